What follows belongs to an exercise in optimizing a design on an open flow for small area, a short achievable clock period and few clock cycles per item; a production flow would make more cautious choices.
Function was checked by simulation only, so behaviour that the tests miss may differ from the original.
Order is by start time. A run may have started before the one above it ended, and the first run may already hold edits.
The series may have gaps, and a smaller design here may also do less where the tests do not look.
No activity file was given, so power comes from the tool's default toggle rates.

**flow/run.sh**
```bash
#!/bin/bash
# synth_recipe.tcl (not shown) runs the flow's synth.tcl, then flattens the netlist and writes it again
# the make line also repeats each setting of config.mk as NAME=value (left out here)
make -C /OpenROAD-flow-scripts/flow DESIGN_CONFIG=/design/flow/config.mk WORK_HOME=/design/flow/orfs CLKGATE_MAP_FILE= SYNTH_SCRIPT=/design/flow/synth_recipe.tcl finish
```
**flow/config.mk**
```make
export PLATFORM = sky130hd
export DESIGN_NAME = matrix_mul
export DESIGN_NICKNAME = matrix_mul
export VERILOG_FILES = /design/flow/design.v
export SDC_FILE = /design/flow/constraint.sdc
export NUM_CORES = 4
export LEC_CHECK = 0
export CAP_MARGIN = 20
export CORE_MARGIN = 2
export CORE_UTILIZATION = 40
export SLEW_MARGIN = 20
```
**flow/constraint.sdc**
```tcl
create_clock -name core_clock -period 8.0 [get_ports {clk}]
set_input_delay 1.6000 -clock core_clock [delete_from_list [all_inputs] [get_ports {clk}]]
set_output_delay 1.6000 -clock core_clock [all_outputs]
set_load 0.01 [all_outputs]
```
**flow/design.v**
```verilog
`timescale 1ns / 1ps
module mac_core;
endmodule
`timescale 1ns / 1ps
module mac_string #(
    parameter int BITS = 8,
    parameter WIDTH = 4
)(
    input logic [WIDTH*BITS-1:0] element_i,
    input logic [WIDTH*BITS-1:0] element_j,
    output logic [2*BITS-1:0] res
);
logic signed [2*BITS-1:0] prod [WIDTH];
logic signed [BITS-1:0] ei [WIDTH];
logic signed [BITS-1:0] ej [WIDTH];
always_comb begin
    res = '0;
    for (int k = 0; k < WIDTH; k++) begin
        ei[k] = element_i[k*BITS +: BITS];
        ej[k] = element_j[k*BITS +: BITS];
        prod[k] = ei[k] * ej[k];
        res = res + prod[k];
    end
end
endmodule
`timescale 1ns / 1ps
module matrix_mul #(
    parameter BITS = 8,
    parameter WIDTH = 4,
    parameter HEIGHT_A = 4,
    parameter WIDTH_B = 4
)(
    input logic clk,
    input logic reset,
    input logic start,
    input logic [HEIGHT_A*WIDTH*BITS-1:0] i_array_a,
    input logic [WIDTH*WIDTH_B*BITS-1:0] i_array_b,
    output logic [HEIGHT_A*WIDTH_B*2*BITS-1:0] o_array_res,
    output logic done
);
logic [HEIGHT_A*WIDTH_B*2*BITS-1:0] res_d;
genvar i, j;
generate
    for (i = 0; i < HEIGHT_A; i++) begin : row
        for (j = 0; j < WIDTH_B; j++) begin : col
            mac_string #(.BITS(BITS), .WIDTH(WIDTH)) dot (
                .element_i(i_array_a[i*WIDTH*BITS +: WIDTH*BITS]),
                .element_j({i_array_b[(3*WIDTH_B+j)*BITS +: BITS], i_array_b[(2*WIDTH_B+j)*BITS +: BITS],
                            i_array_b[(1*WIDTH_B+j)*BITS +: BITS], i_array_b[(0*WIDTH_B+j)*BITS +: BITS]}),
                .res(res_d[(i*WIDTH_B+j)*2*BITS +: 2*BITS])
            );
        end
    end
endgenerate
always_ff @(posedge clk) begin
    if (start) o_array_res <= res_d;
end
always_ff @(posedge clk or negedge reset) begin
    if (!reset) done <= 1'b0;
    else if (start) done <= 1'b1;
end
endmodule
```
==> results of run 1 <==
-- final cells by class --
class,instances,area (um2)
multi-input cells,11490,143300
well taps,5734,7174
fillers,41380,229500
clock inverters,25,259.0
repair buffers,2630,24430
diodes,66,165.2
flip-flops and latches,257,7712
clock buffers,49,1099
inverters,5468,20530
-- flip-flops by register name, indices dropped and copies added (netlist names) --
| name | flops |
|---|---|
| done | 1 |
| o_array_res | 256 |
-- per-stage QoR --
| step | std cells | setup slack [ns] | util | hold WS, ns |
|---|---|---|---|---|
| 2_1_floorplan | 17980 | 0.06793 | - | 0.5121 |
| 3_3_place_gp | 25580 | -0.7642 | 0.4676 | 0.4534 |
| 3_5_place_dp | 25580 | -0.7961 | 0.4676 | 0.4589 |
| 4_1_cts | 25650 | 0.03974 | 0.4707 | 0.4786 |
| 5_1_grt | 25700 | -0.04574 | 0.4713 | 0.5333 |
| 6_report | 25720 | 0.1381 | 0.4714 | 0.4779 |
-- cells by family (layout without fill, tap and decap cells) --
| kind of cell | Yosys count | after routing | share of synthesized area |
|---|---|---|---|
| AOI/OAI and AO/OA | 358 | 358 | 0.01364 |
| xor gates and xnor gates | 667 | 667 | 0.03351 |
| adders and majority gates | 6164 | 6164 | 0.6417 |
| buffers and inverters | 6234 | 8172 | 0.1342 |
| DFF | 257 | 257 | 0.04424 |
| muxes | 2 | 2 | 0.0001148 |
| other | 0 | 66 | 0 |
| and+or+nand+nor | 4302 | 4302 | 0.1326 |
-- worst paths after layout --
| check | cells after the start | startpoint | to |
|---|---|---|---|
| worst min-delay path | 1 | done$_DFFE_PN0P_ | done$_DFFE_PN0P_ |
| worst min register to register | 1 | done$_DFFE_PN0P_ | done$_DFFE_PN0P_ |
| worst max-delay path | 24 | i_array_b[15] | o_array_res[95]$_DFFE_PP_ |
| min in group asynchronous | 1 | reset | done$_DFFE_PN0P_ |
| max in group asynchronous | 1 | reset | done$_DFFE_PN0P_ |
| worst max register to register | 1 | done$_DFFE_PN0P_ | done$_DFFE_PN0P_ |
-- layer usage --
layer	routed length [um]	vias up	GRT usage
li1	-	54170	-
met1	217000	63260	0.3246
met2	262800	2744	0.4326
met3	28040	657	0.03283
met4	29840	28	0.1135
met5	174	-	0
-- what timing repair did --
action	4_1_cts	5_1_grt
setup endpoints to repair	1	22
endpoints found under the hold margin	0	0
gates resized for setup	1	35
setup buffers	0	3
pin swaps	0	6
-- synth_stat cells, types with 2 or more instances --
| cell | instances |
|---|---|
| sky130_fd_sc_hd__nand2b_1 | 235 |
| sky130_fd_sc_hd__o211ai_1 | 14 |
| sky130_fd_sc_hd__a311oi_1 | 5 |
| sky130_fd_sc_hd__edfxtp_1 | 256 |
| sky130_fd_sc_hd__mux2i_1 | 2 |
| sky130_fd_sc_hd__or2_2 | 3 |
| sky130_fd_sc_hd__nand2_1 | 1304 |
| sky130_fd_sc_hd__ha_1 | 1536 |
| sky130_fd_sc_hd__a22o_1 | 2 |
| sky130_fd_sc_hd__fa_1 | 4628 |
| sky130_fd_sc_hd__nand3_1 | 21 |
| sky130_fd_sc_hd__o21bai_1 | 27 |
| sky130_fd_sc_hd__a31o_2 | 7 |
| sky130_fd_sc_hd__and3_1 | 10 |
| sky130_fd_sc_hd__a21o_1 | 47 |
| sky130_fd_sc_hd__a2111oi_4 | 2 |
| sky130_fd_sc_hd__o311ai_1 | 2 |
| sky130_fd_sc_hd__or4_1 | 8 |
| sky130_fd_sc_hd__a21boi_0 | 5 |
| sky130_fd_sc_hd__and2_1 | 2345 |
| sky130_fd_sc_hd__inv_1 | 5467 |
| sky130_fd_sc_hd__nor2_1 | 186 |
| sky130_fd_sc_hd__nor2b_1 | 134 |
| sky130_fd_sc_hd__xor2_1 | 98 |
| sky130_fd_sc_hd__clkbuf_1 | 764 |
| sky130_fd_sc_hd__a31oi_1 | 8 |
| sky130_fd_sc_hd__a211oi_2 | 2 |
| sky130_fd_sc_hd__nor3_1 | 50 |
| sky130_fd_sc_hd__xnor2_1 | 569 |
| sky130_fd_sc_hd__nor4_1 | 2 |
| sky130_fd_sc_hd__o21ai_0 | 74 |
| sky130_fd_sc_hd__a21oi_2 | 2 |
| sky130_fd_sc_hd__nand4_1 | 2 |
| sky130_fd_sc_hd__a41oi_1 | 8 |
| sky130_fd_sc_hd__buf_1 | 2 |
| sky130_fd_sc_hd__a21oi_1 | 98 |
| sky130_fd_sc_hd__o21a_1 | 37 |
| sky130_fd_sc_hd__a2111oi_0 | 4 |
| sky130_fd_sc_hd__o41ai_2 | 3 |
==> results.sh, run 1 <==
export IMPL_crit_buf_inv=8
export IMPL_cts_inserted_buffers=42
export IMPL_dieHeight_um=664.2
export IMPL_post_route_cell_area_um2=204700
export IMPL_grt_start_max_net_pins=90
export IMPL_min_period_ns=7.862
export IMPL_cp_cell_sequence="clkdlybuf4s50_1, buf_12, clkinvlp_4, buf_4, nor2_1, fa_1, fa_2, fa_1, inv_1, fa_1, fa_1, inv_1, fa_1, fa_1, inv_1, fa_1, inv_1, ha_1, and3_1, a221o_1, a21bo_2, a21o_1, a21oi_1, xnor2_1"
export IMPL_min_period_over_period=0.9827
export IMPL_synth_top_cell_by_area="sky130_fd_sc_hd__fa_1"
export IMPL_vias_per_cell=4.699
export IMPL_drc=0
export IMPL_area_growth_syn_to_layout_pct=17.42
export IMPL_timing_critical_path_to_type="flip-flop"
export IMPL_worst_ep_required_time_ns=8.49
export IMPL_most_common_layout_cells="5463 x sky130_fd_sc_hd__inv_1, 4624 x sky130_fd_sc_hd__fa_1, 2344 x sky130_fd_sc_hd__and2_1"
export IMPL_synth_top_area_share=0.5315
export IMPL_final_hold_fails=0
export IMPL_yosys_most_used_dff="sky130_fd_sc_hd__edfxtp_1"
export IMPL_start_kind="input pin"
export IMPL_worst_skew_pair_late_latency_ns=0.72
export IMPL_cp_common_cell="sky130_fd_sc_hd__fa_1"
export IMPL_io_buffer_count=515
export IMPL_fin_skew_ns=0
export IMPL_design_final_nets=26320
export IMPL_max_slew_margin_rel=0.4685
export IMPL_timing_critical_path_slowest_stage_cell="sky130_fd_sc_hd__clkdlybuf4s50_1"
export IMPL_cp_top_family="adder cells"
export IMPL_syn_area_per_cell_um2=9.693
export IMPL_count_of_different_cell_masters_after_synthesis=54
export IMPL_cts_root_buf="sky130_fd_sc_hd__clkbuf_16"
export IMPL_clock_path_buffers=3
export IMPL_netlist_area_pre_place_um2=174300
export IMPL_asyncSetResetFlopFracSynth=0.003891
export IMPL_finish_stage_setup_viols=0
export IMPL_top_cells_by_area_in_the_synthesized_netlist="sky130_fd_sc_hd__fa_1 53%, sky130_fd_sc_hd__inv_1 12%, sky130_fd_sc_hd__ha_1 11%"
export IMPL_delay_contributed_by_the_slowest_stage_of_the_critical_path_ns=0.51
export IMPL_timing_setup_critical_path_class="input pin to flip-flop"
export IMPL_critPathArrivalTime_ns=8.35
export IMPL_slew_viol_final=0
export IMPL_status="complete, no violations"
export IMPL_synth_yosys_warnings=5
export IMPL_maxCapViolations=0
export IMPL_coreArea_um2=434200
export IMPL_postSynthRegisterBits=257
export IMPL_hpwl_um=485400
export IMPL_dr_total_vias=120900
export IMPL_first_global_vias=136300
export IMPL_timing_critical_path_fanout_max=7
export IMPL_holdBufCountCts=0
export IMPL_initial_core_util=0.4015
export IMPL_routedWlPerCell_um=20.91
export IMPL_number_of_antenna_violations_at_the_first_check_in_global_routing=74
export IMPL_grt_residual_overflow=0
export IMPL_worst_setup_hold_path_clk_slew_ns=0.07
export IMPL_finalSetupTns_ns=0
export IMPL_proportion_of_layout_cells_with_a_drive_suffix_above_1=0.1200
export IMPL_gp_congestion=0.9094
export IMPL_synth_edff_count=256
export IMPL_worst_hold_path_type="flip-flop to flip-flop"
export IMPL_layout_cells_most_common="sky130_fd_sc_hd__inv_1"
export IMPL_antenna_violating_nets_post_route=0
export IMPL_tritoncts="built"
export IMPL_die_area_um2=441100
export IMPL_rsz_0062_raised_after_global_routing="yes"
export IMPL_synth_seq_area_share=0.04424
export IMPL_grt_pass1_wl_um=837300
export IMPL_synth_cells=17980
export IMPL_clock_sink_count=257
export IMPL_htree_levels=2
export IMPL_post_dp_cell_area_um2=203000
export IMPL_drt_pre_antenna_iters=6
export IMPL_rrSetupSlack_ns=7.22
export IMPL_grt_total_usage=0.2544
export IMPL_placementRows=242
export IMPL_dr_first_iter_drc_count=6225
export IMPL_least_margin_pin_slew_ns=0.7973
export IMPL_max_freq_ghz=0.1272
export IMPL_die_wd_um=664.2
export IMPL_floorplan_io_pins=516
export IMPL_finalWirelength_um=537800
export IMPL_syn_num_nets=24410
Testbench counts, summed over its fixed seeds: cycles 2,000, items 2,000.
Power of run 1 is left out: the tool's default activity adds up to more than one toggle a clock period on the data nets, which glitch-free logic cannot reach.
==> run 2, diff against run 1 <==
==> flow/design.v (replaced) <==
`timescale 1ns / 1ps
module fa (
    input logic a, b, c,
    output logic s, co
);
assign s = a ^ b ^ c;
assign co = (a & b) | (a & c) | (b & c);
endmodule
module ha (
    input logic a, b,
    output logic s, co
);
assign s = a ^ b;
assign co = a & b;
endmodule
module hb (
    input logic a, b,
    output logic s, co
);
assign s = ~(a ^ b);
assign co = a | b;
endmodule
`timescale 1ns / 1ps
module dot4 (
    input logic [7:0] a0, a1, a2, a3,
    input logic [7:0] b0, b1, b2, b3,
    output logic [15:0] row0,
    output logic [15:0] row1
);
logic p1;
logic p2;
logic p3;
logic p4;
logic p5;
logic p6;
logic p7;
logic p8;
logic p9;
logic p10;
logic p11;
logic p12;
logic p13;
logic p14;
logic p15;
logic p16;
logic p17;
logic p18;
logic p19;
logic p20;
logic p21;
logic p22;
logic p23;
logic p24;
logic p25;
logic p26;
logic p27;
logic p28;
logic p29;
logic p30;
logic p31;
logic p32;
logic p33;
logic p34;
logic p35;
logic p36;
logic p37;
logic p38;
logic p39;
logic p40;
logic p41;
logic p42;
logic p43;
logic p44;
logic p45;
logic p46;
logic p47;
logic p48;
logic p49;
logic p50;
logic p51;
logic p52;
logic p53;
logic p54;
logic p55;
logic p56;
logic p57;
logic p58;
logic p59;
logic p60;
logic p61;
logic p62;
logic p63;
logic p64;
logic p65;
logic p66;
logic p67;
logic p68;
logic p69;
logic p70;
logic p71;
logic p72;
logic p73;
logic p74;
logic p75;
logic p76;
logic p77;
logic p78;
logic p79;
logic p80;
logic p81;
logic p82;
logic p83;
logic p84;
logic p85;
logic p86;
logic p87;
logic p88;
logic p89;
logic p90;
logic p91;
logic p92;
logic p93;
logic p94;
logic p95;
logic p96;
logic p97;
logic p98;
logic p99;
logic p100;
logic p101;
logic p102;
logic p103;
logic p104;
logic p105;
logic p106;
logic p107;
logic p108;
logic p109;
logic p110;
logic p111;
logic p112;
logic p113;
logic p114;
logic p115;
logic p116;
logic p117;
logic p118;
logic p119;
logic p120;
logic p121;
logic p122;
logic p123;
logic p124;
logic p125;
logic p126;
logic p127;
logic p128;
logic p129;
logic p130;
logic p131;
logic p132;
logic p133;
logic p134;
logic p135;
logic p136;
logic p137;
logic p138;
logic p139;
logic p140;
logic p141;
logic p142;
logic p143;
logic p144;
logic p145;
logic p146;
logic p147;
logic p148;
logic p149;
logic p150;
logic p151;
logic p152;
logic p153;
logic p154;
logic p155;
logic p156;
logic p157;
logic p158;
logic p159;
logic p160;
logic p161;
logic p162;
logic p163;
logic p164;
logic p165;
logic p166;
logic p167;
logic p168;
logic p169;
logic p170;
logic p171;
logic p172;
logic p173;
logic p174;
logic p175;
logic p176;
logic p177;
logic p178;
logic p179;
logic p180;
logic p181;
logic p182;
logic p183;
logic p184;
logic p185;
logic p186;
logic p187;
logic p188;
logic p189;
logic p190;
logic p191;
logic p192;
logic p194;
logic p195;
logic p196;
logic p197;
logic p198;
logic p199;
logic p200;
logic p201;
logic p202;
logic p203;
logic p204;
logic p205;
logic p206;
logic p207;
logic p208;
logic p209;
logic p210;
logic p211;
logic p212;
logic p213;
logic p214;
logic p215;
logic p216;
logic p217;
logic p218;
logic p219;
logic p220;
logic p221;
logic p222;
logic p223;
logic p224;
logic p225;
logic p226;
logic p227;
logic p228;
logic p229;
logic p230;
logic p231;
logic p232;
logic p233;
logic p234;
logic p235;
logic p236;
logic p237;
logic p238;
logic p239;
logic p240;
logic p241;
logic p242;
logic p243;
logic p244;
logic p245;
logic p246;
logic p247;
logic p248;
logic p249;
logic p250;
logic p251;
logic p252;
logic p253;
logic p254;
logic p255;
logic p256;
logic s257;
logic c258;
logic s259;
logic c260;
logic s261;
logic c262;
logic s263;
logic c264;
logic s265;
logic c266;
logic s267;
logic c268;
logic s269;
logic c270;
logic s271;
logic c272;
logic s273;
logic c274;
logic s275;
logic c276;
logic s277;
logic c278;
logic s279;
logic c280;
logic s281;
logic c282;
logic s283;
logic c284;
logic s285;
logic c286;
logic s287;
logic c288;
logic s289;
logic c290;
logic s291;
logic c292;
logic s293;
logic c294;
logic s295;
logic c296;
logic s297;
logic c298;
logic s299;
logic c300;
logic s301;
logic c302;
logic s303;
logic c304;
logic s305;
logic c306;
logic s307;
logic c308;
logic s309;
logic c310;
logic s311;
logic c312;
logic s313;
logic c314;
logic s315;
logic c316;
logic s317;
logic c318;
logic s319;
logic c320;
logic s321;
logic c322;
logic s323;
logic c324;
logic s325;
logic c326;
logic s327;
logic c328;
logic s329;
logic c330;
logic s331;
logic c332;
logic s333;
logic c334;
logic s335;
logic c336;
logic s337;
logic c338;
logic s339;
logic c340;
logic s341;
logic c342;
logic s343;
logic c344;
logic s345;
logic c346;
logic s347;
logic c348;
logic s349;
logic c350;
logic s351;
logic c352;
logic s353;
logic c354;
logic s355;
logic c356;
logic s357;
logic c358;
logic s359;
logic c360;
logic s361;
logic c362;
logic s363;
logic c364;
logic s365;
logic c366;
logic s367;
logic c368;
logic s369;
logic c370;
logic s371;
logic c372;
logic s373;
logic c374;
logic s375;
logic c376;
logic s377;
logic c378;
logic s379;
logic c380;
logic s381;
logic c382;
logic s383;
logic c384;
logic s385;
logic c386;
logic s387;
logic c388;
logic s389;
logic c390;
logic s391;
logic c392;
logic s393;
logic c394;
logic s395;
logic c396;
logic s397;
logic c398;
logic s399;
logic c400;
logic s401;
logic c402;
logic s403;
logic c404;
logic s405;
logic c406;
logic s407;
logic c408;
logic s409;
logic c410;
logic s411;
logic c412;
logic s413;
logic c414;
logic s415;
logic c416;
logic s417;
logic c418;
logic s419;
logic c420;
logic s421;
logic c422;
logic s423;
logic c424;
logic s425;
logic c426;
logic s427;
logic c428;
logic s429;
logic c430;
logic s431;
logic c432;
logic s433;
logic c434;
logic s435;
logic c436;
logic s437;
logic c438;
logic s439;
logic c440;
logic s441;
logic c442;
logic s443;
logic c444;
logic s445;
logic c446;
logic s447;
logic c448;
logic s449;
logic c450;
logic s451;
logic c452;
logic s453;
logic c454;
logic s455;
logic c456;
logic s457;
logic c458;
logic s459;
logic c460;
logic s461;
logic c462;
logic s463;
logic c464;
logic s465;
logic c466;
logic s467;
logic c468;
logic s469;
logic c470;
logic s471;
logic c472;
logic s473;
logic c474;
logic s475;
logic c476;
logic s477;
logic c478;
logic s479;
logic c480;
logic s481;
logic c482;
logic s483;
logic c484;
logic s485;
logic c486;
logic s487;
logic c488;
logic s489;
logic c490;
logic s491;
logic c492;
logic s493;
logic c494;
logic s495;
logic c496;
logic s497;
logic c498;
logic s499;
logic c500;
logic s501;
logic c502;
logic s503;
logic c504;
logic s505;
logic c506;
logic s507;
logic c508;
logic s509;
logic c510;
logic s511;
logic c512;
logic s513;
logic c514;
logic s515;
logic c516;
logic s517;
logic c518;
logic s519;
logic c520;
logic s521;
logic c522;
logic s523;
logic c524;
logic s525;
logic c526;
logic s527;
logic c528;
logic s529;
logic c530;
logic s531;
logic c532;
logic s533;
logic c534;
logic s535;
logic c536;
logic s537;
logic c538;
logic s539;
logic c540;
logic s541;
logic c542;
logic s543;
logic c544;
logic s545;
logic c546;
logic s547;
logic c548;
logic s549;
logic c550;
logic s551;
logic c552;
logic s553;
logic c554;
logic s555;
logic c556;
logic s557;
logic c558;
logic s559;
logic c560;
logic s561;
logic c562;
logic s563;
logic c564;
logic s565;
logic c566;
logic s567;
logic c568;
logic s569;
logic c570;
logic s571;
logic c572;
logic s573;
logic c574;
logic s575;
logic c576;
logic s577;
logic c578;
logic s579;
logic c580;
logic s581;
logic c582;
logic s583;
logic c584;
logic s585;
logic c586;
logic s587;
logic c588;
logic s589;
logic c590;
logic s591;
logic c592;
logic s593;
logic c594;
logic s595;
logic c596;
logic s597;
logic c598;
logic s599;
logic c600;
logic s601;
logic c602;
logic s603;
logic c604;
logic s605;
logic c606;
logic s607;
logic c608;
logic s609;
logic c610;
logic s611;
logic c612;
logic s613;
logic c614;
logic s615;
logic c616;
logic s617;
logic c618;
logic s619;
logic c620;
logic s621;
logic c622;
logic s623;
logic c624;
logic s625;
logic c626;
logic s627;
logic c628;
logic s629;
logic c630;
logic s631;
logic c632;
logic s633;
logic c634;
logic s635;
logic c636;
logic s637;
logic c638;
logic s639;
logic c640;
logic s641;
logic c642;
logic s643;
logic c644;
logic s645;
logic c646;
logic s647;
logic c648;
logic s649;
logic c650;
logic s651;
logic c652;
logic s653;
logic c654;
logic s655;
logic c656;
logic s657;
logic c658;
logic s659;
logic c660;
logic s661;
logic c662;
logic s663;
logic c664;
logic s665;
logic c666;
logic s667;
logic c668;
logic s669;
logic c670;
logic s671;
logic c672;
logic s673;
logic c674;
logic s675;
logic c676;
logic s677;
logic c678;
logic s679;
logic c680;
logic s681;
logic c682;
logic s683;
logic c684;
logic s685;
logic c686;
logic s687;
logic c688;
logic s689;
logic c690;
logic s691;
logic c692;
logic s693;
assign p1 = ~(a0[0] & b0[0]);
assign p2 = ~(a0[0] & b0[1]);
assign p3 = ~(a0[0] & b0[2]);
assign p4 = ~(a0[0] & b0[3]);
assign p5 = ~(a0[0] & b0[4]);
assign p6 = ~(a0[0] & b0[5]);
assign p7 = ~(a0[0] & b0[6]);
assign p8 = a0[0] & b0[7];
assign p9 = ~(a0[1] & b0[0]);
assign p10 = ~(a0[1] & b0[1]);
assign p11 = ~(a0[1] & b0[2]);
assign p12 = ~(a0[1] & b0[3]);
assign p13 = ~(a0[1] & b0[4]);
assign p14 = ~(a0[1] & b0[5]);
assign p15 = ~(a0[1] & b0[6]);
assign p16 = a0[1] & b0[7];
assign p17 = ~(a0[2] & b0[0]);
assign p18 = ~(a0[2] & b0[1]);
assign p19 = ~(a0[2] & b0[2]);
assign p20 = ~(a0[2] & b0[3]);
assign p21 = ~(a0[2] & b0[4]);
assign p22 = ~(a0[2] & b0[5]);
assign p23 = ~(a0[2] & b0[6]);
assign p24 = a0[2] & b0[7];
assign p25 = ~(a0[3] & b0[0]);
assign p26 = ~(a0[3] & b0[1]);
assign p27 = ~(a0[3] & b0[2]);
assign p28 = ~(a0[3] & b0[3]);
assign p29 = ~(a0[3] & b0[4]);
assign p30 = ~(a0[3] & b0[5]);
assign p31 = ~(a0[3] & b0[6]);
assign p32 = a0[3] & b0[7];
assign p33 = ~(a0[4] & b0[0]);
assign p34 = ~(a0[4] & b0[1]);
assign p35 = ~(a0[4] & b0[2]);
assign p36 = ~(a0[4] & b0[3]);
assign p37 = ~(a0[4] & b0[4]);
assign p38 = ~(a0[4] & b0[5]);
assign p39 = ~(a0[4] & b0[6]);
assign p40 = a0[4] & b0[7];
assign p41 = ~(a0[5] & b0[0]);
assign p42 = ~(a0[5] & b0[1]);
assign p43 = ~(a0[5] & b0[2]);
assign p44 = ~(a0[5] & b0[3]);
assign p45 = ~(a0[5] & b0[4]);
assign p46 = ~(a0[5] & b0[5]);
assign p47 = ~(a0[5] & b0[6]);
assign p48 = a0[5] & b0[7];
assign p49 = ~(a0[6] & b0[0]);
assign p50 = ~(a0[6] & b0[1]);
assign p51 = ~(a0[6] & b0[2]);
assign p52 = ~(a0[6] & b0[3]);
assign p53 = ~(a0[6] & b0[4]);
assign p54 = ~(a0[6] & b0[5]);
assign p55 = ~(a0[6] & b0[6]);
assign p56 = a0[6] & b0[7];
assign p57 = a0[7] & b0[0];
assign p58 = a0[7] & b0[1];
assign p59 = a0[7] & b0[2];
assign p60 = a0[7] & b0[3];
assign p61 = a0[7] & b0[4];
assign p62 = a0[7] & b0[5];
assign p63 = a0[7] & b0[6];
assign p64 = ~(a0[7] & b0[7]);
assign p65 = ~(a1[0] & b1[0]);
assign p66 = ~(a1[0] & b1[1]);
assign p67 = ~(a1[0] & b1[2]);
assign p68 = ~(a1[0] & b1[3]);
assign p69 = ~(a1[0] & b1[4]);
assign p70 = ~(a1[0] & b1[5]);
assign p71 = ~(a1[0] & b1[6]);
assign p72 = a1[0] & b1[7];
assign p73 = ~(a1[1] & b1[0]);
assign p74 = ~(a1[1] & b1[1]);
assign p75 = ~(a1[1] & b1[2]);
assign p76 = ~(a1[1] & b1[3]);
assign p77 = ~(a1[1] & b1[4]);
assign p78 = ~(a1[1] & b1[5]);
assign p79 = ~(a1[1] & b1[6]);
assign p80 = a1[1] & b1[7];
assign p81 = ~(a1[2] & b1[0]);
assign p82 = ~(a1[2] & b1[1]);
assign p83 = ~(a1[2] & b1[2]);
assign p84 = ~(a1[2] & b1[3]);
assign p85 = ~(a1[2] & b1[4]);
assign p86 = ~(a1[2] & b1[5]);
assign p87 = ~(a1[2] & b1[6]);
assign p88 = a1[2] & b1[7];
assign p89 = ~(a1[3] & b1[0]);
assign p90 = ~(a1[3] & b1[1]);
assign p91 = ~(a1[3] & b1[2]);
assign p92 = ~(a1[3] & b1[3]);
assign p93 = ~(a1[3] & b1[4]);
assign p94 = ~(a1[3] & b1[5]);
assign p95 = ~(a1[3] & b1[6]);
assign p96 = a1[3] & b1[7];
assign p97 = ~(a1[4] & b1[0]);
assign p98 = ~(a1[4] & b1[1]);
assign p99 = ~(a1[4] & b1[2]);
assign p100 = ~(a1[4] & b1[3]);
assign p101 = ~(a1[4] & b1[4]);
assign p102 = ~(a1[4] & b1[5]);
assign p103 = ~(a1[4] & b1[6]);
assign p104 = a1[4] & b1[7];
assign p105 = ~(a1[5] & b1[0]);
assign p106 = ~(a1[5] & b1[1]);
assign p107 = ~(a1[5] & b1[2]);
assign p108 = ~(a1[5] & b1[3]);
assign p109 = ~(a1[5] & b1[4]);
assign p110 = ~(a1[5] & b1[5]);
assign p111 = ~(a1[5] & b1[6]);
assign p112 = a1[5] & b1[7];
assign p113 = ~(a1[6] & b1[0]);
assign p114 = ~(a1[6] & b1[1]);
assign p115 = ~(a1[6] & b1[2]);
assign p116 = ~(a1[6] & b1[3]);
assign p117 = ~(a1[6] & b1[4]);
assign p118 = ~(a1[6] & b1[5]);
assign p119 = ~(a1[6] & b1[6]);
assign p120 = a1[6] & b1[7];
assign p121 = a1[7] & b1[0];
assign p122 = a1[7] & b1[1];
assign p123 = a1[7] & b1[2];
assign p124 = a1[7] & b1[3];
assign p125 = a1[7] & b1[4];
assign p126 = a1[7] & b1[5];
assign p127 = a1[7] & b1[6];
assign p128 = ~(a1[7] & b1[7]);
assign p129 = ~(a2[0] & b2[0]);
assign p130 = ~(a2[0] & b2[1]);
assign p131 = ~(a2[0] & b2[2]);
assign p132 = ~(a2[0] & b2[3]);
assign p133 = ~(a2[0] & b2[4]);
assign p134 = ~(a2[0] & b2[5]);
assign p135 = ~(a2[0] & b2[6]);
assign p136 = a2[0] & b2[7];
assign p137 = ~(a2[1] & b2[0]);
assign p138 = ~(a2[1] & b2[1]);
assign p139 = ~(a2[1] & b2[2]);
assign p140 = ~(a2[1] & b2[3]);
assign p141 = ~(a2[1] & b2[4]);
assign p142 = ~(a2[1] & b2[5]);
assign p143 = ~(a2[1] & b2[6]);
assign p144 = a2[1] & b2[7];
assign p145 = ~(a2[2] & b2[0]);
assign p146 = ~(a2[2] & b2[1]);
assign p147 = ~(a2[2] & b2[2]);
assign p148 = ~(a2[2] & b2[3]);
assign p149 = ~(a2[2] & b2[4]);
assign p150 = ~(a2[2] & b2[5]);
assign p151 = ~(a2[2] & b2[6]);
assign p152 = a2[2] & b2[7];
assign p153 = ~(a2[3] & b2[0]);
assign p154 = ~(a2[3] & b2[1]);
assign p155 = ~(a2[3] & b2[2]);
assign p156 = ~(a2[3] & b2[3]);
assign p157 = ~(a2[3] & b2[4]);
assign p158 = ~(a2[3] & b2[5]);
assign p159 = ~(a2[3] & b2[6]);
assign p160 = a2[3] & b2[7];
assign p161 = ~(a2[4] & b2[0]);
assign p162 = ~(a2[4] & b2[1]);
assign p163 = ~(a2[4] & b2[2]);
assign p164 = ~(a2[4] & b2[3]);
assign p165 = ~(a2[4] & b2[4]);
assign p166 = ~(a2[4] & b2[5]);
assign p167 = ~(a2[4] & b2[6]);
assign p168 = a2[4] & b2[7];
assign p169 = ~(a2[5] & b2[0]);
assign p170 = ~(a2[5] & b2[1]);
assign p171 = ~(a2[5] & b2[2]);
assign p172 = ~(a2[5] & b2[3]);
assign p173 = ~(a2[5] & b2[4]);
assign p174 = ~(a2[5] & b2[5]);
assign p175 = ~(a2[5] & b2[6]);
assign p176 = a2[5] & b2[7];
assign p177 = ~(a2[6] & b2[0]);
assign p178 = ~(a2[6] & b2[1]);
assign p179 = ~(a2[6] & b2[2]);
assign p180 = ~(a2[6] & b2[3]);
assign p181 = ~(a2[6] & b2[4]);
assign p182 = ~(a2[6] & b2[5]);
assign p183 = ~(a2[6] & b2[6]);
assign p184 = a2[6] & b2[7];
assign p185 = a2[7] & b2[0];
assign p186 = a2[7] & b2[1];
assign p187 = a2[7] & b2[2];
assign p188 = a2[7] & b2[3];
assign p189 = a2[7] & b2[4];
assign p190 = a2[7] & b2[5];
assign p191 = a2[7] & b2[6];
assign p192 = ~(a2[7] & b2[7]);
assign row1[0] = ~(a3[0] & b3[0]);
assign p194 = ~(a3[0] & b3[1]);
assign p195 = ~(a3[0] & b3[2]);
assign p196 = ~(a3[0] & b3[3]);
assign p197 = ~(a3[0] & b3[4]);
assign p198 = ~(a3[0] & b3[5]);
assign p199 = ~(a3[0] & b3[6]);
assign p200 = a3[0] & b3[7];
assign p201 = ~(a3[1] & b3[0]);
assign p202 = ~(a3[1] & b3[1]);
assign p203 = ~(a3[1] & b3[2]);
assign p204 = ~(a3[1] & b3[3]);
assign p205 = ~(a3[1] & b3[4]);
assign p206 = ~(a3[1] & b3[5]);
assign p207 = ~(a3[1] & b3[6]);
assign p208 = a3[1] & b3[7];
assign p209 = ~(a3[2] & b3[0]);
assign p210 = ~(a3[2] & b3[1]);
assign p211 = ~(a3[2] & b3[2]);
assign p212 = ~(a3[2] & b3[3]);
assign p213 = ~(a3[2] & b3[4]);
assign p214 = ~(a3[2] & b3[5]);
assign p215 = ~(a3[2] & b3[6]);
assign p216 = a3[2] & b3[7];
assign p217 = ~(a3[3] & b3[0]);
assign p218 = ~(a3[3] & b3[1]);
assign p219 = ~(a3[3] & b3[2]);
assign p220 = ~(a3[3] & b3[3]);
assign p221 = ~(a3[3] & b3[4]);
assign p222 = ~(a3[3] & b3[5]);
assign p223 = ~(a3[3] & b3[6]);
assign p224 = a3[3] & b3[7];
assign p225 = ~(a3[4] & b3[0]);
assign p226 = ~(a3[4] & b3[1]);
assign p227 = ~(a3[4] & b3[2]);
assign p228 = ~(a3[4] & b3[3]);
assign p229 = ~(a3[4] & b3[4]);
assign p230 = ~(a3[4] & b3[5]);
assign p231 = ~(a3[4] & b3[6]);
assign p232 = a3[4] & b3[7];
assign p233 = ~(a3[5] & b3[0]);
assign p234 = ~(a3[5] & b3[1]);
assign p235 = ~(a3[5] & b3[2]);
assign p236 = ~(a3[5] & b3[3]);
assign p237 = ~(a3[5] & b3[4]);
assign p238 = ~(a3[5] & b3[5]);
assign p239 = ~(a3[5] & b3[6]);
assign p240 = a3[5] & b3[7];
assign p241 = ~(a3[6] & b3[0]);
assign p242 = ~(a3[6] & b3[1]);
assign p243 = ~(a3[6] & b3[2]);
assign p244 = ~(a3[6] & b3[3]);
assign p245 = ~(a3[6] & b3[4]);
assign p246 = ~(a3[6] & b3[5]);
assign p247 = ~(a3[6] & b3[6]);
assign p248 = a3[6] & b3[7];
assign p249 = a3[7] & b3[0];
assign p250 = a3[7] & b3[1];
assign p251 = a3[7] & b3[2];
assign p252 = a3[7] & b3[3];
assign p253 = a3[7] & b3[4];
assign p254 = a3[7] & b3[5];
assign p255 = a3[7] & b3[6];
assign p256 = ~(a3[7] & b3[7]);
fa u258 (.a(p8), .b(p15), .c(p22), .s(s257), .co(c258));
fa u260 (.a(p29), .b(p36), .c(p43), .s(s259), .co(c260));
fa u262 (.a(p16), .b(p23), .c(p30), .s(s261), .co(c262));
hb u264 (.a(p5), .b(p12), .s(s263), .co(c264));
fa u266 (.a(p6), .b(p13), .c(p20), .s(s265), .co(c266));
fa u268 (.a(p27), .b(p34), .c(p41), .s(s267), .co(c268));
fa u270 (.a(p70), .b(p77), .c(p84), .s(s269), .co(c270));
fa u272 (.a(p7), .b(p14), .c(p21), .s(s271), .co(c272));
fa u274 (.a(p28), .b(p35), .c(p42), .s(s273), .co(c274));
fa u276 (.a(p49), .b(p71), .c(p78), .s(s275), .co(c276));
fa u278 (.a(p85), .b(p92), .c(p99), .s(s277), .co(c278));
fa u280 (.a(p106), .b(p113), .c(p135), .s(s279), .co(c280));
fa u282 (.a(p142), .b(p149), .c(p156), .s(s281), .co(c282));
fa u284 (.a(s257), .b(s259), .c(p50), .s(s283), .co(c284));
fa u286 (.a(p57), .b(p72), .c(p79), .s(s285), .co(c286));
fa u288 (.a(p86), .b(p93), .c(p100), .s(s287), .co(c288));
fa u290 (.a(p107), .b(p114), .c(p121), .s(s289), .co(c290));
fa u292 (.a(p136), .b(p143), .c(p150), .s(s291), .co(c292));
fa u294 (.a(p157), .b(p164), .c(p171), .s(s293), .co(c294));
fa u296 (.a(p178), .b(p185), .c(p200), .s(s295), .co(c296));
hb u298 (.a(p207), .b(p214), .s(s297), .co(c298));
fa u300 (.a(c258), .b(c260), .c(s261), .s(s299), .co(c300));
fa u302 (.a(p37), .b(p44), .c(p51), .s(s301), .co(c302));
fa u304 (.a(p58), .b(p80), .c(p87), .s(s303), .co(c304));
fa u306 (.a(p94), .b(p101), .c(p108), .s(s305), .co(c306));
fa u308 (.a(p115), .b(p122), .c(p144), .s(s307), .co(c308));
fa u310 (.a(p151), .b(p158), .c(p165), .s(s309), .co(c310));
fa u312 (.a(p172), .b(p179), .c(p186), .s(s311), .co(c312));
fa u314 (.a(p208), .b(p215), .c(p222), .s(s313), .co(c314));
hb u316 (.a(p229), .b(p236), .s(s315), .co(c316));
fa u318 (.a(c262), .b(p24), .c(p31), .s(s317), .co(c318));
fa u320 (.a(p38), .b(p45), .c(p52), .s(s319), .co(c320));
fa u322 (.a(p59), .b(p88), .c(p95), .s(s321), .co(c322));
fa u324 (.a(p102), .b(p109), .c(p116), .s(s323), .co(c324));
fa u326 (.a(p123), .b(p152), .c(p159), .s(s325), .co(c326));
fa u328 (.a(p166), .b(p173), .c(p180), .s(s327), .co(c328));
fa u330 (.a(p187), .b(p216), .c(p223), .s(s329), .co(c330));
hb u332 (.a(p230), .b(p237), .s(s331), .co(c332));
fa u334 (.a(p32), .b(p39), .c(p46), .s(s333), .co(c334));
fa u336 (.a(p53), .b(p60), .c(p96), .s(s335), .co(c336));
fa u338 (.a(p103), .b(p110), .c(p117), .s(s337), .co(c338));
fa u340 (.a(p124), .b(p160), .c(p167), .s(s339), .co(c340));
fa u342 (.a(p174), .b(p181), .c(p188), .s(s341), .co(c342));
fa u344 (.a(p40), .b(p47), .c(p54), .s(s343), .co(c344));
fa u346 (.a(p4), .b(p11), .c(p18), .s(s345), .co(c346));
hb u348 (.a(p25), .b(p68), .s(s347), .co(c348));
fa u350 (.a(s263), .b(p19), .c(p26), .s(s349), .co(c350));
fa u352 (.a(p33), .b(p69), .c(p76), .s(s351), .co(c352));
fa u354 (.a(p83), .b(p90), .c(p97), .s(s353), .co(c354));
fa u356 (.a(p133), .b(p140), .c(p147), .s(s355), .co(c356));
fa u358 (.a(c264), .b(s265), .c(s267), .s(s357), .co(c358));
fa u360 (.a(s269), .b(p91), .c(p98), .s(s359), .co(c360));
fa u362 (.a(p105), .b(p134), .c(p141), .s(s361), .co(c362));
fa u364 (.a(p148), .b(p155), .c(p162), .s(s363), .co(c364));
fa u366 (.a(p169), .b(p198), .c(p205), .s(s365), .co(c366));
fa u368 (.a(c266), .b(c268), .c(c270), .s(s367), .co(c368));
fa u370 (.a(s271), .b(s273), .c(s275), .s(s369), .co(c370));
fa u372 (.a(s277), .b(s279), .c(s281), .s(s371), .co(c372));
fa u374 (.a(p163), .b(p170), .c(p177), .s(s373), .co(c374));
fa u376 (.a(p199), .b(p206), .c(p213), .s(s375), .co(c376));
hb u378 (.a(p220), .b(p227), .s(s377), .co(c378));
fa u380 (.a(c272), .b(c274), .c(c276), .s(s379), .co(c380));
fa u382 (.a(c278), .b(c280), .c(c282), .s(s381), .co(c382));
fa u384 (.a(s283), .b(s285), .c(s287), .s(s383), .co(c384));
fa u386 (.a(s289), .b(s291), .c(s293), .s(s385), .co(c386));
fa u388 (.a(s295), .b(s297), .c(p221), .s(s387), .co(c388));
fa u390 (.a(p228), .b(p235), .c(p242), .s(s389), .co(c390));
fa u392 (.a(c284), .b(c286), .c(c288), .s(s391), .co(c392));
fa u394 (.a(c290), .b(c292), .c(c294), .s(s393), .co(c394));
fa u396 (.a(c296), .b(c298), .c(s299), .s(s395), .co(c396));
fa u398 (.a(s301), .b(s303), .c(s305), .s(s397), .co(c398));
fa u400 (.a(s307), .b(s309), .c(s311), .s(s399), .co(c400));
fa u402 (.a(s313), .b(s315), .c(p243), .s(s401), .co(c402));
fa u404 (.a(c300), .b(c302), .c(c304), .s(s403), .co(c404));
fa u406 (.a(c306), .b(c308), .c(c310), .s(s405), .co(c406));
fa u408 (.a(c312), .b(c314), .c(c316), .s(s407), .co(c408));
fa u410 (.a(s317), .b(s319), .c(s321), .s(s409), .co(c410));
fa u412 (.a(s323), .b(s325), .c(s327), .s(s411), .co(c412));
fa u414 (.a(s329), .b(s331), .c(p244), .s(s413), .co(c414));
fa u416 (.a(c318), .b(c320), .c(c322), .s(s415), .co(c416));
fa u418 (.a(c324), .b(c326), .c(c328), .s(s417), .co(c418));
fa u420 (.a(c330), .b(c332), .c(s333), .s(s419), .co(c420));
fa u422 (.a(s335), .b(s337), .c(s339), .s(s421), .co(c422));
fa u424 (.a(s341), .b(p224), .c(p231), .s(s423), .co(c424));
fa u426 (.a(p238), .b(p245), .c(p252), .s(s425), .co(c426));
fa u428 (.a(c334), .b(c336), .c(c338), .s(s427), .co(c428));
fa u430 (.a(c340), .b(c342), .c(s343), .s(s429), .co(c430));
fa u432 (.a(p61), .b(p104), .c(p111), .s(s431), .co(c432));
fa u434 (.a(p118), .b(p125), .c(p168), .s(s433), .co(c434));
fa u436 (.a(p175), .b(p182), .c(p189), .s(s435), .co(c436));
fa u438 (.a(p232), .b(p239), .c(p246), .s(s437), .co(c438));
fa u440 (.a(c344), .b(p48), .c(p55), .s(s439), .co(c440));
fa u442 (.a(p62), .b(p112), .c(p119), .s(s441), .co(c442));
fa u444 (.a(p126), .b(p176), .c(p183), .s(s443), .co(c444));
fa u446 (.a(p3), .b(p10), .c(p17), .s(s445), .co(c446));
hb u448 (.a(p67), .b(p74), .s(s447), .co(c448));
fa u450 (.a(s345), .b(s347), .c(p75), .s(s449), .co(c450));
fa u452 (.a(p82), .b(p89), .c(p132), .s(s451), .co(c452));
fa u454 (.a(p139), .b(p146), .c(p153), .s(s453), .co(c454));
fa u456 (.a(c346), .b(c348), .c(s349), .s(s455), .co(c456));
fa u458 (.a(s351), .b(s353), .c(s355), .s(s457), .co(c458));
fa u460 (.a(p154), .b(p161), .c(p197), .s(s459), .co(c460));
hb u462 (.a(p204), .b(p211), .s(s461), .co(c462));
fa u464 (.a(c350), .b(c352), .c(c354), .s(s463), .co(c464));
fa u466 (.a(c356), .b(s357), .c(s359), .s(s465), .co(c466));
fa u468 (.a(s361), .b(s363), .c(s365), .s(s467), .co(c468));
fa u470 (.a(p212), .b(p219), .c(p226), .s(s469), .co(c470));
fa u472 (.a(c358), .b(c360), .c(c362), .s(s471), .co(c472));
fa u474 (.a(c364), .b(c366), .c(s367), .s(s473), .co(c474));
fa u476 (.a(s369), .b(s371), .c(s373), .s(s475), .co(c476));
fa u478 (.a(s375), .b(s377), .c(p234), .s(s477), .co(c478));
fa u480 (.a(c368), .b(c370), .c(c372), .s(s479), .co(c480));
fa u482 (.a(c374), .b(c376), .c(c378), .s(s481), .co(c482));
fa u484 (.a(s379), .b(s381), .c(s383), .s(s483), .co(c484));
fa u486 (.a(s385), .b(s387), .c(s389), .s(s485), .co(c486));
fa u488 (.a(c380), .b(c382), .c(c384), .s(s487), .co(c488));
fa u490 (.a(c386), .b(c388), .c(c390), .s(s489), .co(c490));
fa u492 (.a(s391), .b(s393), .c(s395), .s(s491), .co(c492));
fa u494 (.a(s397), .b(s399), .c(s401), .s(s493), .co(c494));
fa u496 (.a(c392), .b(c394), .c(c396), .s(s495), .co(c496));
fa u498 (.a(c398), .b(c400), .c(c402), .s(s497), .co(c498));
fa u500 (.a(s403), .b(s405), .c(s407), .s(s499), .co(c500));
fa u502 (.a(s409), .b(s411), .c(s413), .s(s501), .co(c502));
fa u504 (.a(c404), .b(c406), .c(c408), .s(s503), .co(c504));
fa u506 (.a(c410), .b(c412), .c(c414), .s(s505), .co(c506));
fa u508 (.a(s415), .b(s417), .c(s419), .s(s507), .co(c508));
fa u510 (.a(s421), .b(s423), .c(s425), .s(s509), .co(c510));
fa u512 (.a(c416), .b(c418), .c(c420), .s(s511), .co(c512));
fa u514 (.a(c422), .b(c424), .c(c426), .s(s513), .co(c514));
fa u516 (.a(s427), .b(s429), .c(s431), .s(s515), .co(c516));
fa u518 (.a(s433), .b(s435), .c(s437), .s(s517), .co(c518));
fa u520 (.a(c428), .b(c430), .c(c432), .s(s519), .co(c520));
fa u522 (.a(c434), .b(c436), .c(c438), .s(s521), .co(c522));
fa u524 (.a(s439), .b(s441), .c(s443), .s(s523), .co(c524));
fa u526 (.a(p190), .b(p240), .c(p247), .s(s525), .co(c526));
fa u528 (.a(c440), .b(c442), .c(c444), .s(s527), .co(c528));
fa u530 (.a(p56), .b(p63), .c(p120), .s(s529), .co(c530));
fa u532 (.a(p127), .b(p184), .c(p191), .s(s531), .co(c532));
fa u534 (.a(p2), .b(p9), .c(p66), .s(s533), .co(c534));
fa u536 (.a(s445), .b(s447), .c(p81), .s(s535), .co(c536));
fa u538 (.a(p131), .b(p138), .c(p145), .s(s537), .co(c538));
fa u540 (.a(c446), .b(c448), .c(s449), .s(s539), .co(c540));
fa u542 (.a(s451), .b(s453), .c(p196), .s(s541), .co(c542));
hb u544 (.a(p203), .b(p210), .s(s543), .co(c544));
fa u546 (.a(c450), .b(c452), .c(c454), .s(s545), .co(c546));
fa u548 (.a(s455), .b(s457), .c(s459), .s(s547), .co(c548));
fa u550 (.a(s461), .b(p218), .c(p225), .s(s549), .co(c550));
fa u552 (.a(c456), .b(c458), .c(c460), .s(s551), .co(c552));
fa u554 (.a(c462), .b(s463), .c(s465), .s(s553), .co(c554));
fa u556 (.a(s467), .b(s469), .c(p233), .s(s555), .co(c556));
fa u558 (.a(c464), .b(c466), .c(c468), .s(s557), .co(c558));
fa u560 (.a(c470), .b(s471), .c(s473), .s(s559), .co(c560));
fa u562 (.a(s475), .b(s477), .c(p241), .s(s561), .co(c562));
fa u564 (.a(c472), .b(c474), .c(c476), .s(s563), .co(c564));
fa u566 (.a(c478), .b(s479), .c(s481), .s(s565), .co(c566));
fa u568 (.a(s483), .b(s485), .c(p249), .s(s567), .co(c568));
fa u570 (.a(c480), .b(c482), .c(c484), .s(s569), .co(c570));
fa u572 (.a(c486), .b(s487), .c(s489), .s(s571), .co(c572));
fa u574 (.a(s491), .b(s493), .c(p250), .s(s573), .co(c574));
fa u576 (.a(c488), .b(c490), .c(c492), .s(s575), .co(c576));
fa u578 (.a(c494), .b(s495), .c(s497), .s(s577), .co(c578));
fa u580 (.a(s499), .b(s501), .c(p251), .s(s579), .co(c580));
fa u582 (.a(c496), .b(c498), .c(c500), .s(s581), .co(c582));
fa u584 (.a(c502), .b(s503), .c(s505), .s(s583), .co(c584));
ha u586 (.a(s507), .b(s509), .s(s585), .co(c586));
fa u588 (.a(c504), .b(c506), .c(c508), .s(s587), .co(c588));
fa u590 (.a(c510), .b(s511), .c(s513), .s(s589), .co(c590));
fa u592 (.a(s515), .b(s517), .c(p253), .s(s591), .co(c592));
fa u594 (.a(c512), .b(c514), .c(c516), .s(s593), .co(c594));
fa u596 (.a(c518), .b(s519), .c(s521), .s(s595), .co(c596));
fa u598 (.a(s523), .b(s525), .c(p254), .s(s597), .co(c598));
fa u600 (.a(c520), .b(c522), .c(c524), .s(s599), .co(c600));
fa u602 (.a(c526), .b(s527), .c(s529), .s(s601), .co(c602));
fa u604 (.a(s531), .b(p248), .c(p255), .s(s603), .co(c604));
fa u606 (.a(c528), .b(c530), .c(c532), .s(s605), .co(c606));
fa u608 (.a(p64), .b(p128), .c(p192), .s(s607), .co(c608));
fa u610 (.a(s533), .b(p73), .c(p130), .s(s609), .co(c610));
fa u612 (.a(c534), .b(s535), .c(s537), .s(s611), .co(c612));
hb u614 (.a(p195), .b(p202), .s(s613), .co(c614));
fa u616 (.a(c536), .b(c538), .c(s539), .s(s615), .co(c616));
fa u618 (.a(s541), .b(s543), .c(p217), .s(s617), .co(c618));
fa u620 (.a(c540), .b(c542), .c(c544), .s(s619), .co(c620));
fa u622 (.a(s545), .b(s547), .c(s549), .s(s621), .co(c622));
fa u624 (.a(c546), .b(c548), .c(c550), .s(s623), .co(c624));
fa u626 (.a(s551), .b(s553), .c(s555), .s(s625), .co(c626));
fa u628 (.a(c552), .b(c554), .c(c556), .s(s627), .co(c628));
fa u630 (.a(s557), .b(s559), .c(s561), .s(s629), .co(c630));
fa u632 (.a(c558), .b(c560), .c(c562), .s(s631), .co(c632));
fa u634 (.a(s563), .b(s565), .c(s567), .s(s633), .co(c634));
fa u636 (.a(c564), .b(c566), .c(c568), .s(s635), .co(c636));
fa u638 (.a(s569), .b(s571), .c(s573), .s(s637), .co(c638));
fa u640 (.a(c570), .b(c572), .c(c574), .s(s639), .co(c640));
fa u642 (.a(s575), .b(s577), .c(s579), .s(s641), .co(c642));
fa u644 (.a(c576), .b(c578), .c(c580), .s(s643), .co(c644));
fa u646 (.a(s581), .b(s583), .c(s585), .s(s645), .co(c646));
fa u648 (.a(c582), .b(c584), .c(c586), .s(s647), .co(c648));
fa u650 (.a(s587), .b(s589), .c(s591), .s(s649), .co(c650));
fa u652 (.a(c588), .b(c590), .c(c592), .s(s651), .co(c652));
fa u654 (.a(s593), .b(s595), .c(s597), .s(s653), .co(c654));
fa u656 (.a(c594), .b(c596), .c(c598), .s(s655), .co(c656));
fa u658 (.a(s599), .b(s601), .c(s603), .s(s657), .co(c658));
fa u660 (.a(c600), .b(c602), .c(c604), .s(s659), .co(c660));
fa u662 (.a(s605), .b(s607), .c(p256), .s(s661), .co(c662));
hb u664 (.a(p1), .b(p65), .s(s663), .co(c664));
fa u666 (.a(s609), .b(p137), .c(p194), .s(s665), .co(c666));
fa u668 (.a(c610), .b(s611), .c(s613), .s(s667), .co(c668));
fa u670 (.a(c612), .b(c614), .c(s615), .s(s669), .co(c670));
fa u672 (.a(c616), .b(c618), .c(s619), .s(s671), .co(c672));
fa u674 (.a(c620), .b(c622), .c(s623), .s(s673), .co(c674));
fa u676 (.a(c624), .b(c626), .c(s627), .s(s675), .co(c676));
fa u678 (.a(c628), .b(c630), .c(s631), .s(s677), .co(c678));
fa u680 (.a(c632), .b(c634), .c(s635), .s(s679), .co(c680));
fa u682 (.a(c636), .b(c638), .c(s639), .s(s681), .co(c682));
fa u684 (.a(c640), .b(c642), .c(s643), .s(s683), .co(c684));
fa u686 (.a(c644), .b(c646), .c(s647), .s(s685), .co(c686));
fa u688 (.a(c648), .b(c650), .c(s651), .s(s687), .co(c688));
fa u690 (.a(c652), .b(c654), .c(s655), .s(s689), .co(c690));
fa u692 (.a(c656), .b(c658), .c(s659), .s(s691), .co(c692));
assign s693 = c660 ^ c662 ^ c606;
hb u695 (.a(s663), .b(p129), .s(row0[0]), .co(row0[1]));
fa u697 (.a(c664), .b(s665), .c(p201), .s(row1[1]), .co(row0[2]));
fa u699 (.a(c666), .b(s667), .c(p209), .s(row1[2]), .co(row0[3]));
fa u701 (.a(c668), .b(s669), .c(s617), .s(row1[3]), .co(row0[4]));
fa u703 (.a(c670), .b(s671), .c(s621), .s(row1[4]), .co(row0[5]));
fa u705 (.a(c672), .b(s673), .c(s625), .s(row1[5]), .co(row0[6]));
fa u707 (.a(c674), .b(s675), .c(s629), .s(row1[6]), .co(row0[7]));
fa u709 (.a(c676), .b(s677), .c(s633), .s(row1[7]), .co(row0[8]));
fa u711 (.a(c678), .b(s679), .c(s637), .s(row1[8]), .co(row0[9]));
fa u713 (.a(c680), .b(s681), .c(s641), .s(row1[9]), .co(row0[10]));
fa u715 (.a(c682), .b(s683), .c(s645), .s(row1[10]), .co(row0[11]));
fa u717 (.a(c684), .b(s685), .c(s649), .s(row1[11]), .co(row0[12]));
fa u719 (.a(c686), .b(s687), .c(s653), .s(row1[12]), .co(row0[13]));
fa u721 (.a(c688), .b(s689), .c(s657), .s(row1[13]), .co(row0[14]));
fa u723 (.a(c690), .b(s691), .c(s661), .s(row1[14]), .co(row0[15]));
assign row1[15] = c692 ^ s693 ^ c608;
endmodule
`timescale 1ns / 1ps
module matrix_mul #(
    parameter BITS = 8,  
    parameter WIDTH = 4,  
    parameter HEIGHT_A = 4,  
    parameter WIDTH_B = 4  
)(
    input logic clk,  
    input logic reset,  
    input logic start,  
    input logic [HEIGHT_A*WIDTH*BITS-1:0] i_array_a,  
    input logic [WIDTH*WIDTH_B*BITS-1:0] i_array_b,  
    output logic [HEIGHT_A*WIDTH_B*2*BITS-1:0] o_array_res,  
    output logic done  
);
logic [HEIGHT_A*WIDTH_B*2*BITS-1:0] row0, row1, res;
genvar i, j;
generate
    for (i = 0; i < HEIGHT_A; i++) begin : row
        for (j = 0; j < WIDTH_B; j++) begin : col
            localparam int R = i*WIDTH_B + j;
            dot4 dot (
                .a0(i_array_a[(i*WIDTH+0)*BITS +: BITS]), .b0(i_array_b[(0*WIDTH_B+j)*BITS +: BITS]),
                .a1(i_array_a[(i*WIDTH+1)*BITS +: BITS]), .b1(i_array_b[(1*WIDTH_B+j)*BITS +: BITS]),
                .a2(i_array_a[(i*WIDTH+2)*BITS +: BITS]), .b2(i_array_b[(2*WIDTH_B+j)*BITS +: BITS]),
                .a3(i_array_a[(i*WIDTH+3)*BITS +: BITS]), .b3(i_array_b[(3*WIDTH_B+j)*BITS +: BITS]),
                .row0(row0[R*2*BITS +: 2*BITS]),
                .row1(row1[R*2*BITS +: 2*BITS])
            );
            assign res[R*2*BITS +: 2*BITS] = ~row0_q[R*2*BITS +: 2*BITS] + ~row1_q[R*2*BITS +: 2*BITS];
        end
    end
endgenerate
logic [HEIGHT_A*WIDTH_B*2*BITS-1:0] row0_q, row1_q;
always_ff @(posedge clk) begin
    if (start) begin
        row0_q <= row0;
        row1_q <= row1;
    end
end
assign o_array_res = res;
always_ff @(posedge clk or negedge reset) begin
    if (!reset) done <= 1'b0;
    else if (start) done <= 1'b1;
end
endmodule
--- a/flow/config.mk
+++ b/flow/config.mk
@@ -9,3 +9,4 @@
 export CORE_MARGIN = 2
 export CORE_UTILIZATION = 40
 export SLEW_MARGIN = 20
+export SYNTH_HIERARCHICAL = 1
==> results.sh, run 2 <==
export IMPL_area_growth_syn_to_layout_pct=11.58
export IMPL_worst_ep_required_time_ns=8.55
export IMPL_cts_inserted_buffers=81
export IMPL_synth_cells=11400
export IMPL_count_of_different_cell_masters_after_synthesis=62
export IMPL_die_area_um2=312400
export IMPL_grt_residual_overflow=0
export IMPL_cp_common_cell="sky130_fd_sc_hd__fa_1"
export IMPL_yosys_most_used_dff="sky130_fd_sc_hd__edfxtp_1"
export IMPL_number_of_antenna_violations_at_the_first_check_in_global_routing=63
export IMPL_dp_worst_setup_slack_ns=0.9775
export IMPL_coreArea_um2=306100
export IMPL_fin_skew_ns=0
export IMPL_timing_critical_path_slowest_stage_cell="sky130_fd_sc_hd__clkdlybuf4s50_1"
export IMPL_reg2reg_to="done$_DFFE_PN0P_"
export IMPL_vias_per_cell=5.709
export IMPL_antenna_violating_nets_post_route=0
export IMPL_reg_top3="row0_q (256), row1_q (256), done (1)"
export IMPL_regToRegStartpoint="done$_DFFE_PN0P_"
export IMPL_worst_hold_path_type="flip-flop to flip-flop"
export IMPL_max_slew_margin_rel=0.1587
export IMPL_min_period_over_period=0.7879
export IMPL_io_buffer_count=515
export IMPL_final_setup_worst_slack_ns=1.697
export IMPL_clock_sink_count=513
export IMPL_power_density_nw_per_um2=429.7
export IMPL_tritoncts="built"
export IMPL_top_cells_by_area_in_the_synthesized_netlist="sky130_fd_sc_hd__fa_1 57%, sky130_fd_sc_hd__edfxtp_1 12%, sky130_fd_sc_hd__nand2_1 9.9%"
export IMPL_setup_worst_path_end="row1_q[168]$_DFFE_PP_"
export IMPL_postSynthRegisterBits=513
export IMPL_drt_pre_antenna_iters=8
export IMPL_netlist_area_pre_place_um2=123200
export IMPL_finalWirelength_um=493600
export IMPL_holdBufCountCts=0
export IMPL_critPathArrivalTime_ns=6.85
export IMPL_instances_no_fill=16150
export IMPL_asyncSetResetFlopFracSynth=0.001949
export IMPL_synth_yosys_warnings=7
export IMPL_clock_path_buffers=4
export IMPL_status="complete, no violations"
export IMPL_postCtsSetupRepairBufs=0
export IMPL_max_freq_ghz=0.1587
export IMPL_synth_top_area_share=0.5747
export IMPL_htree_levels=3
export IMPL_synthMostInstantiatedCell="sky130_fd_sc_hd__fa_1"
export IMPL_hold_path_cell_count=1
export IMPL_finalSetupTns_ns=0
export IMPL_min_period_ns=6.303
export IMPL_rsz_0062_raised_after_global_routing="no"
export IMPL_grt_pass1_wl_um=713800
export IMPL_routedWlPerCell_um=30.56
export IMPL_layout_cells_most_common="sky130_fd_sc_hd__fa_1"
export IMPL_hpwl_um=348100
export IMPL_startpoint="i_array_a[69]"
export IMPL_cts_root_buf="sky130_fd_sc_hd__clkbuf_16"
export IMPL_dr_first_iter_drc_count=10690
export IMPL_worst_skew_pair_late_latency_ns=0.81
export IMPL_timing_setup_critical_path_class="input pin to flip-flop"
export IMPL_floorplan_io_pins=516
export IMPL_synth_seq_area_share=0.1250
export IMPL_final_fill_count=28650
export IMPL_die_wd_um=558.9
export IMPL_slew_viol_final=0
export IMPL_maxCapViolations=0
export IMPL_rr_worst_depth=1
export IMPL_sequential_cell_area_um2=15400
export IMPL_dr_total_vias=92220
export IMPL_rrSetupSlack_ns=7.23
export IMPL_placed_cells_incl_taps=15960
export IMPL_gp_congestion=0.9360
export IMPL_total_power_w=0.05906
export IMPL_synth_top_cell_by_area="sky130_fd_sc_hd__fa_1"
export IMPL_peakVddDrop_v=0.0004225
export IMPL_start_kind="input pin"
export IMPL_proportion_of_layout_cells_with_a_drive_suffix_above_1=0.06032
export IMPL_syn_area_per_cell_um2=10.80
export IMPL_placementRows=203
export IMPL_worst_setup_hold_path_clk_slew_ns=0.05
export IMPL_ys_top_cells_by_count="3536 x sky130_fd_sc_hd__fa_1, 3253 x sky130_fd_sc_hd__nand2_1, 1289 x sky130_fd_sc_hd__inv_1"
export IMPL_least_margin_pin_slew_ns=1.262
export IMPL_cp_cell_sequence="clkdlybuf4s50_1, nand2_1, fa_1, fa_1, fa_1, fa_1, fa_1, fa_1, fa_1, fa_1"
export IMPL_ctsResizeCount=0
export IMPL_finish_stage_setup_viols=0
export IMPL_design_final_nets=16190
export IMPL_dieHeight_um=558.9
export IMPL_syn_num_nets=15650
export IMPL_grt_start_max_net_pins=137
export IMPL_first_global_vias=101600
export IMPL_leakage_nw=55.73
export IMPL_timing_critical_path_to_type="flip-flop"
export IMPL_most_common_layout_cells="3536 x sky130_fd_sc_hd__fa_1, 3253 x sky130_fd_sc_hd__nand2_1, 1289 x sky130_fd_sc_hd__inv_1"
export IMPL_timing_critical_path_fanout_max=9
export IMPL_initial_core_util=0.4024
export IMPL_multi_input_comb_area_um2=101200
export IMPL_delay_contributed_by_the_slowest_stage_of_the_critical_path_ns=1.11
export IMPL_final_hold_fails=0
export IMPL_grt_total_usage=0.3194
export IMPL_final_core_util=0.4490
export IMPL_synth_edff_count=512
export IMPL_drc=0
-- run 2: cell count changes after synthesis, moves of 45 or more --
cell / delta
sky130_fd_sc_hd__nand2_1: +1949
sky130_fd_sc_hd__nor2_1: -89
sky130_fd_sc_hd__nand2b_1: -227
sky130_fd_sc_hd__inv_1: -4178
sky130_fd_sc_hd__a21oi_1: +69
sky130_fd_sc_hd__clkbuf_1: -300
sky130_fd_sc_hd__and2_1: -1440
sky130_fd_sc_hd__xnor2_1: -403
sky130_fd_sc_hd__a21o_1: +45
sky130_fd_sc_hd__ha_1: -1088
sky130_fd_sc_hd__fa_1: -1092
sky130_fd_sc_hd__nor2b_1: -107
sky130_fd_sc_hd__edfxtp_1: +256
-- run 2: critical path, delay by kind of cell --
kind / cells / cell delay (ns)
fa+ha+maj: 8 / 3.91
simple gates: 1 / 0.22
buf+inv: 1 / 1.11
-- run 2: cells by family after synthesis --
family          synth area share
xor+xnor                 0.02106
buf+inv                  0.05342
simple gates              0.1537
flops                     0.1250
fa+ha+maj                 0.6202
mux                   0.00008127
compound gates           0.02648
-- run 2: cell type report --
class                   instances  share of cell area
multi-input cells            9138              0.7363
diodes                         51           0.0009286
inverters                    1289             0.03521
flip-flops and latches        513              0.1121
well taps                    4100             0.03733
repair buffers                921             0.05927
clock buffers                  91             0.01518
clock inverters                51            0.003751
-- run 2: worst min-delay path by stage --
| stage | slack (ns) | from | endpoint |
|---|---|---|---|
| 3_3_place_gp | 0.45 | done$_DFFE_PN0P_ | done$_DFFE_PN0P_ |
| 5_1_grt | 0.49 | done$_DFFE_PN0P_ | done$_DFFE_PN0P_ |
| 3_5_place_dp | 0.46 | done$_DFFE_PN0P_ | done$_DFFE_PN0P_ |
| 2_1_floorplan | 0.51 | done$_DFFE_PN0P_ | done$_DFFE_PN0P_ |
| 6_report | 0.46 | done$_DFFE_PN0P_ | done$_DFFE_PN0P_ |
| 4_1_cts | 0.47 | done$_DFFE_PN0P_ | done$_DFFE_PN0P_ |
-- run 2: per-module statistics from Yosys, one instance, submodules excluded --
module / times used / cells inside
hb: 192 / 5
ha: 16 / 1
dot4: 16 / 288
fa: 3520 / 1
matrix_mul: 1 / 2300
-- run 2: routing by layer --
metal,global-route usage,share of wire
met5,0.0007622,0.00044
met2,0.4702,0.43
met1,0.4029,0.36
met4,0.2008,0.073
met3,0.1099,0.13
-- run 2: where the power goes --
group	leakage, nW	switching [W]	internal [W]
logic	49.4	0.0255	0.0219
clock network	1.26	0.00159	0.00214
registers	5.04	0.000387	0.00758
-- run 2: per-stage QoR --
stage | hold slack, ns | instance area [um2]
CTS | 0.4679 | 137300
floorplan | 0.5121 | 123200
global placement | 0.4526 | 134700
global route | 0.4909 | 137300
detailed placement | 0.4557 | 134700
finish | 0.4619 | 137400
Testbench counts for the RTL of run 2, summed over its fixed seeds: cycles 2,000, items 2,000.
==> run 3, diff against run 2 <==
==> flow/design.v (replaced) <==
`timescale 1ns / 1ps
module fa (
    input logic a, b, c,
    output logic s, co
);
assign s = a ^ b ^ c;
assign co = (a & b) | (a & c) | (b & c);
endmodule
module ha (
    input logic a, b,
    output logic s, co
);
assign s = a ^ b;
assign co = a & b;
endmodule
module hb (
    input logic a, b,
    output logic s, co
);
fa add (.a(a), .b(b), .c(1'b1), .s(s), .co(co));
endmodule
module booth_enc (
    input logic [7:0] b,
    output logic [3:0] one,
    output logic [3:0] two,
    output logic [3:0] neg
);
logic [8:0] bx;
assign bx = {b, 1'b0};
genvar r;
generate
    for (r = 0; r < 4; r++) begin : digit
        assign one[r] = bx[2*r+1] ^ bx[2*r];
        assign two[r] = (bx[2*r+2] & ~bx[2*r+1] & ~bx[2*r]) | (~bx[2*r+2] & bx[2*r+1] & bx[2*r]);
        assign neg[r] = bx[2*r+2] & ~(bx[2*r+1] & bx[2*r]);
    end
endgenerate
endmodule
`timescale 1ns / 1ps
module dot4 (
    input logic [7:0] a0, a1, a2, a3,
    input logic [3:0] one0, one1, one2, one3,
    input logic [3:0] two0, two1, two2, two3,
    input logic [3:0] neg0, neg1, neg2, neg3,
    output logic [15:0] row0,
    output logic [15:0] row1
);
logic p1;
logic p2;
logic p3;
logic p4;
logic p5;
logic p6;
logic p7;
logic p8;
logic p9;
logic p10;
logic p11;
logic p12;
logic p13;
logic p14;
logic p15;
logic p16;
logic p17;
logic p18;
logic p19;
logic p20;
logic p21;
logic p22;
logic p23;
logic p24;
logic p25;
logic p26;
logic p27;
logic p28;
logic p29;
logic p30;
logic p31;
logic p32;
logic p33;
logic p34;
logic p35;
logic p36;
logic p37;
logic p38;
logic p39;
logic p40;
logic p41;
logic p42;
logic p43;
logic p44;
logic p45;
logic p46;
logic p47;
logic p48;
logic p49;
logic p50;
logic p51;
logic p52;
logic p53;
logic p54;
logic p55;
logic p56;
logic p57;
logic p58;
logic p59;
logic p60;
logic p61;
logic p62;
logic p63;
logic p64;
logic p65;
logic p66;
logic p67;
logic p68;
logic p69;
logic p70;
logic p71;
logic p72;
logic p73;
logic p74;
logic p75;
logic p76;
logic p77;
logic p78;
logic p79;
logic p80;
logic p81;
logic p82;
logic p83;
logic p84;
logic p85;
logic p86;
logic p87;
logic p88;
logic p89;
logic p90;
logic p91;
logic p92;
logic p93;
logic p94;
logic p95;
logic p96;
logic p97;
logic p98;
logic p99;
logic p100;
logic p101;
logic p102;
logic p103;
logic p104;
logic p105;
logic p106;
logic p107;
logic p108;
logic p109;
logic p110;
logic p111;
logic p112;
logic p113;
logic p114;
logic p115;
logic p116;
logic p117;
logic p118;
logic p119;
logic p121;
logic p122;
logic p123;
logic p124;
logic p125;
logic p126;
logic p127;
logic p128;
logic p129;
logic p130;
logic p131;
logic p132;
logic p133;
logic p134;
logic p135;
logic p136;
logic p137;
logic p138;
logic p139;
logic p140;
logic p141;
logic p142;
logic p143;
logic p144;
logic p145;
logic p146;
logic p147;
logic p148;
logic p149;
logic p150;
logic p151;
logic p152;
logic p153;
logic p154;
logic p155;
logic p156;
logic p157;
logic p158;
logic s159;
logic c160;
logic s161;
logic c162;
logic s163;
logic c164;
logic s165;
logic c166;
logic s167;
logic c168;
logic s169;
logic c170;
logic s171;
logic c172;
logic s173;
logic c174;
logic s175;
logic c176;
logic s177;
logic c178;
logic s179;
logic c180;
logic s181;
logic c182;
logic s183;
logic c184;
logic s185;
logic c186;
logic s187;
logic c188;
logic s189;
logic c190;
logic s191;
logic c192;
logic s193;
logic c194;
logic s195;
logic c196;
logic s197;
logic c198;
logic s199;
logic c200;
logic s201;
logic c202;
logic s203;
logic c204;
logic s205;
logic c206;
logic s207;
logic c208;
logic s209;
logic c210;
logic s211;
logic c212;
logic s213;
logic c214;
logic s215;
logic c216;
logic s217;
logic c218;
logic s219;
logic c220;
logic s221;
logic c222;
logic s223;
logic c224;
logic s225;
logic c226;
logic s227;
logic c228;
logic s229;
logic c230;
logic s231;
logic c232;
logic s233;
logic c234;
logic s235;
logic c236;
logic s237;
logic c238;
logic s239;
logic c240;
logic s241;
logic c242;
logic s243;
logic c244;
logic s245;
logic c246;
logic s247;
logic c248;
logic s249;
logic c250;
logic s251;
logic c252;
logic s253;
logic c254;
logic s255;
logic c256;
logic s257;
logic c258;
logic s259;
logic c260;
logic s261;
logic c262;
logic s263;
logic c264;
logic s265;
logic c266;
logic s267;
logic c268;
logic s269;
logic c270;
logic s271;
logic c272;
logic s273;
logic c274;
logic s275;
logic c276;
logic s277;
logic c278;
logic s279;
logic c280;
logic s281;
logic c282;
logic s283;
logic c284;
logic s285;
logic c286;
logic s287;
logic c288;
logic s289;
logic c290;
logic s291;
logic c292;
logic s293;
logic c294;
logic s295;
logic c296;
logic s297;
logic c298;
logic s299;
logic c300;
logic s301;
logic c302;
logic s303;
logic c304;
logic s305;
logic c306;
logic s307;
logic c308;
logic s309;
logic c310;
logic s311;
logic c312;
logic s313;
logic c314;
logic s315;
logic c316;
logic s317;
logic c318;
logic s319;
logic c320;
logic s321;
logic c322;
logic s323;
logic c324;
logic s325;
logic c326;
logic s327;
logic c328;
logic s329;
logic c330;
logic s331;
logic c332;
logic s333;
logic c334;
logic s335;
logic c336;
logic s337;
logic c338;
logic s339;
logic c340;
logic s341;
logic c342;
logic s343;
logic c344;
logic s345;
logic c346;
logic s347;
logic c348;
logic s349;
logic c350;
logic s351;
logic c352;
logic s353;
logic c354;
logic s355;
logic c356;
logic s357;
logic c358;
logic s359;
logic c360;
logic s361;
logic c362;
logic s363;
logic c364;
logic s365;
logic c366;
logic s367;
logic c368;
logic s369;
logic c370;
logic s371;
logic c372;
logic s373;
logic c374;
logic s375;
logic c376;
logic s377;
logic c378;
logic s379;
logic c380;
logic s381;
logic c382;
logic s383;
logic c384;
logic s385;
logic c386;
logic s387;
logic c388;
logic s389;
logic c390;
logic s391;
logic c392;
logic s393;
logic c394;
logic s395;
logic c396;
logic s397;
logic c398;
logic s399;
logic c400;
logic s401;
logic c402;
logic s403;
logic c404;
logic s405;
logic c406;
logic s407;
logic c408;
logic s409;
logic c410;
logic s411;
logic c412;
logic s413;
logic c414;
logic s415;
assign p1 = one0[0] & a0[0];
assign p2 = neg0[0] & ~(one0[0] & a0[0]);
assign p3 = ((one0[0] & a0[1]) | (two0[0] & a0[0])) ^ neg0[0];
assign p4 = ((one0[0] & a0[2]) | (two0[0] & a0[1])) ^ neg0[0];
assign p5 = ((one0[0] & a0[3]) | (two0[0] & a0[2])) ^ neg0[0];
assign p6 = ((one0[0] & a0[4]) | (two0[0] & a0[3])) ^ neg0[0];
assign p7 = ((one0[0] & a0[5]) | (two0[0] & a0[4])) ^ neg0[0];
assign p8 = ((one0[0] & a0[6]) | (two0[0] & a0[5])) ^ neg0[0];
assign p9 = ((one0[0] & a0[7]) | (two0[0] & a0[6])) ^ neg0[0];
assign p10 = ~(((one0[0] & a0[7]) | (two0[0] & a0[7])) ^ neg0[0]);
assign p11 = one0[1] & a0[0];
assign p12 = neg0[1] & ~(one0[1] & a0[0]);
assign p13 = ((one0[1] & a0[1]) | (two0[1] & a0[0])) ^ neg0[1];
assign p14 = ((one0[1] & a0[2]) | (two0[1] & a0[1])) ^ neg0[1];
assign p15 = ((one0[1] & a0[3]) | (two0[1] & a0[2])) ^ neg0[1];
assign p16 = ((one0[1] & a0[4]) | (two0[1] & a0[3])) ^ neg0[1];
assign p17 = ((one0[1] & a0[5]) | (two0[1] & a0[4])) ^ neg0[1];
assign p18 = ((one0[1] & a0[6]) | (two0[1] & a0[5])) ^ neg0[1];
assign p19 = ((one0[1] & a0[7]) | (two0[1] & a0[6])) ^ neg0[1];
assign p20 = ~(((one0[1] & a0[7]) | (two0[1] & a0[7])) ^ neg0[1]);
assign p21 = one0[2] & a0[0];
assign p22 = neg0[2] & ~(one0[2] & a0[0]);
assign p23 = ((one0[2] & a0[1]) | (two0[2] & a0[0])) ^ neg0[2];
assign p24 = ((one0[2] & a0[2]) | (two0[2] & a0[1])) ^ neg0[2];
assign p25 = ((one0[2] & a0[3]) | (two0[2] & a0[2])) ^ neg0[2];
assign p26 = ((one0[2] & a0[4]) | (two0[2] & a0[3])) ^ neg0[2];
assign p27 = ((one0[2] & a0[5]) | (two0[2] & a0[4])) ^ neg0[2];
assign p28 = ((one0[2] & a0[6]) | (two0[2] & a0[5])) ^ neg0[2];
assign p29 = ((one0[2] & a0[7]) | (two0[2] & a0[6])) ^ neg0[2];
assign p30 = ~(((one0[2] & a0[7]) | (two0[2] & a0[7])) ^ neg0[2]);
assign p31 = one0[3] & a0[0];
assign p32 = neg0[3] & ~(one0[3] & a0[0]);
assign p33 = ((one0[3] & a0[1]) | (two0[3] & a0[0])) ^ neg0[3];
assign p34 = ((one0[3] & a0[2]) | (two0[3] & a0[1])) ^ neg0[3];
assign p35 = ((one0[3] & a0[3]) | (two0[3] & a0[2])) ^ neg0[3];
assign p36 = ((one0[3] & a0[4]) | (two0[3] & a0[3])) ^ neg0[3];
assign p37 = ((one0[3] & a0[5]) | (two0[3] & a0[4])) ^ neg0[3];
assign p38 = ((one0[3] & a0[6]) | (two0[3] & a0[5])) ^ neg0[3];
assign p39 = ((one0[3] & a0[7]) | (two0[3] & a0[6])) ^ neg0[3];
assign p40 = ~(((one0[3] & a0[7]) | (two0[3] & a0[7])) ^ neg0[3]);
assign p41 = one1[0] & a1[0];
assign p42 = neg1[0] & ~(one1[0] & a1[0]);
assign p43 = ((one1[0] & a1[1]) | (two1[0] & a1[0])) ^ neg1[0];
assign p44 = ((one1[0] & a1[2]) | (two1[0] & a1[1])) ^ neg1[0];
assign p45 = ((one1[0] & a1[3]) | (two1[0] & a1[2])) ^ neg1[0];
assign p46 = ((one1[0] & a1[4]) | (two1[0] & a1[3])) ^ neg1[0];
assign p47 = ((one1[0] & a1[5]) | (two1[0] & a1[4])) ^ neg1[0];
assign p48 = ((one1[0] & a1[6]) | (two1[0] & a1[5])) ^ neg1[0];
assign p49 = ((one1[0] & a1[7]) | (two1[0] & a1[6])) ^ neg1[0];
assign p50 = ~(((one1[0] & a1[7]) | (two1[0] & a1[7])) ^ neg1[0]);
assign p51 = one1[1] & a1[0];
assign p52 = neg1[1] & ~(one1[1] & a1[0]);
assign p53 = ((one1[1] & a1[1]) | (two1[1] & a1[0])) ^ neg1[1];
assign p54 = ((one1[1] & a1[2]) | (two1[1] & a1[1])) ^ neg1[1];
assign p55 = ((one1[1] & a1[3]) | (two1[1] & a1[2])) ^ neg1[1];
assign p56 = ((one1[1] & a1[4]) | (two1[1] & a1[3])) ^ neg1[1];
assign p57 = ((one1[1] & a1[5]) | (two1[1] & a1[4])) ^ neg1[1];
assign p58 = ((one1[1] & a1[6]) | (two1[1] & a1[5])) ^ neg1[1];
assign p59 = ((one1[1] & a1[7]) | (two1[1] & a1[6])) ^ neg1[1];
assign p60 = ~(((one1[1] & a1[7]) | (two1[1] & a1[7])) ^ neg1[1]);
assign p61 = one1[2] & a1[0];
assign p62 = neg1[2] & ~(one1[2] & a1[0]);
assign p63 = ((one1[2] & a1[1]) | (two1[2] & a1[0])) ^ neg1[2];
assign p64 = ((one1[2] & a1[2]) | (two1[2] & a1[1])) ^ neg1[2];
assign p65 = ((one1[2] & a1[3]) | (two1[2] & a1[2])) ^ neg1[2];
assign p66 = ((one1[2] & a1[4]) | (two1[2] & a1[3])) ^ neg1[2];
assign p67 = ((one1[2] & a1[5]) | (two1[2] & a1[4])) ^ neg1[2];
assign p68 = ((one1[2] & a1[6]) | (two1[2] & a1[5])) ^ neg1[2];
assign p69 = ((one1[2] & a1[7]) | (two1[2] & a1[6])) ^ neg1[2];
assign p70 = ~(((one1[2] & a1[7]) | (two1[2] & a1[7])) ^ neg1[2]);
assign p71 = one1[3] & a1[0];
assign p72 = neg1[3] & ~(one1[3] & a1[0]);
assign p73 = ((one1[3] & a1[1]) | (two1[3] & a1[0])) ^ neg1[3];
assign p74 = ((one1[3] & a1[2]) | (two1[3] & a1[1])) ^ neg1[3];
assign p75 = ((one1[3] & a1[3]) | (two1[3] & a1[2])) ^ neg1[3];
assign p76 = ((one1[3] & a1[4]) | (two1[3] & a1[3])) ^ neg1[3];
assign p77 = ((one1[3] & a1[5]) | (two1[3] & a1[4])) ^ neg1[3];
assign p78 = ((one1[3] & a1[6]) | (two1[3] & a1[5])) ^ neg1[3];
assign p79 = ((one1[3] & a1[7]) | (two1[3] & a1[6])) ^ neg1[3];
assign p80 = ~(((one1[3] & a1[7]) | (two1[3] & a1[7])) ^ neg1[3]);
assign p81 = one2[0] & a2[0];
assign p82 = neg2[0] & ~(one2[0] & a2[0]);
assign p83 = ((one2[0] & a2[1]) | (two2[0] & a2[0])) ^ neg2[0];
assign p84 = ((one2[0] & a2[2]) | (two2[0] & a2[1])) ^ neg2[0];
assign p85 = ((one2[0] & a2[3]) | (two2[0] & a2[2])) ^ neg2[0];
assign p86 = ((one2[0] & a2[4]) | (two2[0] & a2[3])) ^ neg2[0];
assign p87 = ((one2[0] & a2[5]) | (two2[0] & a2[4])) ^ neg2[0];
assign p88 = ((one2[0] & a2[6]) | (two2[0] & a2[5])) ^ neg2[0];
assign p89 = ((one2[0] & a2[7]) | (two2[0] & a2[6])) ^ neg2[0];
assign p90 = ~(((one2[0] & a2[7]) | (two2[0] & a2[7])) ^ neg2[0]);
assign p91 = one2[1] & a2[0];
assign p92 = neg2[1] & ~(one2[1] & a2[0]);
assign p93 = ((one2[1] & a2[1]) | (two2[1] & a2[0])) ^ neg2[1];
assign p94 = ((one2[1] & a2[2]) | (two2[1] & a2[1])) ^ neg2[1];
assign p95 = ((one2[1] & a2[3]) | (two2[1] & a2[2])) ^ neg2[1];
assign p96 = ((one2[1] & a2[4]) | (two2[1] & a2[3])) ^ neg2[1];
assign p97 = ((one2[1] & a2[5]) | (two2[1] & a2[4])) ^ neg2[1];
assign p98 = ((one2[1] & a2[6]) | (two2[1] & a2[5])) ^ neg2[1];
assign p99 = ((one2[1] & a2[7]) | (two2[1] & a2[6])) ^ neg2[1];
assign p100 = ~(((one2[1] & a2[7]) | (two2[1] & a2[7])) ^ neg2[1]);
assign p101 = one2[2] & a2[0];
assign p102 = neg2[2] & ~(one2[2] & a2[0]);
assign p103 = ((one2[2] & a2[1]) | (two2[2] & a2[0])) ^ neg2[2];
assign p104 = ((one2[2] & a2[2]) | (two2[2] & a2[1])) ^ neg2[2];
assign p105 = ((one2[2] & a2[3]) | (two2[2] & a2[2])) ^ neg2[2];
assign p106 = ((one2[2] & a2[4]) | (two2[2] & a2[3])) ^ neg2[2];
assign p107 = ((one2[2] & a2[5]) | (two2[2] & a2[4])) ^ neg2[2];
assign p108 = ((one2[2] & a2[6]) | (two2[2] & a2[5])) ^ neg2[2];
assign p109 = ((one2[2] & a2[7]) | (two2[2] & a2[6])) ^ neg2[2];
assign p110 = ~(((one2[2] & a2[7]) | (two2[2] & a2[7])) ^ neg2[2]);
assign p111 = ((one2[3] & a2[0])) ^ neg2[3];
assign p112 = ((one2[3] & a2[1]) | (two2[3] & a2[0])) ^ neg2[3];
assign p113 = ((one2[3] & a2[2]) | (two2[3] & a2[1])) ^ neg2[3];
assign p114 = ((one2[3] & a2[3]) | (two2[3] & a2[2])) ^ neg2[3];
assign p115 = ((one2[3] & a2[4]) | (two2[3] & a2[3])) ^ neg2[3];
assign p116 = ((one2[3] & a2[5]) | (two2[3] & a2[4])) ^ neg2[3];
assign p117 = ((one2[3] & a2[6]) | (two2[3] & a2[5])) ^ neg2[3];
assign p118 = ((one2[3] & a2[7]) | (two2[3] & a2[6])) ^ neg2[3];
assign p119 = ~(((one2[3] & a2[7]) | (two2[3] & a2[7])) ^ neg2[3]);
assign row1[0] = one3[0] & a3[0];
assign p121 = neg3[0] & ~(one3[0] & a3[0]);
assign p122 = ((one3[0] & a3[1]) | (two3[0] & a3[0])) ^ neg3[0];
assign p123 = ((one3[0] & a3[2]) | (two3[0] & a3[1])) ^ neg3[0];
assign p124 = ((one3[0] & a3[3]) | (two3[0] & a3[2])) ^ neg3[0];
assign p125 = ((one3[0] & a3[4]) | (two3[0] & a3[3])) ^ neg3[0];
assign p126 = ((one3[0] & a3[5]) | (two3[0] & a3[4])) ^ neg3[0];
assign p127 = ((one3[0] & a3[6]) | (two3[0] & a3[5])) ^ neg3[0];
assign p128 = ((one3[0] & a3[7]) | (two3[0] & a3[6])) ^ neg3[0];
assign p129 = ~(((one3[0] & a3[7]) | (two3[0] & a3[7])) ^ neg3[0]);
assign p130 = one3[1] & a3[0];
assign p131 = neg3[1] & ~(one3[1] & a3[0]);
assign p132 = ((one3[1] & a3[1]) | (two3[1] & a3[0])) ^ neg3[1];
assign p133 = ((one3[1] & a3[2]) | (two3[1] & a3[1])) ^ neg3[1];
assign p134 = ((one3[1] & a3[3]) | (two3[1] & a3[2])) ^ neg3[1];
assign p135 = ((one3[1] & a3[4]) | (two3[1] & a3[3])) ^ neg3[1];
assign p136 = ((one3[1] & a3[5]) | (two3[1] & a3[4])) ^ neg3[1];
assign p137 = ((one3[1] & a3[6]) | (two3[1] & a3[5])) ^ neg3[1];
assign p138 = ((one3[1] & a3[7]) | (two3[1] & a3[6])) ^ neg3[1];
assign p139 = ~(((one3[1] & a3[7]) | (two3[1] & a3[7])) ^ neg3[1]);
assign p140 = one3[2] & a3[0];
assign p141 = neg3[2] & ~(one3[2] & a3[0]);
assign p142 = ((one3[2] & a3[1]) | (two3[2] & a3[0])) ^ neg3[2];
assign p143 = ((one3[2] & a3[2]) | (two3[2] & a3[1])) ^ neg3[2];
assign p144 = ((one3[2] & a3[3]) | (two3[2] & a3[2])) ^ neg3[2];
assign p145 = ((one3[2] & a3[4]) | (two3[2] & a3[3])) ^ neg3[2];
assign p146 = ((one3[2] & a3[5]) | (two3[2] & a3[4])) ^ neg3[2];
assign p147 = ((one3[2] & a3[6]) | (two3[2] & a3[5])) ^ neg3[2];
assign p148 = ((one3[2] & a3[7]) | (two3[2] & a3[6])) ^ neg3[2];
assign p149 = ~(((one3[2] & a3[7]) | (two3[2] & a3[7])) ^ neg3[2]);
assign p150 = ((one3[3] & a3[0])) ^ neg3[3];
assign p151 = ((one3[3] & a3[1]) | (two3[3] & a3[0])) ^ neg3[3];
assign p152 = ((one3[3] & a3[2]) | (two3[3] & a3[1])) ^ neg3[3];
assign p153 = ((one3[3] & a3[3]) | (two3[3] & a3[2])) ^ neg3[3];
assign p154 = ((one3[3] & a3[4]) | (two3[3] & a3[3])) ^ neg3[3];
assign p155 = ((one3[3] & a3[5]) | (two3[3] & a3[4])) ^ neg3[3];
assign p156 = ((one3[3] & a3[6]) | (two3[3] & a3[5])) ^ neg3[3];
assign p157 = ((one3[3] & a3[7]) | (two3[3] & a3[6])) ^ neg3[3];
assign p158 = ~(((one3[3] & a3[7]) | (two3[3] & a3[7])) ^ neg3[3]);
fa u160 (.a(p7), .b(p15), .c(p22), .s(s159), .co(c160));
ha u162 (.a(p23), .b(p47), .s(s161), .co(c162));
fa u164 (.a(p8), .b(p16), .c(p24), .s(s163), .co(c164));
fa u166 (.a(p31), .b(p48), .c(p56), .s(s165), .co(c166));
fa u168 (.a(p64), .b(p71), .c(p88), .s(s167), .co(c168));
ha u170 (.a(p96), .b(p104), .s(s169), .co(c170));
fa u172 (.a(p9), .b(p17), .c(p25), .s(s171), .co(c172));
fa u174 (.a(p32), .b(p33), .c(p49), .s(s173), .co(c174));
fa u176 (.a(p57), .b(p65), .c(p72), .s(s175), .co(c176));
fa u178 (.a(p73), .b(p89), .c(p97), .s(s177), .co(c178));
ha u180 (.a(p105), .b(p112), .s(s179), .co(c180));
fa u182 (.a(p10), .b(p18), .c(p26), .s(s181), .co(c182));
fa u184 (.a(p34), .b(p50), .c(p58), .s(s183), .co(c184));
fa u186 (.a(p66), .b(p74), .c(p90), .s(s185), .co(c186));
fa u188 (.a(p98), .b(p106), .c(p113), .s(s187), .co(c188));
fa u190 (.a(p19), .b(p27), .c(p35), .s(s189), .co(c190));
ha u192 (.a(p59), .b(p67), .s(s191), .co(c192));
fa u194 (.a(p20), .b(p28), .c(p36), .s(s193), .co(c194));
fa u196 (.a(p5), .b(p12), .c(p13), .s(s195), .co(c196));
ha u198 (.a(p45), .b(p52), .s(s197), .co(c198));
fa u200 (.a(p6), .b(p14), .c(p21), .s(s199), .co(c200));
fa u202 (.a(p46), .b(p54), .c(p61), .s(s201), .co(c202));
ha u204 (.a(p86), .b(p94), .s(s203), .co(c204));
fa u206 (.a(s159), .b(s161), .c(p55), .s(s205), .co(c206));
fa u208 (.a(p62), .b(p63), .c(p87), .s(s207), .co(c208));
fa u210 (.a(p95), .b(p102), .c(p103), .s(s209), .co(c210));
ha u212 (.a(p126), .b(p134), .s(s211), .co(c212));
fa u214 (.a(c160), .b(c162), .c(s163), .s(s213), .co(c214));
fa u216 (.a(s165), .b(s167), .c(s169), .s(s215), .co(c216));
fa u218 (.a(p111), .b(neg2[3]), .c(p127), .s(s217), .co(c218));
fa u220 (.a(p135), .b(p143), .c(p150), .s(s219), .co(c220));
fa u222 (.a(c164), .b(c166), .c(c168), .s(s221), .co(c222));
fa u224 (.a(c170), .b(s171), .c(s173), .s(s223), .co(c224));
fa u226 (.a(s175), .b(s177), .c(s179), .s(s225), .co(c226));
fa u228 (.a(p128), .b(p136), .c(p144), .s(s227), .co(c228));
fa u230 (.a(c172), .b(c174), .c(c176), .s(s229), .co(c230));
fa u232 (.a(c178), .b(c180), .c(s181), .s(s231), .co(c232));
fa u234 (.a(s183), .b(s185), .c(s187), .s(s233), .co(c234));
fa u236 (.a(p129), .b(p137), .c(p145), .s(s235), .co(c236));
fa u238 (.a(c182), .b(c184), .c(c186), .s(s237), .co(c238));
fa u240 (.a(c188), .b(s189), .c(s191), .s(s239), .co(c240));
fa u242 (.a(p75), .b(p99), .c(p107), .s(s241), .co(c242));
fa u244 (.a(p114), .b(p138), .c(p146), .s(s243), .co(c244));
fa u246 (.a(c190), .b(c192), .c(s193), .s(s245), .co(c246));
fa u248 (.a(p60), .b(p68), .c(p76), .s(s247), .co(c248));
fa u250 (.a(p100), .b(p108), .c(p115), .s(s249), .co(c250));
fa u252 (.a(p139), .b(p147), .c(p154), .s(s251), .co(c252));
fa u254 (.a(c194), .b(p29), .c(p37), .s(s253), .co(c254));
fa u256 (.a(p69), .b(p77), .c(p109), .s(s255), .co(c256));
ha u258 (.a(p116), .b(p148), .s(s257), .co(c258));
fa u260 (.a(p30), .b(p38), .c(p70), .s(s259), .co(c260));
fa u262 (.a(p2), .b(p3), .c(p42), .s(s261), .co(c262));
fa u264 (.a(p4), .b(p11), .c(p44), .s(s263), .co(c264));
ha u266 (.a(p51), .b(p84), .s(s265), .co(c266));
fa u268 (.a(s195), .b(s197), .c(p53), .s(s267), .co(c268));
fa u270 (.a(p85), .b(p92), .c(p93), .s(s269), .co(c270));
ha u272 (.a(p124), .b(p131), .s(s271), .co(c272));
fa u274 (.a(c196), .b(c198), .c(s199), .s(s273), .co(c274));
fa u276 (.a(s201), .b(s203), .c(p101), .s(s275), .co(c276));
fa u278 (.a(p125), .b(p133), .c(p140), .s(s277), .co(c278));
fa u280 (.a(c200), .b(c202), .c(c204), .s(s279), .co(c280));
fa u282 (.a(s205), .b(s207), .c(s209), .s(s281), .co(c282));
fa u284 (.a(s211), .b(p141), .c(p142), .s(s283), .co(c284));
fa u286 (.a(c206), .b(c208), .c(c210), .s(s285), .co(c286));
fa u288 (.a(c212), .b(s213), .c(s215), .s(s287), .co(c288));
fa u290 (.a(s217), .b(s219), .c(neg3[3]), .s(s289), .co(c290));
fa u292 (.a(c214), .b(c216), .c(c218), .s(s291), .co(c292));
fa u294 (.a(c220), .b(s221), .c(s223), .s(s293), .co(c294));
fa u296 (.a(s225), .b(s227), .c(p151), .s(s295), .co(c296));
fa u298 (.a(c222), .b(c224), .c(c226), .s(s297), .co(c298));
fa u300 (.a(c228), .b(s229), .c(s231), .s(s299), .co(c300));
fa u302 (.a(s233), .b(s235), .c(p152), .s(s301), .co(c302));
fa u304 (.a(c230), .b(c232), .c(c234), .s(s303), .co(c304));
fa u306 (.a(c236), .b(s237), .c(s239), .s(s305), .co(c306));
fa u308 (.a(s241), .b(s243), .c(p153), .s(s307), .co(c308));
fa u310 (.a(c238), .b(c240), .c(c242), .s(s309), .co(c310));
fa u312 (.a(c244), .b(s245), .c(s247), .s(s311), .co(c312));
hb u314 (.a(s249), .b(s251), .s(s313), .co(c314));
fa u316 (.a(c246), .b(c248), .c(c250), .s(s315), .co(c316));
fa u318 (.a(c252), .b(s253), .c(s255), .s(s317), .co(c318));
hb u320 (.a(s257), .b(p155), .s(s319), .co(c320));
fa u322 (.a(c254), .b(c256), .c(c258), .s(s321), .co(c322));
fa u324 (.a(s259), .b(p78), .c(p110), .s(s323), .co(c324));
fa u326 (.a(p117), .b(p149), .c(p156), .s(s325), .co(c326));
fa u328 (.a(c260), .b(p39), .c(p79), .s(s327), .co(c328));
ha u330 (.a(p118), .b(p157), .s(s329), .co(c330));
fa u332 (.a(s261), .b(p43), .c(p82), .s(s331), .co(c332));
fa u334 (.a(c262), .b(s263), .c(s265), .s(s333), .co(c334));
ha u336 (.a(p91), .b(p123), .s(s335), .co(c336));
fa u338 (.a(c264), .b(c266), .c(s267), .s(s337), .co(c338));
fa u340 (.a(s269), .b(s271), .c(p132), .s(s339), .co(c340));
fa u342 (.a(c268), .b(c270), .c(c272), .s(s341), .co(c342));
fa u344 (.a(s273), .b(s275), .c(s277), .s(s343), .co(c344));
fa u346 (.a(c274), .b(c276), .c(c278), .s(s345), .co(c346));
fa u348 (.a(s279), .b(s281), .c(s283), .s(s347), .co(c348));
fa u350 (.a(c280), .b(c282), .c(c284), .s(s349), .co(c350));
fa u352 (.a(s285), .b(s287), .c(s289), .s(s351), .co(c352));
fa u354 (.a(c286), .b(c288), .c(c290), .s(s353), .co(c354));
fa u356 (.a(s291), .b(s293), .c(s295), .s(s355), .co(c356));
fa u358 (.a(c292), .b(c294), .c(c296), .s(s357), .co(c358));
fa u360 (.a(s297), .b(s299), .c(s301), .s(s359), .co(c360));
fa u362 (.a(c298), .b(c300), .c(c302), .s(s361), .co(c362));
fa u364 (.a(s303), .b(s305), .c(s307), .s(s363), .co(c364));
fa u366 (.a(c304), .b(c306), .c(c308), .s(s365), .co(c366));
fa u368 (.a(s309), .b(s311), .c(s313), .s(s367), .co(c368));
fa u370 (.a(c310), .b(c312), .c(c314), .s(s369), .co(c370));
fa u372 (.a(s315), .b(s317), .c(s319), .s(s371), .co(c372));
fa u374 (.a(c316), .b(c318), .c(c320), .s(s373), .co(c374));
fa u376 (.a(s321), .b(s323), .c(s325), .s(s375), .co(c376));
fa u378 (.a(c322), .b(c324), .c(c326), .s(s377), .co(c378));
hb u380 (.a(s327), .b(s329), .s(s379), .co(c380));
fa u382 (.a(c328), .b(c330), .c(p40), .s(s381), .co(c382));
fa u384 (.a(p80), .b(p119), .c(p158), .s(s383), .co(c384));
ha u386 (.a(p1), .b(p41), .s(s385), .co(c386));
fa u388 (.a(s331), .b(p83), .c(p121), .s(s387), .co(c388));
fa u390 (.a(c332), .b(s333), .c(s335), .s(s389), .co(c390));
fa u392 (.a(c334), .b(c336), .c(s337), .s(s391), .co(c392));
fa u394 (.a(c338), .b(c340), .c(s341), .s(s393), .co(c394));
fa u396 (.a(c342), .b(c344), .c(s345), .s(s395), .co(c396));
fa u398 (.a(c346), .b(c348), .c(s349), .s(s397), .co(c398));
fa u400 (.a(c350), .b(c352), .c(s353), .s(s399), .co(c400));
fa u402 (.a(c354), .b(c356), .c(s357), .s(s401), .co(c402));
fa u404 (.a(c358), .b(c360), .c(s361), .s(s403), .co(c404));
fa u406 (.a(c362), .b(c364), .c(s365), .s(s405), .co(c406));
fa u408 (.a(c366), .b(c368), .c(s369), .s(s407), .co(c408));
fa u410 (.a(c370), .b(c372), .c(s373), .s(s409), .co(c410));
fa u412 (.a(c374), .b(c376), .c(s377), .s(s411), .co(c412));
fa u414 (.a(c378), .b(c380), .c(s381), .s(s413), .co(c414));
assign s415 = c382 ^ c384;
ha u417 (.a(s385), .b(p81), .s(row0[0]), .co(row0[1]));
fa u419 (.a(c386), .b(s387), .c(p122), .s(row1[1]), .co(row0[2]));
fa u421 (.a(c388), .b(s389), .c(p130), .s(row1[2]), .co(row0[3]));
fa u423 (.a(c390), .b(s391), .c(s339), .s(row1[3]), .co(row0[4]));
fa u425 (.a(c392), .b(s393), .c(s343), .s(row1[4]), .co(row0[5]));
fa u427 (.a(c394), .b(s395), .c(s347), .s(row1[5]), .co(row0[6]));
fa u429 (.a(c396), .b(s397), .c(s351), .s(row1[6]), .co(row0[7]));
fa u431 (.a(c398), .b(s399), .c(s355), .s(row1[7]), .co(row0[8]));
fa u433 (.a(c400), .b(s401), .c(s359), .s(row1[8]), .co(row0[9]));
fa u435 (.a(c402), .b(s403), .c(s363), .s(row1[9]), .co(row0[10]));
fa u437 (.a(c404), .b(s405), .c(s367), .s(row1[10]), .co(row0[11]));
fa u439 (.a(c406), .b(s407), .c(s371), .s(row1[11]), .co(row0[12]));
fa u441 (.a(c408), .b(s409), .c(s375), .s(row1[12]), .co(row0[13]));
fa u443 (.a(c410), .b(s411), .c(s379), .s(row1[13]), .co(row0[14]));
fa u445 (.a(c412), .b(s413), .c(s383), .s(row1[14]), .co(row0[15]));
assign row1[15] = c414 ^ s415 ^ 1'b1;
endmodule
`timescale 1ns / 1ps
module matrix_mul #(
    parameter BITS = 8,  
    parameter WIDTH = 4,  
    parameter HEIGHT_A = 4,  
    parameter WIDTH_B = 4  
)(
    input logic clk,  
    input logic reset,  
    input logic start,  
    input logic [HEIGHT_A*WIDTH*BITS-1:0] i_array_a,  
    input logic [WIDTH*WIDTH_B*BITS-1:0] i_array_b,  
    output logic [HEIGHT_A*WIDTH_B*2*BITS-1:0] o_array_res,  
    output logic done  
);
logic [HEIGHT_A*WIDTH_B*2*BITS-1:0] row0, row1, res;
logic [3:0] one [WIDTH*WIDTH_B];
logic [3:0] two [WIDTH*WIDTH_B];
logic [3:0] neg [WIDTH*WIDTH_B];
genvar e;
generate
    for (e = 0; e < WIDTH*WIDTH_B; e++) begin : enc
        booth_enc be (.b(i_array_b[e*BITS +: BITS]), .one(one[e]), .two(two[e]), .neg(neg[e]));
    end
endgenerate
genvar i, j;
generate
    for (i = 0; i < HEIGHT_A; i++) begin : row
        for (j = 0; j < WIDTH_B; j++) begin : col
            localparam int R = i*WIDTH_B + j;
            dot4 dot (
                .a0(i_array_a[(i*WIDTH+0)*BITS +: BITS]),
                .a1(i_array_a[(i*WIDTH+1)*BITS +: BITS]),
                .a2(i_array_a[(i*WIDTH+2)*BITS +: BITS]),
                .a3(i_array_a[(i*WIDTH+3)*BITS +: BITS]),
                .one0(one[0*WIDTH_B+j]), .two0(two[0*WIDTH_B+j]), .neg0(neg[0*WIDTH_B+j]),
                .one1(one[1*WIDTH_B+j]), .two1(two[1*WIDTH_B+j]), .neg1(neg[1*WIDTH_B+j]),
                .one2(one[2*WIDTH_B+j]), .two2(two[2*WIDTH_B+j]), .neg2(neg[2*WIDTH_B+j]),
                .one3(one[3*WIDTH_B+j]), .two3(two[3*WIDTH_B+j]), .neg3(neg[3*WIDTH_B+j]),
                .row0(row0[R*2*BITS +: 2*BITS]),
                .row1(row1[R*2*BITS +: 2*BITS])
            );
            assign res[R*2*BITS +: 2*BITS] = row0_q[R*2*BITS +: 2*BITS] + row1_q[R*2*BITS +: 2*BITS];
        end
    end
endgenerate
logic [HEIGHT_A*WIDTH_B*2*BITS-1:0] row0_q, row1_q;
always_ff @(posedge clk) begin
    if (start) begin
        row0_q <= row0;
        row1_q <= row1;
    end
end
assign o_array_res = res;
always_ff @(posedge clk or negedge reset) begin
    if (!reset) done <= 1'b0;
    else if (start) done <= 1'b1;
end
endmodule
==> results.sh, run 3 <==
export IMPL_critPathArrivalTime_ns=6.90
export IMPL_crit_buf_inv=2
export IMPL_slew_viol_final=0
export IMPL_synth_compound_area_share=0.1574
export IMPL_coreArea_um2=296300
export IMPL_hold_path_cell_count=1
export IMPL_grt_start_max_net_pins=125
export IMPL_min_period_ns=6.436
export IMPL_worstHoldEndpoint="done$_DFFE_PN0P_"
export IMPL_rrSetupSlack_ns=7.22
export IMPL_final_hold_fails=0
export IMPL_timing_critical_path_slowest_stage_cell="sky130_fd_sc_hd__ha_1"
export IMPL_postCtsSetupRepairBufs=0
export IMPL_holdBufCountCts=0
export IMPL_yosys_most_used_dff="sky130_fd_sc_hd__edfxtp_1"
export IMPL_finish_stage_setup_viols=0
export IMPL_floorplan_io_pins=516
export IMPL_tritoncts="built"
export IMPL_synth_fa_ha_area_frac=0.4044
export IMPL_critical_path_cell_count=10
export IMPL_syn_num_nets=13050
export IMPL_synth_top_cell_by_area="sky130_fd_sc_hd__fa_1"
export IMPL_top_cells_by_area_in_the_synthesized_netlist="sky130_fd_sc_hd__fa_1 35%, sky130_fd_sc_hd__xnor2_1 15%, sky130_fd_sc_hd__edfxtp_1 13%"
export IMPL_startpoint="i_array_b[85]"
export IMPL_most_common_layout_cells="2080 x sky130_fd_sc_hd__fa_1, 1997 x sky130_fd_sc_hd__xnor2_1, 1747 x sky130_fd_sc_hd__a22oi_1"
export IMPL_netlist_area_pre_place_um2=118800
export IMPL_reg_top3="row0_q (256), row1_q (256), done (1)"
export IMPL_area_share_of_and_or_nand_nor_cells_after_synthesis=0.04232
export IMPL_grt_residual_overflow=0
export IMPL_ys_top_cells_by_count="2080 x sky130_fd_sc_hd__fa_1, 1997 x sky130_fd_sc_hd__xnor2_1, 1747 x sky130_fd_sc_hd__a22oi_1"
export IMPL_synthMostInstantiatedCell="sky130_fd_sc_hd__fa_1"
export IMPL_synth_yosys_warnings=10
export IMPL_maxCapViolations=0
export IMPL_fin_skew_ns=0
export IMPL_cp_cell_sequence="clkdlybuf4s50_1, ha_1, buf_4, nand2_1, xnor2_1, fa_1, fa_1, fa_1, fa_1, fa_1"
export IMPL_rr_worst_depth=1
export IMPL_die_wd_um=549.0
export IMPL_xor_xnor_share_of_the_synthesized_area=0.1726
export IMPL_cts_root_buf="sky130_fd_sc_hd__clkbuf_16"
export IMPL_timing_setup_critical_path_class="input pin to flip-flop"
export IMPL_hpwl_um=341500
export IMPL_ctsResizeCount=0
export IMPL_dieHeight_um=549.0
export IMPL_placementRows=200
export IMPL_finalWirelength_um=492200
export IMPL_worst_setup_hold_path_clk_slew_ns=0.06
export IMPL_asyncSetResetFlopFracSynth=0.001949
export IMPL_synth_edff_count=512
export IMPL_dr_total_vias=90680
export IMPL_dr_first_iter_drc_count=12060
export IMPL_min_period_over_period=0.8045
export IMPL_cp_common_cell="sky130_fd_sc_hd__fa_1"
export IMPL_least_margin_pin_slew_ns=1.284
export IMPL_antenna_violating_nets_post_route=0
export IMPL_drc=0
export IMPL_finalSetupTns_ns=0
export IMPL_worst_skew_pair_late_latency_ns=0.72
export IMPL_cts_inserted_buffers=74
export IMPL_reg2reg_to="done$_DFFE_PN0P_"
export IMPL_htree_levels=3
export IMPL_timing_critical_path_fanout_max=9
export IMPL_routedWlPerCell_um=34.94
export IMPL_synth_cells=10200
export IMPL_hold_path_startpoint="done$_DFFE_PN0P_"
export IMPL_status="complete, no violations"
export IMPL_drt_pre_antenna_iters=9
export IMPL_max_freq_ghz=0.1554
export IMPL_postSynthRegisterBits=513
export IMPL_clock_sink_count=513
export IMPL_number_of_antenna_violations_at_the_first_check_in_global_routing=44
export IMPL_syn_area_per_cell_um2=11.65
export IMPL_grt_pass1_wl_um=700000
export IMPL_first_global_vias=97550
export IMPL_rsz_0062_raised_after_global_routing="no"
export IMPL_gp_congestion=0.9617
export IMPL_yosys_mux_area_fraction=0
export IMPL_layout_cells_most_common="sky130_fd_sc_hd__fa_1"
export IMPL_vias_per_cell=6.437
export IMPL_start_kind="input pin"
export IMPL_count_of_different_cell_masters_after_synthesis=70
export IMPL_hold_slack_ns=0.4769
export IMPL_io_buffer_count=515
export IMPL_synth_top_area_share=0.3505
export IMPL_timing_critical_path_to_type="flip-flop"
export IMPL_grt_total_usage=0.3224
export IMPL_regToRegStartpoint="done$_DFFE_PN0P_"
export IMPL_worst_hold_path_type="flip-flop to flip-flop"
export IMPL_clock_path_buffers=3
export IMPL_synth_seq_area_share=0.1296
export IMPL_area_growth_syn_to_layout_pct=5.447
export IMPL_initial_core_util=0.4009
export IMPL_max_slew_margin_rel=0.1413
export IMPL_die_area_um2=301400
export IMPL_delay_contributed_by_the_slowest_stage_of_the_critical_path_ns=1.06
export IMPL_design_final_nets=12920
export IMPL_cp_top_family="adder cells"
export IMPL_synth_top_family_by_area="adder cells"
export IMPL_worst_ep_required_time_ns=8.46
export IMPL_proportion_of_layout_cells_with_a_drive_suffix_above_1=0.08530
==> run 3: cell types whose count changed after synthesis, sizes merged, moves of 1136 or more <==
cell,change
nand2,-3130
buf,+1136
inv,-1257
fa,-1456
a22oi,+1793
xnor2,+1831
==> run 3: worst max path at each step <==
stage | endpoint | slack [ns]
after floorplan | row1_q[105]$_DFFE_PP_ | 2.25
after global placement | row1_q[154]$_DFFE_PP_ | 1.12
after detailed placement | row1_q[201]$_DFFE_PP_ | 1.09
after CTS | o_array_res[159] | 1.57
after global routing | o_array_res[110] | 1.50
final | row1_q[167]$_DFFE_PP_ | 1.56
==> run 3: logic make-up (layout without fill, tap and decap cells) <==
logic type / Yosys count / after routing
flops: 513 / 513
compound gates: 2598 / 2598
xor+xnor: 2341 / 2341
simple gates: 887 / 887
buf+inv: 1217 / 1150
other cells: 48 / 67
fa+ha+maj: 2592 / 2592
==> run 3: stage by stage <==
stage                     area, um2  worst slack (ns)  std cells    util
after global routing         125200             1.501      14080  0.4227
after CTS                    125200             1.566      14070  0.4224
after detailed placement     122600             1.088      13930  0.4139
after floorplan              118800             2.251      10200       -
final                        125300             1.564      14090  0.4228
after global placement       122600             1.124      13930  0.4138
==> run 3: metal layers <==
metal | vias to the layer above | wire (um) | GRT usage | share of wire
li1 | 34950 | - | - | -
met1 | 46680 | 182000 | 0.4030 | 0.37
met2 | 7220 | 211200 | 0.4783 | 0.43
met3 | 1784 | 61390 | 0.1076 | 0.12
met4 | 46 | 37250 | 0.2039 | 0.076
met5 | - | 354 | 0.002691 | 0.00072
==> run 3: layout make-up <==
type                    count  area (um2)
diodes                     19       47.55
clock buffers              82        1988
clock inverters            51       539.3
fillers                 27820      171000
inverters                  32       120.1
multi-input cells        8466       93150
flip-flops and latches    513       15400
well taps                3939        4928
repair buffers            985        9091
==> run 3: per-module statistics from Yosys, one instance, submodules excluded <==
module	copies in the design	cells	flops+latches	area [um2]
booth_enc	16	18	0	135.1
ha	224	1	0	12.51
dot4	16	362	0	2935
matrix_mul	1	1780	513	25360
hb	48	1	0	3.754
fa	2064	1	0	20.02
Testbench counts for the RTL of run 3, summed over its fixed seeds: cycles 2,000, items 2,000.
Power of run 3 is not shown: the default activity estimate is doubtful for this run.
==> run 4, diff against run 3 <==
--- a/flow/config.mk
+++ b/flow/config.mk
@@ -7,6 +7,7 @@
 export LEC_CHECK = 0
 export CAP_MARGIN = 20
 export CORE_MARGIN = 2
-export CORE_UTILIZATION = 40
+export CORE_UTILIZATION = 60
+export SETUP_SLACK_MARGIN = 2.5
 export SLEW_MARGIN = 20
 export SYNTH_HIERARCHICAL = 1
==> results.sh, run 4 <==
export IMPL_placed_cells_incl_taps=12640
export IMPL_placementRows=163
export IMPL_min_period_ns=5.536
export IMPL_timing_setup_critical_path_class="input pin to flip-flop"
export IMPL_power_density_nw_per_um2=513.7
export IMPL_postSynthRegisterBits=513
export IMPL_grt_residual_overflow=0
export IMPL_dieHeight_um=449.0
export IMPL_count_of_different_cell_masters_after_synthesis=70
export IMPL_layout_cells_most_common="sky130_fd_sc_hd__fa_1"
export IMPL_maxCapViolations=0
export IMPL_clock_path_buffers=3
export IMPL_final_core_util=0.6691
export IMPL_synth_seq_area_share=0.1296
export IMPL_instances_no_fill=13220
export IMPL_cp_common_cell="sky130_fd_sc_hd__fa_1"
export IMPL_clock_sink_count=513
export IMPL_grt_start_max_net_pins=140
export IMPL_timing_critical_path_to_type="flip-flop"
export IMPL_proportion_of_layout_cells_with_a_drive_suffix_above_1=0.1468
export IMPL_total_power_w=0.06771
export IMPL_routedWlPerCell_um=39.86
export IMPL_first_global_vias=100800
export IMPL_drc=0
export IMPL_peakVddDrop_v=0.0006165
export IMPL_grt_pass1_wl_um=730500
export IMPL_worst_setup_hold_path_clk_slew_ns=0.06
export IMPL_cts_inserted_buffers=73
export IMPL_max_freq_ghz=0.1806
export IMPL_die_area_um2=201600
export IMPL_design_final_nets=13350
export IMPL_synth_yosys_warnings=10
export IMPL_finalSetupTns_ns=0
export IMPL_grt_met3_usage=0.2383
export IMPL_grt_total_usage=0.5080
export IMPL_asyncSetResetFlopFracSynth=0.001949
export IMPL_dr_first_iter_drc_count=16370
export IMPL_number_of_antenna_violations_at_the_first_check_in_global_routing=37
export IMPL_rsz_0062_raised_after_global_routing="yes"
export IMPL_netlist_area_pre_place_um2=118800
export IMPL_antenna_violating_nets_post_route=0
export IMPL_vias_per_cell=7.420
export IMPL_fin_skew_ns=0
export IMPL_drt_pre_antenna_iters=14
export IMPL_final_hold_fails=0
export IMPL_start_kind="input pin"
export IMPL_leakage_nw=49.49
export IMPL_post_route_cell_area_um2=131800
export IMPL_synth_edff_count=512
export IMPL_synth_cells=10200
export IMPL_slew_viol_final=0
export IMPL_rr_worst_depth=1
export IMPL_ys_top_cells_by_count="2080 x sky130_fd_sc_hd__fa_1, 1997 x sky130_fd_sc_hd__xnor2_1, 1747 x sky130_fd_sc_hd__a22oi_1"
export IMPL_floorplan_io_pins=516
export IMPL_dr_total_vias=98110
export IMPL_status="complete, no violations"
export IMPL_yosys_most_used_dff="sky130_fd_sc_hd__edfxtp_1"
export IMPL_syn_num_nets=13050
export IMPL_timing_critical_path_fanout_max=12
export IMPL_io_buffer_count=515
export IMPL_groute_layer_met1_usage=0.6258
export IMPL_hpwl_um=326100
export IMPL_synth_top_cell_by_area="sky130_fd_sc_hd__fa_1"
export IMPL_gp_congestion=0.9974
export IMPL_finish_stage_setup_viols=0
export IMPL_htree_levels=3
export IMPL_coreArea_um2=197000
export IMPL_syn_area_per_cell_um2=11.65
export IMPL_holdBufCountCts=0
export IMPL_cp_cell_sequence="buf_2, buf_4, a22oi_1, xnor2_2, fa_1, fa_1, fa_2, fa_1, fa_1, fa_1"
export IMPL_max_slew_margin_rel=0.1772
export IMPL_die_wd_um=449.0
export IMPL_cts_root_buf="sky130_fd_sc_hd__clkbuf_16"
export IMPL_final_fill_count=15140
export IMPL_grt_most_used_layer="met2"
export IMPL_worst_hold_path_type="flip-flop to flip-flop"
export IMPL_critPathArrivalTime_ns=6.03
export IMPL_timing_critical_path_slowest_stage_cell="sky130_fd_sc_hd__fa_1"
export IMPL_area_growth_syn_to_layout_pct=10.96
export IMPL_least_margin_pin_slew_ns=1.234
export IMPL_met2_usage=0.6829
export IMPL_delay_contributed_by_the_slowest_stage_of_the_critical_path_ns=0.56
export IMPL_synth_top_area_share=0.3505
export IMPL_worst_ep_required_time_ns=8.50
export IMPL_post_dp_cell_area_um2=121000
export IMPL_tritoncts="built"
export IMPL_min_period_over_period=0.6921
export IMPL_finalWirelength_um=527000
export IMPL_synthMostInstantiatedCell="sky130_fd_sc_hd__fa_1"
export IMPL_top_cells_by_area_in_the_synthesized_netlist="sky130_fd_sc_hd__fa_1 35%, sky130_fd_sc_hd__xnor2_1 15%, sky130_fd_sc_hd__edfxtp_1 13%"
export IMPL_hold_path_cell_count=1
export IMPL_most_common_layout_cells="1989 x sky130_fd_sc_hd__fa_1, 1976 x sky130_fd_sc_hd__xnor2_1, 1744 x sky130_fd_sc_hd__a22oi_1"
export IMPL_worst_skew_pair_late_latency_ns=0.74
export IMPL_reg_top3="row0_q (256), row1_q (256), done (1)"
export IMPL_initial_core_util=0.6030
[run 4: changes by cell type in the layout (fill, tap and decap cells not counted), moves of 30 or more]
cell	before	now
sky130_fd_sc_hd__bufbuf_16	0	30
sky130_fd_sc_hd__buf_12	60	230
sky130_fd_sc_hd__fa_1	2080	1989
sky130_fd_sc_hd__ha_1	504	467
sky130_fd_sc_hd__dlygate4sd2_1	0	30
sky130_fd_sc_hd__ha_4	3	44
sky130_fd_sc_hd__buf_6	0	36
sky130_fd_sc_hd__fa_2	0	91
sky130_fd_sc_hd__clkdlybuf4s50_1	444	330
sky130_fd_sc_hd__buf_4	411	549
[run 4: through the flow]
| stage | worst slack, ns | hold slack (ns) |
|---|---|---|
| after CTS | 2.492 | 0.4732 |
| after global routing | 2.431 | 0.5044 |
| final | 2.464 | 0.4745 |
| after global placement | 0.9612 | 0.4513 |
| after floorplan | 2.504 | 0.5121 |
| after detailed placement | 0.9401 | 0.4618 |
[run 4: logic make-up (layout without fill, tap and decap cells)]
kind of cell	after synthesis	after routing	share of synthesized area
other	48	79	0.001517
buffers and inverters	1217	1571	0.09204
adder cells (fa/ha/maj)	2592	2592	0.4044
AND/OR/NAND/NOR	887	888	0.04232
flip-flops	513	513	0.1296
AO/OA/AOI/OAI	2598	2599	0.1574
XOR/XNOR	2341	2341	0.1726
[run 4: power by group]
| part | total (W) | leakage, nW | internal (W) | switching (W) |
|---|---|---|---|---|
| Clock | 0.00331 | 1.10 | 0.00187 | 0.00144 |
| Sequential | 0.00879 | 5.00 | 0.00820 | 0.000587 |
| Combinational | 0.0556 | 43.4 | 0.0260 | 0.0296 |
| Total | 0.0677 | 49.5 | 0.0361 | 0.0317 |
[run 4: layout make-up]
type | instances | area, um2 | share of cell area
diodes | 31 | 77.57 | 0.0005885
clock buffers | 91 | 1937 | 0.01469
clock inverters | 36 | 321.6 | 0.002439
inverters | 32 | 120.1 | 0.0009112
multi-input cells | 8468 | 94770 | 0.7190
flip-flops and latches | 513 | 15400 | 0.1168
well taps | 2640 | 3303 | 0.02506
repair buffers | 1412 | 15890 | 0.1205
[run 4: per-layer routing]
layer | wire length, um | vias up | share of wire
li1 | - | 35890 | -
met1 | 178700 | 49220 | 0.34
met2 | 207800 | 9943 | 0.39
met3 | 86900 | 2997 | 0.16
met4 | 52480 | 59 | 0.10
met5 | 1116 | - | 0.0021
[run 4: worst paths after layout]
check	startpoint	to	slack, ns
max	i_array_a[113]	row1_q[217]$_DFFE_PP_	2.46
min	done$_DFFE_PN0P_	done$_DFFE_PN0P_	0.47
max reg2reg	done$_DFFE_PN0P_	done$_DFFE_PN0P_	7.22
min reg2reg	done$_DFFE_PN0P_	done$_DFFE_PN0P_	0.47
max in group asynchronous	reset	done$_DFFE_PN0P_	6.90
min in group asynchronous	reset	done$_DFFE_PN0P_	1.00
[run 4: Yosys stat by module, one instance, submodules excluded]
module / flops+latches / area [um2] / cells
booth_enc: 0 / 135.1 / 18
ha: 0 / 12.51 / 1
fa: 0 / 20.02 / 1
hb: 0 / 3.754 / 1
matrix_mul: 513 / 25360 / 1780
dot4: 0 / 2935 / 362
[run 4: repair_timing]
action | in CTS | in global routing
gates resized for setup | 451 | 374
pin swaps | 102 | 239
endpoints found under the setup margin | 378 | 305
setup buffers | 295 | 79
gates cloned | 44 | 11
[run 4: critical path: cells and delay by family]
kind | cells | cell delay [ns]
adder cells (fa/ha/maj) | 6 | 2.92
buffers and inverters | 2 | 0.94
AO/OA/AOI/OAI | 1 | 0.19
XOR/XNOR | 1 | 0.32
==> run 5, diff against run 4 <==
--- a/flow/design.v
+++ b/flow/design.v
@@ -36,14 +36,98 @@
     end
 endgenerate
 endmodule
+module cpa16 (
+    input logic [15:0] a,
+    input logic [15:0] b,
+    output logic [15:0] s
+);
+logic [15:0] p, g;
+assign p = a ^ b;
+assign g = a & b;
+logic g0_1;
+assign g0_1 = g[1] | (p[1] & g[0]);
+logic g0_3;
+assign g0_3 = g[3] | (p[3] & g[2]);
+logic p0_3;
+assign p0_3 = p[3] & p[2];
+logic g0_5;
+assign g0_5 = g[5] | (p[5] & g[4]);
+logic p0_5;
+assign p0_5 = p[5] & p[4];
+logic g0_7;
+assign g0_7 = g[7] | (p[7] & g[6]);
+logic p0_7;
+assign p0_7 = p[7] & p[6];
+logic g0_9;
+assign g0_9 = g[9] | (p[9] & g[8]);
+logic p0_9;
+assign p0_9 = p[9] & p[8];
+logic g0_11;
+assign g0_11 = g[11] | (p[11] & g[10]);
+logic p0_11;
+assign p0_11 = p[11] & p[10];
+logic g0_13;
+assign g0_13 = g[13] | (p[13] & g[12]);
+logic p0_13;
+assign p0_13 = p[13] & p[12];
+logic g1_3;
+assign g1_3 = g0_3 | (p0_3 & g0_1);
+logic g1_7;
+assign g1_7 = g0_7 | (p0_7 & g0_5);
+logic p1_7;
+assign p1_7 = p0_7 & p0_5;
+logic g1_11;
+assign g1_11 = g0_11 | (p0_11 & g0_9);
+logic p1_11;
+assign p1_11 = p0_11 & p0_9;
+logic g2_7;
+assign g2_7 = g1_7 | (p1_7 & g1_3);
+logic g5_11;
+assign g5_11 = g1_11 | (p1_11 & g2_7);
+logic g6_5;
+assign g6_5 = g0_5 | (p0_5 & g1_3);
+logic g6_9;
+assign g6_9 = g0_9 | (p0_9 & g2_7);
+logic g6_13;
+assign g6_13 = g0_13 | (p0_13 & g5_11);
+logic g7_2;
+assign g7_2 = g[2] | (p[2] & g0_1);
+logic g7_4;
+assign g7_4 = g[4] | (p[4] & g1_3);
+logic g7_6;
+assign g7_6 = g[6] | (p[6] & g6_5);
+logic g7_8;
+assign g7_8 = g[8] | (p[8] & g2_7);
+logic g7_10;
+assign g7_10 = g[10] | (p[10] & g6_9);
+logic g7_12;
+assign g7_12 = g[12] | (p[12] & g5_11);
+logic g7_14;
+assign g7_14 = g[14] | (p[14] & g6_13);
+assign s[0] = p[0];
+assign s[1] = p[1] ^ g[0];
+assign s[2] = p[2] ^ g0_1;
+assign s[3] = p[3] ^ g7_2;
+assign s[4] = p[4] ^ g1_3;
+assign s[5] = p[5] ^ g7_4;
+assign s[6] = p[6] ^ g6_5;
+assign s[7] = p[7] ^ g7_6;
+assign s[8] = p[8] ^ g2_7;
+assign s[9] = p[9] ^ g7_8;
+assign s[10] = p[10] ^ g6_9;
+assign s[11] = p[11] ^ g7_10;
+assign s[12] = p[12] ^ g5_11;
+assign s[13] = p[13] ^ g7_12;
+assign s[14] = p[14] ^ g6_13;
+assign s[15] = p[15] ^ g7_14;
+endmodule
 `timescale 1ns / 1ps
 module dot4 (
     input logic [7:0] a0, a1, a2, a3,
     input logic [3:0] one0, one1, one2, one3,
     input logic [3:0] two0, two1, two2, two3,
     input logic [3:0] neg0, neg1, neg2, neg3,
-    output logic [15:0] row0,
-    output logic [15:0] row1
+    output logic [31:0] cs
 );
 logic p1;
 logic p2;
@@ -578,7 +662,7 @@
 assign p117 = ((one2[3] & a2[6]) | (two2[3] & a2[5])) ^ neg2[3];
 assign p118 = ((one2[3] & a2[7]) | (two2[3] & a2[6])) ^ neg2[3];
 assign p119 = ~(((one2[3] & a2[7]) | (two2[3] & a2[7])) ^ neg2[3]);
-assign row1[0] = one3[0] & a3[0];
+assign cs[1] = one3[0] & a3[0];
 assign p121 = neg3[0] & ~(one3[0] & a3[0]);
 assign p122 = ((one3[0] & a3[1]) | (two3[0] & a3[0])) ^ neg3[0];
 assign p123 = ((one3[0] & a3[2]) | (two3[0] & a3[1])) ^ neg3[0];
@@ -746,22 +830,31 @@
 fa u412 (.a(c374), .b(c376), .c(s377), .s(s411), .co(c412));
 fa u414 (.a(c378), .b(c380), .c(s381), .s(s413), .co(c414));
 assign s415 = c382 ^ c384;
-ha u417 (.a(s385), .b(p81), .s(row0[0]), .co(row0[1]));
-fa u419 (.a(c386), .b(s387), .c(p122), .s(row1[1]), .co(row0[2]));
-fa u421 (.a(c388), .b(s389), .c(p130), .s(row1[2]), .co(row0[3]));
-fa u423 (.a(c390), .b(s391), .c(s339), .s(row1[3]), .co(row0[4]));
-fa u425 (.a(c392), .b(s393), .c(s343), .s(row1[4]), .co(row0[5]));
-fa u427 (.a(c394), .b(s395), .c(s347), .s(row1[5]), .co(row0[6]));
-fa u429 (.a(c396), .b(s397), .c(s351), .s(row1[6]), .co(row0[7]));
-fa u431 (.a(c398), .b(s399), .c(s355), .s(row1[7]), .co(row0[8]));
-fa u433 (.a(c400), .b(s401), .c(s359), .s(row1[8]), .co(row0[9]));
-fa u435 (.a(c402), .b(s403), .c(s363), .s(row1[9]), .co(row0[10]));
-fa u437 (.a(c404), .b(s405), .c(s367), .s(row1[10]), .co(row0[11]));
-fa u439 (.a(c406), .b(s407), .c(s371), .s(row1[11]), .co(row0[12]));
-fa u441 (.a(c408), .b(s409), .c(s375), .s(row1[12]), .co(row0[13]));
-fa u443 (.a(c410), .b(s411), .c(s379), .s(row1[13]), .co(row0[14]));
-fa u445 (.a(c412), .b(s413), .c(s383), .s(row1[14]), .co(row0[15]));
-assign row1[15] = c414 ^ s415 ^ 1'b1;
+ha u417 (.a(s385), .b(p81), .s(cs[0]), .co(cs[2]));
+fa u419 (.a(c386), .b(s387), .c(p122), .s(cs[3]), .co(cs[4]));
+fa u421 (.a(c388), .b(s389), .c(p130), .s(cs[5]), .co(cs[6]));
+fa u423 (.a(c390), .b(s391), .c(s339), .s(cs[7]), .co(cs[8]));
+fa u425 (.a(c392), .b(s393), .c(s343), .s(cs[9]), .co(cs[10]));
+fa u427 (.a(c394), .b(s395), .c(s347), .s(cs[11]), .co(cs[12]));
+fa u429 (.a(c396), .b(s397), .c(s351), .s(cs[13]), .co(cs[14]));
+fa u431 (.a(c398), .b(s399), .c(s355), .s(cs[15]), .co(cs[16]));
+fa u433 (.a(c400), .b(s401), .c(s359), .s(cs[17]), .co(cs[18]));
+fa u435 (.a(c402), .b(s403), .c(s363), .s(cs[19]), .co(cs[20]));
+fa u437 (.a(c404), .b(s405), .c(s367), .s(cs[21]), .co(cs[22]));
+fa u439 (.a(c406), .b(s407), .c(s371), .s(cs[23]), .co(cs[24]));
+fa u441 (.a(c408), .b(s409), .c(s375), .s(cs[25]), .co(cs[26]));
+fa u443 (.a(c410), .b(s411), .c(s379), .s(cs[27]), .co(cs[28]));
+fa u445 (.a(c412), .b(s413), .c(s383), .s(cs[29]), .co(cs[30]));
+assign cs[31] = c414 ^ s415 ^ 1'b1;
+endmodule
+module dot4_fin (
+    input logic [31:0] cs,
+    output logic [15:0] res
+);
+logic [15:0] row0, row1;
+assign row0 = {cs[30], cs[28], cs[26], cs[24], cs[22], cs[20], cs[18], cs[16], cs[14], cs[12], cs[10], cs[8], cs[6], cs[4], cs[2], cs[0]};
+assign row1 = {cs[31], cs[29], cs[27], cs[25], cs[23], cs[21], cs[19], cs[17], cs[15], cs[13], cs[11], cs[9], cs[7], cs[5], cs[3], cs[1]};
+cpa16 add (.a(row0), .b(row1), .s(res));
 endmodule
 `timescale 1ns / 1ps
 module matrix_mul #(
@@ -778,7 +871,7 @@
     output logic [HEIGHT_A*WIDTH_B*2*BITS-1:0] o_array_res,  
     output logic done  
 );
-logic [HEIGHT_A*WIDTH_B*2*BITS-1:0] row0, row1, res;
+localparam int NCS = 32;  
 logic [3:0] one [WIDTH*WIDTH_B];
 logic [3:0] two [WIDTH*WIDTH_B];
 logic [3:0] neg [WIDTH*WIDTH_B];
@@ -788,6 +881,7 @@
         booth_enc be (.b(i_array_b[e*BITS +: BITS]), .one(one[e]), .two(two[e]), .neg(neg[e]));
     end
 endgenerate
+logic [HEIGHT_A*WIDTH_B*NCS-1:0] cs, cs_q;
 genvar i, j;
 generate
     for (i = 0; i < HEIGHT_A; i++) begin : row
@@ -802,21 +896,15 @@
                 .one1(one[1*WIDTH_B+j]), .two1(two[1*WIDTH_B+j]), .neg1(neg[1*WIDTH_B+j]),
                 .one2(one[2*WIDTH_B+j]), .two2(two[2*WIDTH_B+j]), .neg2(neg[2*WIDTH_B+j]),
                 .one3(one[3*WIDTH_B+j]), .two3(two[3*WIDTH_B+j]), .neg3(neg[3*WIDTH_B+j]),
-                .row0(row0[R*2*BITS +: 2*BITS]),
-                .row1(row1[R*2*BITS +: 2*BITS])
+                .cs(cs[R*NCS +: NCS])
             );
-            assign res[R*2*BITS +: 2*BITS] = row0_q[R*2*BITS +: 2*BITS] + row1_q[R*2*BITS +: 2*BITS];
+            dot4_fin fin (.cs(cs_q[R*NCS +: NCS]), .res(o_array_res[R*2*BITS +: 2*BITS]));
         end
     end
 endgenerate
-logic [HEIGHT_A*WIDTH_B*2*BITS-1:0] row0_q, row1_q;
 always_ff @(posedge clk) begin
-    if (start) begin
-        row0_q <= row0;
-        row1_q <= row1;
-    end
+    if (start) cs_q <= cs;
 end
-assign o_array_res = res;
 always_ff @(posedge clk or negedge reset) begin
     if (!reset) done <= 1'b0;
     else if (start) done <= 1'b1;
--- a/flow/config.mk
+++ b/flow/config.mk
@@ -7,7 +7,7 @@
 export LEC_CHECK = 0
 export CAP_MARGIN = 20
 export CORE_MARGIN = 2
-export CORE_UTILIZATION = 60
+export CORE_UTILIZATION = 55
 export SETUP_SLACK_MARGIN = 2.5
 export SLEW_MARGIN = 20
 export SYNTH_HIERARCHICAL = 1
==> results.sh, run 5 <==
export IMPL_share_seq_of_total_power=0.138
export IMPL_dr_first_iter_drc_count=13120
export IMPL_dp_worst_setup_slack_ns=0.9390
export IMPL_most_common_layout_cells="2108 x sky130_fd_sc_hd__fa_1, 1901 x sky130_fd_sc_hd__xnor2_1, 1742 x sky130_fd_sc_hd__a22oi_1"
export IMPL_proportion_of_layout_cells_with_a_drive_suffix_above_1=0.1404
export IMPL_timing_critical_path_to_type="flip-flop"
export IMPL_synth_yosys_warnings=10
export IMPL_synth_cells=10050
export IMPL_clock_path_buffers=3
export IMPL_dieHeight_um=468.6
export IMPL_timing_setup_critical_path_class="input pin to flip-flop"
export IMPL_sequential_cell_area_um2=15400
export IMPL_min_period_ns=5.567
export IMPL_max_slew_margin_rel=0.1922
export IMPL_clock_sink_count=513
export IMPL_count_of_different_cell_masters_after_synthesis=34
export IMPL_cts_root_buf="sky130_fd_sc_hd__clkbuf_16"
export IMPL_flip_flop_count_of_the_largest_register_after_layout=512
export IMPL_worst_skew_pair_late_latency_ns=0.75
export IMPL_dr_total_vias=90170
export IMPL_top_cells_by_area_in_the_synthesized_netlist="sky130_fd_sc_hd__fa_1 37%, sky130_fd_sc_hd__xnor2_1 14%, sky130_fd_sc_hd__edfxtp_1 13%"
export IMPL_post_dp_cell_area_um2=121000
export IMPL_gp_congestion=0.9575
export IMPL_placed_cells_incl_taps=12670
export IMPL_grt_residual_overflow=0
export IMPL_die_area_um2=219600
export IMPL_asyncSetResetFlopFracSynth=0.001949
export IMPL_final_hold_fails=0
export IMPL_finalWirelength_um=461000
export IMPL_initial_core_util=0.5531
export IMPL_io_buffer_count=515
export IMPL_cts_inserted_buffers=75
export IMPL_die_wd_um=468.6
export IMPL_yosys_most_used_dff="sky130_fd_sc_hd__edfxtp_1"
export IMPL_registers_top_by_ff_count="cs_q"
export IMPL_first_global_vias=95840
export IMPL_layout_cells_most_common="sky130_fd_sc_hd__fa_1"
export IMPL_max_freq_ghz=0.1796
export IMPL_number_of_antenna_violations_at_the_first_check_in_global_routing=54
export IMPL_vias_per_cell=6.831
export IMPL_reg_top3="cs_q (512), done (1)"
export IMPL_internal_power_w=0.03493
export IMPL_instances_no_fill=13200
export IMPL_synth_top_area_share=0.3697
export IMPL_status="complete, no violations"
export IMPL_maxCapViolations=0
export IMPL_worst_ep_required_time_ns=8.47
export IMPL_drt_pre_antenna_iters=7
export IMPL_power_density_nw_per_um2=495.8
export IMPL_placementRows=170
export IMPL_power_clock_fraction=0.054
export IMPL_pwr_share_comb=0.808
export IMPL_slew_viol_final=0
export IMPL_fin_skew_ns=0
export IMPL_switching_share=0.4597
export IMPL_min_period_over_period=0.6958
export IMPL_syn_num_nets=12980
export IMPL_design_final_nets=13190
export IMPL_grt_pass1_wl_um=655400
export IMPL_peakVddDrop_v=0.0004141
export IMPL_grt_start_max_net_pins=129
export IMPL_ys_top_cells_by_count="2192 x sky130_fd_sc_hd__fa_1, 1920 x sky130_fd_sc_hd__xnor2_1, 1744 x sky130_fd_sc_hd__a22oi_1"
export IMPL_syn_area_per_cell_um2=11.81
export IMPL_least_margin_pin_slew_ns=1.212
export IMPL_final_setup_worst_slack_ns=2.433
export IMPL_grt_total_usage=0.4123
export IMPL_final_fill_count=17360
export IMPL_critPathArrivalTime_ns=6.04
export IMPL_coreArea_um2=214600
export IMPL_synth_seq_area_share=0.1297
export IMPL_hpwl_um=307900
export IMPL_synthMostInstantiatedCell="sky130_fd_sc_hd__fa_1"
export IMPL_synth_top_cell_by_area="sky130_fd_sc_hd__fa_1"
export IMPL_drc=0
export IMPL_floorplan_io_pins=516
export IMPL_rsz_0062_raised_after_global_routing="yes"
export IMPL_postSynthRegisterBits=513
export IMPL_worst_hold_path_type="flip-flop to flip-flop"
export IMPL_multi_input_comb_area_um2=93710
export IMPL_routedWlPerCell_um=34.92
export IMPL_finish_stage_setup_viols=0
export IMPL_area_growth_syn_to_layout_pct=9.838
export IMPL_finalSetupTns_ns=0
export IMPL_net_switching_power_w=0.02972
export IMPL_htree_levels=3
export IMPL_post_route_cell_area_um2=130400
export IMPL_netlist_area_pre_place_um2=118700
export IMPL_worst_setup_hold_path_clk_slew_ns=0.06
export IMPL_tritoncts="built"
export IMPL_antenna_violating_nets_post_route=0
export IMPL_leakage_nw=48.83
export IMPL_holdBufCountCts=0
export IMPL_start_kind="input pin"
export IMPL_synth_edff_count=512
export IMPL_timing_critical_path_fanout_max=12
==> run 5: changes by cell type after synthesis, sizes merged, moves of 31 or more <==
cell,before,now
nand3,31,0
nor2,79,32
a21oi,176,112
fa,2080,2192
ha,512,480
xnor2,1997,1920
nand2b,54,128
inv,32,224
a21o,84,16
==> run 5: path summary, 6_finish.rpt <==
| path | startpoint | depth (start not counted) | end | slack [ns] |
|---|---|---|---|---|
| worst max-delay path | i_array_a[79] | 10 | cs_q[311]$_DFFE_PP_ | 2.43 |
| worst min-delay path | done$_DFFE_PN0P_ | 1 | done$_DFFE_PN0P_ | 0.46 |
| worst max register to register | done$_DFFE_PN0P_ | 1 | done$_DFFE_PN0P_ | 7.29 |
| worst min register to register | done$_DFFE_PN0P_ | 1 | done$_DFFE_PN0P_ | 0.46 |
| max in group asynchronous | reset | 1 | done$_DFFE_PN0P_ | 6.91 |
| min in group asynchronous | reset | 1 | done$_DFFE_PN0P_ | 0.99 |
==> run 5: cells by family (layout without fill, tap and decap cells) <==
logic type / after synthesis / after routing / synth area share
adders and majority gates: 2672 / 2672 / 0.4203
AOI/OAI and AO/OA: 2352 / 2352 / 0.1450
xor gates and xnor gates: 2240 / 2240 / 0.1653
buffers and inverters: 1408 / 1671 / 0.09815
and+or+nand+nor: 817 / 819 / 0.04002
DFF: 513 / 513 / 0.1297
other: 48 / 95 / 0.001518
==> run 5: modules after synthesis (local to each module, per instance), excerpt <==
module | cells inside | flip-flops and latches
matrix_mul | 514 | 513
hb | 1 | 0
booth_enc | 18 | 0
cpa16 | 70 | 0
ha | 1 | 0
fa | 1 | 0
dot4 | 362 | 0
==> run 5: final cells by class <==
type / count / share of cell area
multi-input combinational: 8131 / 0.7187
sequential: 513 / 0.1181
timing repair buffer: 1311 / 0.1098
tap: 2838 / 0.02723
clock buffer: 94 / 0.01541
inverter: 224 / 0.006449
clock inverter: 42 / 0.003426
antenna: 47 / 0.0009021
==> run 5: routing by layer <==
metal | part of all wire | track usage | wire (um)
met1 | 0.36 | 0.5325 | 166800
met2 | 0.43 | 0.6081 | 199600
met3 | 0.14 | 0.1322 | 63190
met4 | 0.068 | 0.2437 | 31150
met5 | 0.00057 | 0 | 261
==> run 5: what timing repair did <==
item	CTS	global route
cloned	31	17
setup buffers	206	91
pin swaps	82	211
gates resized for setup	340	373
endpoints found under the hold margin	0	0
setup endpoints to repair	348	279
==> run 5: worst max-delay path, stage by stage <==
cell	delay, ns
sky130_fd_sc_hd__dlygate4sd2_1	0.96
sky130_fd_sc_hd__buf_4	0.40
sky130_fd_sc_hd__a22oi_1	0.14
sky130_fd_sc_hd__xnor2_1	0.16
sky130_fd_sc_hd__ha_1	0.32
sky130_fd_sc_hd__fa_1	0.41
sky130_fd_sc_hd__fa_1	0.51
sky130_fd_sc_hd__fa_1	0.46
sky130_fd_sc_hd__fa_1	0.51
sky130_fd_sc_hd__fa_1	0.53
==> run 5: stage by stage <==
| step | power (W) | hold WS [ns] | util |
|---|---|---|---|
| after CTS | 0.06422 | 0.4723 | 0.5966 |
| after detailed placement | 0.05964 | 0.4537 | 0.5638 |
| after global routing | 0.07062 | 0.4990 | 0.6074 |
| after global placement | 0.05846 | 0.4475 | 0.5638 |
| final | 0.06464 | 0.4628 | 0.6075 |
| after floorplan | 0.04096 | 0.5039 | - |
==> run 5: power by group through the flow <==
stage          Sequential, W  Combinational [W]  Clock [W]
3_5_place_dp         0.00896             0.0507          0
2_1_floorplan        0.00872             0.0322          0
5_1_grt              0.00907             0.0579    0.00363
3_3_place_gp         0.00893             0.0495          0
4_1_cts              0.00893             0.0517    0.00355
6_report             0.00891             0.0522    0.00349
Testbench counts for the RTL of run 5, summed over its fixed seeds: cycles 2,000, items 2,000.
==> run 6, diff against run 5 <==
--- a/flow/config.mk
+++ b/flow/config.mk
@@ -7,7 +7,7 @@
 export LEC_CHECK = 0
 export CAP_MARGIN = 20
 export CORE_MARGIN = 2
-export CORE_UTILIZATION = 55
+export CORE_UTILIZATION = 40
 export SETUP_SLACK_MARGIN = 2.5
 export SLEW_MARGIN = 20
 export SYNTH_HIERARCHICAL = 1
==> results.sh, run 6 <==
export IMPL_count_of_different_cell_masters_after_synthesis=34
export IMPL_cp_top_family="adder cells"
export IMPL_grt_residual_overflow=0
export IMPL_proportion_of_layout_cells_with_a_drive_suffix_above_1=0.1444
export IMPL_registers_top_by_ff_count="cs_q"
export IMPL_startpoint="i_array_b[90]"
export IMPL_clock_sink_count=513
export IMPL_worst_setup_hold_path_clk_slew_ns=0.05
export IMPL_min_period_over_period=0.7008
export IMPL_critPathArrivalTime_ns=6.05
export IMPL_worst_ep_required_time_ns=8.45
export IMPL_dr_total_vias=93840
export IMPL_worst_hold_path_type="flip-flop to flip-flop"
export IMPL_asyncSetResetFlopFracSynth=0.001949
export IMPL_finalSetupTns_ns=0
export IMPL_max_freq_ghz=0.1784
export IMPL_routedWlPerCell_um=37.20
export IMPL_rrSetupSlack_ns=7.29
export IMPL_reg_top3="cs_q (512), done (1)"
export IMPL_synth_yosys_warnings=10
export IMPL_drt_pre_antenna_iters=12
export IMPL_delay_contributed_by_the_slowest_stage_of_the_critical_path_ns=0.65
export IMPL_synth_edff_count=512
export IMPL_reg2reg_to="done$_DFFE_PN0P_"
export IMPL_maxCapViolations=0
export IMPL_start_kind="input pin"
export IMPL_finalWirelength_um=532000
export IMPL_grt_pass1_wl_um=722400
export IMPL_area_growth_syn_to_layout_pct=11.80
export IMPL_cts_root_buf="sky130_fd_sc_hd__clkbuf_16"
export IMPL_crit_buf_inv=3
export IMPL_worst_skew_pair_late_latency_ns=0.72
export IMPL_top_cells_by_area_in_the_synthesized_netlist="sky130_fd_sc_hd__fa_1 37%, sky130_fd_sc_hd__xnor2_1 14%, sky130_fd_sc_hd__edfxtp_1 13%"
export IMPL_hold_path_startpoint="done$_DFFE_PN0P_"
export IMPL_synth_top_cell_by_area="sky130_fd_sc_hd__fa_1"
export IMPL_initial_core_util=0.4010
export IMPL_design_final_nets=13190
export IMPL_most_common_layout_cells="2069 x sky130_fd_sc_hd__fa_1, 1906 x sky130_fd_sc_hd__xnor2_1, 1744 x sky130_fd_sc_hd__a22oi_1"
export IMPL_layout_cells_most_common="sky130_fd_sc_hd__fa_1"
export IMPL_cp_cell_sequence="dlygate4sd2_1, nand2b_4, o22ai_4, buf_4, buf_12, a22oi_1, xnor2_1, fa_1, fa_2, fa_1, fa_2, fa_1, fa_1"
export IMPL_dieHeight_um=548.8
export IMPL_placed_cells_incl_taps=13760
export IMPL_grt_met3_usage=0.1743
export IMPL_timing_critical_path_to_type="flip-flop"
export IMPL_grt_most_used_layer="met2"
export IMPL_met2_usage=0.4761
export IMPL_regToRegStartpoint="done$_DFFE_PN0P_"
export IMPL_drc=0
export IMPL_syn_num_nets=12980
export IMPL_number_of_antenna_violations_at_the_first_check_in_global_routing=75
export IMPL_flip_flop_count_of_the_largest_register_after_layout=512
export IMPL_synth_top_area_share=0.3697
export IMPL_synth_cells=10050
export IMPL_io_buffer_count=515
export IMPL_syn_area_per_cell_um2=11.81
export IMPL_min_period_ns=5.606
export IMPL_finish_stage_setup_viols=0
export IMPL_antenna_violating_nets_post_route=0
export IMPL_rsz_0062_raised_after_global_routing="yes"
export IMPL_slew_viol_final=0
export IMPL_grt_start_max_net_pins=142
export IMPL_synthMostInstantiatedCell="sky130_fd_sc_hd__fa_1"
export IMPL_die_wd_um=548.8
export IMPL_netlist_area_pre_place_um2=118700
export IMPL_timing_critical_path_slowest_stage_cell="sky130_fd_sc_hd__fa_1"
export IMPL_postSynthRegisterBits=513
export IMPL_cts_inserted_buffers=75
export IMPL_yosys_most_used_dff="sky130_fd_sc_hd__edfxtp_1"
export IMPL_rr_worst_depth=1
export IMPL_power_density_nw_per_um2=501.3
export IMPL_placementRows=200
export IMPL_die_area_um2=301100
export IMPL_peakVddDrop_v=0.0004435
export IMPL_fin_skew_ns=0
export IMPL_gp_congestion=0.9451
export IMPL_floorplan_io_pins=516
export IMPL_max_slew_margin_rel=0.1807
export IMPL_timing_critical_path_fanout_max=7
export IMPL_groute_layer_met1_usage=0.4118
export IMPL_ys_top_cells_by_count="2192 x sky130_fd_sc_hd__fa_1, 1920 x sky130_fd_sc_hd__xnor2_1, 1744 x sky130_fd_sc_hd__a22oi_1"
export IMPL_first_global_vias=98140
export IMPL_dr_first_iter_drc_count=14760
export IMPL_timing_setup_critical_path_class="input pin to flip-flop"
export IMPL_final_hold_fails=0
export IMPL_instances_no_fill=14300
export IMPL_leakage_nw=49.24
export IMPL_coreArea_um2=296000
export IMPL_vias_per_cell=6.562
export IMPL_status="complete, no violations"
export IMPL_clock_path_buffers=3
export IMPL_synth_seq_area_share=0.1297
export IMPL_htree_levels=3
export IMPL_worstHoldEndpoint="done$_DFFE_PN0P_"
export IMPL_least_margin_pin_slew_ns=1.227
export IMPL_hold_path_cell_count=1
export IMPL_cp_common_cell="sky130_fd_sc_hd__fa_1"
export IMPL_tritoncts="built"
export IMPL_hpwl_um=326200
export IMPL_grt_total_usage=0.3384
run 6: cell counts after synthesis:
Identical to the previous run, type by type.
run 6: cells by family (layout without fill, tap and decap cells):
| family | after synthesis | after routing | synth area share |
|---|---|---|---|
| buffers and inverters | 1408 | 1667 | 0.09815 |
| DFF | 513 | 513 | 0.1297 |
| adders and majority gates | 2672 | 2672 | 0.4203 |
| AOI/OAI and AO/OA | 2352 | 2352 | 0.1450 |
| and+or+nand+nor | 817 | 817 | 0.04002 |
| xor gates and xnor gates | 2240 | 2240 | 0.1653 |
| other | 48 | 100 | 0.001518 |
run 6: per-stage QoR:
| stage | hold slack (ns) | cell area (um2) | setup WS, ns | util | power [W] |
|---|---|---|---|---|---|
| 4_1_cts | 0.4741 | 130100 | 2.402 | 0.4396 | 0.06591 |
| 2_1_floorplan | 0.5039 | 119000 | 2.504 | - | 0.04096 |
| 3_5_place_dp | 0.4593 | 122400 | 1.077 | 0.4136 | 0.06116 |
| 5_1_grt | 0.4776 | 132600 | 2.386 | 0.4479 | 0.07272 |
| 6_report | 0.4682 | 132700 | 2.394 | 0.4483 | 0.06653 |
| 3_3_place_gp | 0.4465 | 122400 | 0.7355 | 0.4134 | 0.06016 |
run 6: timing repair:
action / CTS / global route
gates cloned: 48 / 17
pin swaps: 108 / 260
endpoints found under the setup margin: 327 / 300
hold buffers: 0 / 0
buffers inserted: 201 / 92
resized for setup: 350 / 420
run 6: cell type report:
| cell class | instances | area [um2] |
|---|---|---|
| Timing Repair Buffer | 1312 | 15080 |
| Multi-Input combinational cell | 8129 | 93800 |
| Tap cell | 3939 | 4928 |
| Inverter | 224 | 840.8 |
| Fill cell | 27000 | 163300 |
| Sequential cell | 513 | 15400 |
| Clock buffer | 91 | 1989 |
| Clock inverter | 40 | 541.8 |
| Antenna cell | 52 | 130.1 |
run 6: worst max path at each step:
stage / endpoint / slack (ns) / depth (start not counted)
6_report: cs_q[499]$_DFFE_PP_ / 2.39 / 13
5_1_grt: cs_q[501]$_DFFE_PP_ / 2.39 / 14
3_3_place_gp: cs_q[211]$_DFFE_PP_ / 0.74 / 12
4_1_cts: o_array_res[217] / 2.40 / 10
2_1_floorplan: cs_q[109]$_DFFE_PP_ / 2.50 / 11
3_5_place_dp: cs_q[211]$_DFFE_PP_ / 1.08 / 11
run 6: per-module statistics from Yosys, one instance, submodules excluded, a selection:
module	flip-flops and latches	cell area, um2	cells inside
booth_enc	0	135.1	18
cpa16	0	616.8	70
dot4	0	2935	362
fa	0	20.02	1
ha	0	12.51	1
hb	0	3.754	1
matrix_mul	513	15410	514
run 6: per-layer routing:
layer | vias up | routed length [um]
met2 | 8801 | 212600
met1 | 48200 | 186100
met4 | 92 | 38950
li1 | 34590 | -
met3 | 2156 | 91620
met5 | - | 2682
run 6: where the power goes:
part	switching (W)	leakage (nW)	total (W)	internal [W]
combinational	0.0289	43.0	0.0539	0.0250
clock	0.00156	1.23	0.00372	0.00216
sequential	0.000678	5.00	0.00889	0.00821
==> run 7, diff against run 6 <==
--- a/flow/config.mk
+++ b/flow/config.mk
@@ -7,7 +7,7 @@
 export LEC_CHECK = 0
 export CAP_MARGIN = 20
 export CORE_MARGIN = 2
-export CORE_UTILIZATION = 40
-export SETUP_SLACK_MARGIN = 2.5
+export CORE_UTILIZATION = 55
+export SETUP_SLACK_MARGIN = 2.6
 export SLEW_MARGIN = 20
 export SYNTH_HIERARCHICAL = 1
==> results.sh, run 7 <==
export IMPL_status="complete, no violations"
export IMPL_synth_cells=10050
export IMPL_post_dp_cell_area_um2=122400
export IMPL_finalWirelength_um=512700
export IMPL_slew_viol_final=0
export IMPL_htree_levels=3
export IMPL_floorplan_io_pins=516
export IMPL_cp_cell_sequence="buf_2, a22oi_1, xnor2_1, fa_1, fa_1, fa_2, fa_1, fa_1, fa_1"
export IMPL_number_of_antenna_violations_at_the_first_check_in_global_routing=55
export IMPL_finalSetupTns_ns=0
export IMPL_routedWlPerCell_um=38.52
export IMPL_min_period_ns=5.446
export IMPL_cp_common_cell="sky130_fd_sc_hd__fa_1"
export IMPL_ys_top_cells_by_count="2192 x sky130_fd_sc_hd__fa_1, 1920 x sky130_fd_sc_hd__xnor2_1, 1744 x sky130_fd_sc_hd__a22oi_1"
export IMPL_die_area_um2=219600
export IMPL_grt_pass1_wl_um=703700
export IMPL_min_period_over_period=0.6807
export IMPL_dr_first_iter_drc_count=14920
export IMPL_timing_critical_path_slowest_stage_cell="sky130_fd_sc_hd__buf_2"
export IMPL_count_of_different_cell_masters_after_synthesis=34
export IMPL_syn_num_nets=12980
export IMPL_die_wd_um=468.6
export IMPL_maxCapViolations=0
export IMPL_syn_area_per_cell_um2=11.81
export IMPL_reg_top3="cs_q (512), done (1)"
export IMPL_layout_cells_most_common="sky130_fd_sc_hd__xnor2_1"
export IMPL_antenna_violating_nets_post_route=0
export IMPL_design_final_nets=13300
export IMPL_timing_critical_path_fanout_max=24
export IMPL_postSynthRegisterBits=513
export IMPL_finish_stage_setup_viols=0
export IMPL_coreArea_um2=214600
export IMPL_cp_top_family="adder cells"
export IMPL_synth_edff_count=512
export IMPL_leakage_nw=49.28
export IMPL_final_fill_count=17080
export IMPL_max_freq_ghz=0.1836
export IMPL_io_buffer_count=515
export IMPL_synth_top_cell_by_area="sky130_fd_sc_hd__fa_1"
export IMPL_crit_buf_inv=1
export IMPL_yosys_most_used_dff="sky130_fd_sc_hd__edfxtp_1"
export IMPL_critPathArrivalTime_ns=5.91
export IMPL_worst_setup_hold_path_clk_slew_ns=0.06
export IMPL_synth_top_area_share=0.3697
export IMPL_worst_ep_required_time_ns=8.47
export IMPL_grt_total_usage=0.4543
export IMPL_drc=0
export IMPL_cts_inserted_buffers=73
export IMPL_proportion_of_layout_cells_with_a_drive_suffix_above_1=0.1908
export IMPL_worst_skew_pair_late_latency_ns=0.72
export IMPL_dr_total_vias=94390
export IMPL_clock_sink_count=513
export IMPL_initial_core_util=0.5531
export IMPL_hpwl_um=329200
export IMPL_final_hold_fails=0
export IMPL_timing_critical_path_to_type="flip-flop"
export IMPL_start_kind="input pin"
export IMPL_grt_start_max_net_pins=113
export IMPL_dieHeight_um=468.6
export IMPL_tritoncts="built"
export IMPL_least_margin_pin_slew_ns=1.245
export IMPL_top_cells_by_area_in_the_synthesized_netlist="sky130_fd_sc_hd__fa_1 37%, sky130_fd_sc_hd__xnor2_1 14%, sky130_fd_sc_hd__edfxtp_1 13%"
export IMPL_netlist_area_pre_place_um2=118700
export IMPL_asyncSetResetFlopFracSynth=0.001949
export IMPL_multi_input_comb_area_um2=94790
export IMPL_flip_flop_count_of_the_largest_register_after_layout=512
export IMPL_timing_setup_critical_path_class="input pin to flip-flop"
export IMPL_vias_per_cell=7.091
export IMPL_most_common_layout_cells="1906 x sky130_fd_sc_hd__xnor2_1, 1784 x sky130_fd_sc_hd__fa_1, 1742 x sky130_fd_sc_hd__a22oi_1"
export IMPL_gp_congestion=0.9948
export IMPL_synth_yosys_warnings=10
export IMPL_peakVddDrop_v=0.0005440
export IMPL_clock_path_buffers=3
export IMPL_sequential_cell_area_um2=15400
export IMPL_power_density_nw_per_um2=503.4
export IMPL_synthMostInstantiatedCell="sky130_fd_sc_hd__fa_1"
export IMPL_first_global_vias=97680
export IMPL_synth_seq_area_share=0.1297
export IMPL_worst_hold_path_type="flip-flop to flip-flop"
export IMPL_delay_contributed_by_the_slowest_stage_of_the_critical_path_ns=0.88
export IMPL_max_slew_margin_rel=0.1697
export IMPL_area_growth_syn_to_layout_pct=11.31
export IMPL_post_route_cell_area_um2=132100
export IMPL_grt_residual_overflow=0
export IMPL_registers_top_by_ff_count="cs_q"
export IMPL_placementRows=170
export IMPL_drt_pre_antenna_iters=10
export IMPL_holdBufCountCts=0
export IMPL_cts_root_buf="sky130_fd_sc_hd__clkbuf_16"
export IMPL_rsz_0062_raised_after_global_routing="yes"
export IMPL_fin_skew_ns=0
==> run 7: final cells by class <==
cell class                      instances  share of cell area
Tap cell                             2838             0.02687
Timing Repair Buffer                 1424              0.1135
Multi-Input combinational cell       8136              0.7174
Sequential cell                       513              0.1166
Clock buffer                           95             0.01525
Clock inverter                         39            0.003257
Inverter                              224            0.006363
Antenna cell                           42           0.0007954
==> run 7: modules after synthesis (local to each module, per instance), a selection <==
module / cells inside / flops+latches
booth_enc: 18 / 0
matrix_mul: 514 / 513
dot4: 362 / 0
cpa16: 70 / 0
fa: 1 / 0
ha: 1 / 0
==> run 7: where the power goes <==
part,switching [W],internal [W]
registers,0.000729,0.00822
clock network,0.00149,0.00201
logic,0.0284,0.0256
total,0.0307,0.0359
==> run 7: worst paths after layout <==
kind | startpoint | end | slack, ns | cells after the start
min | done$_DFFE_PN0P_ | done$_DFFE_PN0P_ | 0.46 | 1
min reg2reg | done$_DFFE_PN0P_ | done$_DFFE_PN0P_ | 0.46 | 1
max in group asynchronous | reset | done$_DFFE_PN0P_ | 6.88 | 1
max reg2reg | done$_DFFE_PN0P_ | done$_DFFE_PN0P_ | 7.30 | 1
max | i_array_a[110] | cs_q[495]$_DFFE_PP_ | 2.55 | 9
min in group asynchronous | reset | done$_DFFE_PN0P_ | 1.02 | 1
==> run 7: layer usage <==
layer  routed length, um  vias up  GRT usage
li1                    -    34860          -
met1              175200    48070     0.5585
met2              208200     9004     0.6372
met3               81890     2420     0.2018
met4               47150       34     0.3166
met5                 321        -   0.002381
==> run 7: metrics by stage <==
stage / cells / total power, W / hold WS [ns] / utilization / setup slack [ns]
2_1_floorplan: 10050 / 0.04188 / 0.5039 / - / 2.538
3_3_place_gp: 12730 / 0.05991 / 0.4475 / 0.5704 / 1.023
3_5_place_dp: 12730 / 0.06117 / 0.4531 / 0.5704 / 0.9820
4_1_cts: 13160 / 0.06579 / 0.4652 / 0.6060 / 2.562
5_1_grt: 13280 / 0.07211 / 0.5040 / 0.6152 / 2.551
6_report: 13310 / 0.06651 / 0.4578 / 0.6157 / 2.554
==> run 7: cell families (layout without fill, tap and decap cells) <==
group / count (synthesis) / count (layout) / synth area share
flops: 513 / 513 / 0.1297
fa+ha+maj: 2672 / 2672 / 0.4203
other cells: 48 / 90 / 0.001518
buf+inv: 1408 / 1782 / 0.09815
xor+xnor: 2240 / 2240 / 0.1653
simple gates: 817 / 821 / 0.04002
compound gates: 2352 / 2355 / 0.1450
==> run 7: timing repair <==
| item | CTS | global route |
|---|---|---|
| buffers inserted | 267 | 98 |
| pin swaps | 128 | 180 |
| gates resized for setup | 340 | 315 |
| cloned | 32 | 7 |
| endpoints found under the setup margin | 408 | 270 |
==> run 8, diff against run 7 <==
--- a/flow/design.v
+++ b/flow/design.v
@@ -32,7 +32,7 @@
     for (r = 0; r < 4; r++) begin : digit
         assign one[r] = bx[2*r+1] ^ bx[2*r];
         assign two[r] = (bx[2*r+2] & ~bx[2*r+1] & ~bx[2*r]) | (~bx[2*r+2] & bx[2*r+1] & bx[2*r]);
-        assign neg[r] = bx[2*r+2] & ~(bx[2*r+1] & bx[2*r]);
+        assign neg[r] = bx[2*r+2];
     end
 endgenerate
 endmodule
--- a/flow/config.mk
+++ b/flow/config.mk
@@ -8,6 +8,6 @@
 export CAP_MARGIN = 20
 export CORE_MARGIN = 2
 export CORE_UTILIZATION = 55
-export SETUP_SLACK_MARGIN = 2.6
+export SETUP_SLACK_MARGIN = 2.5
 export SLEW_MARGIN = 20
 export SYNTH_HIERARCHICAL = 1
==> results.sh, run 8 <==
export IMPL_netlist_area_pre_place_um2=118500
export IMPL_rsz_0062_raised_after_global_routing="yes"
export IMPL_die_wd_um=468.2
export IMPL_finalSetupTns_ns=0
export IMPL_first_global_vias=96270
export IMPL_holdBufCountCts=0
export IMPL_postSynthRegisterBits=513
export IMPL_synth_compound_area_share=0.1442
export IMPL_peakVddDrop_v=0.0004210
export IMPL_delay_contributed_by_the_slowest_stage_of_the_critical_path_ns=0.83
export IMPL_drt_pre_antenna_iters=11
export IMPL_worst_ep_required_time_ns=8.48
export IMPL_die_area_um2=219200
export IMPL_dr_first_iter_drc_count=13660
export IMPL_number_of_antenna_violations_at_the_first_check_in_global_routing=44
export IMPL_routedWlPerCell_um=37.31
export IMPL_proportion_of_layout_cells_with_a_drive_suffix_above_1=0.1285
export IMPL_placementRows=170
export IMPL_hold_path_startpoint="done$_DFFE_PN0P_"
export IMPL_antenna_violating_nets_post_route=0
export IMPL_grt_residual_overflow=0
export IMPL_maxCapViolations=0
export IMPL_worst_hold_path_type="flip-flop to flip-flop"
export IMPL_syn_area_per_cell_um2=11.79
export IMPL_total_power_w=0.06281
export IMPL_io_buffer_count=515
export IMPL_flip_flop_count_of_the_largest_register_after_layout=512
export IMPL_reg_top3="cs_q (512), done (1)"
export IMPL_slew_viol_final=0
export IMPL_synth_seq_area_share=0.1299
export IMPL_grt_pass1_wl_um=680800
export IMPL_cp_common_cell="sky130_fd_sc_hd__fa_1"
export IMPL_startpoint="i_array_a[1]"
export IMPL_power_density_nw_per_um2=487.7
export IMPL_top_cells_by_area_in_the_synthesized_netlist="sky130_fd_sc_hd__fa_1 37%, sky130_fd_sc_hd__xnor2_1 14%, sky130_fd_sc_hd__edfxtp_1 13%"
export IMPL_timing_critical_path_to_type="flip-flop"
export IMPL_synth_edff_count=512
export IMPL_dieHeight_um=468.2
export IMPL_timing_critical_path_fanout_max=25
export IMPL_cts_root_buf="sky130_fd_sc_hd__clkbuf_16"
export IMPL_min_period_ns=5.577
export IMPL_design_final_nets=13030
export IMPL_count_of_different_cell_masters_after_synthesis=33
export IMPL_fin_skew_ns=0
export IMPL_least_margin_pin_slew_ns=1.306
export IMPL_worst_skew_pair_late_latency_ns=0.75
export IMPL_initial_core_util=0.5528
export IMPL_cp_cell_sequence="buf_2, a22oi_1, xnor2_1, fa_1, fa_1, fa_1, fa_1, fa_1, fa_1"
export IMPL_sequential_cell_area_um2=15400
export IMPL_met2RoutedLength_um=201000
export IMPL_yosys_most_used_dff="sky130_fd_sc_hd__edfxtp_1"
export IMPL_grt_total_usage=0.4326
export IMPL_area_share_of_and_or_nand_nor_cells_after_synthesis=0.03806
export IMPL_worstHoldEndpoint="done$_DFFE_PN0P_"
export IMPL_cts_inserted_buffers=76
export IMPL_vias_per_cell=7.013
export IMPL_routedLengthMet1_um=171700
export IMPL_registers_top_by_ff_count="cs_q"
export IMPL_timing_setup_critical_path_class="input pin to flip-flop"
export IMPL_area_growth_syn_to_layout_pct=8.657
export IMPL_synth_top_cell_by_area="sky130_fd_sc_hd__fa_1"
export IMPL_dr_total_vias=91740
export IMPL_htree_levels=3
export IMPL_start_kind="input pin"
export IMPL_max_slew_margin_rel=0.1292
export IMPL_syn_num_nets=12930
export IMPL_clock_path_buffers=3
export IMPL_max_freq_ghz=0.1793
export IMPL_yosys_mux_area_fraction=0
export IMPL_reg2reg_to="done$_DFFE_PN0P_"
export IMPL_hold_path_cell_count=1
export IMPL_asyncSetResetFlopFracSynth=0.001949
export IMPL_layout_cells_most_common="sky130_fd_sc_hd__fa_1"
export IMPL_xor_xnor_share_of_the_synthesized_area=0.1691
export IMPL_synth_cells=10050
export IMPL_timing_critical_path_slowest_stage_cell="sky130_fd_sc_hd__buf_2"
export IMPL_floorplan_io_pins=516
export IMPL_synthMostInstantiatedCell="sky130_fd_sc_hd__fa_1"
export IMPL_leakage_nw=47.68
export IMPL_worst_setup_hold_path_clk_slew_ns=0.06
export IMPL_synth_top_area_share=0.3702
export IMPL_tritoncts="built"
export IMPL_min_period_over_period=0.6971
export IMPL_hpwl_um=313100
export IMPL_multi_input_comb_area_um2=92990
export IMPL_final_hold_fails=0
export IMPL_ys_top_cells_by_count="2192 x sky130_fd_sc_hd__fa_1, 1920 x sky130_fd_sc_hd__xnor2_1, 1744 x sky130_fd_sc_hd__a22oi_1"
export IMPL_rr_worst_depth=1
export IMPL_met3RoutedLength_um=74500
export IMPL_synth_top_family_by_area="adder cells"
export IMPL_synth_fa_ha_area_frac=0.4158
export IMPL_rrSetupSlack_ns=7.30
export IMPL_grt_start_max_net_pins=138
export IMPL_status="complete, no violations"
export IMPL_crit_buf_inv=1
export IMPL_drc=0
export IMPL_regToRegStartpoint="done$_DFFE_PN0P_"
export IMPL_final_fill_count=17600
export IMPL_uppermost_metal_layer_occupied_by_signal_nets="met5"
export IMPL_cp_top_family="adder cells"
export IMPL_most_common_layout_cells="2156 x sky130_fd_sc_hd__fa_1, 1903 x sky130_fd_sc_hd__xnor2_1, 1744 x sky130_fd_sc_hd__a22oi_1"
export IMPL_clock_sink_count=513
export IMPL_gp_congestion=0.9566
export IMPL_finish_stage_setup_viols=0
export IMPL_synth_yosys_warnings=10
export IMPL_critPathArrivalTime_ns=6.06
export IMPL_finalWirelength_um=488100
export IMPL_coreArea_um2=214400
==> run 8: cell count changes after synthesis, sizes merged, moves of 48 or more <==
cell   before   now
buf      1136  1184
ha        480   432
nor2b     288   240
xor2      320   368
==> run 8: timing repair <==
action,in CTS,in global routing
buffers inserted,118,95
resized for setup,259,330
setup endpoints to repair,340,282
gates cloned,28,25
pin swaps,64,153
==> run 8: layout make-up <==
cell class / instances / share of cell area
antenna: 37 / 0.0007189
inverter: 224 / 0.006529
clock buffer: 90 / 0.01551
timing repair buffer: 1250 / 0.1037
sequential: 513 / 0.1196
multi-input combinational: 8082 / 0.7221
clock inverter: 48 / 0.004304
tap: 2838 / 0.02757
==> run 8: cells by family (layout without fill, tap and decap cells) <==
| group | Yosys count | count (layout) |
|---|---|---|
| AO/OA/AOI/OAI | 2352 | 2352 |
| XOR/XNOR | 2288 | 2288 |
| adder cells (fa/ha/maj) | 2624 | 2624 |
| buffers and inverters | 1456 | 1612 |
| flip-flops | 513 | 513 |
| other | 48 | 85 |
| AND/OR/NAND/NOR | 769 | 770 |
==> run 8: worst max-delay path by stage <==
stage                          end  slack, ns  depth (start not counted)
5_1_grt         cs_q[15]$_DFFE_PP_       2.46                         14
3_5_place_dp   cs_q[277]$_DFFE_PP_       0.96                         11
2_1_floorplan  cs_q[109]$_DFFE_PP_       2.51                         11
4_1_cts         cs_q[17]$_DFFE_PP_       2.48                         12
3_3_place_gp   cs_q[145]$_DFFE_PP_       1.01                         12
6_report        cs_q[51]$_DFFE_PP_       2.42                          9
==> run 8: routing by layer <==
layer  vias to the layer above  track usage
met1                     47050       0.5517
met5                         -     0.001318
met3                      2136       0.1682
met2                      8282       0.6140
met4                        26       0.2747
li1                      34250            -
==> run 8: modules after synthesis, one instance, submodules excluded, a selection <==
module | area (um2) | cells
matrix_mul | 15410 | 514
dot4 | 2935 | 362
fa | 20.02 | 1
hb | 3.754 | 1
cpa16 | 616.8 | 70
ha | 12.51 | 1
booth_enc | 123.9 | 18
==> run 8: through the flow <==
step	std cells	area (um2)	hold slack [ns]	util	worst slack, ns
detailed placement	12640	120600	0.4505	0.5627	0.9599
CTS	12930	126200	0.4662	0.5887	2.482
finish	13080	128800	0.4586	0.6007	2.423
floorplan	10050	118700	0.5039	-	2.512
global placement	12640	120600	0.4520	0.5623	1.013
global route	13070	128800	0.5033	0.6005	2.456
==> run 8: report_power, final <==
part	internal, W	switching, W
registers	0.00803	0.000739
clock network	0.00211	0.00154
logic	0.0237	0.0267
Testbench counts for the RTL of run 8, summed over its fixed seeds: cycles 2,000, items 2,000.
==> run 9, diff against run 8 <==
--- a/flow/config.mk
+++ b/flow/config.mk
@@ -8,6 +8,6 @@
 export CAP_MARGIN = 20
 export CORE_MARGIN = 2
 export CORE_UTILIZATION = 55
-export SETUP_SLACK_MARGIN = 2.5
+export SETUP_SLACK_MARGIN = 2.65
 export SLEW_MARGIN = 20
 export SYNTH_HIERARCHICAL = 1
==> results.sh, run 9 <==
export IMPL_final_setup_worst_slack_ns=2.535
export IMPL_initial_core_util=0.5528
export IMPL_rr_worst_depth=1
export IMPL_drt_pre_antenna_iters=9
export IMPL_finalWirelength_um=483500
export IMPL_ys_top_cells_by_count="2192 x sky130_fd_sc_hd__fa_1, 1920 x sky130_fd_sc_hd__xnor2_1, 1744 x sky130_fd_sc_hd__a22oi_1"
export IMPL_grt_start_max_net_pins=136
export IMPL_tritoncts="built"
export IMPL_hpwl_um=306400
export IMPL_synthMostInstantiatedCell="sky130_fd_sc_hd__fa_1"
export IMPL_cts_inserted_buffers=75
export IMPL_finish_stage_setup_viols=0
export IMPL_asyncSetResetFlopFracSynth=0.001949
export IMPL_hold_path_cell_count=1
export IMPL_holdBufCountCts=0
export IMPL_timing_setup_critical_path_class="input pin to flip-flop"
export IMPL_rsz_0062_raised_after_global_routing="yes"
export IMPL_worst_setup_hold_path_clk_slew_ns=0.05
export IMPL_synth_top_cell_by_area="sky130_fd_sc_hd__fa_1"
export IMPL_floorplan_io_pins=516
export IMPL_die_wd_um=468.2
export IMPL_cp_top_family="adder cells"
export IMPL_synth_seq_area_share=0.1299
export IMPL_number_of_antenna_violations_at_the_first_check_in_global_routing=58
export IMPL_crit_buf_inv=2
export IMPL_hold_path_startpoint="done$_DFFE_PN0P_"
export IMPL_count_of_different_cell_masters_after_synthesis=33
export IMPL_timing_critical_path_slowest_stage_cell="sky130_fd_sc_hd__dlymetal6s2s_1"
export IMPL_synth_top_area_share=0.3702
export IMPL_start_kind="input pin"
export IMPL_grt_residual_overflow=0
export IMPL_worst_hold_path_type="flip-flop to flip-flop"
export IMPL_final_fill_count=17010
export IMPL_timing_critical_path_fanout_max=16
export IMPL_internal_power_w=0.03476
export IMPL_total_power_w=0.06417
export IMPL_gp_congestion=0.9463
export IMPL_flip_flop_count_of_the_largest_register_after_layout=512
export IMPL_reg2reg_to="done$_DFFE_PN0P_"
export IMPL_yosys_most_used_dff="sky130_fd_sc_hd__edfxtp_1"
export IMPL_drc=0
export IMPL_vias_per_cell=6.914
export IMPL_fin_skew_ns=0
export IMPL_dr_total_vias=91340
export IMPL_status="complete, no violations"
export IMPL_syn_area_per_cell_um2=11.79
export IMPL_synth_yosys_warnings=10
export IMPL_clock_path_buffers=3
export IMPL_slew_viol_final=0
export IMPL_io_buffer_count=515
export IMPL_maxCapViolations=0
export IMPL_power_density_nw_per_um2=482.7
export IMPL_max_slew_margin_rel=0.1251
export IMPL_dieHeight_um=468.2
export IMPL_layout_cells_most_common="sky130_fd_sc_hd__xnor2_1"
export IMPL_grt_total_usage=0.4159
export IMPL_cp_cell_sequence="dlymetal6s2s_1, buf_12, a22oi_1, xnor2_1, fa_1, fa_1, fa_2, fa_2, fa_1, fa_1"
export IMPL_least_margin_pin_slew_ns=1.311
export IMPL_area_growth_syn_to_layout_pct=12.16
export IMPL_rrSetupSlack_ns=7.30
export IMPL_coreArea_um2=214400
export IMPL_power_clock_fraction=0.055
export IMPL_htree_levels=3
export IMPL_worstHoldEndpoint="done$_DFFE_PN0P_"
export IMPL_postSynthRegisterBits=513
export IMPL_design_final_nets=13150
export IMPL_switching_share=0.4583
export IMPL_worst_ep_required_time_ns=8.48
export IMPL_dp_worst_setup_slack_ns=1.149
export IMPL_max_freq_ghz=0.1830
export IMPL_registers_top_by_ff_count="cs_q"
export IMPL_first_global_vias=96250
export IMPL_pwr_share_comb=0.809
export IMPL_routedWlPerCell_um=36.60
export IMPL_min_period_ns=5.465
export IMPL_synth_edff_count=512
export IMPL_peakVddDrop_v=0.0004641
export IMPL_worst_skew_pair_late_latency_ns=0.75
export IMPL_synth_cells=10050
export IMPL_net_switching_power_w=0.02941
export IMPL_netlist_area_pre_place_um2=118500
export IMPL_reg_top3="cs_q (512), done (1)"
export IMPL_top_cells_by_area_in_the_synthesized_netlist="sky130_fd_sc_hd__fa_1 37%, sky130_fd_sc_hd__xnor2_1 14%, sky130_fd_sc_hd__edfxtp_1 13%"
export IMPL_leakage_nw=48.72
export IMPL_clock_sink_count=513
export IMPL_die_area_um2=219200
export IMPL_placementRows=170
export IMPL_cts_root_buf="sky130_fd_sc_hd__clkbuf_16"
export IMPL_cp_common_cell="sky130_fd_sc_hd__fa_1"
export IMPL_regToRegStartpoint="done$_DFFE_PN0P_"
export IMPL_timing_critical_path_to_type="flip-flop"
export IMPL_delay_contributed_by_the_slowest_stage_of_the_critical_path_ns=0.64
export IMPL_proportion_of_layout_cells_with_a_drive_suffix_above_1=0.1896
export IMPL_finalSetupTns_ns=0
export IMPL_dr_first_iter_drc_count=13870
export IMPL_antenna_violating_nets_post_route=0
export IMPL_min_period_over_period=0.6832
export IMPL_final_hold_fails=0
export IMPL_grt_pass1_wl_um=661600
export IMPL_syn_num_nets=12930
export IMPL_critPathArrivalTime_ns=5.94
export IMPL_most_common_layout_cells="1896 x sky130_fd_sc_hd__xnor2_1, 1727 x sky130_fd_sc_hd__fa_1, 1688 x sky130_fd_sc_hd__a22oi_1"
export IMPL_share_seq_of_total_power=0.136
run 9: worst max path at each step:
stage / start / cells past startpoint / endpoint
final: i_array_a[14] / 10 / cs_q[15]$_DFFE_PP_
after global routing: i_array_a[14] / 10 / cs_q[15]$_DFFE_PP_
after CTS: cs_q[0]$_DFFE_PP_ / 10 / o_array_res[9]
after detailed placement: i_array_b[58] / 11 / cs_q[371]$_DFFE_PP_
after global placement: i_array_b[11] / 12 / cs_q[429]$_DFFE_PP_
after floorplan: i_array_b[30] / 11 / cs_q[247]$_DFFE_PP_
run 9: metal layers:
layer	vias to the layer above	wire [um]	global-route usage
li1	34510	-	-
met1	46990	174400	0.5465
met2	7917	201800	0.5964
met3	1901	72400	0.1410
met4	21	34540	0.2452
met5	-	334	0.002635
run 9: cells by family (layout without fill, tap and decap cells):
group	after synthesis	count (layout)	synth area share
adders and majority gates	2624	2624	0.4158
DFF	513	513	0.1299
buffers and inverters	1456	1719	0.1013
and+or+nand+nor	769	769	0.03806
xor gates and xnor gates	2288	2294	0.1691
AOI/OAI and AO/OA	2352	2355	0.1442
other	48	98	0.001520
run 9: per-module statistics from Yosys (local to each module, per instance), excerpt:
module,cells,flip-flops and latches,area [um2]
booth_enc,18,0,123.9
cpa16,70,0,616.8
dot4,362,0,2935
fa,1,0,20.02
ha,1,0,12.51
hb,1,0,3.754
matrix_mul,514,513,15410
run 9: cell type report:
class                           instances  area, um2  share of cell area
Inverter                              224      843.3            0.006344
Clock inverter                         45      465.4            0.003501
Multi-Input combinational cell       8090      94940              0.7142
Sequential cell                       513      15400              0.1158
Antenna cell                           50      125.1           0.0009412
Tap cell                             2838       3551             0.02671
Timing Repair Buffer                 1358      15610              0.1174
Clock buffer                           92       2004             0.01508
run 9: what timing repair did:
| item | in CTS | in global routing |
|---|---|---|
| endpoints found under the setup margin | 394 | 284 |
| buffers inserted | 158 | 144 |
| resized for setup | 380 | 572 |
| hold endpoints to repair | 0 | 0 |
| cloned | 30 | 53 |
| pin swaps | 74 | 205 |
run 9: power by group through the flow:
stage	registers (W)	clock network (W)	logic, W
floorplan	0.00853	0	0.0321
global placement	0.00875	0	0.0489
detailed placement	0.00878	0	0.0500
CTS	0.00875	0.00356	0.0510
global route	0.00890	0.00364	0.0573
finish	0.00874	0.00351	0.0519
run 9: per-stage QoR:
step	cells	hold slack, ns	cell area, um2	util
4_1_cts	12960	0.4651	128500	0.5995
3_3_place_gp	12640	0.4494	122100	0.5697
5_1_grt	13200	0.4948	132900	0.6199
2_1_floorplan	10050	0.5039	120600	-
6_report	13210	0.4674	132900	0.6200
3_5_place_dp	12640	0.4575	122100	0.5697
==> run 10, diff against run 9 <==
==> flow/config.mk (replaced) <==
export PLATFORM = sky130hd
export DESIGN_NAME = matrix_mul
export DESIGN_NICKNAME = matrix_mul
export VERILOG_FILES = /design/flow/design.v
export SDC_FILE = /design/flow/constraint.sdc
export NUM_CORES = 4
export LEC_CHECK = 0
export CAP_MARGIN = 10
export CORE_MARGIN = 2
export CORE_UTILIZATION = 55
export SETUP_SLACK_MARGIN = 2.5
export SLEW_MARGIN = 10
export SYNTH_HIERARCHICAL = 1
==> results.sh, run 10 <==
export IMPL_clock_sink_count=513
export IMPL_instances_no_fill=13080
export IMPL_htree_levels=3
export IMPL_hold_slack_ns=0.4613
export IMPL_finish_stage_setup_viols=0
export IMPL_dr_total_vias=91300
export IMPL_first_global_vias=96640
export IMPL_max_slew_margin_rel=0.1282
export IMPL_top_cells_by_area_in_the_synthesized_netlist="sky130_fd_sc_hd__fa_1 37%, sky130_fd_sc_hd__xnor2_1 14%, sky130_fd_sc_hd__edfxtp_1 13%"
export IMPL_setup_worst_path_end="cs_q[53]$_DFFE_PP_"
export IMPL_layout_cells_most_common="sky130_fd_sc_hd__fa_1"
export IMPL_grt_start_max_net_pins=138
export IMPL_dp_worst_setup_slack_ns=0.9768
export IMPL_reg_top3="cs_q (512), done (1)"
export IMPL_design_final_nets=13030
export IMPL_number_of_antenna_violations_at_the_first_check_in_global_routing=51
export IMPL_registers_top_by_ff_count="cs_q"
export IMPL_rr_worst_depth=1
export IMPL_min_period_ns=5.543
export IMPL_final_fill_count=17670
export IMPL_maxCapViolations=0
export IMPL_min_period_over_period=0.6929
export IMPL_synth_edff_count=512
export IMPL_startpoint="i_array_a[18]"
export IMPL_count_of_different_cell_masters_after_synthesis=33
export IMPL_coreArea_um2=214400
export IMPL_routedWlPerCell_um=37.04
export IMPL_dieHeight_um=468.2
export IMPL_placed_cells_incl_taps=12640
export IMPL_clock_path_buffers=3
export IMPL_grt_total_usage=0.4324
export IMPL_syn_num_nets=12930
export IMPL_die_area_um2=219200
export IMPL_antenna_violating_nets_post_route=0
export IMPL_final_setup_worst_slack_ns=2.457
export IMPL_proportion_of_layout_cells_with_a_drive_suffix_above_1=0.1282
export IMPL_synth_top_cell_by_area="sky130_fd_sc_hd__fa_1"
export IMPL_finalSetupTns_ns=0
export IMPL_drt_pre_antenna_iters=7
export IMPL_timing_critical_path_to_type="flip-flop"
export IMPL_cts_root_buf="sky130_fd_sc_hd__clkbuf_16"
export IMPL_fin_skew_ns=0
export IMPL_critPathArrivalTime_ns=6.03
export IMPL_area_growth_syn_to_layout_pct=8.514
export IMPL_start_kind="input pin"
export IMPL_peakVddDrop_v=0.0004209
export IMPL_ys_top_cells_by_count="2192 x sky130_fd_sc_hd__fa_1, 1920 x sky130_fd_sc_hd__xnor2_1, 1744 x sky130_fd_sc_hd__a22oi_1"
export IMPL_initial_core_util=0.5528
export IMPL_worst_ep_required_time_ns=8.48
export IMPL_flip_flop_count_of_the_largest_register_after_layout=512
export IMPL_hold_path_cell_count=1
export IMPL_regToRegStartpoint="done$_DFFE_PN0P_"
export IMPL_die_wd_um=468.2
export IMPL_timing_critical_path_fanout_max=32
export IMPL_drc=0
export IMPL_status="complete, no violations"
export IMPL_dr_first_iter_drc_count=13980
export IMPL_floorplan_io_pins=516
export IMPL_vias_per_cell=6.979
export IMPL_synthMostInstantiatedCell="sky130_fd_sc_hd__fa_1"
export IMPL_worst_hold_path_type="flip-flop to flip-flop"
export IMPL_grt_residual_overflow=0
export IMPL_gp_congestion=0.9566
export IMPL_synth_cells=10050
export IMPL_slew_viol_final=0
export IMPL_synth_seq_area_share=0.1299
export IMPL_worst_setup_hold_path_clk_slew_ns=0.06
export IMPL_least_margin_pin_slew_ns=1.308
export IMPL_final_hold_fails=0
export IMPL_tritoncts="built"
export IMPL_netlist_area_pre_place_um2=118500
export IMPL_power_density_nw_per_um2=486.8
export IMPL_rrSetupSlack_ns=7.29
export IMPL_leakage_nw=47.63
export IMPL_synth_yosys_warnings=10
export IMPL_grt_pass1_wl_um=680100
export IMPL_syn_area_per_cell_um2=11.79
export IMPL_hpwl_um=312800
export IMPL_total_power_w=0.06260
export IMPL_placementRows=170
export IMPL_reg2reg_to="done$_DFFE_PN0P_"
export IMPL_yosys_most_used_dff="sky130_fd_sc_hd__edfxtp_1"
export IMPL_timing_setup_critical_path_class="input pin to flip-flop"
export IMPL_finalWirelength_um=484600
export IMPL_most_common_layout_cells="2160 x sky130_fd_sc_hd__fa_1, 1903 x sky130_fd_sc_hd__xnor2_1, 1743 x sky130_fd_sc_hd__a22oi_1"
export IMPL_cts_inserted_buffers=76
export IMPL_rsz_0062_raised_after_global_routing="yes"
export IMPL_io_buffer_count=515
export IMPL_asyncSetResetFlopFracSynth=0.001949
export IMPL_max_freq_ghz=0.1804
export IMPL_synth_top_area_share=0.3702
export IMPL_postSynthRegisterBits=513
export IMPL_worst_skew_pair_late_latency_ns=0.76
## run 10: cell counts after synthesis
No cell type changed its count.
## run 10: report_power, final
part	switching [W]	internal [W]	leakage, nW
logic	0.0267	0.0236	41.4
registers	0.000734	0.00803	5.01
clock network	0.00153	0.00201	1.18
total	0.0289	0.0337	47.6
## run 10: repair_timing
item	4_1_cts	5_1_grt
cloned	28	21
endpoints found under the setup margin	341	266
hold buffers	0	0
pin swaps	70	115
setup buffers	144	77
gates resized for setup	270	308
## run 10: final cells by class
class,count,area (um2),share of cell area
diodes,36,90.09,0.0007004
clock buffers,91,2001,0.01556
clock inverters,47,467.9,0.003638
inverters,224,840.8,0.006537
multi-input cells,8083,93000,0.7231
flip-flops and latches,513,15400,0.1197
well taps,2838,3551,0.02761
repair buffers,1250,13270,0.1031
## run 10: per-module statistics from Yosys (local to each module, per instance), excerpt
module / times used / cells inside / flops+latches
matrix_mul: 1 / 514 / 513
booth_enc: 16 / 18 / 0
ha: 224 / 1 / 0
hb: 48 / 1 / 0
dot4: 16 / 362 / 0
fa: 2064 / 1 / 0
cpa16: 16 / 70 / 0
## run 10: cells by family after synthesis
kind of cell,share of synthesized area
XOR/XNOR,0.1691
adder cells (fa/ha/maj),0.4158
AND/OR/NAND/NOR,0.03806
other,0.001520
AO/OA/AOI/OAI,0.1442
buffers and inverters,0.1013
flip-flops,0.1299
## run 10: stage by stage
step | area [um2] | util
final | 128600 | 0.5999
after global placement | 120600 | 0.5623
after floorplan | 118700 | -
after CTS | 126400 | 0.5895
after detailed placement | 120600 | 0.5624
after global routing | 128600 | 0.5997
## run 10: worst min path at each step
stage | from | endpoint | slack [ns]
3_3_place_gp | done$_DFFE_PN0P_ | done$_DFFE_PN0P_ | 0.45
5_1_grt | done$_DFFE_PN0P_ | done$_DFFE_PN0P_ | 0.51
3_5_place_dp | done$_DFFE_PN0P_ | done$_DFFE_PN0P_ | 0.45
2_1_floorplan | done$_DFFE_PN0P_ | done$_DFFE_PN0P_ | 0.50
4_1_cts | done$_DFFE_PN0P_ | done$_DFFE_PN0P_ | 0.47
6_report | done$_DFFE_PN0P_ | done$_DFFE_PN0P_ | 0.46
## run 10: metal layers
layer | share of wire | routed length, um | track usage
met3 | 0.15 | 72740 | 0.1679
met1 | 0.36 | 172300 | 0.5488
met2 | 0.41 | 199900 | 0.6150
met5 | 0.00050 | 240 | 0.004392
met4 | 0.081 | 39400 | 0.2785
## run 10: worst max-delay path: stages
cell and delay [ns]:
sky130_fd_sc_hd__clkdlybuf4s50_1 0.47, sky130_fd_sc_hd__buf_6 0.43, sky130_fd_sc_hd__a22oi_1 0.16, sky130_fd_sc_hd__xnor2_1 0.19, sky130_fd_sc_hd__fa_1 0.44, sky130_fd_sc_hd__fa_1 0.61
sky130_fd_sc_hd__fa_1 0.46, sky130_fd_sc_hd__fa_1 0.44, sky130_fd_sc_hd__fa_1 0.66, sky130_fd_sc_hd__fa_1 0.47
==> run 11, diff against run 10 <==
--- a/flow/config.mk
+++ b/flow/config.mk
@@ -5,9 +5,9 @@
 export SDC_FILE = /design/flow/constraint.sdc
 export NUM_CORES = 4
 export LEC_CHECK = 0
-export CAP_MARGIN = 10
+export CAP_MARGIN = 5
 export CORE_MARGIN = 2
 export CORE_UTILIZATION = 55
 export SETUP_SLACK_MARGIN = 2.5
-export SLEW_MARGIN = 10
+export SLEW_MARGIN = 5
 export SYNTH_HIERARCHICAL = 1
==> results.sh, run 11 <==
export IMPL_dr_first_iter_drc_count=13510
export IMPL_leakage_nw=47.62
export IMPL_timing_setup_critical_path_class="input pin to flip-flop"
export IMPL_die_wd_um=468.2
export IMPL_synth_top_area_share=0.3702
export IMPL_coreArea_um2=214400
export IMPL_cp_top_family="adder cells"
export IMPL_timing_critical_path_fanout_max=11
export IMPL_grt_total_usage=0.4343
export IMPL_tritoncts="built"
export IMPL_groute_layer_met1_usage=0.5428
export IMPL_worst_skew_pair_late_latency_ns=0.75
export IMPL_reg_top3="cs_q (512), done (1)"
export IMPL_min_period_over_period=0.6951
export IMPL_vias_per_cell=7.011
export IMPL_most_common_layout_cells="2123 x sky130_fd_sc_hd__fa_1, 1903 x sky130_fd_sc_hd__xnor2_1, 1742 x sky130_fd_sc_hd__a22oi_1"
export IMPL_clock_path_buffers=3
export IMPL_final_fill_count=17600
export IMPL_synth_seq_area_share=0.1299
export IMPL_maxCapViolations=0
export IMPL_peakVddDrop_v=0.0005050
export IMPL_max_slew_margin_rel=0.1315
export IMPL_routedWlPerCell_um=37.27
export IMPL_synth_edff_count=512
export IMPL_grt_residual_overflow=0
export IMPL_grt_start_max_net_pins=138
export IMPL_floorplan_io_pins=516
export IMPL_area_growth_syn_to_layout_pct=8.748
export IMPL_cts_root_buf="sky130_fd_sc_hd__clkbuf_16"
export IMPL_clock_sink_count=513
export IMPL_timing_critical_path_slowest_stage_cell="sky130_fd_sc_hd__clkdlybuf4s15_1"
export IMPL_final_core_util=0.6012
export IMPL_io_buffer_count=515
export IMPL_post_route_cell_area_um2=128900
export IMPL_min_period_ns=5.561
export IMPL_layout_cells_most_common="sky130_fd_sc_hd__fa_1"
export IMPL_met2_usage=0.6183
export IMPL_start_kind="input pin"
export IMPL_number_of_antenna_violations_at_the_first_check_in_global_routing=45
export IMPL_rsz_0062_raised_after_global_routing="yes"
export IMPL_hpwl_um=312600
export IMPL_finalSetupTns_ns=0
export IMPL_drt_pre_antenna_iters=10
export IMPL_yosys_most_used_dff="sky130_fd_sc_hd__edfxtp_1"
export IMPL_grt_pass1_wl_um=683000
export IMPL_multi_input_comb_area_um2=93160
export IMPL_syn_num_nets=12930
export IMPL_crit_buf_inv=1
export IMPL_status="complete, no violations"
export IMPL_fin_skew_ns=0
export IMPL_critPathArrivalTime_ns=6.06
export IMPL_final_hold_fails=0
export IMPL_post_dp_cell_area_um2=120600
export IMPL_worst_setup_hold_path_clk_slew_ns=0.06
export IMPL_delay_contributed_by_the_slowest_stage_of_the_critical_path_ns=0.89
export IMPL_synthMostInstantiatedCell="sky130_fd_sc_hd__fa_1"
export IMPL_ys_top_cells_by_count="2192 x sky130_fd_sc_hd__fa_1, 1920 x sky130_fd_sc_hd__xnor2_1, 1744 x sky130_fd_sc_hd__a22oi_1"
export IMPL_grt_met3_usage=0.1805
export IMPL_finish_stage_setup_viols=0
export IMPL_finalWirelength_um=487200
export IMPL_drc=0
export IMPL_final_setup_worst_slack_ns=2.439
export IMPL_gp_congestion=0.9566
export IMPL_netlist_area_pre_place_um2=118500
export IMPL_placementRows=170
export IMPL_synth_top_cell_by_area="sky130_fd_sc_hd__fa_1"
export IMPL_postSynthRegisterBits=513
export IMPL_syn_area_per_cell_um2=11.79
export IMPL_power_density_nw_per_um2=488.4
export IMPL_slew_viol_final=0
export IMPL_worst_ep_required_time_ns=8.50
export IMPL_hold_slack_ns=0.4586
export IMPL_synth_cells=10050
export IMPL_cp_common_cell="sky130_fd_sc_hd__fa_1"
export IMPL_worst_hold_path_type="flip-flop to flip-flop"
export IMPL_first_global_vias=96600
export IMPL_dp_worst_setup_slack_ns=0.9497
export IMPL_top_cells_by_area_in_the_synthesized_netlist="sky130_fd_sc_hd__fa_1 37%, sky130_fd_sc_hd__xnor2_1 14%, sky130_fd_sc_hd__edfxtp_1 13%"
export IMPL_cts_inserted_buffers=77
export IMPL_design_final_nets=13020
export IMPL_cp_cell_sequence="clkdlybuf4s15_1, a22oi_1, xnor2_1, fa_1, fa_1, fa_1, fa_1, fa_1, fa_1"
export IMPL_count_of_different_cell_masters_after_synthesis=33
export IMPL_timing_critical_path_to_type="flip-flop"
export IMPL_least_margin_pin_slew_ns=1.303
export IMPL_asyncSetResetFlopFracSynth=0.001949
export IMPL_initial_core_util=0.5528
export IMPL_dieHeight_um=468.2
export IMPL_flip_flop_count_of_the_largest_register_after_layout=512
export IMPL_registers_top_by_ff_count="cs_q"
export IMPL_synth_yosys_warnings=10
export IMPL_sequential_cell_area_um2=15400
export IMPL_die_area_um2=219200
export IMPL_htree_levels=3
export IMPL_antenna_violating_nets_post_route=0
export IMPL_grt_most_used_layer="met2"
export IMPL_max_freq_ghz=0.1798
export IMPL_dr_total_vias=91640
export IMPL_proportion_of_layout_cells_with_a_drive_suffix_above_1=0.1320
==> run 11: path summary, 6_finish.rpt <==
path                       cells after the start                   to              from  slack [ns]
setup / recovery                               9  cs_q[497]$_DFFE_PP_    i_array_a[119]        2.44
hold / removal                                 1     done$_DFFE_PN0P_  done$_DFFE_PN0P_        0.46
setup reg to reg                               1     done$_DFFE_PN0P_  done$_DFFE_PN0P_        7.30
hold reg to reg                                1     done$_DFFE_PN0P_  done$_DFFE_PN0P_        0.46
max in group asynchronous                      1     done$_DFFE_PN0P_             reset        6.91
min in group asynchronous                      1     done$_DFFE_PN0P_             reset        0.99
==> run 11: modules after synthesis, one instance, submodules excluded, a selection <==
module,cell area [um2],flops+latches,copies in the design
matrix_mul,15410,513,1
fa,20.02,0,2064
ha,12.51,0,224
hb,3.754,0,48
booth_enc,123.9,0,16
cpa16,616.8,0,16
dot4,2935,0,16
==> run 11: cells by family after synthesis <==
logic type | synth area share
buf+inv | 0.1013
xor+xnor | 0.1691
flops | 0.1299
compound gates | 0.1442
fa+ha+maj | 0.4158
other cells | 0.001520
simple gates | 0.03806
==> run 11: cell type report <==
type / count / area share
Multi-Input combinational cell: 8084 / 0.7228
Sequential cell: 513 / 0.1195
Timing Repair Buffer: 1237 / 0.1036
Tap cell: 2838 / 0.02755
Clock buffer: 90 / 0.01549
Inverter: 224 / 0.006523
Clock inverter: 52 / 0.003893
Antenna cell: 33 / 0.0006407
==> run 11: what timing repair did <==
item | in CTS | in global routing
hold buffers | 0 | 0
setup endpoints to repair | 343 | 281
pin swaps | 66 | 190
gates cloned | 32 | 23
setup buffers | 114 | 90
hold endpoints to repair | 0 | 0
resized for setup | 272 | 392
==> run 11: where the power goes <==
group	internal, W	switching, W	total, W	leakage [nW]
Sequential	0.00803	0.000740	0.00877	5.01
Combinational	0.0238	0.0268	0.0506	41.4
Clock	0.00202	0.00155	0.00357	1.19
==> run 11: metal layers <==
layer / vias up / part of all wire
li1: 34210 / -
met1: 47290 / 0.36
met2: 8005 / 0.41
met3: 2116 / 0.15
met4: 18 / 0.081
met5: - / 0.00053
==> run 11: stage by stage <==
| step | cells | total power, W |
|---|---|---|
| floorplan | 10050 | 0.03958 |
| global placement | 12640 | 0.05661 |
| detailed placement | 12640 | 0.05770 |
| CTS | 12930 | 0.06206 |
| global route | 13060 | 0.06852 |
| finish | 13070 | 0.06296 |
==> run 12, diff against run 11 <==
==> flow/config.mk (replaced) <==
export PLATFORM = sky130hd
export DESIGN_NAME = matrix_mul
export DESIGN_NICKNAME = matrix_mul
export VERILOG_FILES = /design/flow/design.v
export SDC_FILE = /design/flow/constraint.sdc
export NUM_CORES = 4
export LEC_CHECK = 0
export CAP_MARGIN = 10
export CORE_MARGIN = 2
export CORE_UTILIZATION = 62
export SETUP_SLACK_MARGIN = 2.5
export SLEW_MARGIN = 10
export SYNTH_HIERARCHICAL = 1
==> results.sh, run 12 <==
export IMPL_finish_stage_setup_viols=0
export IMPL_ys_top_cells_by_count="2192 x sky130_fd_sc_hd__fa_1, 1920 x sky130_fd_sc_hd__xnor2_1, 1744 x sky130_fd_sc_hd__a22oi_1"
export IMPL_max_slew_margin_rel=0.1152
export IMPL_worst_skew_pair_late_latency_ns=0.76
export IMPL_synth_top_cell_by_area="sky130_fd_sc_hd__fa_1"
export IMPL_antenna_violating_nets_post_route=0
export IMPL_critPathArrivalTime_ns=6.03
export IMPL_grt_total_usage=0.5012
export IMPL_yosys_most_used_dff="sky130_fd_sc_hd__edfxtp_1"
export IMPL_sequential_cell_area_um2=15400
export IMPL_drc=0
export IMPL_hpwl_um=323900
export IMPL_rrSetupSlack_ns=7.29
export IMPL_dr_total_vias=91810
export IMPL_grt_pass1_wl_um=687800
export IMPL_proportion_of_layout_cells_with_a_drive_suffix_above_1=0.1263
export IMPL_final_hold_fails=0
export IMPL_reg_top3="cs_q (512), done (1)"
export IMPL_grt_residual_overflow=0
export IMPL_placementRows=160
export IMPL_final_fill_count=14610
export IMPL_dieHeight_um=441.2
export IMPL_least_margin_pin_slew_ns=1.327
export IMPL_netlist_area_pre_place_um2=118500
export IMPL_floorplan_io_pins=516
export IMPL_regToRegStartpoint="done$_DFFE_PN0P_"
export IMPL_clock_sink_count=513
export IMPL_htree_levels=3
export IMPL_worst_hold_path_type="flip-flop to flip-flop"
export IMPL_finalSetupTns_ns=0
export IMPL_first_global_vias=96390
export IMPL_cts_inserted_buffers=73
export IMPL_cts_root_buf="sky130_fd_sc_hd__clkbuf_16"
export IMPL_min_period_ns=5.535
export IMPL_synth_seq_area_share=0.1299
export IMPL_coreArea_um2=190000
export IMPL_die_area_um2=194700
export IMPL_asyncSetResetFlopFracSynth=0.001949
export IMPL_io_buffer_count=515
export IMPL_status="complete, no violations"
export IMPL_synth_cells=10050
export IMPL_worst_setup_hold_path_clk_slew_ns=0.05
export IMPL_max_freq_ghz=0.1807
export IMPL_multi_input_comb_area_um2=92960
export IMPL_timing_critical_path_to_type="flip-flop"
export IMPL_clock_path_buffers=3
export IMPL_vias_per_cell=7.230
export IMPL_count_of_different_cell_masters_after_synthesis=33
export IMPL_final_core_util=0.6679
export IMPL_routedWlPerCell_um=38.92
export IMPL_synth_top_area_share=0.3702
export IMPL_syn_area_per_cell_um2=11.79
export IMPL_maxCapViolations=0
export IMPL_layout_cells_most_common="sky130_fd_sc_hd__fa_1"
export IMPL_tritoncts="built"
export IMPL_most_common_layout_cells="2176 x sky130_fd_sc_hd__fa_1, 1906 x sky130_fd_sc_hd__xnor2_1, 1742 x sky130_fd_sc_hd__a22oi_1"
export IMPL_startpoint="i_array_a[115]"
export IMPL_fin_skew_ns=0
export IMPL_synth_edff_count=512
export IMPL_rsz_0062_raised_after_global_routing="yes"
export IMPL_design_final_nets=12990
export IMPL_synth_yosys_warnings=10
export IMPL_gp_congestion=0.9909
export IMPL_timing_setup_critical_path_class="input pin to flip-flop"
export IMPL_registers_top_by_ff_count="cs_q"
export IMPL_postSynthRegisterBits=513
export IMPL_syn_num_nets=12930
export IMPL_worst_ep_required_time_ns=8.50
export IMPL_grt_start_max_net_pins=113
export IMPL_synthMostInstantiatedCell="sky130_fd_sc_hd__fa_1"
export IMPL_timing_critical_path_fanout_max=19
export IMPL_top_cells_by_area_in_the_synthesized_netlist="sky130_fd_sc_hd__fa_1 37%, sky130_fd_sc_hd__xnor2_1 14%, sky130_fd_sc_hd__edfxtp_1 13%"
export IMPL_min_period_over_period=0.6919
export IMPL_number_of_antenna_violations_at_the_first_check_in_global_routing=44
export IMPL_hold_slack_ns=0.4801
export IMPL_initial_core_util=0.6239
export IMPL_die_wd_um=441.2
export IMPL_start_kind="input pin"
export IMPL_flip_flop_count_of_the_largest_register_after_layout=512
export IMPL_finalWirelength_um=494300
export IMPL_dr_first_iter_drc_count=14550
export IMPL_hold_path_startpoint="done$_DFFE_PN0P_"
export IMPL_slew_viol_final=0
export IMPL_area_growth_syn_to_layout_pct=7.058
export IMPL_drt_pre_antenna_iters=7
## run 12: cell count changes in the layout (fill, tap and decap cells not counted), sizes merged, moves of 6 or more
cell | before | now
clkinvlp | 11 | 2
bufbuf | 23 | 16
buf | 757 | 792
clkdlybuf4s50 | 358 | 297
clkbuf | 160 | 154
dlygate4sd2 | 18 | 28
## run 12: layout make-up
cell class | instances | share of cell area
diodes | 28 | 0.0005522
inverters | 224 | 0.006626
repair buffers | 1206 | 0.09526
multi-input cells | 8085 | 0.7326
well taps | 2511 | 0.02476
clock buffers | 94 | 0.01626
clock inverters | 37 | 0.002593
flip-flops and latches | 513 | 0.1214
## run 12: critical path, stage by stage
cell	delay, ns
sky130_fd_sc_hd__buf_2	0.87
sky130_fd_sc_hd__buf_4	0.26
sky130_fd_sc_hd__a22oi_1	0.09
sky130_fd_sc_hd__xnor2_1	0.27
sky130_fd_sc_hd__fa_1	0.48
sky130_fd_sc_hd__fa_1	0.48
sky130_fd_sc_hd__fa_1	0.45
sky130_fd_sc_hd__fa_1	0.43
sky130_fd_sc_hd__fa_1	0.64
sky130_fd_sc_hd__fa_1	0.43
## run 12: metal layers
| layer | track usage | share of wire |
|---|---|---|
| met1 | 0.6039 | 0.33 |
| met5 | 0.0009775 | 0.00083 |
| met3 | 0.2412 | 0.17 |
| met2 | 0.6945 | 0.41 |
| met4 | 0.3710 | 0.093 |
## run 12: final timing paths
| check | end | depth (start not counted) |
|---|---|---|
| min | done$_DFFE_PN0P_ | 1 |
| min in group asynchronous | done$_DFFE_PN0P_ | 1 |
| max reg2reg | done$_DFFE_PN0P_ | 1 |
| max | cs_q[501]$_DFFE_PP_ | 10 |
| min reg2reg | done$_DFFE_PN0P_ | 1 |
| max in group asynchronous | done$_DFFE_PN0P_ | 1 |
## run 12: logic make-up (layout without fill, tap and decap cells)
family / count (synthesis) / in the layout / share of synthesized area
other: 48 / 76 / 0.001520
AOI/OAI and AO/OA: 2352 / 2353 / 0.1442
xor gates and xnor gates: 2288 / 2291 / 0.1691
adders and majority gates: 2624 / 2624 / 0.4158
buffers and inverters: 1456 / 1561 / 0.1013
DFF: 513 / 513 / 0.1299
and+or+nand+nor: 769 / 769 / 0.03806
## run 12: through the flow
stage                     setup WS [ns]  cell area (um2)  instances
after floorplan                   2.512           118700      10050
after global placement           0.7755           120200      12340
after detailed placement         0.7197           120200      12340
after CTS                         2.502           125500      12620
after global routing              2.475           126800      12670
final                             2.465           126900      12700
## run 12: per-module statistics from Yosys, one instance, submodules excluded, excerpt
| module | times used | cells | area [um2] |
|---|---|---|---|
| booth_enc | 16 | 18 | 123.9 |
| cpa16 | 16 | 70 | 616.8 |
| dot4 | 16 | 362 | 2935 |
| fa | 2064 | 1 | 20.02 |
| ha | 224 | 1 | 12.51 |
| hb | 48 | 1 | 3.754 |
| matrix_mul | 1 | 514 | 15410 |
## run 12: repair_timing
item | CTS | global route
buffers inserted | 125 | 39
gates cloned | 23 | 15
pin swaps | 71 | 86
endpoints found under the setup margin | 349 | 256
gates resized for setup | 259 | 222
hold buffers | 0 | 0
Power of run 12 is not shown: the default activity estimate is doubtful for this run.
==> run 13, diff against run 12 <==
--- a/flow/config.mk
+++ b/flow/config.mk
@@ -8,6 +8,6 @@
 export CAP_MARGIN = 10
 export CORE_MARGIN = 2
 export CORE_UTILIZATION = 62
-export SETUP_SLACK_MARGIN = 2.5
+export SETUP_SLACK_MARGIN = 2.4
 export SLEW_MARGIN = 10
 export SYNTH_HIERARCHICAL = 1
==> results.sh, run 13 <==
export IMPL_status="complete, no violations"
export IMPL_first_global_vias=93950
export IMPL_clock_path_buffers=3
export IMPL_htree_levels=3
export IMPL_placementRows=160
export IMPL_worst_hold_path_type="flip-flop to flip-flop"
export IMPL_power_density_nw_per_um2=490.9
export IMPL_final_core_util=0.6635
export IMPL_design_final_nets=12900
export IMPL_grt_residual_overflow=0
export IMPL_io_buffer_count=515
export IMPL_grt_most_used_layer="met2"
export IMPL_holdBufCountCts=0
export IMPL_final_hold_fails=0
export IMPL_timing_critical_path_fanout_max=11
export IMPL_die_wd_um=441.2
export IMPL_tritoncts="built"
export IMPL_proportion_of_layout_cells_with_a_drive_suffix_above_1=0.1118
export IMPL_fin_skew_ns=0
export IMPL_dr_total_vias=88650
export IMPL_final_fill_count=14600
export IMPL_reg2reg_to="done$_DFFE_PN0P_"
export IMPL_synth_yosys_warnings=10
export IMPL_initial_core_util=0.6239
export IMPL_postSynthRegisterBits=513
export IMPL_die_area_um2=194700
export IMPL_most_common_layout_cells="2180 x sky130_fd_sc_hd__fa_1, 1911 x sky130_fd_sc_hd__xnor2_1, 1744 x sky130_fd_sc_hd__a22oi_1"
export IMPL_synth_top_cell_by_area="sky130_fd_sc_hd__fa_1"
export IMPL_grt_pass1_wl_um=617600
export IMPL_cts_inserted_buffers=71
export IMPL_antenna_violating_nets_post_route=0
export IMPL_maxCapViolations=0
export IMPL_dieHeight_um=441.2
export IMPL_synth_top_area_share=0.3702
export IMPL_slew_viol_final=0
export IMPL_critPathArrivalTime_ns=6.13
export IMPL_synthMostInstantiatedCell="sky130_fd_sc_hd__fa_1"
export IMPL_cts_root_buf="sky130_fd_sc_hd__clkbuf_16"
export IMPL_finalWirelength_um=435300
export IMPL_clock_sink_count=513
export IMPL_rsz_0062_raised_after_global_routing="yes"
export IMPL_netlist_area_pre_place_um2=118500
export IMPL_gp_congestion=0.9556
export IMPL_area_growth_syn_to_layout_pct=6.349
export IMPL_registers_top_by_ff_count="cs_q"
export IMPL_rr_worst_depth=1
export IMPL_regToRegStartpoint="done$_DFFE_PN0P_"
export IMPL_vias_per_cell=7.034
export IMPL_worst_setup_hold_path_clk_slew_ns=0.06
export IMPL_drc=0
export IMPL_drt_pre_antenna_iters=19
export IMPL_timing_setup_critical_path_class="input pin to flip-flop"
export IMPL_syn_num_nets=12930
export IMPL_number_of_antenna_violations_at_the_first_check_in_global_routing=29
export IMPL_hold_path_startpoint="done$_DFFE_PN0P_"
export IMPL_coreArea_um2=190000
export IMPL_grt_start_max_net_pins=123
export IMPL_top_cells_by_area_in_the_synthesized_netlist="sky130_fd_sc_hd__fa_1 37%, sky130_fd_sc_hd__xnor2_1 14%, sky130_fd_sc_hd__edfxtp_1 13%"
export IMPL_dr_first_iter_drc_count=12420
export IMPL_grt_met3_usage=0.1357
export IMPL_max_freq_ghz=0.1764
export IMPL_grt_total_usage=0.4357
export IMPL_least_margin_pin_slew_ns=1.200
export IMPL_worst_skew_pair_late_latency_ns=0.72
export IMPL_yosys_most_used_dff="sky130_fd_sc_hd__edfxtp_1"
export IMPL_sequential_cell_area_um2=15400
export IMPL_startpoint="i_array_a[23]"
export IMPL_syn_area_per_cell_um2=11.79
export IMPL_final_setup_worst_slack_ns=2.330
export IMPL_synth_cells=10050
export IMPL_flip_flop_count_of_the_largest_register_after_layout=512
export IMPL_synth_seq_area_share=0.1299
export IMPL_count_of_different_cell_masters_after_synthesis=33
export IMPL_timing_critical_path_to_type="flip-flop"
export IMPL_start_kind="input pin"
export IMPL_total_power_w=0.06188
export IMPL_rrSetupSlack_ns=7.29
export IMPL_post_route_cell_area_um2=126100
export IMPL_leakage_nw=46.51
export IMPL_post_dp_cell_area_um2=119900
export IMPL_worstHoldEndpoint="done$_DFFE_PN0P_"
export IMPL_finish_stage_setup_viols=0
export IMPL_finalSetupTns_ns=0
export IMPL_peakVddDrop_v=0.0006965
export IMPL_layout_cells_most_common="sky130_fd_sc_hd__fa_1"
export IMPL_max_slew_margin_rel=0.2003
export IMPL_dp_worst_setup_slack_ns=0.9249
export IMPL_min_period_over_period=0.7087
export IMPL_worst_ep_required_time_ns=8.46
export IMPL_multi_input_comb_area_um2=92830
export IMPL_reg_top3="cs_q (512), done (1)"
export IMPL_synth_edff_count=512
export IMPL_groute_layer_met1_usage=0.5592
export IMPL_met2_usage=0.6469
export IMPL_floorplan_io_pins=516
export IMPL_routedWlPerCell_um=34.54
export IMPL_ys_top_cells_by_count="2192 x sky130_fd_sc_hd__fa_1, 1920 x sky130_fd_sc_hd__xnor2_1, 1744 x sky130_fd_sc_hd__a22oi_1"
export IMPL_hold_path_cell_count=1
export IMPL_asyncSetResetFlopFracSynth=0.001949
export IMPL_hpwl_um=293800
export IMPL_min_period_ns=5.670
[run 13: cell types whose count changed in the layout (fill, tap and decap cells not counted), sizes merged, moves of 2 or more]
cell	change
xor2	+4
clkbuf	-19
buf	-134
bufinv	-2
dlymetal6s2s	-5
clkinv	+3
clkdlybuf4s50	+69
clkinvlp	+3
diode	-8
inv	+3
bufbuf	-3
dlygate4sd2	-7
[run 13: stage by stage]
stage / instances / hold slack, ns
after floorplan: 10050 / 0.5039
after global placement: 12280 / 0.4480
after detailed placement: 12280 / 0.4661
after CTS: 12500 / 0.4793
after global routing: 12600 / 0.4910
final: 12600 / 0.4703
[run 13: final cells by class]
type,count,share of cell area
Antenna cell,20,0.0003970
Clock buffer,83,0.01521
Clock inverter,44,0.002581
Inverter,224,0.006670
Multi-Input combinational cell,8088,0.7365
Sequential cell,513,0.1222
Tap cell,2511,0.02492
Timing Repair Buffer,1119,0.09159
[run 13: routing by layer]
layer | up-vias | wire length (um)
li1 | 33950 | -
met1 | 45520 | 154200
met2 | 7441 | 189000
met3 | 1723 | 61150
met4 | 18 | 30660
met5 | - | 295
[run 13: logic make-up after synthesis]
group | count (synthesis) | share of synthesized area
DFF | 513 | 0.1299
adders and majority gates | 2624 | 0.4158
AOI/OAI and AO/OA | 2352 | 0.1442
xor gates and xnor gates | 2288 | 0.1691
buffers and inverters | 1456 | 0.1013
and+or+nand+nor | 769 | 0.03806
other | 48 | 0.001520
[run 13: where the power goes]
part,leakage (nW),total [W],switching [W],internal (W)
sequential,5.01,0.00870,0.000680,0.00802
clock,1.10,0.00319,0.00138,0.00181
combinational,40.4,0.0500,0.0264,0.0235
total,46.5,0.0619,0.0285,0.0334
[run 13: modules after synthesis, one instance, submodules excluded, excerpt]
module / cells inside / cell area [um2] / flip-flops and latches
booth_enc: 18 / 123.9 / 0
matrix_mul: 514 / 15410 / 513
ha: 1 / 12.51 / 0
cpa16: 70 / 616.8 / 0
hb: 1 / 3.754 / 0
fa: 1 / 20.02 / 0
dot4: 362 / 2935 / 0
[run 13: worst max-delay path: stages]
cell and delay, ns:
sky130_fd_sc_hd__clkdlybuf4s15_1 0.95, sky130_fd_sc_hd__o21ai_1 0.37, sky130_fd_sc_hd__xor2_1 0.26, sky130_fd_sc_hd__fa_1 0.58, sky130_fd_sc_hd__fa_1 0.46, sky130_fd_sc_hd__fa_1 0.51, sky130_fd_sc_hd__fa_1 0.40, sky130_fd_sc_hd__fa_1 0.56
sky130_fd_sc_hd__fa_1 0.43
[run 13: repair_timing]
| item | in CTS | in global routing |
|---|---|---|
| endpoints found under the setup margin | 297 | 272 |
| gates resized for setup | 192 | 208 |
| pin swaps | 39 | 80 |
| cloned | 22 | 23 |
| setup buffers | 77 | 55 |
[run 13: worst max-delay path by stage]
stage                     cells past startpoint                   to
after CTS                                     9  cs_q[113]$_DFFE_PP_
final                                         9   cs_q[19]$_DFFE_PP_
after detailed placement                     12  cs_q[213]$_DFFE_PP_
after global placement                       12  cs_q[209]$_DFFE_PP_
after floorplan                              11  cs_q[115]$_DFFE_PP_
after global routing                         10  cs_q[113]$_DFFE_PP_

-- port drivers added, routing unchanged --
No port has a modelled driver above. Below, the same layouts with a new extraction and two added sets of constraints. Step 1 (the two cells are an assumption about what drives the block):
set clk [get_ports {clk}]
set_driving_cell -lib_cell sky130_fd_sc_hd__clkbuf_16 $clk
set_driving_cell -lib_cell sky130_fd_sc_hd__buf_2 [delete_from_list [all_inputs] $clk]
Step 2 moves the port delays by t, midway between the first and last clock arrival at a register: inputs arrive t later, outputs are due t later. That takes back most of the time a late clock gives input paths. Slacks: ideal / step 1 / step 2; pairs: ideal / step 1.
| run | shift t [ns] | slack for setup (ns) | worst setup path after step 2 | worst slew at a driven data input, ns |
|---|---|---|---|---|
| run 1 | 0.838 | 0.138 / 0.169 / -0.669 | input to register | 0.35 |
| run 2 | 0.933 | 1.697 / 1.601 / 0.832 | input to register | 0.13 |
| run 3 | 0.841 | 1.564 / 1.486 / 0.791 | input to register | 0.11 |
| run 4 | 0.851 | 2.464 / 2.385 / 1.534 | input to register | 0.32 |
| run 5 | 0.830 | 2.433 / 2.482 / 1.665 | input to register | 0.16 |
| run 6 | 0.821 | 2.394 / 2.381 / 1.647 | input to register | 0.15 |
| run 7 | 0.842 | 2.554 / 2.540 / 1.781 | input to register | 0.11 |
| run 8 | 0.847 | 2.423 / 2.404 / 1.558 | input to register | 0.29 |
| run 9 | 0.847 | 2.535 / 2.584 / 1.738 | input to register | 0.25 |
| run 10 | 0.847 | 2.457 / 2.387 / 1.540 | input to register | 0.29 |
| run 11 | 0.857 | 2.439 / 2.389 / 1.583 | input to register | 0.30 |
| run 12 | 0.870 | 2.465 / 2.452 / 1.664 | input to register | 0.10 |
| run 13 | 0.835 | 2.330 / 2.345 / 1.510 | input to register | 0.16 |
Met with ideal ports but missed after step 2: setup timing in run 1. For run 4, which loses most, drivers alone change the setup slack by -0.079 ns; drivers and shift together by -0.930 ns.
